Source: an optimization exercise on an open RTL-to-GDS flow (aim: small area, a short achievable clock period and few clock cycles). Production flows keep margins and buffers that such runs may drop.
RTL that was checked went through simulation tests only; none was proved equivalent to the original.
The runs stand in the order in which they began. Some may have run side by side, so a run need not build on the results above it, and the first need not be the original design.
The series may have gaps, and a smaller design here may also do less where the tests do not look.
Function not checked in runs 2 to 5, 9, 11, 14, 15 and 30 to 32: the RTL went through the layout flow alone.

<file path="design.v">
module demosaic(clk, reset, in_en, data_in, wr_r, addr_r, wdata_r, rdata_r, wr_g, addr_g, wdata_g, rdata_g, wr_b, addr_b, wdata_b, rdata_b, done);
input clk;
input reset;
input in_en;
input [7:0] data_in;
output reg wr_r;
output reg [13:0] addr_r;
output reg [7:0] wdata_r;
input [7:0] rdata_r;
output reg wr_g;
output reg [13:0] addr_g;
output reg [7:0] wdata_g;
input [7:0] rdata_g;
output reg wr_b;
output reg [13:0] addr_b;
output reg [7:0] wdata_b;
input [7:0] rdata_b;
output reg done;
parameter [3:0] GETDATA = 'd0,
                SETTING = 'd1,
                RESET = 'd2,
                GREEN_BLOCK1_GETDATA = 'd3,
                GREEN_BLOCK2_GETDATA = 'd4,
                RED_BLOCK_GETDATA = 'd5,
                BLUE_BLOCK_GETDATA = 'd6,
                WRITE_MEMORY = 'd7,
                RESULT = 'd8;
reg [3:0] state, nextstate;
reg [13:0] center;   
reg [2:0] counter;   
wire [6:0] cx_add1, cx_minus1, cy_add1, cy_minus1;
assign cx_add1 =  center[6:0] + 7'd1;
assign cx_minus1 =  center[6:0] - 7'd1;
assign cy_add1 =  center[13:7] + 7'd1;
assign cy_minus1 =  center[13:7] - 7'd1;
reg [15:0] r_tmp, g_tmp, b_tmp;
always @(*) begin
    case (state)
        GETDATA: nextstate = (center==16383)? SETTING : GETDATA;
        SETTING: nextstate = RESET;
        RESET:begin
            case ({center[7],center[0]})
                'b00: nextstate = GREEN_BLOCK1_GETDATA;
                'b11: nextstate = GREEN_BLOCK2_GETDATA;
                'b01: nextstate = RED_BLOCK_GETDATA;
                'b10: nextstate = BLUE_BLOCK_GETDATA;
                default: nextstate = GREEN_BLOCK1_GETDATA;
            endcase
        end
        GREEN_BLOCK1_GETDATA: nextstate = (counter<='d1)? GREEN_BLOCK1_GETDATA : WRITE_MEMORY;
        GREEN_BLOCK2_GETDATA: nextstate = (counter<='d1)? GREEN_BLOCK2_GETDATA : WRITE_MEMORY;
        RED_BLOCK_GETDATA: nextstate = (counter<='d3)? RED_BLOCK_GETDATA : WRITE_MEMORY;
        BLUE_BLOCK_GETDATA: nextstate = (counter<='d3)? BLUE_BLOCK_GETDATA : WRITE_MEMORY;
        WRITE_MEMORY: nextstate = (center<='d16253)? RESET : RESULT;
        RESULT: nextstate = RESULT;
        default: nextstate = GETDATA;
    endcase
end
always @(posedge clk or posedge reset) begin
    if (reset) begin
        state <= GETDATA;
    end else begin
        state <= nextstate;
    end
end
always @(posedge clk or posedge reset) begin
    if (reset) begin
        wr_r <= 0;
        wr_g <= 0;
        wr_b <= 0;
        addr_r <= 0;
        addr_g <= 0;
        addr_b <= 0;
        wdata_r <= 0;
        wdata_g <= 0;
        wdata_b <= 0;
        center <= 0;
        done <= 0;
    end else begin
        case (state)
            GETDATA: begin
                if (in_en) begin
                    center <= center + 1;
                    case ({center[7],center[0]})
                        'b00, 'b11: begin
                            wr_r <= 0;
                            wr_g <= 1;
                            wr_b <= 0;
                            addr_g <= center;
                            wdata_g <= data_in;
                        end
                        'b01: begin
                            wr_r <= 1;
                            wr_g <= 0;
                            wr_b <= 0;
                            addr_r <= center;
                            wdata_r <= data_in;
                        end
                        'b10: begin
                            wr_r <= 0;
                            wr_g <= 0;
                            wr_b <= 1;
                            addr_b <= center;
                            wdata_b <= data_in;
                        end
                    endcase
                end
            end
            SETTING: center <= 129;
            RESET: begin
                r_tmp <= 0;
                g_tmp <= 0;
                b_tmp <= 0;
                counter <= 0;
                wr_r <= 0;
                wr_g <= 0;
                wr_b <= 0;
            end
            GREEN_BLOCK1_GETDATA: begin
                counter <= counter + 1;
                if (counter<=1) begin
                    case (counter)
                        'd0: begin
                            addr_r <= {center[13:7], cx_minus1};
                            addr_b <= {cy_minus1, center[6:0]};
                        end
                        'd1: begin
                            addr_r <= {center[13:7], cx_add1};
                            addr_b <= {cy_add1, center[6:0]};
                        end
                    endcase
                end
                if (counter>=1) begin
                    r_tmp <= r_tmp + rdata_r;
                    b_tmp <= b_tmp + rdata_b;
                end
            end
            GREEN_BLOCK2_GETDATA: begin
                counter <= counter + 1;
                if (counter<=1) begin
                    case (counter)
                        'd0: begin
                            addr_r <= {cy_minus1, center[6:0]};
                            addr_b <= {center[13:7], cx_minus1};
                        end
                        'd1: begin
                            addr_r <= {cy_add1, center[6:0]};
                            addr_b <= {center[13:7], cx_add1};
                        end
                    endcase
                end
                if (counter>=1) begin
                    r_tmp <= r_tmp + rdata_r;
                    b_tmp <= b_tmp + rdata_b;
                end
            end
            RED_BLOCK_GETDATA: begin
                counter <= counter + 1;
                if (counter<=3) begin
                    case (counter)
                        'd0: begin
                            addr_g <= {cy_minus1, center[6:0]};
                            addr_b <= {cy_minus1, cx_minus1};                        
                        end
                        'd1: begin
                            addr_g <= {center[13:7], cx_minus1};
                            addr_b <= {cy_minus1, cx_add1};
                        end
                        'd2: begin
                            addr_g <= {center[13:7], cx_add1};
                            addr_b <= {cy_add1, cx_minus1};
                        end
                        'd3: begin
                            addr_g <= {cy_add1, center[6:0]};
                            addr_b <= {cy_add1, cx_add1};
                        end
                    endcase
                end
                if(counter>=1) begin
                    g_tmp <= g_tmp + rdata_g;
                    b_tmp <= b_tmp + rdata_b;
                end
            end
            BLUE_BLOCK_GETDATA: begin
                counter <= counter + 1;
                if (counter<=3) begin
                    case (counter)
                        'd0: begin
                            addr_r <= {cy_minus1, cx_minus1};
                            addr_g <= {cy_minus1, center[6:0]};
                        end
                        'd1: begin
                            addr_r <= {cy_minus1, cx_add1};
                            addr_g <= {center[13:7], cx_minus1};
                        end
                        'd2: begin
                            addr_r <= {cy_add1, cx_minus1};
                            addr_g <= {center[13:7], cx_add1};
                        end
                        'd3: begin
                            addr_r <= {cy_add1, cx_add1};
                            addr_g <= {cy_add1, center[6:0]};
                        end
                    endcase
                end
                if (counter>=1) begin
                    r_tmp <= rdata_r + r_tmp;
                    g_tmp <= rdata_g + g_tmp;
                end
            end
            WRITE_MEMORY: begin
                if (center[6:0]!=126) begin
                    center <= center + 1;
                end else begin
                    center <= center + 3;
                end
                addr_r <= center;
                addr_g <= center;
                addr_b <= center;
                case ({center[7], center[0]})
                    'b00, 'b11: begin
                        wr_r <= 1;
                        wr_g <= 0;
                        wr_b <= 1;
                        wdata_r <= r_tmp[8:1];
                        wdata_b <= b_tmp[8:1];
                    end
                    'b01: begin
                        wr_r <= 0;
                        wr_g <= 1;
                        wr_b <= 1;
                        wdata_g <= g_tmp[9:2];
                        wdata_b <= b_tmp[9:2];
                    end
                    'b10: begin
                        wr_r <= 1;
                        wr_g <= 1;
                        wr_b <= 0;
                        wdata_r <= r_tmp[9:2];
                        wdata_g <= g_tmp[9:2];
                    end
                endcase
            end
            RESULT: begin
                done <= 1;
            end
        endcase
    end
end
endmodule
</file>
<file path="constraint.sdc">
create_clock -name core_clock -period 5.0 [get_ports {clk}]
set_input_delay 1.0000 -clock core_clock [delete_from_list [all_inputs] [get_ports {clk}]]
set_output_delay 1.0000 -clock core_clock [all_outputs]
set_load 0.01 [all_outputs]
</file>
<file path="config.mk">
export PLATFORM = sky130hd
export DESIGN_NAME = demosaic
export DESIGN_NICKNAME = demosaic
export VERILOG_FILES = /design/flow/design.v
export SDC_FILE = /design/flow/constraint.sdc
export NUM_CORES = 4
export LEC_CHECK = 0
export CAP_MARGIN = 20
export CORE_MARGIN = 2
export CORE_UTILIZATION = 40
export SLEW_MARGIN = 20
</file>
<file path="run.sh">
#!/bin/bash
# synth_recipe.tcl (not shown) runs the flow's synth.tcl, then flattens the netlist and writes it again
# the make line also repeats each setting of config.mk as NAME=value (left out here)
make -C /OpenROAD-flow-scripts/flow DESIGN_CONFIG=/design/flow/config.mk WORK_HOME=/design/flow/orfs CLKGATE_MAP_FILE= SYNTH_SCRIPT=/design/flow/synth_recipe.tcl finish
</file>
==> run_results.csv, run 1 <==
group,metric,value,unit
cells_and_area,antenna_cells_inserted,0,
yosys,synth_common_cells,"nor2_1, dfrtp_1, nand2_1",
route,vias,8346,
yosys,syn-instance-count,1040,
place,routabilityCongestion,0.962,
clocking,ctsHoldBuffers,0,
yosys,synth_cell_types,88,
place,hpwl,21000,microns
run_status,status,"complete, no violations",
grt,grt_pass1_vias,7741,
critical_path,worstPathMaxFanout,22,
sta,worst_clock_skew,10.1,ps
route,ant_nets,0,
critical_path,critPathRequiredTime,5310,ps
yosys,synth_top_cell_area_share,24.5,%
floorplan,die_h,154,microns
clocking,cts_inserted_buffers,17,
route,drt_iter0_markers,832,
critical_path,startpoint_type,"register",
clocking,path_clk_slew,60,ps
critical_path,worstSetupPathType,"reg2reg",
sta,setup_violations,0,
grt,grt_usage,24.0,%
route,first_pass_iters,8,
yosys,synth_edf_count,33,
flow_run,drv_cap,0,
route,vias_per_cell,5.98,
floorplan,core-area,22000,sq um
yosys,synth_top_family_by_area,"compound AO/OA/AOI/OAI gates",
yosys,yosys.area.top_type,"dfrtp_1",
cells_and_area,nets,1180,
yosys,synthTopCellsByArea,"dfrtp_1, edfxtp_1, ha_1",
clocking,root_buffer,"clkbuf_16",
yosys,async_reset_ff_share,72.7,%
sta,hold_viol_final,0,
clocking,clock_sinks,121,
yosys,ys.flop_type,"dfrtp_1",
sta,fmax,273,MHz
yosys,ys_seq_area_share,35.5,%
grt,gr-total-overflow,0,
clocking,h-tree-depth,4,
grt,antenna_found_initial,1,
sta,finalCritPeriodShare,73.2,%
yosys,synth_compound_area_share,25.4,%
clocking,cts_resized,0,
clocking,clockBufferDepth,2,
floorplan,die_x,154,microns
floorplan,ioPinCount,105,
sta,slew_viol_final,0,
yosys,post-synth-top-count-cell,"nor2_1",
yosys,syn-num-nets,1117,
yosys,ys_ff_latch,121,
cells_and_area,syn2layout_area_growth,18.8,%
yosys,synth_warnings,1,
yosys,synth_fa_ha_area_share,6.10,%
clocking,cts_tree,"yes",
clocking,postCtsSetupRepairBufs,0,
floorplan,rows,54,
critical_path,worst_setup_path_end_kind,"register",
yosys,synth_simple_gate_area_share,18.5,%
route,wl_per_cell,20.4,microns
clocking,insertion_delay,440,ps
hold_path,hold_path_class,"reg2reg",
sta,final.setup.tns,0,ps
route,wirelength,28500,microns
sta,tightest_slew,1010,ps
sta,max_slew_margin,32.6,%
sta,grt_setup_unrepaired,"false",
cells_and_area,drive_gt1_share,8.15,%
critical_path,arrival,3970,ps
yosys,postSynthAreaPerCell,8.64,sq um
yosys,synth_xor_area_share,3.70,%
yosys,synthMuxAreaShare,4.60,%
place,port_buffers,104,
grt,grt_max_degree,52,
floorplan,start_util,40.9,%
route,drc,0,
yosys,synth.cell_area,8980,sq um
floorplan,die_area,23700,sq um
grt,grt_pass1_wl,44200,microns
sta,finalCriticalPeriod,3660,ps
[layer usage]
| metal | part of all wire, % | track usage (%) | wire, microns |
|---|---|---|---|
| met1 | 44 | 32.8 | 12600 |
| met2 | 47 | 38.6 | 13500 |
| met3 | 6.4 | 4.90 | 1820 |
| met4 | 1.8 | 6.94 | 520 |
| met5 | 0.053 | 0 | 15 |
[cell type report]
cell class | count | area [sq um]
Clock inverter | 15 | 143
Sequential cell | 121 | 3190
Clock buffer | 17 | 425
Timing Repair Buffer | 121 | 1170
Multi-Input combinational cell | 803 | 5250
Inverter | 39 | 149
Tap cell | 280 | 350
Fill cell | 2090 | 11300
[stage by stage]
stage / hold slack [ps] / util (%) / std cells / setup WS, ps / area (sq um)
after detailed placement: 465 / 46.0 / 1364 / 1390 / 10100
final: 473 / 48.6 / 1396 / 1340 / 10700
after global placement: 459 / 46.0 / 1364 / 1520 / 10100
after CTS: 478 / 48.6 / 1396 / 1370 / 10700
after floorplan: 512 / - / 1040 / 1720 / 8980
after global routing: 498 / 48.6 / 1396 / 1010 / 10700
[sequential cells by signal (all words and copies together), names as in the netlist, 4 cells and up]
| register | cells |
|---|---|
| addr_b | 14 |
| addr_g | 14 |
| addr_r | 14 |
| center | 14 |
| b_tmp | 10 |
| g_tmp | 10 |
| r_tmp | 10 |
| wdata_b | 8 |
| wdata_g | 8 |
| wdata_r | 8 |
| state | 4 |
[cells by family (layout without fill, tap and decap cells)]
| kind of cell | after synthesis | count (layout) |
|---|---|---|
| AO/OA/AOI/OAI | 344 | 344 |
| XOR/XNOR | 38 | 38 |
| adder cells (fa/ha/maj) | 42 | 42 |
| buffers and inverters | 116 | 192 |
| flip-flops | 121 | 121 |
| multiplexers | 40 | 40 |
| AND/OR/NAND/NOR | 339 | 339 |
[cell usage in the layout, fill, tap and decap left out, drive strengths merged, types with 23 or more instances in the layout]
| cell | instances |
|---|---|
| nor2 | 110 |
| a21o | 26 |
| o21ai | 82 |
| nand3 | 31 |
| a211oi | 23 |
| dfrtp | 88 |
| a21oi | 76 |
| edfxtp | 33 |
| ha | 39 |
| nor3 | 34 |
| a31oi | 28 |
| xnor2 | 26 |
| inv | 44 |
| clkdlybuf4s50 | 104 |
| mux2i | 30 |
| nand2 | 88 |
[path summary, 6_finish.rpt]
kind | slack (ps) | startpoint | endpoint | cells after the start
worst max register to register | 1340 | center[0] | addr_b[6] | 7
min in group asynchronous | 1210 | reset | wdata_b[2] | 2
worst min-delay path | 470 | wdata_r[0] | wdata_r[0] | 1
worst min register to register | 470 | wdata_r[0] | wdata_r[0] | 1
worst max-delay path | 1340 | center[0] | addr_b[6] | 7
max in group asynchronous | 2990 | reset | addr_b[9] | 3
[critical path, stage by stage (launching register included)]
cell     delay, ps
dfrtp_1        660
inv_1          360
ha_1           730
a21oi_1        140
o21ai_0        310
nand3_1        620
inv_1          360
mux2_2         370
Testbench counts, summed over its fixed seeds: cycles 1,339,704.
Power of run 1 is not shown: the default activity estimate is doubtful for this run.
==> run 2: changes to the inputs <==
==> design.v (replaced) <==
module demosaic(clk, reset, in_en, data_in, wr_r, addr_r, wdata_r, rdata_r, wr_g, addr_g, wdata_g, rdata_g, wr_b, addr_b, wdata_b, rdata_b, done);
input clk;
input reset;
input in_en;
input [7:0] data_in;
output reg wr_r;
output reg [13:0] addr_r;
output reg [7:0] wdata_r;
input [7:0] rdata_r;
output reg wr_g;
output reg [13:0] addr_g;
output reg [7:0] wdata_g;
input [7:0] rdata_g;
output reg wr_b;
output reg [13:0] addr_b;
output reg [7:0] wdata_b;
input [7:0] rdata_b;
output reg done;
reg        in_en_q;
reg [7:0]  din_q;
reg [13:0] lcnt;       
reg        ld_done;    
always @(posedge clk) din_q <= data_in;
always @(posedge clk or posedge reset) begin
    if (reset) begin
        in_en_q <= 1'b0;
        lcnt    <= 14'd0;
        ld_done <= 1'b0;
    end else begin
        in_en_q <= in_en;
        if (in_en_q) begin
            lcnt <= lcnt + 14'd1;
            if (&lcnt) ld_done <= 1'b1;
        end
    end
end
wire busy_g = in_en_q & ~(lcnt[7] ^ lcnt[0]);
wire busy_r = in_en_q & ~lcnt[7] &  lcnt[0];
wire busy_b = in_en_q &  lcnt[7] & ~lcnt[0];
reg  [5:0] g_yh;       
reg  [6:0] g_x;        
reg  [6:0] g_xm;       
reg  [6:0] g_s;        
reg        g_wait, g_fin;
reg  [7:0] g_cur0, g_cur1, g_cur2, g_cur3;
reg  [7:0] g_m10, g_m11, g_m12, g_m13;
reg  [7:0] g_m20, g_m21, g_m22, g_m23;
reg  [8:0] g_s1, g_s2;
reg        g_rv;
reg  [1:0] g_ri;
wire g_go = ~g_fin & ~g_wait & ~busy_g;
wire g_rd = |g_s[3:0];
wire g_wv = g_go & ~g_rd & (g_x[6:1] != 6'd0);
wire [1:0] g_roff = {g_s[2] | g_s[3] | (g_s[5] & ~g_x[0]) | g_s[6],
                     g_s[1] | g_s[3] | (g_s[4] & ~g_x[0]) | (g_s[5] & g_x[0]) | (g_s[6] & ~g_x[0])};
wire [5:0] g_rrow = g_yh + {4'd0, g_roff};
wire [13:0] g_addr = {g_rrow, g_x[0], (g_rd ? g_x : g_xm)};
wire [9:0] g_sum = g_s1 + g_s2;
wire ge = ~g_x[0];
wire [7:0] g_c_sel  = ({8{g_s[3] & g_x[0]}} & g_cur0) | ({8{(g_s[3] & ge) | (g_s[4] & g_x[0])}} & g_cur1) |
                      ({8{(g_s[4] & ge) | (g_s[5] & g_x[0])}} & g_cur2) | ({8{g_s[5] & ge}} & g_cur3);
wire [7:0] g_m2_sel = ({8{g_s[3] & g_x[0]}} & g_m20) | ({8{(g_s[3] & ge) | (g_s[4] & g_x[0])}} & g_m21) |
                      ({8{(g_s[4] & ge) | (g_s[5] & g_x[0])}} & g_m22) | ({8{g_s[5] & ge}} & g_m23);
wire [7:0] g_m1a = ({8{g_s[3]}} & g_m10) | ({8{g_s[4]}} & g_m11) | ({8{g_s[5]}} & g_m12);
wire [7:0] g_m1b = ({8{g_s[3]}} & g_m11) | ({8{g_s[4]}} & g_m12) | ({8{g_s[5]}} & g_m13);
always @(posedge clk) begin
    if (g_rv) begin
        case (g_ri)
            2'd0: g_cur0 <= rdata_g;
            2'd1: g_cur1 <= rdata_g;
            2'd2: g_cur2 <= rdata_g;
            default: g_cur3 <= rdata_g;
        endcase
    end
    if (g_go & g_s[6]) begin
        g_m10 <= g_cur0; g_m11 <= g_cur1; g_m12 <= g_cur2; g_m13 <= g_cur3;
        g_m20 <= g_m10;  g_m21 <= g_m11;  g_m22 <= g_m12;  g_m23 <= g_m13;
    end
    if (g_go & (g_s[3] | g_s[4] | g_s[5])) begin
        g_s1 <= g_c_sel + g_m2_sel;
        g_s2 <= g_m1a + g_m1b;
    end
end
always @(posedge clk or posedge reset) begin
    if (reset) begin
        g_yh   <= 6'd0;
        g_x    <= 7'd0;
        g_xm   <= 7'd127;
        g_s    <= 7'd1;
        g_wait <= 1'b1;
        g_fin  <= 1'b0;
        g_rv   <= 1'b0;
        g_ri   <= 2'd0;
    end else begin
        g_rv <= g_go & g_rd;
        g_ri <= {g_s[2] | g_s[3], g_s[1] | g_s[3]};
        if (g_wait & (ld_done | ({1'b0, lcnt[13:8]} >= {1'b0, g_yh} + 7'd4)))
            g_wait <= 1'b0;
        if (g_go) begin
            g_s <= {g_s[5:0], g_s[6]};
            if (g_s[6]) begin
                g_x  <= g_x + 7'd1;
                g_xm <= g_x;
                if (&g_x) begin
                    g_yh   <= g_yh + 6'd3;
                    g_wait <= 1'b1;
                    if (g_yh == 6'd60) g_fin <= 1'b1;
                end
            end
        end
    end
end
wire        r_wv, b_wv, r_fin, b_fin;
wire [13:0] r_addr, b_addr;
wire [7:0]  r_wdata, b_wdata;
demosaic_rb #(.P(1'b1)) u_r (
    .clk(clk), .reset(reset), .busy(busy_r), .ld_done(ld_done), .lrow(lcnt[13:7]),
    .rdata(rdata_r), .wv(r_wv), .addr(r_addr), .wdata(r_wdata), .fin(r_fin));
demosaic_rb #(.P(1'b0)) u_b (
    .clk(clk), .reset(reset), .busy(busy_b), .ld_done(ld_done), .lrow(lcnt[13:7]),
    .rdata(rdata_b), .wv(b_wv), .addr(b_addr), .wdata(b_wdata), .fin(b_fin));
always @(posedge clk) begin
    addr_g  <= busy_g ? lcnt  : g_addr;
    wdata_g <= busy_g ? din_q : g_sum[9:2];
    addr_r  <= busy_r ? lcnt  : r_addr;
    wdata_r <= busy_r ? din_q : r_wdata;
    addr_b  <= busy_b ? lcnt  : b_addr;
    wdata_b <= busy_b ? din_q : b_wdata;
end
always @(posedge clk or posedge reset) begin
    if (reset) begin
        wr_g <= 1'b0;
        wr_r <= 1'b0;
        wr_b <= 1'b0;
        done <= 1'b0;
    end else begin
        wr_g <= busy_g | g_wv;
        wr_r <= busy_r | r_wv;
        wr_b <= busy_b | b_wv;
        done <= ld_done & g_fin & r_fin & b_fin;
    end
end
endmodule
module demosaic_rb #(parameter P = 1'b1) (
    input             clk,
    input             reset,
    input             busy,
    input             ld_done,
    input      [6:0]  lrow,
    input      [7:0]  rdata,
    output            wv,
    output     [13:0] addr,
    output     [7:0]  wdata,
    output reg        fin
);
reg [5:0] ti, ti1;     
reg [5:0] xi, xp;      
reg       x64;         
reg [4:0] s;           
reg       wt;
reg [7:0] a, b, hp;
reg [8:0] vc, vp;
reg       rv, ri;
wire go = ~fin & ~wt & ~busy;
wire [7:0] hs = P ? b : a;
wire [6:0] row_m1 = P ? {ti, 1'b0}  : {ti, 1'b1};
wire [6:0] row_t  = P ? {ti, 1'b1}  : {ti1, 1'b0};
wire [6:0] row_p1 = P ? {ti1, 1'b0} : {ti1, 1'b1};
wire [6:0] row_h  = P ? row_p1 : row_m1;
wire [6:0] col_x  = {xi, P};
wire [6:0] col_x1 = P ? {xi, 1'b0} : {xp, 1'b1};
wire [6:0] col_x2 = P ? {xp, 1'b1} : {xp, 1'b0};
wire xi_lo = (xi == 6'd0) & ~x64;
wire hd_ok = ~xi_lo & ~x64;                                    
wire v_ok  = P ? hd_ok : (x64 | (xi[5:1] != 5'd0));           
reg [6:0] arow, acol;
reg       wok;
reg [7:0] wd;
wire [8:0] hsum = hp + hs;
wire [9:0] dsum = vp + vc;
always @(*) begin
    arow = ({7{s[0]}} & row_m1) | ({7{s[1]}} & row_p1) | ({7{s[2] | s[4]}} & row_t) | ({7{s[3]}} & row_h);
    acol = ({7{s[0] | s[1]}} & col_x) | ({7{s[2]}} & col_x2) | ({7{s[3] | s[4]}} & col_x1);
    wok  = (s[2] & v_ok) | ((s[3] | s[4]) & hd_ok);
    wd   = ({8{s[2]}} & vp[8:1]) | ({8{s[3]}} & hsum[8:1]) | ({8{s[4]}} & dsum[9:2]);
end
assign addr  = {arow, acol};
assign wdata = wd;
assign wv    = go & wok;
always @(posedge clk) begin
    if (rv) begin
        if (ri) b <= rdata;
        else    a <= rdata;
    end
    if (go & s[3]) vc <= a + b;
    if (go & s[4]) begin
        vp <= vc;
        hp <= hs;
    end
end
always @(posedge clk or posedge reset) begin
    if (reset) begin
        ti  <= 6'd0;
        ti1 <= 6'd1;
        xi  <= 6'd0;
        xp  <= 6'd63;
        x64 <= 1'b0;
        s   <= 5'd1;
        wt  <= 1'b1;
        fin <= 1'b0;
        rv  <= 1'b0;
        ri  <= 1'b0;
    end else begin
        rv <= go & (s[0] | s[1]);
        ri <= s[1];
        if (wt & (ld_done | ({1'b0, lrow[6:1]} >= {1'b0, ti} + 7'd2)))
            wt <= 1'b0;
        if (go) begin
            s <= {s[3:0], s[4]};
            if (s[4]) begin
                if (x64) begin
                    xi  <= 6'd0;
                    xp  <= 6'd63;
                    x64 <= 1'b0;
                    ti  <= ti1;
                    ti1 <= ti1 + 6'd1;
                    wt  <= 1'b1;
                    if (ti == 6'd62) fin <= 1'b1;
                end else begin
                    xi  <= xi + 6'd1;
                    xp  <= xi;
                    x64 <= &xi;
                end
            end
        end
    end
end
endmodule
--- a/config.mk
+++ b/config.mk
@@ -10,2 +10,3 @@
 export CORE_UTILIZATION = 40
+export SETUP_SLACK_MARGIN = 2.5
 export SLEW_MARGIN = 20
==> run 2 against run 1 <==
Core utilization increased by 0.21 points; clock skew is 16 ps higher; area after synthesis is 95% higher; via count up 40%; flip-flop and latch count up 271; critical path depth up 4; global-route usage down 6.0 points; setup slack better by 800 ps; final cell count increased by 59%; largest cell class is now sequential cells; die area grew 92%; count of clock-buffer cells in the layout grew 41; still clean on timing, DRC and antenna; synthesized cell count grew 41%; critical path type unchanged.
==> run_results.csv, run 2 <==
group,metric,value,unit
run_status,status,"complete, no violations",
cells_and_area,fillers,3830,
yosys,ys_seq_area_share,59.8,%
route,ant_nets,0,
clocking,clock_sinks,392,
place,hpwl,27800,microns
route,first_pass_iters,7,
sta,finalCriticalPeriod,2860,ps
sta,fmax,349,MHz
grt,grt_max_degree,121,
sta,setup_violations,0,
floorplan,rows,76,
floorplan,die_area,45400,sq um
cells_and_area,final_common_cell,"edfxtp_1",
yosys,synth_common_cells,"edfxtp_1, nand2_1, nor2_1",
route,wl_per_cell,18.2,microns
critical_path,r2r_slack,2140,ps
cells_and_area,final_cells,2215,
critical_path,critPathRequiredTime,5330,ps
grt,grt_usage,18.0,%
clocking,root_buffer,"clkbuf_16",
grt,grt_pass1_wl,63200,microns
yosys,synth_cell_types,77,
place,routabilityCongestion,0.832,
sta,finalCritPeriodShare,57.2,%
yosys,postSynthAreaPerCell,12.0,sq um
sta,worst_clock_skew,25.7,ps
clocking,cts_inserted_buffers,43,
sta,grt_setup_unrepaired,"true",
yosys,ys.flop_type,"edfxtp_1",
sta,tightest_slew,913,ps
clocking,h-tree-depth,2,
yosys,async_reset_ff_share,30.6,%
cells_and_area,nets,1739,
cells_and_area,syn2layout_area_growth,20.3,%
clocking,insertion_delay,580,ps
route,vias,11646,
yosys,synth_warnings,3,
grt,antenna_found_initial,0,
floorplan,die_x,213,microns
route,drc,0,
place,place_inst,2103,
yosys,post-synth-top-count-cell,"edfxtp_1",
sta,final.setup.tns,0,ps
route,wirelength,40200,microns
critical_path,worstSetupPathType,"reg2reg",
cells_and_area,antenna_cells_inserted,0,
grt,gr-total-overflow,0,
yosys,syn-num-nets,1606,
clocking,path_clk_slew,60,ps
place,port_buffers,104,
clocking,cts_tree,"yes",
sta,max_slew_margin,39.0,%
critical_path,worst_setup_path_end_kind,"register",
sta,slew_viol_final,0,
critical_path,worstPathMaxFanout,5,
cells_and_area,final_cell_mix,"edfxtp_1, nand2_1, nor2_1",
yosys,synthTopCellsByArea,"edfxtp_1, dfrtp_1, dfxtp_1",
grt,grt_pass1_vias,11483,
yosys,synth.cell_area,17500,sq um
hold_path,hold_path_class,"reg2reg",
sta,hold_viol_final,0,
cells_and_area,drive_gt1_share,13.1,%
floorplan,ioPinCount,105,
critical_path,startpoint_type,"register",
yosys,synth_edf_count,198,
route,drt_iter0_markers,1044,
flow_run,drv_cap,0,
floorplan,start_util,40.6,%
floorplan,die_h,213,microns
yosys,yosys.area.top_type,"edfxtp_1",
critical_path,arrival,3200,ps
yosys,ys_ff_latch,392,
route,vias_per_cell,5.26,
yosys,synth_top_cell_area_share,34.0,%
floorplan,core-area,43100,sq um
clocking,clockBufferDepth,3,
yosys,syn-instance-count,1462,
run 2: cell types whose count changed after synthesis, moves of 18 or more:
cell,before,now
a221oi_1,7,26
ha_1,39,102
nor2_1,107,137
xor2_1,12,30
mux2i_1,30,11
nand2_1,87,166
buf_2,29,5
xnor2_1,26,59
edfxtp_1,33,198
dfxtp_1,0,74
a222oi_1,3,37
inv_1,37,57
dfstp_2,0,27
run 2: layout make-up:
class                           count  area [sq um]  share of cell area [%]
Clock buffer                       58          1190                    5.67
Clock inverter                     22           285                    1.36
Inverter                           60           236                    1.12
Multi-Input combinational cell    955          6760                    32.1
Sequential cell                   392         10500                    49.8
Tap cell                          585           732                    3.48
Timing Repair Buffer              143          1360                    6.45
run 2: kinds of logic after synthesis:
group | count (synthesis) | share of synthesized area (%)
compound gates | 282 | 11.4
xor+xnor | 90 | 4.55
fa+ha+maj | 109 | 8.10
buf+inv | 115 | 2.53
flops | 392 | 59.8
mux | 32 | 1.98
simple gates | 442 | 11.6
run 2: path summary, 6_finish.rpt:
check / depth (start not counted) / endpoint / from
max in group asynchronous: 3 / g_s[5] / reset
setup reg to reg: 11 / g_s1[6] / g_x[0]
min in group asynchronous: 3 / u_b.ti[0] / reset
hold reg to reg: 0 / g_m10[5] / g_cur0[5]
setup / recovery: 11 / g_s1[6] / g_x[0]
hold / removal: 0 / g_m10[5] / g_cur0[5]
run 2: what timing repair did:
action                                  4_1_cts  5_1_grt
pin swaps                                    20       11
endpoints found under the setup margin       99      105
buffers inserted                             28        4
hold endpoints to repair                      0        0
hold buffers                                  0        0
resized for setup                            45       22
run 2: critical path, stage by stage, from the launching register on:
cell	delay (ps)
dfrtp_2	450
mux2_4	340
buf_6	120
a222oi_1	320
nand2_1	110
ha_2	210
fa_2	360
a21o_1	170
a21oi_2	150
o21bai_1	120
a21oi_2	170
xnor2_1	80
run 2: through the flow:
| step | hold WS (ps) | worst slack (ps) | area (sq um) | utilization (%) |
|---|---|---|---|---|
| 2_1_floorplan | 392 | 2150 | 17600 | - |
| 3_3_place_gp | 429 | 1530 | 19200 | 44.5 |
| 3_5_place_dp | 433 | 1340 | 19200 | 44.5 |
| 4_1_cts | 442 | 2150 | 20900 | 48.6 |
| 5_1_grt | 453 | 2030 | 21000 | 48.8 |
| 6_report | 443 | 2140 | 21000 | 48.8 |
run 2: layer usage:
layer	track usage, %	vias up	part of all wire, %
met5	0	-	0
met2	29.2	284	48
met4	6.63	0	2.8
met3	2.56	59	4.5
met1	24.6	5711	45
li1	-	5592	-
Power of run 2 is not shown: the default activity estimate is doubtful for this run.
==> run 3: changes to the inputs <==
--- a/config.mk
+++ b/config.mk
@@ -7,2 +7,3 @@
 export LEC_CHECK = 0
+export ABC_CLOCK_PERIOD_IN_PS = 2500
 export CAP_MARGIN = 20
==> run 3 against run 2 <==
Still clean; setup slack stayed put; non-clock buffer count stayed put; fmax stayed put; final cell count stayed put; sequential share of layout area stayed put; worst hold slack stayed put; global-route usage stayed put; first-iteration DRC count stayed put; synthesized cell count stayed put; critical path type unchanged; highest routed layer unchanged.
==> run_results.csv, run 3 <==
group,metric,value,unit
route,vias,11646,
grt,grt_busiest_layer,"met2",
grt,gr-total-overflow,0,
grt,grt_usage,18.0,%
yosys,ys_seq_area_share,59.8,%
yosys,syn-instance-count,1462,
critical_path,cp_cell_sequence,"mux2_4, buf_6, a222oi_1, nand2_1, ha_2, fa_2, a21o_1, a21oi_2, o21bai_1, a21oi_2, xnor2_1",
place,pre_cts_ws,1340,ps
critical_path,crit_top_cell,"a21oi_2",
critical_path,startpoint_type,"register",
yosys,synth_warnings,3,
sta,setup_violations,0,
sta,setup_ws,2140,ps
yosys,synth_edf_count,198,
grt,gr-usage-met1,24.6,%
critical_path,arrival,3200,ps
yosys,yosys.area.top_type,"edfxtp_1",
grt,grt_util_met2,29.2,%
yosys,synth_common_cells,"edfxtp_1, nand2_1, nor2_1",
sta,finalCriticalPeriod,2860,ps
route,wl_per_cell,18.2,microns
clocking,clockBufferDepth,3,
grt,use_met3,2.56,%
cells_and_area,nets,1739,
cells_and_area,final_cell_mix,"edfxtp_1, nand2_1, nor2_1",
grt,grt_pass1_vias,11483,
grt,grt_max_degree,121,
critical_path,cp_top_family,"compound AO/OA/AOI/OAI gates",
floorplan,die_x,213,microns
flow_run,drv_cap,0,
clocking,path_clk_slew,60,ps
floorplan,ioPinCount,105,
sta,finalCritPeriodShare,57.2,%
yosys,synthTopCellsByArea,"edfxtp_1, dfrtp_1, dfxtp_1",
yosys,postSynthAreaPerCell,12.0,sq um
route,drt_iter0_markers,1044,
cells_and_area,syn2layout_area_growth,20.3,%
cells_and_area,multi_input_area,6760,sq um
grt,antenna_found_initial,0,
sta,tightest_slew,913,ps
sta,slew_viol_final,0,
yosys,post-synth-top-count-cell,"edfxtp_1",
place,routabilityCongestion,0.832,
route,wirelength,40200,microns
hold_path,hold_path_class,"reg2reg",
run_status,status,"complete, no violations",
sta,grt_setup_unrepaired,"true",
route,ant_nets,0,
critical_path,cp_num_buf_inv,1,
yosys,ys_ff_latch,392,
yosys,ys.flop_type,"edfxtp_1",
sta,final.setup.tns,0,ps
floorplan,die_h,213,microns
critical_path,worst_setup_path_end_kind,"register",
clocking,insertion_delay,580,ps
yosys,syn-num-nets,1606,
clocking,h-tree-depth,2,
place,hpwl,27800,microns
sta,fmax,349,MHz
grt,grt_pass1_wl,63200,microns
yosys,synth_top_cell_area_share,34.0,%
clocking,clock_sinks,392,
cells_and_area,fillers,3830,
sta,hold_viol_final,0,
critical_path,worstSetupPathType,"reg2reg",
clocking,root_buffer,"clkbuf_16",
route,vias_per_cell,5.26,
critical_path,worst_path_largest_cell_delay,450,ps
cells_and_area,final_common_cell,"edfxtp_1",
place,port_buffers,104,
critical_path,crit_path_top_delay_cell,"dfrtp_2",
route,first_pass_iters,7,
sta,worst_clock_skew,25.7,ps
cells_and_area,drive_gt1_share,13.1,%
critical_path,critPathRequiredTime,5330,ps
floorplan,die_area,45400,sq um
critical_path,worstPathMaxFanout,5,
floorplan,start_util,40.6,%
floorplan,core-area,43100,sq um
sta,max_slew_margin,39.0,%
route,drc,0,
yosys,synth.cell_area,17500,sq um
yosys,async_reset_ff_share,30.6,%
yosys,synth_cell_types,77,
cells_and_area,regArea,10500,sq um
clocking,cts_tree,"yes",
clocking,cts_inserted_buffers,43,
floorplan,rows,76,
cells_and_area,antenna_cells_inserted,0,
[run 3: worst paths after layout]
path / from / end / slack, ps / cells after the start
hold reg to reg: g_cur0[5] / g_m10[5] / 440 / 0
max in group asynchronous: reset / g_s[5] / 3490 / 3
setup / recovery: g_x[0] / g_s1[6] / 2140 / 11
hold / removal: g_cur0[5] / g_m10[5] / 440 / 0
min in group asynchronous: reset / u_b.ti[0] / 1000 / 3
setup reg to reg: g_x[0] / g_s1[6] / 2140 / 11
[run 3: logic make-up after synthesis]
logic type	Yosys count	share of synthesized area (%)
AND/OR/NAND/NOR	442	11.6
flip-flops	392	59.8
AO/OA/AOI/OAI	282	11.4
buffers and inverters	115	2.53
adder cells (fa/ha/maj)	109	8.10
XOR/XNOR	90	4.55
multiplexers	32	1.98
[run 3: layout make-up]
cell class              count  share of cell area [%]
repair buffers            143                    6.45
multi-input cells         955                    32.1
clock buffers              58                    5.67
clock inverters            22                    1.36
well taps                 585                    3.48
flip-flops and latches    392                    49.8
inverters                  60                    1.12
[run 3: worst register-to-register path, stage by stage, from the launching register on]
cell and delay (ps):
dfrtp_2 450, mux2_4 340, buf_6 120, a222oi_1 330, nand2_1 110, ha_2 210, fa_2 360, a21o_1 170
a21oi_2 150, o21bai_1 120, a21oi_2 170, xnor2_1 80
[run 3: repair_timing]
item,in CTS,in global routing
resized for setup,45,22
setup buffers,28,4
pin swaps,20,11
hold buffers,0,0
endpoints found under the setup margin,99,105
[run 3: through the flow]
step	area [sq um]	std cells	hold slack, ps	utilization [%]
2_1_floorplan	17600	1462	392	-
3_3_place_gp	19200	2103	429	44.5
3_5_place_dp	19200	2103	433	44.5
4_1_cts	20900	2211	442	48.6
5_1_grt	21000	2215	453	48.8
6_report	21000	2215	443	48.8
[run 3: routing by layer]
metal	vias up	wire, microns
met5	-	0
met4	0	1130
met3	59	1810
met2	284	19100
met1	5711	18100
li1	5592	-
Power of run 3 is not shown: the default activity estimate is doubtful for this run.
==> run 4: changes to the inputs <==
--- a/design.v
+++ b/design.v
@@ -58,9 +58,11 @@
 wire [9:0] g_sum = g_s1 + g_s2;
+reg  [3:0] g_selc;
+reg  [2:0] g_selm;
+wire [7:0] g_c_sel  = ({8{g_selc[0]}} & g_cur0) | ({8{g_selc[1]}} & g_cur1) |
+                      ({8{g_selc[2]}} & g_cur2) | ({8{g_selc[3]}} & g_cur3);
+wire [7:0] g_m2_sel = ({8{g_selc[0]}} & g_m20) | ({8{g_selc[1]}} & g_m21) |
+                      ({8{g_selc[2]}} & g_m22) | ({8{g_selc[3]}} & g_m23);
+wire [7:0] g_m1a = ({8{g_selm[0]}} & g_m10) | ({8{g_selm[1]}} & g_m11) | ({8{g_selm[2]}} & g_m12);
+wire [7:0] g_m1b = ({8{g_selm[0]}} & g_m11) | ({8{g_selm[1]}} & g_m12) | ({8{g_selm[2]}} & g_m13);
 wire ge = ~g_x[0];
-wire [7:0] g_c_sel  = ({8{g_s[3] & g_x[0]}} & g_cur0) | ({8{(g_s[3] & ge) | (g_s[4] & g_x[0])}} & g_cur1) |
-                      ({8{(g_s[4] & ge) | (g_s[5] & g_x[0])}} & g_cur2) | ({8{g_s[5] & ge}} & g_cur3);
-wire [7:0] g_m2_sel = ({8{g_s[3] & g_x[0]}} & g_m20) | ({8{(g_s[3] & ge) | (g_s[4] & g_x[0])}} & g_m21) |
-                      ({8{(g_s[4] & ge) | (g_s[5] & g_x[0])}} & g_m22) | ({8{g_s[5] & ge}} & g_m23);
-wire [7:0] g_m1a = ({8{g_s[3]}} & g_m10) | ({8{g_s[4]}} & g_m11) | ({8{g_s[5]}} & g_m12);
-wire [7:0] g_m1b = ({8{g_s[3]}} & g_m11) | ({8{g_s[4]}} & g_m12) | ({8{g_s[5]}} & g_m13);
 always @(posedge clk) begin
@@ -78,3 +80,3 @@
     end
-    if (g_go & (g_s[3] | g_s[4] | g_s[5])) begin
+    if (g_go & (|g_selm)) begin
         g_s1 <= g_c_sel + g_m2_sel;
@@ -93,2 +95,4 @@
         g_ri   <= 2'd0;
+        g_selc <= 4'd0;
+        g_selm <= 3'd0;
     end else begin
@@ -100,2 +104,5 @@
             g_s <= {g_s[5:0], g_s[6]};
+            g_selc <= {g_s[4] & ge, (g_s[3] & ge) | (g_s[4] & g_x[0]),
+                       (g_s[2] & ge) | (g_s[3] & g_x[0]), g_s[2] & g_x[0]};
+            g_selm <= g_s[4:2];
             if (g_s[6]) begin
--- a/config.mk
+++ b/config.mk
@@ -7,3 +7,2 @@
 export LEC_CHECK = 0
-export ABC_CLOCK_PERIOD_IN_PS = 2500
 export CAP_MARGIN = 20
@@ -11,3 +10,3 @@
 export CORE_UTILIZATION = 40
-export SETUP_SLACK_MARGIN = 2.5
+export SETUP_SLACK_MARGIN = 3.0
 export SLEW_MARGIN = 20
==> run 4 against run 3 <==
Still clean on timing, DRC and antenna; setup slack improved by 330 ps; via count is 3.2% higher; count of clock-buffer cells in the layout grew 9; non-clock buffer count up 44; worst hold slack lost 2.6 ps; critical path depth fell by 2; sequential share of layout area fell by 2.0 points; clock skew down 11 ps; die area rose by 0.51%; wire length is 3.9% higher; critical path type unchanged.
==> run_results.csv, run 4 <==
group,metric,value,unit
run_status,status,"complete, no violations",
cells_and_area,nets,1799,
grt,antenna_found_initial,0,
sta,slew_viol_final,0,
critical_path,cp-startpoint,"g_s[5]",
critical_path,worst_setup_path_end_kind,"register",
sta,grt_setup_unrepaired,"true",
critical_path,worstSetupPathType,"reg2reg",
critical_path,worstPathMaxFanout,4,
floorplan,core-area,43300,sq um
sta,worst_clock_skew,14.3,ps
route,first_pass_iters,5,
clocking,clock_sinks,396,
critical_path,startpoint_type,"register",
grt,grt_max_degree,62,
floorplan,ioPinCount,105,
yosys,ys.flop_type,"edfxtp_1",
yosys,ys_seq_area_share,60.1,%
critical_path,arrival,2830,ps
route,wl_per_cell,18.4,microns
clocking,insertion_delay,560,ps
route,ant_nets,0,
floorplan,rows,76,
hold_path,hold_path_class,"reg2reg",
sta,fmax,395,MHz
floorplan,die_area,45600,sq um
cells_and_area,regArea,10600,sq um
critical_path,critPathRequiredTime,5300,ps
cells_and_area,final_cell_mix,"edfxtp_1, nand2_1, nor2_1",
route,drt_iter0_markers,887,
sta,max_slew_margin,38.9,%
route,drc,0,
yosys,synth_top_cell_area_share,33.8,%
clocking,cts_inserted_buffers,43,
yosys,post-synth-top-count-cell,"edfxtp_1",
place,hpwl,27700,microns
clocking,ctsHoldBuffers,0,
cells_and_area,final_common_cell,"edfxtp_1",
sta,hold_ws,441,ps
grt,gr-total-overflow,0,
place,port_buffers,104,
cells_and_area,antenna_cells_inserted,0,
cells_and_area,fillers,3743,
sta,setup_violations,0,
place,routabilityCongestion,0.835,
yosys,synth.cell_area,17600,sq um
floorplan,die_x,214,microns
sta,finalCritPeriodShare,50.6,%
critical_path,timing.rr.start,"g_s[5]",
clocking,clockBufferDepth,3,
clocking,cts_tree,"yes",
yosys,syn-num-nets,1623,
cells_and_area,syn2layout_area_growth,26.6,%
cells_and_area,multi_input_area,7310,sq um
sta,final.setup.tns,0,ps
floorplan,die_h,214,microns
yosys,synthTopCellsByArea,"edfxtp_1, dfrtp_1, dfxtp_1",
yosys,synth_warnings,3,
clocking,path_clk_slew,60,ps
sta,tightest_slew,913,ps
grt,grt_pass1_wl,65700,microns
flow_run,drv_cap,0,
route,vias,12017,
sta,hold_viol_final,0,
grt,grt_pass1_vias,12073,
grt,grt_usage,18.7,%
yosys,synth_cell_types,70,
yosys,ys_ff_latch,396,
cells_and_area,drive_gt1_share,27.5,%
yosys,async_reset_ff_share,31.3,%
hold_path,min_from,"u_r.s[1]",
floorplan,start_util,40.6,%
route,wirelength,41800,microns
clocking,root_buffer,"clkbuf_16",
yosys,syn-instance-count,1479,
sta,finalCriticalPeriod,2530,ps
clocking,h-tree-depth,2,
yosys,postSynthAreaPerCell,11.9,sq um
yosys,synth_common_cells,"edfxtp_1, nand2_1, nor2_1",
route,vias_per_cell,5.28,
yosys,synth_edf_count,198,
yosys,yosys.area.top_type,"edfxtp_1",
## run 4: changes by cell type after synthesis, sizes merged, moves of 4 or more
cell / previous run / this run
a211oi: 9 / 5
a222oi: 37 / 22
a22oi: 0 / 32
a31oi: 11 / 15
clkbuf: 40 / 45
dfrtp: 93 / 97
mux2: 21 / 17
nand3b: 4 / 8
nand4: 11 / 15
or3: 11 / 5
## run 4: repair_timing
item                                    4_1_cts  5_1_grt
pin swaps                                    33       56
setup buffers                                49       22
gates cloned                                  4        0
endpoints found under the setup margin      331      186
gates resized for setup                     432      116
## run 4: final cells by class
type | count | share of cell area, %
inverters | 58 | 1.10
clock inverters | 12 | 0.748
well taps | 585 | 3.29
repair buffers | 187 | 7.98
flip-flops and latches | 396 | 47.8
clock buffers | 67 | 6.24
multi-input cells | 969 | 32.8
## run 4: path summary, 6_finish.rpt
path,to,slack (ps),depth (start not counted)
max,g_s2[7],2470,9
min,u_r.ri,440,0
max reg2reg,g_s2[7],2470,9
min reg2reg,u_r.ri,440,0
max in group asynchronous,u_r.xp[4],3350,4
min in group asynchronous,g_ri[1],790,2
## run 4: critical path, cell delays in order, from the launching register on
cell and delay (ps):
dfrtp_4 520, a222oi_1 450, inv_1 150, ha_4 260, a21o_1 160, a21oi_2 150
nor2b_1 60, o21a_1 180, o41ai_2 240, xnor2_1 100
## run 4: cells by family after synthesis
| kind of cell | after synthesis | share of synthesized area, % |
|---|---|---|
| AO/OA/AOI/OAI | 301 | 11.6 |
| XOR/XNOR | 91 | 4.53 |
| adder cells (fa/ha/maj) | 109 | 8.06 |
| buffers and inverters | 115 | 2.51 |
| flip-flops | 396 | 60.1 |
| multiplexers | 29 | 1.77 |
| AND/OR/NAND/NOR | 438 | 11.4 |
## run 4: through the flow
| step | util (%) | instance area [sq um] | std cells | setup slack, ps |
|---|---|---|---|---|
| 3_3_place_gp | 44.6 | 19300 | 2119 | 2250 |
| 4_1_cts | 49.9 | 21600 | 2251 | 2540 |
| 5_1_grt | 51.4 | 22300 | 2274 | 2350 |
| 2_1_floorplan | - | 17700 | 1479 | 2500 |
| 6_report | 51.4 | 22300 | 2274 | 2470 |
| 3_5_place_dp | 44.6 | 19300 | 2119 | 2170 |
## run 4: metal layers
metal / wire [microns] / track usage (%) / vias to the layer above
met1: 18000 / 24.6 / 5854
met3: 2220 / 2.78 / 86
met5: 0 / 0 / -
li1: - / - / 5734
met4: 1580 / 7.78 / 0
met2: 20000 / 31.0 / 343
Power of run 4 is not shown: the default activity estimate is doubtful for this run.
==> run 5: changes to the inputs <==
--- a/config.mk
+++ b/config.mk
@@ -9,4 +9,4 @@
 export CORE_MARGIN = 2
-export CORE_UTILIZATION = 40
-export SETUP_SLACK_MARGIN = 3.0
+export CORE_UTILIZATION = 55
+export SETUP_SLACK_MARGIN = 3.3
 export SLEW_MARGIN = 20
==> run 5 against run 4 <==
Final cell count is 2.7% lower; largest cell class unchanged; flip-flop and latch count unchanged; via count is 6.9% higher; worst hold slack better by 3.8 ps; still clean on timing, DRC and antenna; sequential share of layout area shrank 3.2 points.
==> run_results.csv, run 5 <==
group,metric,value,unit
route,ant_nets,0,
sta,final.setup.tns,0,ps
sta,setup_ws,2480,ps
clocking,clockBufferDepth,3,
critical_path,critPathRequiredTime,5290,ps
place,port_buffers,104,
run_status,status,"complete, no violations",
critical_path,worstSetupPathType,"reg2reg",
grt,grt_usage,25.9,%
cells_and_area,fillers,2053,
yosys,synth.cell_area,17600,sq um
cells_and_area,nets,1923,
critical_path,worst_setup_path_end_kind,"register",
sta,hold_viol_final,0,
yosys,ys_ff_latch,396,
floorplan,die_area,33400,sq um
yosys,yosys.area.top_type,"edfxtp_1",
yosys,syn-instance-count,1479,
cells_and_area,syn2layout_area_growth,35.5,%
cells_and_area,final_cell_mix,"edfxtp_1, nand2_1, nor2_1",
yosys,post-synth-top-count-cell,"edfxtp_1",
grt,antenna_found_initial,0,
route,wirelength,45300,microns
grt,gr-total-overflow,0,
grt,grt_pass1_wl,67600,microns
place,hpwl,25900,microns
yosys,synth_warnings,3,
sta,tightest_slew,989,ps
grt,grt_pass1_vias,12399,
sta,max_slew_margin,33.9,%
route,first_pass_iters,5,
floorplan,start_util,55.7,%
clocking,path_clk_slew,60,ps
route,vias_per_cell,5.81,
yosys,synthTopCellsByArea,"edfxtp_1, dfrtp_1, dfxtp_1",
critical_path,startpoint_type,"register",
sta,setup_violations,0,
clocking,clock_sinks,396,
yosys,ys.flop_type,"edfxtp_1",
yosys,ys_seq_area_share,60.1,%
floorplan,die_h,183,microns
critical_path,worstPathMaxFanout,7,
cells_and_area,antenna_cells_inserted,0,
floorplan,rows,65,
route,wl_per_cell,20.5,microns
yosys,postSynthAreaPerCell,11.9,sq um
flow_run,drv_cap,0,
sta,slew_viol_final,0,
grt,grt_max_degree,83,
sta,finalCritPeriodShare,50.5,%
sta,grt_setup_unrepaired,"true",
sta,worst_clock_skew,17.1,ps
floorplan,core-area,31600,sq um
yosys,async_reset_ff_share,31.3,%
yosys,synth_common_cells,"edfxtp_1, nand2_1, nor2_1",
clocking,cts_tree,"yes",
yosys,syn-num-nets,1623,
cells_and_area,drive_gt1_share,36.9,%
place,routabilityCongestion,0.814,
yosys,synth_cell_types,70,
route,drt_iter0_markers,1080,
floorplan,die_x,183,microns
route,vias,12847,
sta,finalCriticalPeriod,2520,ps
yosys,synth_top_cell_area_share,33.8,%
sta,hold_ws,444,ps
floorplan,ioPinCount,105,
critical_path,arrival,2810,ps
cells_and_area,final_common_cell,"edfxtp_1",
sta,fmax,396,MHz
route,drc,0,
yosys,synth_edf_count,198,
hold_path,hold_path_class,"reg2reg",
clocking,h-tree-depth,2,
place,pre_cts_ws,1990,ps
clocking,root_buffer,"clkbuf_16",
clocking,insertion_delay,550,ps
clocking,cts_inserted_buffers,41,
[run 5: cell counts after synthesis]
Identical to the previous run, type by type.
[run 5: worst max-delay path, stage by stage (launching register included)]
cell	delay [ps]
dfrtp_4	530
a222oi_1	410
inv_1	90
ha_1	290
a21o_1	180
a21oi_2	160
nor2b_1	70
o21a_1	190
o41ai_2	250
xnor2_1	100
[run 5: final timing paths]
kind                       slack, ps       from  endpoint  cells past startpoint
setup / recovery                2480     g_s[4]   g_s2[7]                      9
hold / removal                   440  g_cur1[4]  g_m11[4]                      0
setup reg to reg                2480     g_s[4]   g_s2[7]                      9
hold reg to reg                  440  g_cur1[4]  g_m11[4]                      0
max in group asynchronous       3390      reset    g_s[3]                      3
min in group asynchronous       1100      reset  lcnt[13]                      2
[run 5: timing repair]
action / 4_1_cts / 5_1_grt
gates cloned: 12 / 13
resized for setup: 495 / 205
setup buffers: 114 / 63
hold buffers: 0 / 0
pin swaps: 113 / 104
endpoints found under the setup margin: 470 / 307
[run 5: layout make-up]
type / count / area (sq um) / area share, %
Inverter: 58 / 269 / 1.13
Timing Repair Buffer: 302 / 3020 / 12.7
Tap cell: 402 / 503 / 2.11
Multi-Input combinational cell: 973 / 8040 / 33.7
Clock inverter: 14 / 76.3 / 0.320
Clock buffer: 61 / 1240 / 5.21
Sequential cell: 396 / 10600 / 44.6
Timing Repair inverter: 7 / 63.8 / 0.268
[run 5: layer usage]
metal,share of wire [%],vias up,GRT usage (%)
met3,5.1,90,3.34
li1,-,5996,-
met1,41,6328,34.6
met5,0,-,0
met2,50,433,44.6
met4,3.1,0,8.00
[run 5: through the flow]
step	util (%)	instance area, sq um	std cells
after detailed placement	61.0	19300	1936
final	75.5	23800	2213
after floorplan	-	18000	1479
after global routing	75.5	23800	2213
after CTS	70.4	22200	2137
after global placement	61.0	19300	1936
[run 5: logic make-up (layout without fill, tap and decap cells)]
family	after synthesis	after routing	share of synthesized area, %
compound gates	301	301	11.6
fa+ha+maj	109	109	8.06
flops	396	396	60.1
xor+xnor	91	91	4.53
buf+inv	115	442	2.51
simple gates	438	443	11.4
mux	29	29	1.77
Power of run 5 is not shown: the default activity estimate is doubtful for this run.
==> run 6: changes to the inputs <==
--- a/design.v
+++ b/design.v
@@ -52,5 +52,5 @@
 wire g_rd = |g_s[3:0];
+wire g_g6 = g_go & g_s[6];
 wire g_wv = g_go & ~g_rd & (g_x[6:1] != 6'd0);
-wire [1:0] g_roff = {g_s[2] | g_s[3] | (g_s[5] & ~g_x[0]) | g_s[6],
-                     g_s[1] | g_s[3] | (g_s[4] & ~g_x[0]) | (g_s[5] & g_x[0]) | (g_s[6] & ~g_x[0])};
+reg  [1:0] g_roff;     
 wire [5:0] g_rrow = g_yh + {4'd0, g_roff};
@@ -59,3 +59,3 @@
 reg  [3:0] g_selc;
-reg  [2:0] g_selm;
+reg  [2:0] g_selm;     
 wire [7:0] g_c_sel  = ({8{g_selc[0]}} & g_cur0) | ({8{g_selc[1]}} & g_cur1) |
@@ -68,2 +68,9 @@
 always @(posedge clk) begin
+    g_ri <= {g_s[2] | g_s[3], g_s[1] | g_s[3]};
+    if (g_go) begin
+        g_selc <= {g_s[4] & ge, (g_s[3] & ge) | (g_s[4] & g_x[0]),
+                   (g_s[2] & ge) | (g_s[3] & g_x[0]), g_s[2] & g_x[0]};
+        g_selm <= g_s[4:2];
+    end
+    if (g_g6) g_xm <= g_x;
     if (g_rv) begin
@@ -80,3 +87,3 @@
     end
-    if (g_go & (|g_selm)) begin
+    if (g_go & (g_s[3] | g_s[4] | g_s[5])) begin
         g_s1 <= g_c_sel + g_m2_sel;
@@ -89,3 +96,2 @@
         g_x    <= 7'd0;
-        g_xm   <= 7'd127;
         g_s    <= 7'd1;
@@ -94,8 +100,5 @@
         g_rv   <= 1'b0;
-        g_ri   <= 2'd0;
-        g_selc <= 4'd0;
-        g_selm <= 3'd0;
+        g_roff <= 2'd0;
     end else begin
         g_rv <= g_go & g_rd;
-        g_ri <= {g_s[2] | g_s[3], g_s[1] | g_s[3]};
         if (g_wait & (ld_done | ({1'b0, lcnt[13:8]} >= {1'b0, g_yh} + 7'd4)))
@@ -104,8 +107,6 @@
             g_s <= {g_s[5:0], g_s[6]};
-            g_selc <= {g_s[4] & ge, (g_s[3] & ge) | (g_s[4] & g_x[0]),
-                       (g_s[2] & ge) | (g_s[3] & g_x[0]), g_s[2] & g_x[0]};
-            g_selm <= g_s[4:2];
+            g_roff <= {g_s[1] | g_s[2] | (g_s[4] & ge) | g_s[5],
+                       g_s[0] | g_s[2] | (g_s[3] & ge) | (g_s[4] & g_x[0]) | (g_s[5] & ge)};
             if (g_s[6]) begin
                 g_x  <= g_x + 7'd1;
-                g_xm <= g_x;
                 if (&g_x) begin
@@ -197,2 +198,4 @@
 always @(posedge clk) begin
+    ri <= s[1];
+    if (go & s[4] & ~x64) xp <= xi;
     if (rv) begin
@@ -212,3 +215,2 @@
         xi  <= 6'd0;
-        xp  <= 6'd63;
         x64 <= 1'b0;
@@ -218,6 +220,4 @@
         rv  <= 1'b0;
-        ri  <= 1'b0;
     end else begin
         rv <= go & (s[0] | s[1]);
-        ri <= s[1];
         if (wt & (ld_done | ({1'b0, lrow[6:1]} >= {1'b0, ti} + 7'd2)))
@@ -229,3 +229,2 @@
                     xi  <= 6'd0;
-                    xp  <= 6'd63;
                     x64 <= 1'b0;
@@ -237,3 +236,2 @@
                     xi  <= xi + 6'd1;
-                    xp  <= xi;
                     x64 <= &xi;
--- a/config.mk
+++ b/config.mk
@@ -9,3 +9,3 @@
 export CORE_MARGIN = 2
-export CORE_UTILIZATION = 55
+export CORE_UTILIZATION = 40
 export SETUP_SLACK_MARGIN = 3.3
==> run 6 against run 5 <==
Still clean on timing, DRC and antenna; setup slack better by 4.7 ps; final cell count rose by 6.6%; wire length grew 5.2%; count of clock-buffer cells in the layout up 4; non-clock buffer count is 10 higher; clock skew is 7.4 ps higher; first-iteration DRC count fell by 10%; flip-flop and latch count is 5 higher; register-to-register slack is essentially flat; sequential share of layout area decreased by 0.50 points; final area up 3.3%.
==> run_results.csv, run 6 <==
group,metric,value,unit
sta,finalCritPeriodShare,50.4,%
critical_path,worstPathMaxFanout,3,
route,vias,12683,
yosys,synth_cell_types,66,
yosys,synth_edf_count,224,
place,hpwl,29000,microns
floorplan,start_util,40.6,%
yosys,synth_xor_area_share,4.53,%
yosys,async_reset_ff_share,24.7,%
cells_and_area,fillers,3402,
sta,finalCriticalPeriod,2520,ps
yosys,post-synth-top-count-cell,"edfxtp_1",
yosys,synth.cell_area,17600,sq um
cells_and_area,antenna_cells_inserted,0,
clocking,cts_tree,"yes",
grt,grt_pass1_wl,70000,microns
sta,setup_violations,0,
clocking,ctsHoldBuffers,0,
yosys,postSynthAreaPerCell,12.3,sq um
route,vias_per_cell,5.38,
yosys,ys.flop_type,"edfxtp_1",
route,drc,0,
sta,worst_clock_skew,24.5,ps
yosys,synth_fa_ha_area_share,8.06,%
grt,gr-total-overflow,0,
place,port_buffers,104,
cells_and_area,nets,1881,
critical_path,worst_setup_path_end_kind,"register",
yosys,syn-instance-count,1425,
grt,grt_usage,20.1,%
yosys,synth_simple_gate_area_share,10.6,%
clocking,path_clk_slew,60,ps
clocking,root_buffer,"clkbuf_16",
cells_and_area,syn2layout_area_growth,40.1,%
yosys,syn-num-nets,1569,
clocking,cts_inserted_buffers,44,
sta,grt_setup_unrepaired,"true",
yosys,synth_common_cells,"edfxtp_1, nand2_1, ha_1, nor2_1, dfrtp_1",
yosys,ys_seq_area_share,61.3,%
yosys,synth_top_family_by_area,"compound AO/OA/AOI/OAI gates",
clocking,clockBufferDepth,3,
yosys,synth_warnings,3,
floorplan,die_area,45600,sq um
yosys,yosys.area.top_type,"edfxtp_1",
clocking,clock_sinks,401,
sta,final.setup.tns,0,ps
route,first_pass_iters,7,
clocking,h-tree-depth,2,
critical_path,arrival,2850,ps
yosys,ys_ff_latch,401,
run_status,status,"complete, no violations",
critical_path,startpoint_type,"register",
critical_path,worstSetupPathType,"reg2reg",
yosys,synthTopCellsByArea,"edfxtp_1, dfrtp_1, dfxtp_1",
sta,slew_viol_final,0,
grt,antenna_found_initial,0,
floorplan,rows,76,
sta,hold_viol_final,0,
yosys,synth_top_cell_area_share,38.3,%
hold_path,hold_path_class,"reg2reg",
place,routabilityCongestion,0.820,
route,wl_per_cell,20.2,microns
floorplan,ioPinCount,105,
yosys,synth_compound_area_share,11.4,%
floorplan,core-area,43300,sq um
cells_and_area,final_common_cell,"edfxtp_1",
clocking,insertion_delay,580,ps
flow_run,drv_cap,0,
sta,max_slew_margin,35.2,%
cells_and_area,final_cell_mix,"edfxtp_1, buf_6, nand2_1",
critical_path,critPathRequiredTime,5330,ps
route,ant_nets,0,
grt,grt_max_degree,44,
floorplan,die_x,214,microns
cells_and_area,drive_gt1_share,38.4,%
sta,fmax,397,MHz
yosys,synthMuxAreaShare,1.53,%
sta,tightest_slew,968,ps
route,drt_iter0_markers,967,
floorplan,die_h,214,microns
grt,grt_pass1_vias,12465,
route,wirelength,47600,microns
==> run 6: cell count changes after synthesis, sizes merged, moves of 6 or more <==
cell and delta:
edfxtp +26, dfstp -19, o21ai +6, a21oi -13, nand2 -22, nor2 -37, dfrtp -6
==> run 6: critical path: stages, from the launching register on <==
cell and delay [ps]:
edfxtp_1 470, a222oi_1 390, buf_4 200, inv_4 40
ha_4 220, a21o_1 180, a21oi_2 160, nor2b_1 60
o21a_1 190, o41ai_2 250, xnor2_1 100
==> run 6: final timing paths <==
path	slack, ps	depth (start not counted)	startpoint	endpoint
worst max register to register	2480	10	g_selm[0]	g_s2[7]
worst max-delay path	2480	10	g_selm[0]	g_s2[7]
worst min-delay path	440	0	u_b.s[1]	u_b.ri
max in group asynchronous	3390	3	reset	u_r.s[0]
min in group asynchronous	1020	2	reset	g_s[5]
worst min register to register	440	0	u_b.s[1]	u_b.ri
==> run 6: kinds of logic after synthesis <==
family	count (synthesis)
adders and majority gates	109
muxes	25
AOI/OAI and AO/OA	290
and+or+nand+nor	397
xor gates and xnor gates	90
DFF	401
buffers and inverters	113
==> run 6: metrics by stage <==
stage | setup WS (ps) | utilization, % | hold slack, ps | instance area, sq um | instances
final | 2480 | 56.9 | 444 | 24600 | 2358
after global routing | 2370 | 56.9 | 466 | 24600 | 2358
after CTS | 2550 | 53.6 | 449 | 23200 | 2296
after detailed placement | 2220 | 45.3 | 423 | 19600 | 2063
after global placement | 2300 | 45.3 | 415 | 19600 | 2063
after floorplan | 649 | - | 386 | 18100 | 1425
==> run 6: cell type report <==
class                      count  area, sq um  share of cell area [%]
clock buffer                  65         1280                    5.20
sequential                   401        10900                    44.1
tap                          585          732                    2.97
inverter                      57          234                   0.950
clock inverter                17          124                   0.503
timing repair inverter         1         5.00                  0.0203
multi-input combinational    920         8020                    32.6
timing repair buffer         312         3370                    13.7
==> run 6: per-layer routing <==
metal	track usage, %	routed length [microns]
met4	6.68	1240
met1	27.5	20600
met3	3.94	3170
met5	0	0
met2	32.2	22600
==> run 6: timing repair <==
action	in CTS	in global routing
gates cloned	18	9
endpoints found under the setup margin	466	453
resized for setup	571	214
pin swaps	96	110
buffers inserted	133	53
Testbench counts for the RTL of run 6, summed over its fixed seeds: cycles 330,408.
Power of run 6 is not shown: the default activity estimate is doubtful for this run.
==> run 7: changes to the inputs <==
--- a/config.mk
+++ b/config.mk
@@ -10,3 +10,3 @@
 export CORE_UTILIZATION = 40
-export SETUP_SLACK_MARGIN = 3.3
+export SETUP_SLACK_MARGIN = 3.0
 export SLEW_MARGIN = 20
==> run 7 against run 6 <==
Worst hold slack lost 11 ps; flip-flop and latch count is the same; via count shrank 5.7%; highest routed layer unchanged; final cell count shrank 4.7%.
==> run_results.csv, run 7 <==
group,metric,value,unit
route,wl_per_cell,19.2,microns
place,routabilityCongestion,0.818,
sta,worst_clock_skew,9.98,ps
yosys,post-synth-top-count-cell,"edfxtp_1",
floorplan,rows,76,
critical_path,endpoint,"g_s2[7]",
sta,setup_violations,0,
yosys,async_reset_ff_share,24.7,%
critical_path,r2r_slack,2470,ps
run_status,status,"complete, no violations",
route,drc,0,
grt,antenna_found_initial,0,
floorplan,ioPinCount,105,
critical_path,reg2regPathDepth,9,
clocking,path_clk_slew,60,ps
floorplan,core-area,43300,sq um
grt,grt_pass1_wl,66100,microns
sta,slew_viol_final,0,
cells_and_area,final_common_cell,"edfxtp_1",
yosys,synth_warnings,3,
cells_and_area,final_cell_mix,"edfxtp_1, nand2_1, nor2_1",
floorplan,die_x,214,microns
critical_path,startpoint_type,"register",
yosys,syn-instance-count,1425,
yosys,synthTopCellsByArea,"edfxtp_1, dfrtp_1, dfxtp_1",
cells_and_area,nets,1769,
yosys,synth_top_cell_area_share,38.3,%
place,hpwl,28200,microns
critical_path,worstPathMaxFanout,5,
floorplan,start_util,40.6,%
route,drt_iter0_markers,1058,
yosys,synth_edf_count,224,
yosys,yosys.area.top_type,"edfxtp_1",
flow_run,drv_cap,0,
route,vias_per_cell,5.32,
yosys,syn-num-nets,1569,
grt,grt_max_degree,53,
sta,max_slew_margin,38.2,%
yosys,ys_seq_area_share,61.3,%
clocking,insertion_delay,570,ps
route,first_pass_iters,7,
critical_path,critPathRequiredTime,5320,ps
sta,final.setup.tns,0,ps
cells_and_area,syn2layout_area_growth,27.7,%
yosys,synth_cell_types,66,
sta,finalCriticalPeriod,2530,ps
sta,tightest_slew,923,ps
route,wirelength,43100,microns
yosys,synth.cell_area,17600,sq um
sta,fmax,395,MHz
critical_path,cp-startpoint,"g_selm[1]",
cells_and_area,final_core_util,51.9,%
critical_path,timing.rr.start,"g_selm[1]",
clocking,h-tree-depth,2,
place,port_buffers,104,
cells_and_area,drive_gt1_share,27.2,%
sta,finalCritPeriodShare,50.7,%
yosys,ys.flop_type,"edfxtp_1",
floorplan,die_h,214,microns
route,vias,11957,
critical_path,worst_setup_path_end_kind,"register",
critical_path,arrival,2850,ps
hold_path,hold_path_class,"reg2reg",
sta,grt_setup_unrepaired,"true",
route,ant_nets,0,
grt,grt_usage,18.9,%
clocking,clockBufferDepth,3,
cells_and_area,antenna_cells_inserted,0,
yosys,postSynthAreaPerCell,12.3,sq um
floorplan,die_area,45600,sq um
clocking,cts_tree,"yes",
clocking,clock_sinks,401,
critical_path,reg2reg_to,"g_s2[7]",
grt,gr-total-overflow,0,
clocking,cts_inserted_buffers,44,
grt,grt_pass1_vias,11832,
sta,hold_viol_final,0,
critical_path,worstSetupPathType,"reg2reg",
yosys,synth_common_cells,"edfxtp_1, nand2_1, ha_1, nor2_1, dfrtp_1",
clocking,root_buffer,"clkbuf_16",
yosys,ys_ff_latch,401,
==> run 7: worst min-delay path by stage <==
| stage | from | to | depth (start not counted) |
|---|---|---|---|
| after floorplan | u_b.s[1] | u_b.ri | 0 |
| after global placement | u_b.s[1] | u_b.ri | 0 |
| after detailed placement | u_b.s[1] | u_b.ri | 0 |
| after CTS | u_b.s[1] | u_b.ri | 0 |
| after global routing | g_cur2[5] | g_m12[5] | 0 |
| final | u_b.s[1] | u_b.ri | 0 |
==> run 7: cell type report <==
type	instances	area (sq um)
tap	585	732
sequential	401	10800
clock inverter	19	244
clock buffer	63	1280
inverter	57	230
multi-input combinational	914	7150
timing repair buffer	207	1950
fill	3688	20800
==> run 7: kinds of logic after synthesis <==
kind of cell | count (synthesis) | synth area share [%]
AOI/OAI and AO/OA | 290 | 11.4
xor gates and xnor gates | 90 | 4.53
adders and majority gates | 109 | 8.06
buffers and inverters | 113 | 2.53
DFF | 401 | 61.3
muxes | 25 | 1.53
and+or+nand+nor | 397 | 10.6
==> run 7: worst max-delay path, cell delays in order, from the launching register on <==
cell and delay (ps):
edfxtp_1 480, buf_6 180, buf_4 130, a222oi_1 330
inv_1 120, ha_1 350, nor2b_1 150, o21a_1 200
o41ai_2 240, xnor2_1 100
==> run 7: through the flow <==
step	setup slack [ps]	hold slack, ps	instances	area, sq um
after global placement	2110	413	2065	19300
after global routing	2340	461	2246	22400
after CTS	2550	437	2221	21800
final	2470	434	2246	22400
after floorplan	649	386	1425	17800
after detailed placement	1980	420	2065	19300
==> run 7: repair_timing <==
action                     CTS  global route
buffers inserted            69            20
setup endpoints to repair  340           266
gates resized for setup    433            92
cloned                       5             4
pin swaps                   42            51
hold buffers                 0             0
==> run 7: layer usage <==
layer / global-route usage (%) / part of all wire [%] / up-vias
li1: - / - / 5672
met1: 26.2 / 45 / 5904
met4: 6.47 / 2.5 / 0
met3: 3.44 / 5.4 / 67
met2: 30.0 / 47 / 314
met5: 0 / 0 / -
Power of run 7 is not shown: the default activity estimate is doubtful for this run.
==> run 8: changes to the inputs <==
--- a/config.mk
+++ b/config.mk
@@ -10,2 +10,4 @@
 export CORE_UTILIZATION = 40
+export CTS_BUF_LIST = sky130_fd_sc_hd__clkbuf_4 sky130_fd_sc_hd__clkbuf_8
+export CTS_CLUSTER_SIZE = 30
 export SETUP_SLACK_MARGIN = 3.0
==> run 8 against run 7 <==
Sequential share of layout area rose by 0.39 points; clock skew rose by 14 ps; still clean; area after synthesis did not move; highest routed layer unchanged; core utilization fell by 0.42 points; final area fell by 0.81%; non-clock buffer count fell by 7; setup slack got worse by 13 ps.
==> run_results.csv, run 8 <==
group,metric,value,unit
critical_path,startpoint_type,"register",
sta,tightest_slew,939,ps
cells_and_area,final_area,22300,sq um
floorplan,ioPinCount,105,
route,drc,0,
route,vias,12087,
yosys,synth_simple_gate_area_share,10.6,%
critical_path,r2r_slack,2450,ps
hold_path,min_to,"u_b.ri",
floorplan,core-area,43300,sq um
clocking,h-tree-depth,3,
clocking,clockBufferDepth,3,
floorplan,die_h,214,microns
yosys,ys_ff_latch,401,
yosys,synthTopCellsByArea,"edfxtp_1, dfrtp_1, dfxtp_1",
sta,final.setup.tns,0,ps
route,first_pass_iters,7,
critical_path,worstSetupPathType,"reg2reg",
yosys,async_reset_ff_share,24.7,%
place,post_dp_cell_area,19300,sq um
yosys,synth_top_cell_area_share,38.3,%
cells_and_area,final_cell_mix,"edfxtp_1, nand2_1, nor2_1",
clocking,clock_sinks,401,
yosys,post-synth-top-count-cell,"edfxtp_1",
yosys,synth_fa_ha_area_share,8.06,%
yosys,syn-instance-count,1425,
clocking,root_buffer,"clkbuf_8",
place,port_buffers,104,
cells_and_area,nets,1788,
yosys,synth_warnings,3,
floorplan,start_util,40.6,%
grt,antenna_found_initial,0,
cells_and_area,syn2layout_area_growth,26.6,%
clocking,ctsHoldBuffers,0,
critical_path,reg2reg_to,"g_s2[7]",
yosys,synth_compound_area_share,11.4,%
critical_path,timing.rr.start,"g_selm[1]",
critical_path,worst_setup_path_end_kind,"register",
clocking,insertion_delay,630,ps
yosys,ys_seq_area_share,61.3,%
critical_path,critPathRequiredTime,5380,ps
sta,finalCriticalPeriod,2550,ps
grt,gr-total-overflow,0,
yosys,synth_common_cells,"edfxtp_1, nand2_1, ha_1, nor2_1, dfrtp_1",
cells_and_area,fillers,3742,
yosys,postSynthAreaPerCell,12.3,sq um
floorplan,die_area,45600,sq um
sta,finalCritPeriodShare,51.0,%
place,hpwl,28200,microns
critical_path,arrival,2930,ps
sta,slew_viol_final,0,
hold_path,hold_path_class,"reg2reg",
cells_and_area,final_common_cell,"edfxtp_1",
clocking,cts_inserted_buffers,70,
grt,grt_max_degree,53,
yosys,syn-num-nets,1569,
sta,hold_viol_final,0,
route,wirelength,42800,microns
sta,worst_clock_skew,24.0,ps
floorplan,die_x,214,microns
yosys,synth.cell_area,17600,sq um
route,drt_iter0_markers,877,
route,ant_nets,0,
yosys,synth_xor_area_share,4.53,%
yosys,yosys.area.top_type,"edfxtp_1",
route,wl_per_cell,18.7,microns
sta,fmax,392,MHz
route,vias_per_cell,5.29,
yosys,synth_top_family_by_area,"compound AO/OA/AOI/OAI gates",
yosys,synth_cell_types,66,
yosys,synth_edf_count,224,
clocking,cts_tree,"yes",
clocking,path_clk_slew,60,ps
grt,grt_pass1_wl,66300,microns
cells_and_area,antenna_cells_inserted,0,
grt,grt_pass1_vias,11979,
critical_path,reg2regPathDepth,9,
hold_path,holdPathStages,0,
run_status,status,"complete, no violations",
sta,max_slew_margin,37.2,%
grt,grt_usage,19.0,%
place,routabilityCongestion,0.818,
sta,grt_setup_unrepaired,"true",
hold_path,min_from,"u_b.s[1]",
floorplan,rows,76,
sta,setup_violations,0,
flow_run,drv_cap,0,
cells_and_area,final_core_util,51.4,%
yosys,synthMuxAreaShare,1.53,%
yosys,ys.flop_type,"edfxtp_1",
critical_path,worstPathMaxFanout,5,
cells_and_area,drive_gt1_share,28.7,%
[run 8: cell counts after synthesis]
Identical to the previous run, type by type.
[run 8: worst max-delay path: stages, from the launching register on]
cell	delay [ps]
edfxtp_1	480
buf_6	180
buf_4	130
a222oi_1	320
inv_1	120
ha_1	360
nor2b_1	160
o21a_1	200
o41ai_2	240
xnor2_1	100
[run 8: logic make-up after synthesis]
logic type | after synthesis
xor+xnor | 90
simple gates | 397
flops | 401
fa+ha+maj | 109
buf+inv | 113
compound gates | 290
mux | 25
[run 8: layer usage]
| metal | GRT usage, % | up-vias | part of all wire [%] |
|---|---|---|---|
| li1 | - | 5727 | - |
| met1 | 25.9 | 5907 | 45 |
| met2 | 30.3 | 374 | 47 |
| met3 | 3.93 | 79 | 5.8 |
| met4 | 6.44 | 0 | 2.5 |
| met5 | 0 | - | 0 |
[run 8: metrics by stage]
stage          cells  hold WS [ps]  setup slack [ps]
2_1_floorplan   1425           386               649
3_3_place_gp    2065           413              2110
3_5_place_dp    2065           420              1980
4_1_cts         2262           438              2550
5_1_grt         2286           460              2370
6_report        2286           436              2450
[run 8: worst max-delay path by stage]
stage	startpoint	to	slack [ps]	depth (start not counted)
finish	g_selm[1]	g_s2[7]	2450	9
global route	g_selm[0]	g_s2[7]	2370	10
CTS	g_selm[0]	g_s2[7]	2550	10
detailed placement	in_en_q	u_r.ti[2]	1980	7
global placement	in_en_q	u_r.ti[3]	2110	7
floorplan	lcnt[0]	g_yh[5]	650	7
[run 8: cell type report]
| type | count | area, sq um | area share [%] |
|---|---|---|---|
| Multi-Input combinational cell | 914 | 7090 | 31.9 |
| Clock inverter | 22 | 216 | 0.973 |
| Sequential cell | 401 | 10800 | 48.7 |
| Tap cell | 585 | 732 | 3.29 |
| Inverter | 57 | 230 | 1.03 |
| Timing Repair Buffer | 200 | 1830 | 8.21 |
| Clock buffer | 107 | 1320 | 5.91 |
[run 8: what timing repair did]
item / 4_1_cts / 5_1_grt
endpoints found under the setup margin: 342 / 259
pin swaps: 40 / 56
buffers inserted: 64 / 21
cloned: 4 / 2
gates resized for setup: 421 / 87
endpoints found under the hold margin: 0 / 0
Power of run 8 is not shown: the default activity estimate is doubtful for this run.
==> run 9: changes to the inputs <==
--- a/design.v
+++ b/design.v
@@ -39,10 +39,10 @@
 wire busy_b = in_en_q &  lcnt[7] & ~lcnt[0];
-reg  [5:0] g_yh;       
+reg  [5:0] g_yh;
 reg  [6:0] g_x;        
-reg  [6:0] g_xm;       
 reg  [6:0] g_s;        
 reg        g_wait, g_fin;
-reg  [7:0] g_cur0, g_cur1, g_cur2, g_cur3;
-reg  [7:0] g_m10, g_m11, g_m12, g_m13;
-reg  [7:0] g_m20, g_m21, g_m22, g_m23;
+reg  [1:0] g_roff;     
+reg  [7:0] g_c0, g_c1, g_c2, g_c3;        
+reg  [7:0] g_m10, g_m11, g_m12, g_m13;    
+reg  [7:0] g_m20, g_m21, g_m22;           
 reg  [8:0] g_s1, g_s2;
@@ -50,7 +50,9 @@
 reg  [1:0] g_ri;
-wire g_go = ~g_fin & ~g_wait & ~busy_g;
-wire g_rd = |g_s[3:0];
-wire g_g6 = g_go & g_s[6];
-wire g_wv = g_go & ~g_rd & (g_x[6:1] != 6'd0);
-reg  [1:0] g_roff;     
+wire g_go  = ~g_fin & ~g_wait & ~busy_g;
+wire g_rd  = |g_s[3:0];
+wire g_g6  = g_go & g_s[6];
+wire g_rot = g_go & (g_s[3] | g_s[4] | g_s[5]);
+wire g_wv  = g_go & ~g_rd & (g_x[6:1] != 6'd0);
+wire ge    = ~g_x[0];
+wire [6:0] g_xm = g_x - 7'd1;
 wire [5:0] g_rrow = g_yh + {4'd0, g_roff};
@@ -58,34 +60,25 @@
 wire [9:0] g_sum = g_s1 + g_s2;
-reg  [3:0] g_selc;
-reg  [2:0] g_selm;     
-wire [7:0] g_c_sel  = ({8{g_selc[0]}} & g_cur0) | ({8{g_selc[1]}} & g_cur1) |
-                      ({8{g_selc[2]}} & g_cur2) | ({8{g_selc[3]}} & g_cur3);
-wire [7:0] g_m2_sel = ({8{g_selc[0]}} & g_m20) | ({8{g_selc[1]}} & g_m21) |
-                      ({8{g_selc[2]}} & g_m22) | ({8{g_selc[3]}} & g_m23);
-wire [7:0] g_m1a = ({8{g_selm[0]}} & g_m10) | ({8{g_selm[1]}} & g_m11) | ({8{g_selm[2]}} & g_m12);
-wire [7:0] g_m1b = ({8{g_selm[0]}} & g_m11) | ({8{g_selm[1]}} & g_m12) | ({8{g_selm[2]}} & g_m13);
-wire ge = ~g_x[0];
+wire cap0 = g_rv & (g_ri == 2'd0);
+wire cap1 = g_rv & (g_ri == 2'd1);
+wire cap2 = g_rv & (g_ri == 2'd2);
+wire cap3 = g_rv & (g_ri == 2'd3);
 always @(posedge clk) begin
     g_ri <= {g_s[2] | g_s[3], g_s[1] | g_s[3]};
-    if (g_go) begin
-        g_selc <= {g_s[4] & ge, (g_s[3] & ge) | (g_s[4] & g_x[0]),
-                   (g_s[2] & ge) | (g_s[3] & g_x[0]), g_s[2] & g_x[0]};
-        g_selm <= g_s[4:2];
-    end
-    if (g_g6) g_xm <= g_x;
-    if (g_rv) begin
-        case (g_ri)
-            2'd0: g_cur0 <= rdata_g;
-            2'd1: g_cur1 <= rdata_g;
-            2'd2: g_cur2 <= rdata_g;
-            default: g_cur3 <= rdata_g;
-        endcase
-    end
-    if (g_go & g_s[6]) begin
-        g_m10 <= g_cur0; g_m11 <= g_cur1; g_m12 <= g_cur2; g_m13 <= g_cur3;
-        g_m20 <= g_m10;  g_m21 <= g_m11;  g_m22 <= g_m12;  g_m23 <= g_m13;
-    end
-    if (g_go & (g_s[3] | g_s[4] | g_s[5])) begin
-        g_s1 <= g_c_sel + g_m2_sel;
-        g_s2 <= g_m1a + g_m1b;
+    if (g_rot)      g_c0 <= g_c1;
+    else if (cap0)  g_c0 <= rdata_g;
+    if (g_rot)      g_c1 <= cap2 ? rdata_g : g_c2;
+    else if (cap1)  g_c1 <= rdata_g;
+    if (g_rot)      g_c2 <= g_c0;
+    else if (cap2)  g_c2 <= rdata_g;
+    if (cap3)       g_c3 <= rdata_g;
+    if (g_g6) begin
+        g_m10 <= g_c0;  g_m11 <= g_c1;  g_m12 <= g_c2;  g_m13 <= g_c3;
+        g_m20 <= g_m11; g_m21 <= g_m12; g_m22 <= g_m13;
+    end else if (g_rot) begin
+        g_m10 <= g_m11; g_m11 <= g_m12; g_m12 <= g_m13; g_m13 <= g_m10;
+        g_m20 <= g_m21; g_m21 <= g_m22; g_m22 <= g_m20;
+    end
+    if (g_rot) begin
+        g_s1 <= g_c0 + g_m20;
+        g_s2 <= g_m10 + (ge ? g_m11 : g_m13);
     end
@@ -100,3 +93,3 @@
         g_rv   <= 1'b0;
-        g_roff <= 2'd0;
+        g_roff <= 2'd1;          
     end else begin
@@ -107,6 +100,9 @@
             g_s <= {g_s[5:0], g_s[6]};
-            g_roff <= {g_s[1] | g_s[2] | (g_s[4] & ge) | g_s[5],
-                       g_s[0] | g_s[2] | (g_s[3] & ge) | (g_s[4] & g_x[0]) | (g_s[5] & ge)};
+            if (g_s[6])
+                g_roff <= {1'b0, g_x[0]};            
+            else
+                g_roff <= {g_s[1] | g_s[2] | g_s[5], g_s[0] | g_s[2] | g_s[4]}
+                          + {1'b0, ge};
             if (g_s[6]) begin
-                g_x  <= g_x + 7'd1;
+                g_x <= g_x + 7'd1;
                 if (&g_x) begin
--- a/config.mk
+++ b/config.mk
@@ -10,4 +10,2 @@
 export CORE_UTILIZATION = 40
-export CTS_BUF_LIST = sky130_fd_sc_hd__clkbuf_4 sky130_fd_sc_hd__clkbuf_8
-export CTS_CLUSTER_SIZE = 30
 export SETUP_SLACK_MARGIN = 3.0
==> run 9 against run 8 <==
Final cell count up 0.22%; final area down 1.9%; critical endpoint unchanged; core utilization down 0.75 points; count of clock-buffer cells in the layout down 48; wire length up 0.53%; fmax up 10%; via count down 0.64%; highest routed layer unchanged; register-to-register slack better by 230 ps; area after synthesis down 0.54%.
==> run_results.csv, run 9 <==
group,metric,value,unit
run_status,status,"complete, no violations",
critical_path,critPathRequiredTime,5320,ps
route,vias,12010,
critical_path,cp_num_buf_inv,1,
clocking,insertion_delay,570,ps
grt,gr-total-overflow,0,
grt,grt_usage,18.8,%
cells_and_area,drive_gt1_share,27.7,%
route,wl_per_cell,18.8,microns
clocking,h-tree-depth,2,
flow_run,drv_cap,0,
place,post_dp_cell_area,19200,sq um
cells_and_area,final_cell_mix,"edfxtp_1, nand2_1, nor2_1",
yosys,ys_ff_latch,379,
sta,setup_violations,0,
clocking,clock_sinks,379,
yosys,synth_simple_gate_area_share,12.0,%
grt,grt_max_degree,35,
sta,max_slew_margin,40.5,%
clocking,clockBufferDepth,3,
sta,final.setup.tns,0,ps
clocking,path_clk_slew,60,ps
route,drc,0,
grt,grt_pass1_wl,65600,microns
critical_path,cp_top_family,"compound AO/OA/AOI/OAI gates",
clocking,cts_inserted_buffers,43,
cells_and_area,final_area,21800,sq um
grt,grt_pass1_vias,11784,
clocking,cts_tree,"yes",
yosys,postSynthAreaPerCell,11.8,sq um
sta,grt_setup_unrepaired,"true",
cells_and_area,final_common_cell,"edfxtp_1",
sta,fmax,432,MHz
place,port_buffers,104,
cells_and_area,regArea,10100,sq um
yosys,synth_common_cells,"edfxtp_1, nand2_1, nor2_1",
route,wirelength,43000,microns
critical_path,worstSetupPathType,"reg2reg",
yosys,synth_top_family_by_area,"simple AND/OR/NAND/NOR gates",
sta,slew_viol_final,0,
yosys,ys.flop_type,"edfxtp_1",
route,first_pass_iters,6,
critical_path,worst_setup_path_end_kind,"register",
clocking,root_buffer,"clkbuf_16",
yosys,syn-num-nets,1630,
route,ant_nets,0,
floorplan,core-area,43100,sq um
floorplan,start_util,40.6,%
sta,worst_clock_skew,12.6,ps
yosys,async_reset_ff_share,26.1,%
critical_path,crit_path_top_delay_cell,"dfrtp_2",
floorplan,die_area,45400,sq um
yosys,synth_top_cell_area_share,33.3,%
floorplan,die_h,213,microns
place,hpwl,28200,microns
yosys,synth_fa_ha_area_share,8.25,%
clocking,ctsHoldBuffers,0,
floorplan,die_x,213,microns
yosys,synth_cell_types,65,
yosys,yosys.area.top_type,"edfxtp_1",
sta,finalCritPeriodShare,46.3,%
yosys,synthTopCellsByArea,"edfxtp_1, dfrtp_1, dfxtp_1",
grt,antenna_found_initial,0,
place,routabilityCongestion,0.850,
sta,hold_viol_final,0,
cells_and_area,antenna_cells_inserted,0,
yosys,ys_seq_area_share,57.4,%
yosys,post-synth-top-count-cell,"edfxtp_1",
cells_and_area,nets,1817,
yosys,synthMuxAreaShare,5.70,%
critical_path,arrival,2630,ps
yosys,syn-instance-count,1484,
cells_and_area,syn2layout_area_growth,24.9,%
floorplan,rows,76,
critical_path,cp_cell_sequence,"buf_6, mux2_4, ha_4, a21o_1, a21oi_2, nor2b_1, o21a_1, o41ai_2, xnor2_1",
floorplan,ioPinCount,105,
cells_and_area,multi_input_area,7750,sq um
route,vias_per_cell,5.24,
route,drt_iter0_markers,735,
critical_path,startpoint_type,"register",
critical_path,worst_path_largest_cell_delay,460,ps
hold_path,hold_path_class,"reg2reg",
sta,tightest_slew,891,ps
sta,finalCriticalPeriod,2310,ps
cells_and_area,fillers,3763,
yosys,synth_edf_count,194,
yosys,synth_xor_area_share,5.00,%
yosys,synth_compound_area_share,9.25,%
yosys,synth_warnings,3,
critical_path,worstPathMaxFanout,3,
yosys,synth.cell_area,17500,sq um
-- run 9: cell count changes after synthesis, moves of 5 or more --
| cell | delta |
|---|---|
| a221oi_1 | +5 |
| nand2_1 | +25 |
| a22oi_1 | -37 |
| mux2_2 | +62 |
| edfxtp_1 | -30 |
| nor2_1 | +18 |
| a21oi_1 | +7 |
| xnor2_1 | +7 |
| dfxtp_1 | +8 |
| nand3_1 | +6 |
| a222oi_1 | -15 |
| inv_1 | -10 |
-- run 9: path summary, 6_finish.rpt --
check | slack (ps) | to | from | cells past startpoint
setup / recovery | 2690 | g_s2[7] | g_x[0] | 9
hold / removal | 450 | u_b.ri | u_b.s[1] | 0
setup reg to reg | 2690 | g_s2[7] | g_x[0] | 9
hold reg to reg | 450 | u_b.ri | u_b.s[1] | 0
max in group asynchronous | 3260 | u_r.s[3] | reset | 3
min in group asynchronous | 930 | g_yh[1] | reset | 2
-- run 9: cell families after synthesis --
logic type,after synthesis
compound gates,247
xor+xnor,99
fa+ha+maj,111
buf+inv,106
flops,379
mux,90
simple gates,452
-- run 9: layer usage --
layer | vias up | share of wire [%] | GRT usage, %
li1 | 5759 | - | -
met1 | 5874 | 45 | 25.4
met2 | 300 | 47 | 30.0
met3 | 77 | 5.0 | 3.71
met4 | 0 | 3.2 | 7.28
met5 | - | 0 | 0
-- run 9: area by class of cell --
type / instances / share of cell area [%]
Multi-Input combinational cell: 1006 / 35.5
Clock buffer: 59 / 5.39
Sequential cell: 379 / 46.2
Tap cell: 585 / 3.35
Timing Repair Buffer: 190 / 7.75
Timing Repair inverter: 3 / 0.0974
Clock inverter: 21 / 0.745
Inverter: 48 / 0.963
-- run 9: per-stage QoR --
| step | hold slack [ps] | cells | worst slack (ps) | util [%] |
|---|---|---|---|---|
| 2_1_floorplan | 386 | 1484 | 2690 | - |
| 3_3_place_gp | 418 | 2123 | 2160 | 44.6 |
| 3_5_place_dp | 430 | 2123 | 2030 | 44.6 |
| 4_1_cts | 442 | 2258 | 2680 | 49.4 |
| 5_1_grt | 462 | 2291 | 2600 | 50.7 |
| 6_report | 452 | 2291 | 2690 | 50.7 |
-- run 9: timing repair --
| action | 4_1_cts | 5_1_grt |
|---|---|---|
| gates resized for setup | 418 | 81 |
| cloned | 8 | 4 |
| pin swaps | 36 | 56 |
| setup endpoints to repair | 388 | 338 |
| buffers inserted | 47 | 29 |
Power of run 9 is not shown: the default activity estimate is doubtful for this run.
==> run 10: changes to the inputs <==
--- a/design.v
+++ b/design.v
@@ -159,4 +159,6 @@
 );
-reg [5:0] ti, ti1;     
-reg [5:0] xi, xp;      
+reg [5:0] ti;
+reg [5:0] xi;
+wire [5:0] ti1 = ti + 6'd1;
+wire [5:0] xp  = xi - 6'd1;
 reg       x64;         
@@ -195,3 +197,2 @@
     ri <= s[1];
-    if (go & s[4] & ~x64) xp <= xi;
     if (rv) begin
@@ -209,3 +210,2 @@
         ti  <= 6'd0;
-        ti1 <= 6'd1;
         xi  <= 6'd0;
@@ -227,3 +227,2 @@
                     ti  <= ti1;
-                    ti1 <= ti1 + 6'd1;
                     wt  <= 1'b1;
==> run 10 against run 9 <==
First-iteration DRC count is 8.4% lower; flip-flop and latch count is 24 lower; non-clock buffer count is 11 lower; core utilization is 0.57 points lower; via count is 1.4% lower; synthesized cell count is 0.27% higher; die area is 3.3% lower; final cell count is 2.6% lower; critical path depth is 1 higher; critical endpoint is now g_s2[6].
==> run_results.csv, run 10 <==
group,metric,value,unit
run_status,status,"complete, no violations",
yosys,synth_warnings,3,
place,port_buffers,104,
yosys,synth.cell_area,16900,sq um
critical_path,worstPathMaxFanout,5,
flow_run,drv_cap,0,
yosys,postSynthAreaPerCell,11.4,sq um
yosys,synth_cell_types,65,
cells_and_area,fillers,3662,
floorplan,die_h,210,microns
sta,setup_ws,2760,ps
yosys,synth_edf_count,182,
sta,worst_clock_skew,13.1,ps
yosys,async_reset_ff_share,24.5,%
critical_path,r2r_slack,2760,ps
route,vias,11838,
cells_and_area,drive_gt1_share,26.8,%
critical_path,worst_path_largest_cell_delay,530,ps
grt,grt_usage,18.4,%
route,vias_per_cell,5.31,
sta,grt_setup_unrepaired,"true",
sta,setup_violations,0,
place,hpwl,27600,microns
cells_and_area,final_area,21000,sq um
floorplan,die_x,210,microns
place,post_dp_cell_area,18500,sq um
sta,max_slew_margin,36.2,%
cells_and_area,syn2layout_area_growth,24.1,%
sta,finalCriticalPeriod,2240,ps
route,ant_nets,0,
grt,gr-total-overflow,0,
hold_path,hold_path_class,"reg2reg",
sta,finalCritPeriodShare,44.8,%
grt,grt_pass1_vias,11435,
clocking,clockBufferDepth,3,
critical_path,startpoint_type,"register",
clocking,clock_sinks,355,
critical_path,cp_cell_sequence,"mux2_4, ha_4, inv_2, fa_2, nor2b_1, o21ai_1, nand2b_1, a21o_1, a21oi_2, xnor2_1",
sta,tightest_slew,952,ps
route,wl_per_cell,18.6,microns
clocking,h-tree-depth,2,
route,drc,0,
critical_path,crit_path_top_delay_cell,"dfrtp_4",
cells_and_area,antenna_cells_inserted,0,
yosys,synth_common_cells,"edfxtp_1, nand2_1, ha_1",
yosys,synth_top_cell_area_share,32.3,%
clocking,root_buffer,"clkbuf_16",
floorplan,start_util,40.4,%
cells_and_area,final_common_cell,"edfxtp_1",
critical_path,worst_setup_path_end_kind,"register",
yosys,syn-instance-count,1488,
critical_path,critPathRequiredTime,5290,ps
yosys,ys.flop_type,"edfxtp_1",
clocking,insertion_delay,550,ps
sta,fmax,447,MHz
route,drt_iter0_markers,673,
clocking,ctsHoldBuffers,0,
critical_path,worstSetupPathType,"reg2reg",
cells_and_area,nets,1810,
clocking,cts_inserted_buffers,40,
yosys,ys_seq_area_share,55.5,%
floorplan,rows,75,
route,wirelength,41500,microns
sta,final.setup.tns,0,ps
sta,hold_viol_final,0,
floorplan,die_area,43900,sq um
yosys,yosys.area.top_type,"edfxtp_1",
route,first_pass_iters,5,
yosys,syn-num-nets,1638,
critical_path,arrival,2530,ps
floorplan,ioPinCount,105,
grt,grt_max_degree,65,
sta,slew_viol_final,0,
cells_and_area,final_core_util,50.1,%
place,routabilityCongestion,0.884,
clocking,path_clk_slew,60,ps
place,pre_cts_ws,1510,ps
floorplan,core-area,41900,sq um
yosys,synthTopCellsByArea,"edfxtp_1, dfrtp_1, dfxtp_1",
yosys,ys_ff_latch,355,
grt,grt_pass1_wl,63500,microns
clocking,cts_tree,"yes",
yosys,post-synth-top-count-cell,"edfxtp_1",
cells_and_area,final_cell_mix,"edfxtp_1, nand2_1, ha_1",
grt,antenna_found_initial,1,
run 10: cell types whose count changed after synthesis, moves of 12 or more:
cell	change
o21ai_0	+31
nor2_1	-26
a221oi_1	-23
a21oi_1	+18
nor3_1	+17
and3_1	-12
edfxtp_1	-12
run 10: metal layers:
layer / share of wire, % / up-vias / wire length, microns / track usage, %
met5: 0 / - / 0 / 0
met4: 3.0 / 0 / 1250 / 6.38
met3: 4.9 / 74 / 2050 / 3.61
met2: 48 / 277 / 19900 / 30.4
met1: 44 / 5798 / 18300 / 24.4
li1: - / 5689 / - / -
run 10: path summary, 6_finish.rpt:
kind / startpoint / to / depth (start not counted)
worst max-delay path: g_x[0] / g_s2[6] / 10
worst min-delay path: u_b.vc[1] / u_b.vp[1] / 0
worst max register to register: g_x[0] / g_s2[6] / 10
worst min register to register: u_b.vc[1] / u_b.vp[1] / 0
max in group asynchronous: reset / u_b.wt / 3
min in group asynchronous: reset / g_x[0] / 2
run 10: critical path, delay by kind of cell, from the launching register on:
family          cells  cell delay, ps
compound gates      3             470
xor+xnor            1              90
fa+ha+maj           2             370
buf+inv             1              50
flops               1             530
mux                 1             330
simple gates        2             140
run 10: timing repair:
item | 4_1_cts | 5_1_grt
setup buffers | 35 | 33
setup endpoints to repair | 395 | 373
pin swaps | 17 | 51
cloned | 6 | 6
resized for setup | 412 | 107
run 10: kinds of logic after synthesis:
group | Yosys count | synth area share, %
buf+inv | 113 | 2.61
xor+xnor | 104 | 5.44
compound gates | 284 | 10.2
fa+ha+maj | 115 | 8.83
simple gates | 434 | 12.0
flops | 355 | 55.5
mux | 83 | 5.45
run 10: area by class of cell:
cell class / instances / area (sq um) / share of cell area (%)
repair inverters: 6 / 46.3 / 0.221
multi-input cells: 1023 / 7710 / 36.8
flip-flops and latches: 355 / 9440 / 45.0
inverters: 55 / 245 / 1.17
clock inverters: 18 / 123 / 0.585
well taps: 539 / 674 / 3.22
clock buffers: 56 / 1110 / 5.30
repair buffers: 179 / 1620 / 7.74
run 10: metrics by stage:
step                std cells  hold WS, ps
finish                   2231          456
global route             2231          466
CTS                      2192          457
detailed placement       2077          445
global placement         2077          445
floorplan                1488          422
Testbench counts for the RTL of run 10, summed over its fixed seeds: cycles 330,408.
Power of run 10 is not shown: the default activity estimate is doubtful for this run.
==> run 11: changes to the inputs <==
--- a/design.v
+++ b/design.v
@@ -48,2 +48,3 @@
 reg  [8:0] g_s1, g_s2;
+reg        g_ge;       
 reg        g_rv;
@@ -82,3 +83,3 @@
         g_s1 <= g_c0 + g_m20;
-        g_s2 <= g_m10 + (ge ? g_m11 : g_m13);
+        g_s2 <= g_m10 + (g_ge ? g_m11 : g_m13);
     end
@@ -94,5 +95,6 @@
         g_roff <= 2'd1;          
+        g_ge   <= 1'b1;
     end else begin
         g_rv <= g_go & g_rd;
-        if (g_wait & (ld_done | ({1'b0, lcnt[13:8]} >= {1'b0, g_yh} + 7'd4)))
+        if (g_wait & (ld_done | (lcnt[13:7] >= {g_yh, 1'b1} + 7'd6)))    
             g_wait <= 1'b0;
@@ -106,3 +108,4 @@
             if (g_s[6]) begin
-                g_x <= g_x + 7'd1;
+                g_x  <= g_x + 7'd1;
+                g_ge <= g_x[0];
                 if (&g_x) begin
==> run 11 against run 10 <==
Final cell count rose by 4.8%; register-to-register slack got worse by 160 ps; area after synthesis rose by 0.96%; final area rose by 3.3%; wire length rose by 5.5%; setup slack got worse by 160 ps; global-route usage rose by 0.76 points; die area rose by 0.94%; core utilization rose by 1.4 points; flip-flop and latch count rose by 1; fmax fell by 6.6%; worst hold slack improved by 8.2 ps; critical path type unchanged.
==> run_results.csv, run 11 <==
group,metric,value,unit
clocking,clock_sinks,356,
sta,max_slew_margin,33.5,%
cells_and_area,final_common_cell,"nand2_1",
yosys,syn-num-nets,1740,
floorplan,start_util,40.6,%
yosys,syn-instance-count,1590,
route,vias,12400,
flow_run,drv_cap,0,
grt,grt_usage,19.2,%
yosys,synth_common_cells,"nand2_1, edfxtp_1, ha_1",
critical_path,arrival,2700,ps
sta,slew_viol_final,0,
yosys,synth.cell_area,17100,sq um
yosys,post-synth-top-count-cell,"nand2_1",
place,routabilityCongestion,0.875,
yosys,ys_seq_area_share,55.1,%
floorplan,die_area,44300,sq um
sta,grt_setup_unrepaired,"true",
critical_path,critPathRequiredTime,5310,ps
critical_path,startpoint_type,"register",
clocking,path_clk_slew,60,ps
clocking,h-tree-depth,2,
yosys,postSynthAreaPerCell,10.7,sq um
hold_path,holdPathStages,0,
critical_path,worstPathMaxFanout,5,
cells_and_area,final_core_util,51.5,%
sta,tightest_slew,992,ps
route,vias_per_cell,5.30,
sta,worst_clock_skew,31.9,ps
grt,grt_pass1_vias,12006,
route,drt_iter0_markers,924,
sta,setup_violations,0,
cells_and_area,nets,1916,
yosys,async_reset_ff_share,24.7,%
route,wl_per_cell,18.7,microns
floorplan,core-area,42000,sq um
critical_path,reg2regPathDepth,10,
clocking,cts_inserted_buffers,42,
route,ant_nets,0,
yosys,ys.flop_type,"edfxtp_1",
grt,gr-total-overflow,0,
cells_and_area,syn2layout_area_growth,27.0,%
grt,antenna_found_initial,0,
place,port_buffers,104,
clocking,cts_tree,"yes",
critical_path,worst_setup_path_end_kind,"register",
route,first_pass_iters,6,
critical_path,worst_path_largest_cell_delay,670,ps
critical_path,crit_path_top_delay_cell,"dfstp_4",
critical_path,cp_cell_sequence,"mux2_4, ha_4, inv_2, fa_2, inv_2, a21o_1, a21oi_2, o21bai_1, a21oi_2, o21ai_1",
run_status,status,"complete, no violations",
yosys,synthTopCellsByArea,"edfxtp_1, dfrtp_1, dfxtp_1",
cells_and_area,drive_gt1_share,24.6,%
clocking,insertion_delay,570,ps
yosys,yosys.area.top_type,"edfxtp_1",
floorplan,die_h,210,microns
sta,finalCritPeriodShare,47.9,%
cells_and_area,final_cell_mix,"nand2_1, edfxtp_1, nor2_1",
yosys,ys_ff_latch,356,
cells_and_area,antenna_cells_inserted,0,
sta,finalCriticalPeriod,2400,ps
grt,grt_max_degree,62,
yosys,synth_cell_types,72,
hold_path,hold_path_class,"reg2reg",
yosys,synth_top_cell_area_share,32.0,%
route,wirelength,43800,microns
yosys,synth_edf_count,182,
clocking,clockBufferDepth,3,
floorplan,ioPinCount,105,
floorplan,rows,75,
sta,final.setup.tns,0,ps
sta,hold_viol_final,0,
route,drc,0,
grt,grt_pass1_wl,66700,microns
yosys,synth_warnings,3,
place,hpwl,28100,microns
clocking,root_buffer,"clkbuf_16",
critical_path,worstSetupPathType,"reg2reg",
sta,fmax,418,MHz
floorplan,die_x,210,microns
==> run 11: cell count changes after synthesis, moves of 8 or more <==
cell     previous run  this run
o21ai_1             0        10
mux2_2             72        14
mux2_1              0         8
nand3_1            40        25
nand2_1           178       319
buf_2               8        19
a31oi_1             7        15
nor2_1             94       102
o21ai_0            96        69
o21a_1             16         6
and3_1              4        12
==> run 11: cell families (layout without fill, tap and decap cells) <==
family / Yosys count / count (layout) / synth area share (%)
and+or+nand+nor: 570 / 577 / 14.8
DFF: 356 / 356 / 55.1
AOI/OAI and AO/OA: 282 / 282 / 10.5
buffers and inverters: 121 / 324 / 2.96
adders and majority gates: 115 / 115 / 8.74
xor gates and xnor gates: 111 / 111 / 5.74
muxes: 35 / 35 / 2.22
==> run 11: routing by layer <==
| layer | track usage [%] | up-vias | wire length [microns] |
|---|---|---|---|
| met5 | 0 | - | 0 |
| li1 | - | 5954 | - |
| met1 | 25.9 | 6034 | 19400 |
| met2 | 31.4 | 327 | 20800 |
| met4 | 6.56 | 0 | 1360 |
| met3 | 3.26 | 85 | 2300 |
==> run 11: cell type report <==
class,instances,area (sq um)
clock inverters,19,171
multi-input cells,1120,7990
inverters,51,218
flip-flops and latches,356,9460
repair inverters,2,13.8
repair buffers,193,1820
clock buffers,59,1330
fillers,3696,20400
well taps,539,674
==> run 11: per-stage QoR <==
step	instances	hold WS, ps	setup slack (ps)	instance area (sq um)
after detailed placement	2170	445	1960	18600
final	2339	464	2600	21700
after floorplan	1590	345	2710	17100
after global routing	2339	475	2500	21700
after CTS	2292	462	2550	20800
after global placement	2170	443	2000	18600
==> run 11: worst max-delay path: cells and delay by family (launching register included) <==
kind | cells | cell delay [ps]
flip-flops | 1 | 670
multiplexers | 1 | 320
buffers and inverters | 2 | 80
adder cells (fa/ha/maj) | 2 | 370
AO/OA/AOI/OAI | 5 | 700
==> run 11: worst paths after layout <==
| kind | startpoint | end | slack (ps) |
|---|---|---|---|
| setup reg to reg | g_ge | g_s2[8] | 2600 |
| max in group asynchronous | reset | u_b.s[0] | 3210 |
| setup / recovery | g_ge | g_s2[8] | 2600 |
| hold reg to reg | u_b.vc[2] | u_b.vp[2] | 460 |
| hold / removal | u_b.vc[2] | u_b.vp[2] | 460 |
| min in group asynchronous | reset | in_en_q | 990 |
==> run 11: repair_timing <==
| action | in CTS | in global routing |
|---|---|---|
| hold buffers | 0 | 0 |
| cloned | 11 | 5 |
| setup buffers | 33 | 42 |
| gates resized for setup | 418 | 114 |
| pin swaps | 50 | 60 |
| setup endpoints to repair | 376 | 257 |
Power of run 11 is not shown: the default activity estimate is doubtful for this run.
==> run 12: changes to the inputs <==
--- a/design.v
+++ b/design.v
@@ -74,2 +74,3 @@
     if (cap3)       g_c3 <= rdata_g;
+    if (g_g6) g_ge <= g_x[0];
     if (g_g6) begin
@@ -95,3 +96,2 @@
         g_roff <= 2'd1;          
-        g_ge   <= 1'b1;
     end else begin
@@ -109,3 +109,2 @@
                 g_x  <= g_x + 7'd1;
-                g_ge <= g_x[0];
                 if (&g_x) begin
==> run 12 against run 11 <==
Sequential share of layout area decreased by 0.16 points; still clean on timing, DRC and antenna; global-route usage decreased by 0.19 points; via count decreased by 0.33%; final area increased by 0.53%; first-iteration DRC count increased by 0.11%.
==> run_results.csv, run 12 <==
group,metric,value,unit
route,vias_per_cell,5.29,
yosys,synth.cell_area,17000,sq um
yosys,postSynthAreaPerCell,10.8,sq um
critical_path,critPathRequiredTime,5310,ps
sta,setup_violations,0,
cells_and_area,final_cell_mix,"nand2_1, edfxtp_1, nor2_1",
clocking,cts_inserted_buffers,40,
sta,hold_viol_final,0,
floorplan,ioPinCount,105,
clocking,path_clk_slew,60,ps
cells_and_area,nets,1917,
route,ant_nets,0,
route,wirelength,43100,microns
hold_path,hold_path_class,"reg2reg",
yosys,synth_xor_area_share,5.73,%
yosys,ys_seq_area_share,55.4,%
run_status,status,"complete, no violations",
critical_path,startpoint_type,"register",
clocking,h-tree-depth,2,
cells_and_area,syn2layout_area_growth,28.4,%
yosys,synth_fa_ha_area_share,8.80,%
grt,grt_usage,19.0,%
yosys,ys_ff_latch,356,
critical_path,worst_setup_path_end_kind,"register",
yosys,post-synth-top-count-cell,"nand2_1",
yosys,synthTopCellsByArea,"edfxtp_1, dfrtp_1, dfxtp_1",
yosys,synth_common_cells,"nand2_1, edfxtp_1, nor2_1",
place,routabilityCongestion,0.827,
route,drt_iter0_markers,925,
clocking,clock_sinks,356,
yosys,synth_cell_types,65,
cells_and_area,final_common_cell,"nand2_1",
grt,grt_pass1_wl,65500,microns
clocking,cts_tree,"yes",
grt,grt_pass1_vias,11713,
yosys,synth_top_cell_area_share,32.4,%
cells_and_area,antenna_cells_inserted,0,
hold_path,holdPathStages,0,
route,wl_per_cell,18.5,microns
cells_and_area,final_core_util,52.0,%
route,vias,12359,
floorplan,die_area,44100,sq um
sta,final.setup.tns,0,ps
sta,fmax,449,MHz
sta,finalCritPeriodShare,44.5,%
yosys,syn-instance-count,1569,
place,hpwl,27700,microns
yosys,synth_compound_area_share,10.2,%
floorplan,rows,75,
route,drc,0,
sta,slew_viol_final,0,
yosys,synth_edf_count,183,
critical_path,worstSetupPathType,"reg2reg",
critical_path,reg2regPathDepth,11,
sta,finalCriticalPeriod,2220,ps
yosys,synthMuxAreaShare,2.89,%
route,first_pass_iters,5,
floorplan,die_x,210,microns
sta,grt_setup_unrepaired,"true",
floorplan,die_h,210,microns
clocking,insertion_delay,560,ps
critical_path,worstPathMaxFanout,4,
floorplan,start_util,40.5,%
yosys,async_reset_ff_share,24.4,%
place,port_buffers,104,
grt,antenna_found_initial,0,
yosys,ys.flop_type,"edfxtp_1",
yosys,yosys.area.top_type,"edfxtp_1",
sta,max_slew_margin,34.8,%
yosys,synth_warnings,3,
floorplan,core-area,41900,sq um
yosys,syn-num-nets,1719,
clocking,clockBufferDepth,3,
yosys,synth_simple_gate_area_share,14.1,%
clocking,root_buffer,"clkbuf_16",
flow_run,drv_cap,0,
cells_and_area,drive_gt1_share,26.9,%
critical_path,arrival,2540,ps
yosys,synth_top_family_by_area,"simple AND/OR/NAND/NOR gates",
grt,grt_max_degree,51,
grt,gr-total-overflow,0,
sta,worst_clock_skew,19.9,ps
sta,tightest_slew,979,ps
## run 12: path summary, 6_finish.rpt
path | end | start | slack (ps)
setup / recovery | g_s2[6] | g_ge | 2780
hold / removal | u_r.vp[5] | u_r.vc[5] | 460
setup reg to reg | g_s2[6] | g_ge | 2780
hold reg to reg | u_r.vp[5] | u_r.vc[5] | 460
max in group asynchronous | u_r.s[0] | reset | 3230
min in group asynchronous | u_b.s[3] | reset | 890
## run 12: per-layer routing
metal	global-route usage, %	up-vias	share of wire [%]
met2	31.6	294	49
met3	3.25	83	4.6
met4	6.21	0	2.7
li1	-	5944	-
met1	25.3	6038	44
met5	0	-	0
## run 12: worst max-delay path: stages, from the launching register on
cell	delay, ps
edfxtp_1	430
buf_12	170
mux2_4	300
ha_4	160
inv_2	50
fa_2	200
inv_2	40
a21o_1	160
a21oi_2	130
o21bai_1	100
a21oi_2	170
xnor2_1	70
## run 12: area by class of cell
type,instances,area (sq um)
fillers,3628,20100
clock inverters,7,71.3
flip-flops and latches,356,9470
clock buffers,66,1210
inverters,53,231
repair buffers,222,2180
repair inverters,1,7.51
well taps,539,674
multi-input cells,1093,7940
## run 12: kinds of logic (layout without fill, tap and decap cells)
kind of cell	Yosys count	in the layout
AOI/OAI and AO/OA	281	281
xor gates and xnor gates	111	111
adders and majority gates	115	115
buffers and inverters	122	349
DFF	356	356
muxes	45	45
and+or+nand+nor	539	541
## run 12: repair_timing
action | 4_1_cts | 5_1_grt
endpoints found under the setup margin | 361 | 231
hold buffers | 0 | 0
gates cloned | 6 | 4
pin swaps | 45 | 84
gates resized for setup | 432 | 144
buffers inserted | 42 | 61
## run 12: through the flow
stage,hold WS [ps],cells,cell area (sq um),worst slack (ps)
6_report,465,2337,21800,2780
5_1_grt,476,2337,21800,2680
4_1_cts,461,2272,20600,2760
3_5_place_dp,450,2151,18600,2070
3_3_place_gp,446,2151,18600,2170
2_1_floorplan,345,1569,17100,2860
Testbench counts for the RTL of run 12, summed over its fixed seeds: cycles 329,652.
Power of run 12 is not shown: the default activity estimate is doubtful for this run.
==> run 13: changes to the inputs <==
--- a/config.mk
+++ b/config.mk
@@ -10,3 +10,3 @@
 export CORE_UTILIZATION = 40
-export SETUP_SLACK_MARGIN = 3.0
+export SETUP_SLACK_MARGIN = 2.7
 export SLEW_MARGIN = 20
==> run 13 against run 12 <==
Still clean; fmax fell by 3.3%; worst hold slack got worse by 12 ps; area after synthesis did not move; final cell count fell by 3.1%; critical path type unchanged.
==> run_results.csv, run 13 <==
group,metric,value,unit
run_status,status,"complete, no violations",
grt,grt_max_degree,57,
critical_path,crit_path_top_delay_cell,"edfxtp_1",
floorplan,rows,75,
sta,worst_clock_skew,27.7,ps
critical_path,critPathRequiredTime,5310,ps
sta,grt_setup_unrepaired,"true",
sta,hold_viol_final,0,
sta,setup_violations,0,
route,wirelength,40700,microns
yosys,syn-instance-count,1569,
route,first_pass_iters,7,
floorplan,die_x,210,microns
floorplan,start_util,40.5,%
critical_path,reg2reg_to,"g_s2[6]",
clocking,h-tree-depth,2,
yosys,synth_warnings,3,
sta,finalCriticalPeriod,2300,ps
yosys,ys_seq_area_share,55.4,%
critical_path,arrival,2610,ps
sta,slew_viol_final,0,
sta,fmax,435,MHz
critical_path,worstPathMaxFanout,4,
route,drc,0,
critical_path,endpoint,"g_s2[6]",
yosys,ys_ff_latch,356,
place,port_buffers,104,
sta,final.setup.tns,0,ps
flow_run,drv_cap,0,
yosys,synth_common_cells,"nand2_1, edfxtp_1, nor2_1",
clocking,insertion_delay,560,ps
yosys,async_reset_ff_share,24.4,%
hold_path,hold_path_class,"reg2reg",
clocking,root_buffer,"clkbuf_16",
place,hpwl,27200,microns
critical_path,worst_setup_path_end_kind,"register",
sta,tightest_slew,1050,ps
critical_path,startpoint_type,"register",
sta,max_slew_margin,30.0,%
grt,gr-total-overflow,0,
clocking,clock_sinks,356,
route,drt_iter0_markers,916,
clocking,cts_tree,"yes",
yosys,synth.cell_area,17000,sq um
sta,hold_ws,452,ps
critical_path,cp_num_buf_inv,2,
place,routabilityCongestion,0.850,
sta,finalCritPeriodShare,46.0,%
cells_and_area,nets,1842,
critical_path,cp.depth,10,
yosys,yosys.area.top_type,"edfxtp_1",
route,ant_nets,0,
critical_path,worstSetupPathType,"reg2reg",
cells_and_area,drive_gt1_share,11.8,%
grt,grt_pass1_vias,11398,
cells_and_area,syn2layout_area_growth,20.6,%
floorplan,die_h,210,microns
cells_and_area,final_cell_mix,"nand2_1, edfxtp_1, nor2_1",
clocking,ctsHoldBuffers,0,
yosys,synth_cell_types,65,
grt,grt_pass1_wl,63300,microns
route,vias,11874,
grt,antenna_found_initial,0,
yosys,synth_top_cell_area_share,32.4,%
route,vias_per_cell,5.24,
yosys,postSynthAreaPerCell,10.8,sq um
clocking,cts_inserted_buffers,40,
critical_path,reg2regPathDepth,10,
route,wl_per_cell,18.0,microns
critical_path,worst_path_largest_cell_delay,530,ps
critical_path,timing.rr.start,"g_ge",
critical_path,cp_top_family,"compound AO/OA/AOI/OAI gates",
cells_and_area,final_common_cell,"nand2_1",
critical_path,cp_cell_sequence,"mux2_4, ha_4, inv_2, fa_2, inv_2, a21o_1, a21oi_2, o21bai_1, a21oi_2, xnor2_1",
critical_path,cp-startpoint,"g_ge",
floorplan,die_area,44100,sq um
yosys,ys.flop_type,"edfxtp_1",
clocking,clockBufferDepth,3,
yosys,synthTopCellsByArea,"edfxtp_1, dfrtp_1, dfxtp_1",
yosys,synth_edf_count,183,
clocking,path_clk_slew,60,ps
grt,grt_usage,18.4,%
floorplan,ioPinCount,105,
critical_path,r2r_slack,2700,ps
floorplan,core-area,41900,sq um
yosys,post-synth-top-count-cell,"nand2_1",
yosys,syn-num-nets,1719,
[run 13: changes by cell type in the layout (fill, tap and decap cells not counted), moves of 14 or more]
cell           previous run  this run
dlygate4sd2_1             0        70
buf_6                    61         1
buf_4                    88        34
dfxtp_1                  40        86
dfxtp_2                  44         0
buf_2                    23         0
ha_1                     88       105
a21oi_1                  62        78
o21ai_0                  59        75
a21oi_2                  23         8
ha_4                     17         3
[run 13: kinds of logic (layout without fill, tap and decap cells)]
kind of cell             count (synthesis)  after routing  share of synthesized area [%]
AND/OR/NAND/NOR                        539            539                           14.1
flip-flops                             356            356                           55.4
AO/OA/AOI/OAI                          281            282                           10.2
buffers and inverters                  122            276                           2.80
adder cells (fa/ha/maj)                115            115                           8.80
XOR/XNOR                               111            111                           5.73
multiplexers                            45             45                           2.89
other                                    0              1                              0
[run 13: how the worst min path moves through the flow]
stage	cells after the start	from	endpoint
after floorplan	0	u_r.s[1]	u_r.ri
after global placement	0	u_r.vc[4]	u_r.vp[4]
after detailed placement	0	u_b.vc[2]	u_b.vp[2]
after CTS	0	u_b.vc[2]	u_b.vp[2]
after global routing	0	u_b.vc[2]	u_b.vp[2]
final	0	u_b.vc[2]	u_b.vp[2]
[run 13: area by class of cell]
cell class	count	area (sq um)
diodes	1	2.50
multi-input cells	1092	7330
repair inverters	1	7.51
clock buffers	53	1130
well taps	539	674
inverters	53	240
repair buffers	148	1440
fillers	3739	21400
flip-flops and latches	356	9410
clock inverters	21	214
[run 13: what timing repair did]
item | 4_1_cts | 5_1_grt
endpoints found under the hold margin | 0 | 0
buffers inserted | 16 | 14
gates resized for setup | 117 | 32
gates cloned | 4 | 1
endpoints found under the setup margin | 274 | 77
pin swaps | 9 | 14
[run 13: routing by layer]
metal	part of all wire, %	track usage [%]	routed length, microns	vias up
li1	-	-	-	5797
met1	45	25.1	18300	5697
met2	46	29.5	18800	310
met3	5.8	3.22	2350	70
met4	3.2	6.73	1290	0
met5	0	0	0	-
[run 13: through the flow]
| step | std cells | area, sq um | worst slack (ps) | utilization (%) |
|---|---|---|---|---|
| after floorplan | 1569 | 17000 | 2550 | - |
| after global placement | 2153 | 18500 | 1950 | 44.2 |
| after detailed placement | 2153 | 18500 | 1900 | 44.2 |
| after CTS | 2247 | 20100 | 2600 | 48.1 |
| after global routing | 2263 | 20400 | 2600 | 48.9 |
| final | 2264 | 20500 | 2700 | 48.9 |
Power of run 13 is not shown: the default activity estimate is doubtful for this run.
==> run 14: changes to the inputs <==
--- a/design.v
+++ b/design.v
@@ -18,10 +18,6 @@
 output reg done;
-reg        in_en_q;
-reg [7:0]  din_q;
 reg [13:0] lcnt;       
 reg        ld_done;    
-always @(posedge clk) din_q <= data_in;
-always @(posedge clk or posedge reset) begin
-    if (reset) begin
-        in_en_q <= 1'b0;
+always @(posedge clk or posedge reset) begin
+    if (reset) begin
         lcnt    <= 14'd0;
@@ -29,4 +25,3 @@
     end else begin
-        in_en_q <= in_en;
-        if (in_en_q) begin
+        if (in_en) begin
             lcnt <= lcnt + 14'd1;
@@ -36,5 +31,5 @@
 end
-wire busy_g = in_en_q & ~(lcnt[7] ^ lcnt[0]);
-wire busy_r = in_en_q & ~lcnt[7] &  lcnt[0];
-wire busy_b = in_en_q &  lcnt[7] & ~lcnt[0];
+wire busy_g = in_en & ~(lcnt[7] ^ lcnt[0]);
+wire busy_r = in_en & ~lcnt[7] &  lcnt[0];
+wire busy_b = in_en &  lcnt[7] & ~lcnt[0];
 reg  [5:0] g_yh;
@@ -129,7 +124,7 @@
     addr_g  <= busy_g ? lcnt  : g_addr;
-    wdata_g <= busy_g ? din_q : g_sum[9:2];
+    wdata_g <= busy_g ? data_in : g_sum[9:2];
     addr_r  <= busy_r ? lcnt  : r_addr;
-    wdata_r <= busy_r ? din_q : r_wdata;
+    wdata_r <= busy_r ? data_in : r_wdata;
     addr_b  <= busy_b ? lcnt  : b_addr;
-    wdata_b <= busy_b ? din_q : b_wdata;
+    wdata_b <= busy_b ? data_in : b_wdata;
 end
--- a/config.mk
+++ b/config.mk
@@ -10,3 +10,3 @@
 export CORE_UTILIZATION = 40
-export SETUP_SLACK_MARGIN = 2.7
+export SETUP_SLACK_MARGIN = 2.8
 export SLEW_MARGIN = 20
==> run 14 against run 13 <==
Still clean; wire length grew 1.5%; fmax shrank 3.7%; worst hold slack gained 1.6 ps; global-route usage grew 0.62 points; flip-flop and latch count shrank 9; count of clock-buffer cells in the layout grew 5; area after synthesis shrank 0.91%; final cell count grew 1.2%; largest cell class unchanged; highest routed layer unchanged.
==> run_results.csv, run 14 <==
group,metric,value,unit
yosys,synth_warnings,3,
sta,slew_viol_final,0,
critical_path,worstSetupPathType,"reg2reg",
yosys,yosys.area.top_type,"edfxtp_1",
critical_path,cp_cell_sequence,"buf_6, mux2i_4, inv_2, ha_4, a21o_1, a21oi_4, nor2b_1, o21a_1, o41ai_2, xnor2_1",
place,port_buffers,104,
cells_and_area,drive_gt1_share,13.4,%
route,wl_met1,18900,microns
sta,fmax,418,MHz
grt,grt_usage,19.0,%
critical_path,cp_num_buf_inv,2,
route,wirelength,41300,microns
place,routabilityCongestion,0.869,
critical_path,worstPathMaxFanout,4,
run_status,status,"complete, no violations",
cells_and_area,syn2layout_area_growth,21.4,%
critical_path,timing.rr.start,"g_ge",
cells_and_area,fillers,3815,
clocking,clockBufferDepth,3,
sta,grt_setup_unrepaired,"true",
floorplan,die_x,209,microns
route,top_layer,"met4",
sta,finalCritPeriodShare,47.8,%
floorplan,rows,75,
clocking,clock_sinks,347,
yosys,postSynthAreaPerCell,10.5,sq um
route,wl_met3,2330,microns
route,first_pass_iters,6,
clocking,path_clk_slew,60,ps
yosys,syn-instance-count,1600,
route,drc,0,
sta,final.setup.tns,0,ps
critical_path,worst_path_largest_cell_delay,340,ps
yosys,async_reset_ff_share,24.8,%
floorplan,start_util,40.3,%
grt,gr-total-overflow,0,
sta,hold_viol_final,0,
critical_path,reg2regPathDepth,10,
floorplan,ioPinCount,105,
critical_path,worst_setup_path_end_kind,"register",
cells_and_area,final_core_util,49.0,%
clocking,insertion_delay,550,ps
route,route.met2.wl,19200,microns
yosys,ys_seq_area_share,54.9,%
clocking,cts_inserted_buffers,39,
cells_and_area,antenna_cells_inserted,0,
yosys,post-synth-top-count-cell,"nand2_1",
grt,grt_pass1_vias,11881,
grt,grt_max_degree,57,
sta,worst_clock_skew,15.3,ps
route,drt_iter0_markers,884,
cells_and_area,nets,1873,
yosys,synth_cell_types,68,
hold_path,hold_path_class,"reg2reg",
cells_and_area,final_common_cell,"nand2_1",
route,wl_per_cell,18.0,microns
critical_path,cp_top_family,"compound AO/OA/AOI/OAI gates",
floorplan,die_area,43700,sq um
clocking,cts_tree,"yes",
hold_path,holdPathStages,0,
yosys,ys_ff_latch,347,
critical_path,crit_path_top_delay_cell,"edfxtp_1",
yosys,synth_common_cells,"nand2_1, edfxtp_1, ha_1",
clocking,root_buffer,"clkbuf_16",
critical_path,critPathRequiredTime,5280,ps
sta,max_slew_margin,39.5,%
hold_path,min_from,"u_b.vc[1]",
floorplan,die_h,209,microns
yosys,synth.cell_area,16800,sq um
critical_path,arrival,2670,ps
yosys,synth_top_cell_area_share,32.7,%
flow_run,drv_cap,0,
critical_path,startpoint_type,"register",
hold_path,min_to,"u_b.vp[1]",
route,vias,12147,
grt,antenna_found_initial,0,
cells_and_area,final_cell_mix,"nand2_1, edfxtp_1, ha_1",
sta,setup_violations,0,
route,vias_per_cell,5.30,
floorplan,core-area,41700,sq um
clocking,h-tree-depth,2,
yosys,synth_edf_count,183,
sta,tightest_slew,906,ps
sta,finalCriticalPeriod,2390,ps
sta,hold_ws,454,ps
yosys,ys.flop_type,"edfxtp_1",
yosys,syn-num-nets,1750,
critical_path,r2r_slack,2610,ps
critical_path,reg2reg_to,"g_s2[7]",
grt,grt_pass1_wl,65400,microns
yosys,synthTopCellsByArea,"edfxtp_1, dfrtp_1, dfxtp_1",
place,hpwl,28500,microns
route,ant_nets,0,
## run 14: changes by cell type in the layout (fill, tap and decap cells not counted), sizes merged, moves of 8 or more
cell,before,now
dfxtp,86,78
mux2,32,16
clkdlybuf4s15,0,11
dlygate4sd2,70,57
xnor2,73,58
o21ai,80,100
nand2,288,347
nor2,112,91
a21oi,87,72
## run 14: final cells by class
class                           instances  area (sq um)  share of cell area, %
Clock buffer                           58          1220                   6.00
Clock inverter                         13           151                  0.742
Timing Repair Buffer                  141          1250                   6.13
Timing Repair inverter                  3          21.3                  0.104
Sequential cell                       347          9220                   45.2
Tap cell                              539           674                   3.31
Inverter                               54           226                   1.11
Multi-Input combinational cell       1137          7630                   37.4
## run 14: worst max path at each step
| stage | startpoint | end | slack, ps | cells past startpoint |
|---|---|---|---|---|
| 2_1_floorplan | in_en | g_c0[0] | 2440 | 6 |
| 3_3_place_gp | in_en | g_c1[5] | 900 | 7 |
| 3_5_place_dp | in_en | g_c1[3] | 850 | 7 |
| 4_1_cts | g_ge | g_s2[7] | 2660 | 10 |
| 5_1_grt | g_ge | g_s2[7] | 2510 | 10 |
| 6_report | g_ge | g_s2[7] | 2610 | 10 |
## run 14: stage by stage
step	std cells	area [sq um]	setup WS, ps
finish	2292	20400	2610
global route	2292	20400	2510
CTS	2285	20200	2660
floorplan	1600	17000	2440
detailed placement	2181	18400	852
global placement	2181	18400	904
## run 14: logic make-up after synthesis
group / after synthesis / synth area share [%]
buffers and inverters: 121 / 2.81
and+or+nand+nor: 593 / 15.5
muxes: 29 / 1.85
xor gates and xnor gates: 103 / 5.37
adders and majority gates: 115 / 8.88
AOI/OAI and AO/OA: 292 / 10.7
DFF: 347 / 54.9
## run 14: metal layers
layer,track usage (%),vias to the layer above
met5,0,-
met4,4.98,0
met3,3.50,53
met2,30.9,318
met1,26.3,5886
li1,-,5890
## run 14: repair_timing
action                     4_1_cts  5_1_grt
hold buffers                     0        0
resized for setup              143       34
setup endpoints to repair      416       46
buffers inserted                25        7
gates cloned                     8        0
pin swaps                       18       19
hold endpoints to repair         0        0
Power of run 14 is not shown: the default activity estimate is doubtful for this run.
==> run 15: changes to the inputs <==
--- a/config.mk
+++ b/config.mk
@@ -10,3 +10,4 @@
 export CORE_UTILIZATION = 40
-export SETUP_SLACK_MARGIN = 2.8
+export SETUP_SLACK_MARGIN = 3.0
 export SLEW_MARGIN = 20
+export TNS_END_PERCENT = 10
==> run 15 against run 14 <==
Clock skew decreased by 3.0 ps; first-iteration DRC count decreased by 4.0%; critical path depth increased by 1; final cell count increased by 1.4%; final area increased by 1.8%; critical path type unchanged; flip-flop and latch count unchanged; register-to-register slack improved by 140 ps; count of clock-buffer cells in the layout decreased by 1; wire length increased by 0.80%.
==> run_results.csv, run 15 <==
group,metric,value,unit
sta,final.setup.tns,0,ps
route,wl_met1,19300,microns
sta,slew_viol_final,0,
route,wirelength,41700,microns
yosys,synth.cell_area,16800,sq um
cells_and_area,syn2layout_area_growth,23.6,%
route,vias,12328,
run_status,status,"complete, no violations",
clocking,h-tree-depth,2,
cells_and_area,nets,1906,
route,drt_iter0_markers,849,
yosys,syn-instance-count,1600,
yosys,post-synth-top-count-cell,"nand2_1",
cells_and_area,final_common_cell,"nand2_1",
critical_path,reg2regPathDepth,11,
cells_and_area,drive_gt1_share,13.9,%
grt,gr-total-overflow,0,
route,route.met2.wl,19200,microns
route,vias_per_cell,5.30,
place,port_buffers,104,
yosys,synth_warnings,3,
place,hpwl,28000,microns
grt,grt_pass1_vias,11743,
clocking,clockBufferDepth,3,
sta,tightest_slew,970,ps
critical_path,arrival,2520,ps
critical_path,r2r_slack,2750,ps
place,post_dp_cell_area,18300,sq um
critical_path,worst_setup_path_end_kind,"register",
sta,hold_viol_final,0,
floorplan,die_area,43700,sq um
critical_path,reg2reg_to,"g_s2[8]",
yosys,synth_cell_types,68,
clocking,cts_inserted_buffers,38,
place,routabilityCongestion,0.867,
sta,fmax,445,MHz
clocking,root_buffer,"clkbuf_16",
critical_path,worstSetupPathType,"reg2reg",
yosys,ys_ff_latch,347,
hold_path,holdPathStages,0,
sta,finalCriticalPeriod,2250,ps
clocking,path_clk_slew,60,ps
sta,worst_clock_skew,12.3,ps
route,top_layer,"met4",
route,wl_met3,2460,microns
route,ant_nets,0,
floorplan,rows,75,
floorplan,start_util,40.3,%
critical_path,worstPathMaxFanout,4,
sta,finalCritPeriodShare,44.9,%
yosys,synth_top_cell_area_share,32.7,%
yosys,synthTopCellsByArea,"edfxtp_1, dfrtp_1, dfxtp_1",
yosys,yosys.area.top_type,"edfxtp_1",
clocking,cts_tree,"yes",
sta,setup_violations,0,
critical_path,critPathRequiredTime,5270,ps
cells_and_area,final_cell_mix,"nand2_1, edfxtp_1, ha_1",
floorplan,die_x,209,microns
cells_and_area,final_cells,2324,
grt,antenna_found_initial,0,
grt,grt_usage,18.5,%
hold_path,hold_path_class,"reg2reg",
route,first_pass_iters,5,
route,wl_per_cell,17.9,microns
yosys,ys.flop_type,"edfxtp_1",
floorplan,core-area,41700,sq um
grt,grt_pass1_wl,64500,microns
floorplan,ioPinCount,105,
clocking,insertion_delay,530,ps
yosys,async_reset_ff_share,24.8,%
clocking,ctsHoldBuffers,0,
flow_run,drv_cap,0,
yosys,ys_seq_area_share,54.9,%
sta,grt_setup_unrepaired,"true",
critical_path,startpoint_type,"register",
hold_path,min_to,"u_r.vp[2]",
floorplan,die_h,209,microns
yosys,synth_edf_count,183,
clocking,clock_sinks,347,
yosys,syn-num-nets,1750,
cells_and_area,antenna_cells_inserted,0,
sta,max_slew_margin,35.2,%
route,drc,0,
yosys,postSynthAreaPerCell,10.5,sq um
yosys,synth_common_cells,"nand2_1, edfxtp_1, ha_1",
cells_and_area,fillers,3738,
cells_and_area,final_area,20800,sq um
place,place_inst,2184,
critical_path,timing.rr.start,"g_ge",
grt,grt_max_degree,57,
hold_path,min_from,"u_r.vc[2]",
run 15: area by class of cell:
cell class	count	area, sq um	share of cell area [%]
clock buffer	57	1140	5.48
clock inverter	12	143	0.687
inverter	54	238	1.14
multi-input combinational	1134	7560	36.4
sequential	347	9220	44.4
tap	539	674	3.25
timing repair buffer	180	1780	8.59
timing repair inverter	1	8.76	0.0422
run 15: logic make-up (layout without fill, tap and decap cells):
logic type	Yosys count	after routing	synth area share, %
xor+xnor	103	103	5.37
buf+inv	121	304	2.81
simple gates	593	594	15.5
mux	29	29	1.85
compound gates	292	293	10.7
flops	347	347	54.9
fa+ha+maj	115	115	8.88
run 15: worst max-delay path, cell delays in order, from the launching register on:
cell      delay, ps
edfxtp_1        380
buf_6           160
mux2_4          320
ha_4            160
inv_2            60
fa_2            200
inv_1            50
a21o_1          160
a21oi_2         150
o21bai_1        110
a21oi_2         170
o21ai_1          80
run 15: metrics by stage:
step | utilization [%] | setup slack [ps] | hold slack [ps]
global placement | 44.0 | 1060 | 446
finish | 49.8 | 2750 | 465
detailed placement | 44.0 | 1040 | 453
global route | 49.8 | 2650 | 481
CTS | 47.9 | 2750 | 465
floorplan | - | 2210 | 431
run 15: routing by layer:
metal	global-route usage, %	vias up
met5	0	-
met4	4.41	0
met3	3.16	57
met2	29.6	342
met1	26.4	5968
li1	-	5961
run 15: what timing repair did:
action,4_1_cts,5_1_grt
endpoints found under the setup margin,446,383
pin swaps,13,35
gates resized for setup,133,82
setup buffers,17,45
cloned,4,4
run 15: how the worst max path moves through the flow:
stage,from,depth (start not counted),endpoint,slack [ps]
6_report,g_ge,11,g_s2[8],2750
2_1_floorplan,in_en,8,u_r.ti[5],2210
3_3_place_gp,in_en,5,g_c0[5],1060
3_5_place_dp,in_en,5,g_c1[5],1040
5_1_grt,g_ge,11,g_s2[6],2650
4_1_cts,g_ge,8,g_s2[7],2750
Power of run 15 is not shown: the default activity estimate is doubtful for this run.
==> run 16: changes to the inputs <==
--- a/design.v
+++ b/design.v
@@ -18,6 +18,10 @@
 output reg done;
+reg        in_en_q;
+reg [7:0]  din_q;
 reg [13:0] lcnt;       
 reg        ld_done;    
-always @(posedge clk or posedge reset) begin
-    if (reset) begin
+always @(posedge clk) din_q <= data_in;
+always @(posedge clk or posedge reset) begin
+    if (reset) begin
+        in_en_q <= 1'b0;
         lcnt    <= 14'd0;
@@ -25,3 +29,4 @@
     end else begin
-        if (in_en) begin
+        in_en_q <= in_en;
+        if (in_en_q) begin
             lcnt <= lcnt + 14'd1;
@@ -31,5 +36,5 @@
 end
-wire busy_g = in_en & ~(lcnt[7] ^ lcnt[0]);
-wire busy_r = in_en & ~lcnt[7] &  lcnt[0];
-wire busy_b = in_en &  lcnt[7] & ~lcnt[0];
+wire busy_g = in_en_q & ~(lcnt[7] ^ lcnt[0]);
+wire busy_r = in_en_q & ~lcnt[7] &  lcnt[0];
+wire busy_b = in_en_q &  lcnt[7] & ~lcnt[0];
 reg  [5:0] g_yh;
@@ -124,7 +129,7 @@
     addr_g  <= busy_g ? lcnt  : g_addr;
-    wdata_g <= busy_g ? data_in : g_sum[9:2];
+    wdata_g <= busy_g ? din_q : g_sum[9:2];
     addr_r  <= busy_r ? lcnt  : r_addr;
-    wdata_r <= busy_r ? data_in : r_wdata;
+    wdata_r <= busy_r ? din_q : r_wdata;
     addr_b  <= busy_b ? lcnt  : b_addr;
-    wdata_b <= busy_b ? data_in : b_wdata;
+    wdata_b <= busy_b ? din_q : b_wdata;
 end
==> run 16 against run 15 <==
Still clean on timing, DRC and antenna; worst hold slack worse by 3.9 ps; global-route usage decreased by 0.42 points; critical path depth shrank 10; via count decreased by 2.5%; critical path type is now reg2out.
==> run_results.csv, run 16 <==
group,metric,value,unit
yosys,ys.flop_type,"edfxtp_1",
route,wirelength,41000,microns
grt,grt_pass1_vias,11479,
cells_and_area,syn2layout_area_growth,23.2,%
hold_path,min_from,"u_r.vc[2]",
cells_and_area,nets,1865,
critical_path,crit_path_top_delay_cell,"dfxtp_1",
critical_path,reg2regPathDepth,11,
yosys,synth_top_cell_area_share,32.4,%
yosys,postSynthAreaPerCell,10.8,sq um
critical_path,cp_num_buf_inv,1,
critical_path,cp-startpoint,"addr_r[5]",
sta,slew_viol_final,0,
sta,final.setup.tns,0,ps
yosys,syn-instance-count,1569,
clocking,clockBufferDepth,3,
floorplan,die_x,210,microns
yosys,ys_seq_area_share,55.4,%
cells_and_area,final_cell_mix,"nand2_1, edfxtp_1, nor2_1",
yosys,yosys.area.top_type,"edfxtp_1",
critical_path,cp_cell_sequence,"dlygate4sd2_1",
clocking,insertion_delay,560,ps
critical_path,timing.rr.start,"g_ge",
sta,worst_clock_skew,16.9,ps
floorplan,start_util,40.5,%
floorplan,die_h,210,microns
critical_path,arrival,1200,ps
cells_and_area,antenna_cells_inserted,0,
critical_path,worstPathMaxFanout,1,
critical_path,worstSetupPathType,"reg2out",
place,port_buffers,104,
clocking,path_clk_slew,60,ps
route,drt_iter0_markers,907,
critical_path,worst_setup_path_end_kind,"output pin",
sta,finalCritPeriodShare,44.0,%
sta,finalCriticalPeriod,2200,ps
yosys,synthTopCellsByArea,"edfxtp_1, dfrtp_1, dfxtp_1",
route,drc,0,
yosys,post-synth-top-count-cell,"nand2_1",
yosys,ys_ff_latch,356,
route,vias_per_cell,5.26,
place,hpwl,27400,microns
cells_and_area,final_common_cell,"nand2_1",
clocking,cts_tree,"yes",
sta,fmax,455,MHz
yosys,synth.cell_area,17000,sq um
place,routabilityCongestion,0.859,
route,first_pass_iters,8,
critical_path,reg2reg_to,"g_s2[6]",
hold_path,min_to,"u_r.vp[2]",
critical_path,cp_top_family,"flip-flops",
sta,setup_violations,0,
route,vias,12015,
yosys,synth_warnings,3,
yosys,async_reset_ff_share,24.4,%
critical_path,critPathRequiredTime,4000,ps
floorplan,rows,75,
run_status,status,"complete, no violations",
critical_path,r2r_slack,2820,ps
floorplan,die_area,44100,sq um
grt,gr-total-overflow,0,
route,ant_nets,0,
sta,hold_viol_final,0,
hold_path,hold_path_class,"reg2reg",
yosys,synth_cell_types,65,
grt,antenna_found_initial,0,
clocking,clock_sinks,356,
grt,grt_usage,18.1,%
yosys,syn-num-nets,1719,
sta,grt_setup_unrepaired,"true",
clocking,ctsHoldBuffers,0,
route,wl_per_cell,18.0,microns
clocking,cts_inserted_buffers,39,
critical_path,worst_path_largest_cell_delay,360,ps
grt,grt_max_degree,60,
floorplan,core-area,41900,sq um
yosys,synth_common_cells,"nand2_1, edfxtp_1, nor2_1",
clocking,h-tree-depth,2,
critical_path,startpoint_type,"register",
hold_path,holdPathStages,0,
sta,tightest_slew,1000,ps
cells_and_area,drive_gt1_share,16.5,%
floorplan,ioPinCount,105,
sta,max_slew_margin,32.8,%
flow_run,drv_cap,0,
yosys,synth_edf_count,183,
grt,grt_pass1_wl,62900,microns
clocking,root_buffer,"clkbuf_16",
-- run 16: area by class of cell --
cell class	count	area, sq um
fill	3740	21000
sequential	356	9410
multi-input combinational	1092	7700
timing repair buffer	172	1640
clock buffer	57	1090
tap	539	674
inverter	53	223
clock inverter	15	143
timing repair inverter	1	7.51
-- run 16: stage by stage --
| step | setup WS [ps] | utilization (%) | cell area [sq um] | cells | hold slack, ps |
|---|---|---|---|---|---|
| 3_5_place_dp | 1960 | 44.3 | 18500 | 2151 | 445 |
| 5_1_grt | 2720 | 49.9 | 20900 | 2285 | 473 |
| 6_report | 2800 | 49.9 | 20900 | 2285 | 461 |
| 3_3_place_gp | 2090 | 44.3 | 18500 | 2151 | 447 |
| 2_1_floorplan | 2860 | - | 17100 | 1569 | 345 |
| 4_1_cts | 2760 | 47.8 | 20000 | 2240 | 458 |
-- run 16: per-layer routing --
metal | up-vias | part of all wire, % | global-route usage (%)
met5 | - | 0 | 0
met4 | 0 | 3.1 | 6.82
met3 | 61 | 5.1 | 3.13
met2 | 290 | 47 | 29.1
met1 | 5841 | 45 | 24.7
li1 | 5823 | - | -
-- run 16: logic make-up after synthesis --
| logic type | after synthesis | synth area share [%] |
|---|---|---|
| AO/OA/AOI/OAI | 281 | 10.2 |
| XOR/XNOR | 111 | 5.73 |
| adder cells (fa/ha/maj) | 115 | 8.80 |
| buffers and inverters | 122 | 2.80 |
| flip-flops | 356 | 55.4 |
| multiplexers | 45 | 2.89 |
| AND/OR/NAND/NOR | 539 | 14.1 |
-- run 16: worst max-delay path by stage --
stage	to	slack [ps]	cells after the start
floorplan	g_s2[6]	2860	11
global placement	u_b.ti[5]	2090	7
detailed placement	u_b.ti[5]	1960	7
CTS	addr_r[1]	2760	1
global route	u_r.vc[7]	2720	6
finish	addr_r[5]	2800	1
-- run 16: what timing repair did --
| action | 4_1_cts | 5_1_grt |
|---|---|---|
| setup buffers | 15 | 41 |
| resized for setup | 117 | 115 |
| endpoints found under the hold margin | 0 | 0 |
| pin swaps | 8 | 58 |
| endpoints found under the setup margin | 363 | 326 |
| cloned | 2 | 4 |
Testbench counts for the RTL of run 16, summed over its fixed seeds: cycles 329,652.
Power of run 16 is not shown: the default activity estimate is doubtful for this run.
==> run 17: changes to the inputs <==
--- a/config.mk
+++ b/config.mk
@@ -10,2 +10,4 @@
 export CORE_UTILIZATION = 40
+export CTS_BUF_LIST = sky130_fd_sc_hd__clkbuf_8 sky130_fd_sc_hd__clkbuf_16
+export CTS_CLUSTER_SIZE = 20
 export SETUP_SLACK_MARGIN = 3.0
==> run 17 against run 16 <==
Final cell count stayed put; critical path depth stayed put; register-to-register slack hardly changed; critical path type unchanged; global-route usage stayed put; area after synthesis stayed put; flip-flop and latch count stayed put.
==> run_results.csv, run 17 <==
group,metric,value,unit
clocking,ctsHoldBuffers,0,
floorplan,rows,75,
sta,fmax,455,MHz
floorplan,ioPinCount,105,
yosys,synth_common_cells,"nand2_1, edfxtp_1, nor2_1",
place,port_buffers,104,
floorplan,die_area,44100,sq um
cells_and_area,nets,1865,
grt,gr-total-overflow,0,
yosys,syn-instance-count,1569,
critical_path,crit_path_top_delay_cell,"dfxtp_1",
clocking,insertion_delay,560,ps
sta,setup_violations,0,
yosys,synthMuxAreaShare,2.89,%
flow_run,drv_cap,0,
yosys,synth_simple_gate_area_share,14.1,%
grt,gr-usage-met1,24.7,%
sta,grt_setup_unrepaired,"true",
grt,grt_busiest_layer,"met2",
yosys,synth_warnings,3,
route,drt_iter0_markers,914,
clocking,path_clk_slew,60,ps
route,ant_nets,0,
run_status,status,"complete, no violations",
floorplan,die_h,210,microns
yosys,synth_xor_area_share,5.73,%
grt,grt_max_degree,60,
yosys,ys.flop_type,"edfxtp_1",
yosys,synth_cell_types,65,
place,routabilityCongestion,0.859,
yosys,postSynthAreaPerCell,10.8,sq um
yosys,synth_compound_area_share,10.2,%
sta,finalCritPeriodShare,44.0,%
grt,use_met3,3.13,%
route,drc,0,
sta,worst_clock_skew,18.9,ps
route,first_pass_iters,8,
sta,slew_viol_final,0,
yosys,yosys.area.top_type,"edfxtp_1",
cells_and_area,drive_gt1_share,16.5,%
floorplan,die_x,210,microns
sta,tightest_slew,1010,ps
critical_path,cp_cell_sequence,"dlygate4sd2_1",
cells_and_area,antenna_cells_inserted,0,
route,wl_per_cell,17.9,microns
clocking,h-tree-depth,2,
clocking,clock_sinks,356,
yosys,synth_top_family_by_area,"simple AND/OR/NAND/NOR gates",
critical_path,cp_top_family,"flip-flops",
yosys,synth_edf_count,183,
yosys,synth_fa_ha_area_share,8.80,%
cells_and_area,regArea,9410,sq um
yosys,post-synth-top-count-cell,"nand2_1",
grt,grt_pass1_wl,62900,microns
grt,grt_util_met2,29.1,%
sta,final.setup.tns,0,ps
route,wirelength,41000,microns
critical_path,worstSetupPathType,"reg2out",
yosys,syn-num-nets,1719,
clocking,cts_inserted_buffers,39,
floorplan,start_util,40.5,%
yosys,async_reset_ff_share,24.4,%
yosys,ys_ff_latch,356,
critical_path,arrival,1200,ps
cells_and_area,final_cell_mix,"nand2_1, edfxtp_1, nor2_1",
clocking,root_buffer,"clkbuf_16",
critical_path,worst_path_largest_cell_delay,360,ps
critical_path,worstPathMaxFanout,1,
yosys,synthTopCellsByArea,"edfxtp_1, dfrtp_1, dfxtp_1",
sta,max_slew_margin,32.0,%
yosys,ys_seq_area_share,55.4,%
cells_and_area,syn2layout_area_growth,23.2,%
sta,hold_viol_final,0,
clocking,cts_tree,"yes",
critical_path,critPathRequiredTime,4000,ps
critical_path,worst_setup_path_end_kind,"output pin",
grt,grt_pass1_vias,11479,
critical_path,cp_num_buf_inv,1,
sta,finalCriticalPeriod,2200,ps
cells_and_area,final_common_cell,"nand2_1",
yosys,synth.cell_area,17000,sq um
clocking,clockBufferDepth,3,
yosys,synth_top_cell_area_share,32.4,%
grt,grt_usage,18.1,%
critical_path,startpoint_type,"register",
cells_and_area,fillers,3740,
place,hpwl,27400,microns
route,vias_per_cell,5.26,
hold_path,hold_path_class,"reg2reg",
floorplan,core-area,41900,sq um
cells_and_area,multi_input_area,7700,sq um
grt,antenna_found_initial,0,
route,vias,12022,
run 17: cell counts after synthesis:
Identical to the previous run, type by type.
run 17: area by class of cell:
class                   instances  area share (%)
clock buffers                  44            5.00
clock inverters                28           0.916
inverters                      53            1.07
multi-input cells            1092            36.9
flip-flops and latches        356            45.0
well taps                     539            3.23
repair buffers                172            7.84
repair inverters                1          0.0359
run 17: timing repair:
| item | in CTS | in global routing |
|---|---|---|
| resized for setup | 117 | 115 |
| pin swaps | 8 | 58 |
| buffers inserted | 15 | 41 |
| endpoints found under the hold margin | 0 | 0 |
| cloned | 2 | 4 |
| setup endpoints to repair | 364 | 326 |
run 17: worst paths after layout:
path                           start        end  slack [ps]  depth (start not counted)
max                        addr_r[5]  addr_r[5]        2800                          1
min                        u_r.vc[2]  u_r.vp[2]         460                          0
max reg2reg                     g_ge    g_s2[6]        2810                         11
min reg2reg                u_r.vc[2]  u_r.vp[2]         460                          0
max in group asynchronous      reset    lcnt[0]        3510                          3
min in group asynchronous      reset   lcnt[10]         970                          3
run 17: cells by family (layout without fill, tap and decap cells):
kind of cell / Yosys count / in the layout
flops: 356 / 356
simple gates: 539 / 540
compound gates: 281 / 281
xor+xnor: 111 / 111
mux: 45 / 45
fa+ha+maj: 115 / 115
buf+inv: 122 / 298
run 17: layer usage:
metal	up-vias	routed length (microns)	share of wire [%]
met5	-	0	0
met4	0	1260	3.1
met3	61	2100	5.1
met2	290	19300	47
met1	5846	18400	45
li1	5825	-	-
run 17: stage by stage:
stage	util (%)	setup WS [ps]	instances	area (sq um)	hold WS [ps]
after CTS	47.8	2760	2240	20000	458
after detailed placement	44.3	1960	2151	18500	445
after floorplan	-	2860	1569	17100	345
after global placement	44.3	2090	2151	18500	447
final	49.9	2800	2285	20900	461
after global routing	49.9	2720	2285	20900	473
Power of run 17 is not shown: the default activity estimate is doubtful for this run.
==> run 18: changes to the inputs <==
--- a/config.mk
+++ b/config.mk
@@ -7,2 +7,3 @@
 export LEC_CHECK = 0
+export ABC_AREA = 1
 export CAP_MARGIN = 20
@@ -10,4 +11,5 @@
 export CORE_UTILIZATION = 40
-export CTS_BUF_LIST = sky130_fd_sc_hd__clkbuf_8 sky130_fd_sc_hd__clkbuf_16
-export CTS_CLUSTER_SIZE = 20
+export CTS_BUF_LIST = sky130_fd_sc_hd__clkbuf_8
+export CTS_CLUSTER_DIAMETER = 60
+export CTS_CLUSTER_SIZE = 16
 export SETUP_SLACK_MARGIN = 3.0
==> run 18 against run 17 <==
Final cell count up 15%; non-clock buffer count down 15; critical path depth unchanged; wire length up 6.4%; highest routed layer unchanged; via count up 10%.
==> run_results.csv, run 18 <==
group,metric,value,unit
yosys,postSynthAreaPerCell,9.38,sq um
floorplan,start_util,40.5,%
critical_path,startpoint_type,"register",
sta,max_slew_margin,48.8,%
yosys,synth_edf_count,183,
clocking,path_clk_slew,100,ps
floorplan,die_area,45400,sq um
flow_run,drv_cap,0,
route,vias_per_cell,5.03,
grt,gr-total-overflow,0,
yosys,async_reset_ff_share,24.4,%
hold_path,holdPathStages,0,
sta,finalCriticalPeriod,2190,ps
run_status,status,"complete, no violations",
hold_path,min_from,"u_r.vc[6]",
critical_path,cp_num_buf_inv,1,
floorplan,rows,76,
yosys,yosys.area.top_type,"edfxtp_1",
sta,finalCritPeriodShare,43.8,%
yosys,ys.flop_type,"edfxtp_1",
clocking,cts_tree,"yes",
critical_path,cp.depth,1,
route,wirelength,43600,microns
sta,setup_violations,0,
grt,grt_max_degree,65,
clocking,clock_sinks,356,
sta,worst_clock_skew,35.7,ps
critical_path,arrival,1190,ps
place,hpwl,30800,microns
yosys,synth_common_cells,"nand2_1, inv_1, edfxtp_1",
sta,grt_setup_unrepaired,"true",
route,first_pass_iters,5,
route,drc,0,
yosys,syn-num-nets,2015,
floorplan,die_h,213,microns
yosys,ys_seq_area_share,53.7,%
cells_and_area,syn2layout_area_growth,18.1,%
hold_path,min_to,"u_r.vp[6]",
clocking,root_buffer,"clkbuf_8",
critical_path,r2r_slack,2830,ps
sta,slew_viol_final,0,
place,port_buffers,104,
critical_path,reg2reg_to,"g_s2[6]",
critical_path,crit_path_top_delay_cell,"dfxtp_1",
route,vias,13240,
yosys,synth_top_cell_area_share,31.4,%
critical_path,worst_path_largest_cell_delay,340,ps
grt,antenna_found_initial,0,
floorplan,core-area,43200,sq um
sta,tightest_slew,766,ps
critical_path,worst_setup_path_end_kind,"output pin",
sta,hold_viol_final,0,
route,wl_per_cell,16.6,microns
floorplan,die_x,213,microns
yosys,synth_cell_types,49,
route,drt_iter0_markers,876,
critical_path,cp_cell_sequence,"clkdlybuf4s15_2",
hold_path,hold_path_class,"reg2reg",
cells_and_area,nets,2171,
critical_path,critPathRequiredTime,4000,ps
floorplan,ioPinCount,105,
cells_and_area,final_cell_mix,"nand2_1, inv_1, edfxtp_1",
critical_path,timing.rr.start,"g_ge",
cells_and_area,final_common_cell,"nand2_1",
clocking,h-tree-depth,2,
clocking,clockBufferDepth,3,
yosys,synth_warnings,3,
critical_path,worstSetupPathType,"reg2out",
grt,grt_pass1_wl,66200,microns
critical_path,reg2regPathDepth,10,
critical_path,cp_top_family,"flip-flops",
yosys,syn-instance-count,1865,
yosys,synth.cell_area,17500,sq um
yosys,ys_ff_latch,356,
yosys,synthTopCellsByArea,"edfxtp_1, dfrtp_1, dfxtp_1",
sta,fmax,457,MHz
cells_and_area,antenna_cells_inserted,0,
grt,grt_pass1_vias,12415,
cells_and_area,fillers,4085,
place,routabilityCongestion,0.921,
critical_path,worstPathMaxFanout,1,
route,ant_nets,0,
yosys,post-synth-top-count-cell,"nand2_1",
sta,final.setup.tns,0,ps
clocking,cts_inserted_buffers,36,
clocking,insertion_delay,630,ps
cells_and_area,drive_gt1_share,10.8,%
grt,grt_usage,18.8,%
## run 18: layout make-up
class / instances / area [sq um] / area share, %
Clock inverter: 27 / 268 / 1.30
Tap cell: 585 / 732 / 3.54
Inverter: 228 / 890 / 4.30
Timing Repair inverter: 3 / 21.3 / 0.103
Sequential cell: 356 / 9420 / 45.6
Clock buffer: 39 / 537 / 2.60
Multi-Input combinational cell: 1239 / 7280 / 35.3
Timing Repair Buffer: 157 / 1510 / 7.31
## run 18: cells by family (layout without fill, tap and decap cells)
| logic type | count (synthesis) | in the layout | synth area share (%) |
|---|---|---|---|
| DFF | 356 | 356 | 53.7 |
| AOI/OAI and AO/OA | 354 | 354 | 11.1 |
| adders and majority gates | 115 | 115 | 8.52 |
| muxes | 8 | 8 | 0.458 |
| and+or+nand+nor | 687 | 692 | 16.5 |
| buffers and inverters | 275 | 454 | 6.21 |
| xor gates and xnor gates | 70 | 70 | 3.50 |
## run 18: repair_timing
action	4_1_cts	5_1_grt
setup buffers	14	29
hold buffers	0	0
setup endpoints to repair	363	322
gates resized for setup	200	53
gates cloned	5	6
hold endpoints to repair	0	0
pin swaps	4	10
## run 18: how the worst max path moves through the flow
stage               startpoint         to  slack, ps
global placement       lcnt[7]   g_m22[0]       1850
finish               addr_b[8]  addr_b[8]       2810
global route              g_ge    g_s2[6]       2710
floorplan                 g_ge    g_s2[6]       2930
detailed placement     lcnt[7]   g_m22[0]       1700
CTS                       wr_b       wr_b       2770
## run 18: metrics by stage
stage          hold WS (ps)  instances  util [%]  instance area (sq um)  worst slack [ps]
5_1_grt                 474       2634      47.9                  20700              2710
3_5_place_dp            453       2514      44.3                  19100              1700
3_3_place_gp            445       2514      44.3                  19100              1850
2_1_floorplan           389       1865         -                  17500              2930
6_report                467       2634      47.9                  20700              2810
4_1_cts                 467       2599      46.8                  20200              2770
## run 18: layer usage
metal,part of all wire (%),global-route usage [%]
met1,45,25.1
met5,0,0
met2,47,30.2
met3,5.0,3.47
met4,3.2,7.61
Power of run 18 is not shown: the default activity estimate is doubtful for this run.
==> run 19: changes to the inputs <==
==> flow/run.sh (new file) <==
#!/bin/bash
# Standard layout, with the port buffers made of sky130_fd_sc_hd__buf_2 cells
# instead of the delay cells buffer_ports picks by itself.
set -euo pipefail
export BUFFER_PORTS_ARGS="-buffer_cell sky130_fd_sc_hd__buf_2"
bash standard.sh > standard.log 2>&1
==> standard.sh (new file) <==
#!/bin/bash
# synth_recipe.tcl (not shown) runs the flow's synth.tcl, then flattens the netlist and writes it again
# the make line also repeats each setting of config.mk as NAME=value (left out here)
make -C /OpenROAD-flow-scripts/flow DESIGN_CONFIG=/design/flow/config.mk WORK_HOME=/design/flow/orfs CLKGATE_MAP_FILE= SYNTH_SCRIPT=/design/flow/synth_recipe.tcl "${@:-finish}"
--- a/config.mk
+++ b/config.mk
@@ -7,3 +7,2 @@
 export LEC_CHECK = 0
-export ABC_AREA = 1
 export CAP_MARGIN = 20
removed: run.sh
==> run 19 against run 18 <==
Die area is 3.1% lower; first-iteration DRC count is 16% lower; wire length is 4.2% lower; global-route usage is 0.50 points lower; flip-flop and latch count stayed put; setup slack worse by 110 ps; final cell count is 13% lower; count of clock-buffer cells in the layout is 5 lower; fmax is 4.7% lower; non-clock buffer count is 39 higher; register-to-register slack worse by 130 ps; sequential share of layout area is 1.0 points higher; critical endpoint is now g_s2[6].
==> run_results.csv, run 19 <==
group,metric,value,unit
yosys,synth_common_cells,"nand2_1, edfxtp_1, nor2_1",
critical_path,critPathRequiredTime,5400,ps
yosys,synthTopCellsByArea,"edfxtp_1, dfrtp_1, dfxtp_1",
critical_path,r2r_slack,2700,ps
yosys,syn-instance-count,1569,
sta,setup_violations,0,
clocking,clock_sinks,356,
sta,tightest_slew,998,ps
critical_path,worst_setup_path_end_kind,"register",
cells_and_area,drive_gt1_share,22.9,%
sta,final.setup.tns,0,ps
floorplan,core-area,41900,sq um
cells_and_area,final_common_cell,"nand2_1",
cells_and_area,nets,1881,
floorplan,start_util,40.5,%
sta,grt_setup_unrepaired,"true",
yosys,post-synth-top-count-cell,"nand2_1",
clocking,ctsHoldBuffers,0,
floorplan,rows,75,
clocking,root_buffer,"clkbuf_8",
cells_and_area,fillers,3814,
cells_and_area,final_cell_mix,"nand2_1, edfxtp_1, nor2_1",
grt,gr-total-overflow,0,
yosys,ys.flop_type,"edfxtp_1",
grt,grt_max_degree,61,
sta,fmax,435,MHz
floorplan,ioPinCount,105,
critical_path,worstPathMaxFanout,4,
route,drt_iter0_markers,733,
grt,antenna_found_initial,0,
sta,worst_clock_skew,37.3,ps
hold_path,hold_path_class,"in2async",
grt,grt_pass1_wl,64000,microns
route,vias_per_cell,5.23,
grt,grt_pass1_vias,11601,
grt,grt_usage,18.3,%
sta,finalCriticalPeriod,2300,ps
route,ant_nets,0,
clocking,cts_tree,"yes",
yosys,synth_edf_count,183,
place,routabilityCongestion,0.879,
yosys,async_reset_ff_share,24.4,%
clocking,clockBufferDepth,3,
critical_path,worstSetupPathType,"reg2reg",
yosys,synth.cell_area,17000,sq um
route,drc,0,
route,first_pass_iters,5,
yosys,ys_ff_latch,356,
cells_and_area,antenna_cells_inserted,0,
route,vias,11989,
place,port_buffers,104,
place,hpwl,27600,microns
yosys,postSynthAreaPerCell,10.8,sq um
critical_path,arrival,2700,ps
yosys,synth_warnings,3,
floorplan,die_h,210,microns
critical_path,reg2regPathDepth,10,
flow_run,drv_cap,0,
clocking,path_clk_slew,100,ps
yosys,synth_top_cell_area_share,32.4,%
run_status,status,"complete, no violations",
floorplan,die_x,210,microns
sta,max_slew_margin,33.0,%
sta,hold_viol_final,0,
clocking,h-tree-depth,1,
yosys,syn-num-nets,1719,
yosys,yosys.area.top_type,"edfxtp_1",
sta,slew_viol_final,0,
clocking,cts_inserted_buffers,31,
yosys,synth_cell_types,65,
floorplan,die_area,44100,sq um
route,wl_per_cell,18.2,microns
critical_path,startpoint_type,"register",
cells_and_area,syn2layout_area_growth,19.0,%
yosys,ys_seq_area_share,55.4,%
route,wirelength,41800,microns
clocking,insertion_delay,660,ps
sta,finalCritPeriodShare,46.0,%
run 19: cell count changes after synthesis, sizes merged, moves of 19 or more:
| cell | delta |
|---|---|
| inv | -176 |
| nand2 | -140 |
| o21ai | -89 |
| nand3 | -63 |
| xnor2 | +59 |
| clkbuf | +34 |
| a21oi | -32 |
| mux2 | +32 |
| a21o | +21 |
| nor3 | +21 |
| a22oi | -19 |
run 19: per-stage QoR:
step	instance area [sq um]	util, %	worst slack (ps)	hold WS, ps	cells
2_1_floorplan	17100	-	2860	345	1569
6_report	20200	48.2	2700	347	2294
3_3_place_gp	18000	43.0	2080	443	2151
3_5_place_dp	18000	43.0	1990	448	2152
5_1_grt	20200	48.2	2640	346	2294
4_1_cts	19200	46.0	2710	312	2243
run 19: worst paths after layout:
kind | start | endpoint
worst min-delay path | reset | lcnt[5]
min in group core_clock | data_in[7] | din_q[7]
worst max-delay path | g_ge | g_s2[6]
max in group asynchronous | reset | u_b.s[0]
worst min register to register | u_r.vc[8] | u_r.vp[8]
worst max register to register | g_ge | g_s2[6]
run 19: cells by family (layout without fill, tap and decap cells):
group                      Yosys count  in the layout  synth area share [%]
AOI/OAI and AO/OA                  281            281                  10.2
xor gates and xnor gates           111            111                  5.73
adders and majority gates          115            115                  8.80
buffers and inverters              122            307                  2.80
DFF                                356            356                  55.4
muxes                               45             45                  2.89
and+or+nand+nor                    539            540                  14.1
run 19: critical path: stages, from the launching register on:
cell      delay [ps]
edfxtp_1         540
buf_12           190
mux2i_4          170
buf_4            140
fa_2             350
inv_2             60
a21o_1           120
a21oi_2           60
o21bai_1         180
a21oi_2           90
xnor2_1          140
run 19: layout make-up:
| type | count | area, sq um | share of cell area [%] |
|---|---|---|---|
| clock inverters | 23 | 148 | 0.732 |
| flip-flops and latches | 356 | 9410 | 46.6 |
| clock buffers | 34 | 468 | 2.32 |
| repair buffers | 196 | 1500 | 7.45 |
| inverters | 53 | 219 | 1.08 |
| repair inverters | 1 | 7.51 | 0.0372 |
| multi-input cells | 1092 | 7760 | 38.4 |
| well taps | 539 | 674 | 3.34 |
run 19: timing repair:
item | in CTS | in global routing
buffers inserted | 28 | 48
setup endpoints to repair | 363 | 308
pin swaps | 10 | 67
cloned | 6 | 3
gates resized for setup | 53 | 106
run 19: metal layers:
layer	vias up	part of all wire (%)	global-route usage [%]
met5	-	0	0
met4	0	2.7	5.77
met3	59	4.4	2.45
met2	269	47	30.6
met1	5816	45	24.8
li1	5845	-	-
Power of run 19 is not shown: the default activity estimate is doubtful for this run.
==> run 20: changes to the inputs <==
==> run.sh (new file) <==
#!/bin/bash
# synth_recipe.tcl (not shown) runs the flow's synth.tcl, then flattens the netlist and writes it again
# the make line also repeats each setting of config.mk as NAME=value (left out here)
make -C /OpenROAD-flow-scripts/flow DESIGN_CONFIG=/design/flow/config.mk WORK_HOME=/design/flow/orfs CLKGATE_MAP_FILE= SYNTH_SCRIPT=/design/flow/synth_recipe.tcl finish
--- a/config.mk
+++ b/config.mk
@@ -13,3 +13,3 @@
 export CTS_CLUSTER_SIZE = 16
-export SETUP_SLACK_MARGIN = 3.0
+export SETUP_SLACK_MARGIN = 3.15
 export SLEW_MARGIN = 20
removed: flow/run.sh
removed: standard.sh
==> run 20 against run 19 <==
Synthesized cell count unchanged; non-clock buffer count shrank 28; final area about the same; flip-flop and latch count did not move; critical path depth fell by 9; clock skew up 0.68 ps; via count down 0.92%; highest routed layer unchanged.
==> run_results.csv, run 20 <==
group,metric,value,unit
yosys,synth_simple_gate_area_share,14.1,%
sta,max_slew_margin,31.7,%
cells_and_area,final_cell_mix,"nand2_1, edfxtp_1, nor2_1",
place,hpwl,27400,microns
yosys,syn-instance-count,1569,
yosys,ys_seq_area_share,55.4,%
critical_path,worstSetupPathType,"reg2out",
floorplan,ioPinCount,105,
clocking,insertion_delay,660,ps
flow_run,drv_cap,0,
critical_path,critPathRequiredTime,4000,ps
cells_and_area,antenna_cells_inserted,0,
sta,hold_ws,469,ps
cells_and_area,fillers,3850,
clocking,clock_sinks,356,
sta,setup_violations,0,
yosys,synth_fa_ha_area_share,8.80,%
route,vias,11879,
clocking,root_buffer,"clkbuf_8",
route,drt_iter0_markers,849,
sta,finalCriticalPeriod,2230,ps
sta,setup_ws,2770,ps
floorplan,core-area,41900,sq um
route,wirelength,40500,microns
floorplan,rows,75,
yosys,postSynthAreaPerCell,10.8,sq um
sta,slew_viol_final,0,
cells_and_area,final_area,20200,sq um
yosys,ys_ff_latch,356,
grt,grt_max_degree,60,
yosys,synth_common_cells,"nand2_1, edfxtp_1, nor2_1",
place,routabilityCongestion,0.859,
sta,grt_setup_unrepaired,"true",
place,pre_cts_ws,1960,ps
cells_and_area,nets,1852,
cells_and_area,syn2layout_area_growth,18.9,%
sta,fmax,448,MHz
cells_and_area,final_common_cell,"nand2_1",
route,wl_per_cell,17.9,microns
hold_path,hold_path_class,"reg2reg",
clocking,clockBufferDepth,3,
grt,grt_util_met2,29.4,%
floorplan,die_x,210,microns
clocking,h-tree-depth,1,
yosys,synth_edf_count,183,
sta,hold_viol_final,0,
route,first_pass_iters,5,
grt,gr-total-overflow,0,
grt,use_met3,2.33,%
sta,final.setup.tns,0,ps
critical_path,cp_cell_sequence,"buf_2",
yosys,synthTopCellsByArea,"edfxtp_1, dfrtp_1, dfxtp_1",
yosys,post-synth-top-count-cell,"nand2_1",
critical_path,startpoint_type,"register",
yosys,synth_warnings,3,
place,port_buffers,104,
yosys,async_reset_ff_share,24.4,%
yosys,yosys.area.top_type,"edfxtp_1",
grt,grt_pass1_vias,11463,
critical_path,worst_setup_path_end_kind,"output pin",
grt,grt_pass1_wl,62500,microns
sta,finalCritPeriodShare,44.7,%
critical_path,cp_num_buf_inv,1,
yosys,synth_cell_types,65,
yosys,syn-num-nets,1719,
sta,worst_clock_skew,38.0,ps
route,ant_nets,0,
yosys,synth_xor_area_share,5.73,%
place,post_dp_cell_area,18500,sq um
yosys,synth_top_cell_area_share,32.4,%
grt,gr-usage-met1,24.7,%
route,vias_per_cell,5.24,
floorplan,die_h,210,microns
critical_path,worstPathMaxFanout,1,
yosys,synth.cell_area,17000,sq um
grt,antenna_found_initial,0,
critical_path,arrival,1230,ps
sta,tightest_slew,1020,ps
cells_and_area,multi_input_area,7530,sq um
run_status,status,"complete, no violations",
critical_path,cp_top_family,"flip-flops",
clocking,cts_inserted_buffers,30,
yosys,synth_compound_area_share,10.2,%
clocking,path_clk_slew,100,ps
yosys,synthMuxAreaShare,2.89,%
grt,grt_usage,17.8,%
floorplan,die_area,44100,sq um
yosys,synth_top_family_by_area,"simple AND/OR/NAND/NOR gates",
cells_and_area,regArea,9430,sq um
yosys,ys.flop_type,"edfxtp_1",
clocking,cts_tree,"yes",
critical_path,crit_path_top_delay_cell,"dfrtp_1",
cells_and_area,drive_gt1_share,16.6,%
floorplan,start_util,40.5,%
grt,grt_busiest_layer,"met2",
route,drc,0,
critical_path,worst_path_largest_cell_delay,420,ps
run 20: stage by stage:
stage               utilization (%)  std cells
floorplan                         -       1569
global placement               44.3       2151
detailed placement             44.3       2151
CTS                            46.8       2240
global route                   48.2       2265
finish                         48.2       2265
run 20: layout make-up:
| class | instances | area share, % |
|---|---|---|
| timing repair inverter | 2 | 0.0745 |
| inverter | 53 | 1.10 |
| clock inverter | 21 | 0.757 |
| sequential | 356 | 46.8 |
| clock buffer | 35 | 2.39 |
| multi-input combinational | 1091 | 37.3 |
| timing repair buffer | 168 | 8.22 |
| tap | 539 | 3.34 |
run 20: logic make-up (layout without fill, tap and decap cells):
family / after synthesis / in the layout
compound gates: 281 / 281
xor+xnor: 111 / 111
fa+ha+maj: 115 / 115
buf+inv: 122 / 279
flops: 356 / 356
mux: 45 / 45
simple gates: 539 / 539
run 20: worst paths after layout:
path	start	cells past startpoint	endpoint	slack (ps)
min in group asynchronous	reset	3	lcnt[10]	860
worst min register to register	u_r.vc[2]	0	u_r.vp[2]	470
max in group asynchronous	reset	3	lcnt[0]	3610
worst max-delay path	wr_r	1	wr_r	2770
worst max register to register	g_ge	11	g_s2[6]	2790
worst min-delay path	u_r.vc[2]	0	u_r.vp[2]	470
run 20: per-layer routing:
metal | share of wire [%] | up-vias
li1 | - | 5778
met5 | 0 | -
met3 | 4.7 | 66
met2 | 48 | 259
met1 | 45 | 5776
met4 | 2.4 | 0
run 20: repair_timing:
action                     CTS  global route
hold buffers                 0             0
pin swaps                    8            52
setup endpoints to repair  399           373
hold endpoints to repair     0             0
setup buffers               30            23
cloned                       3             2
gates resized for setup    199           114
Power of run 20 is not shown: the default activity estimate is doubtful for this run.
==> run 21: changes to the inputs <==
--- a/config.mk
+++ b/config.mk
@@ -13,3 +13,3 @@
 export CTS_CLUSTER_SIZE = 16
-export SETUP_SLACK_MARGIN = 3.15
+export SETUP_SLACK_MARGIN = 3.0
 export SLEW_MARGIN = 20
==> run 21 against run 20 <==
Still clean on timing, DRC and antenna; final area down 0.45%; worst hold slack about the same; register-to-register slack about the same; critical path depth unchanged; critical path type unchanged; critical endpoint is now addr_r[9].
==> run_results.csv, run 21 <==
group,metric,value,unit
run_status,status,"complete, no violations",
yosys,yosys.area.top_type,"edfxtp_1",
critical_path,reg2regPathDepth,11,
sta,fmax,449,MHz
yosys,syn-num-nets,1719,
floorplan,die_x,210,microns
sta,finalCritPeriodShare,44.5,%
clocking,h-tree-depth,1,
route,drc,0,
route,vias,11858,
critical_path,arrival,1230,ps
cells_and_area,nets,1848,
clocking,cts_inserted_buffers,30,
sta,tightest_slew,1020,ps
yosys,synth_edf_count,183,
place,routabilityCongestion,0.859,
grt,antenna_found_initial,0,
cells_and_area,final_common_cell,"nand2_1",
critical_path,critPathRequiredTime,4000,ps
grt,grt_pass1_wl,61900,microns
critical_path,worstPathMaxFanout,1,
yosys,ys_seq_area_share,55.4,%
floorplan,rows,75,
critical_path,cp_top_family,"flip-flops",
sta,grt_setup_unrepaired,"true",
grt,gr-total-overflow,0,
floorplan,ioPinCount,105,
sta,final.setup.tns,0,ps
yosys,synthTopCellsByArea,"edfxtp_1, dfrtp_1, dfxtp_1",
flow_run,drv_cap,0,
grt,grt_usage,17.7,%
floorplan,die_h,210,microns
sta,worst_clock_skew,40.9,ps
critical_path,timing.rr.start,"g_ge",
critical_path,startpoint_type,"register",
clocking,cts_tree,"yes",
place,place_inst,2151,
grt,grt_max_degree,60,
yosys,synth_top_cell_area_share,32.4,%
place,hpwl,27400,microns
sta,setup_violations,0,
sta,hold_viol_final,0,
place,pre_cts_ws,1960,ps
yosys,ys_ff_latch,356,
cells_and_area,drive_gt1_share,15.8,%
cells_and_area,antenna_cells_inserted,0,
critical_path,cp.depth,1,
route,wl_per_cell,17.8,microns
clocking,root_buffer,"clkbuf_8",
yosys,postSynthAreaPerCell,10.8,sq um
route,wirelength,40300,microns
route,ant_nets,0,
route,first_pass_iters,5,
route,drt_iter0_markers,814,
hold_path,hold_path_class,"reg2reg",
sta,slew_viol_final,0,
sta,setup_ws,2770,ps
grt,grt_pass1_vias,11316,
critical_path,cp_num_buf_inv,1,
sta,finalCriticalPeriod,2230,ps
cells_and_area,final_cell_mix,"nand2_1, edfxtp_1, nor2_1",
sta,max_slew_margin,31.8,%
critical_path,worst_path_largest_cell_delay,310,ps
yosys,synth_common_cells,"nand2_1, edfxtp_1, nor2_1",
floorplan,die_area,44100,sq um
yosys,ys.flop_type,"edfxtp_1",
clocking,clock_sinks,356,
yosys,synth_warnings,3,
hold_path,min_from,"u_r.vc[2]",
yosys,synth_cell_types,65,
place,port_buffers,104,
route,vias_per_cell,5.24,
cells_and_area,final_cells,2261,
cells_and_area,syn2layout_area_growth,18.4,%
critical_path,worst_setup_path_end_kind,"output pin",
yosys,syn-instance-count,1569,
clocking,clockBufferDepth,3,
critical_path,crit_path_top_delay_cell,"dfxtp_1",
critical_path,cp-startpoint,"addr_r[9]",
yosys,post-synth-top-count-cell,"nand2_1",
yosys,async_reset_ff_share,24.4,%
hold_path,holdPathStages,0,
clocking,insertion_delay,660,ps
yosys,synth.cell_area,17000,sq um
floorplan,start_util,40.5,%
clocking,path_clk_slew,100,ps
critical_path,cp_cell_sequence,"dlygate4sd2_1",
critical_path,worstSetupPathType,"reg2out",
floorplan,core-area,41900,sq um
## run 21: cell counts after synthesis
Identical to the previous run, type by type.
## run 21: logic make-up after synthesis
family | count (synthesis) | share of synthesized area (%)
AO/OA/AOI/OAI | 281 | 10.2
AND/OR/NAND/NOR | 539 | 14.1
adder cells (fa/ha/maj) | 115 | 8.80
multiplexers | 45 | 2.89
buffers and inverters | 122 | 2.80
flip-flops | 356 | 55.4
XOR/XNOR | 111 | 5.73
## run 21: routing by layer
| layer | GRT usage, % | part of all wire, % | up-vias |
|---|---|---|---|
| met5 | 0 | 0 | - |
| met3 | 2.24 | 4.8 | 59 |
| met1 | 24.6 | 46 | 5739 |
| li1 | - | - | 5777 |
| met2 | 29.0 | 47 | 283 |
| met4 | 5.31 | 2.5 | 0 |
## run 21: worst register-to-register path, delay by kind of cell, from the launching register on
family	cells	cell delay, ps
AOI/OAI and AO/OA	4	550
DFF	1	390
adders and majority gates	2	380
muxes	1	310
buffers and inverters	3	240
xor gates and xnor gates	1	80
## run 21: cell type report
type                       count  area (sq um)
fill                        3849         21800
tap                          539           674
timing repair inverter         1          7.51
multi-input combinational   1092          7520
inverter                      53           223
clock inverter                21           153
sequential                   356          9430
clock buffer                  35           482
timing repair buffer         164          1590
## run 21: path summary, 6_finish.rpt
| path | endpoint | slack, ps |
|---|---|---|
| setup reg to reg | g_s2[6] | 2790 |
| setup / recovery | addr_r[9] | 2770 |
| hold reg to reg | u_r.vp[2] | 470 |
| min in group asynchronous | lcnt[10] | 860 |
| hold / removal | u_r.vp[2] | 470 |
| max in group asynchronous | lcnt[0] | 3600 |
## run 21: per-stage QoR
stage	hold WS, ps	util, %	instance area [sq um]
3_5_place_dp	445	44.3	18500
3_3_place_gp	447	44.3	18500
4_1_cts	468	46.5	19400
6_report	469	48.0	20100
2_1_floorplan	345	-	17100
5_1_grt	485	48.0	20100
## run 21: timing repair
item,4_1_cts,5_1_grt
pin swaps,7,50
hold buffers,0,0
gates cloned,2,3
hold endpoints to repair,0,0
setup endpoints to repair,365,315
gates resized for setup,187,95
setup buffers,17,32
Power of run 21 is not shown: the default activity estimate is doubtful for this run.
==> run 22: changes to the inputs <==
--- a/config.mk
+++ b/config.mk
@@ -10,5 +10,5 @@
 export CORE_UTILIZATION = 40
-export CTS_BUF_LIST = sky130_fd_sc_hd__clkbuf_8
-export CTS_CLUSTER_DIAMETER = 60
-export CTS_CLUSTER_SIZE = 16
+export CTS_BUF_LIST = sky130_fd_sc_hd__clkbuf_16
+export CTS_CLUSTER_DIAMETER = 100
+export CTS_CLUSTER_SIZE = 32
 export SETUP_SLACK_MARGIN = 3.0
==> run 22 against run 21 <==
Still clean; first-iteration DRC count up 9.3%; critical path depth up 10; register-to-register slack better by 20 ps; setup slack better by 37 ps; non-clock buffer count up 6; die area unchanged; highest routed layer unchanged.
==> run_results.csv, run 22 <==
group,metric,value,unit
run_status,status,"complete, no violations",
route,vias,11706,
critical_path,worstSetupPathType,"reg2reg",
sta,finalCriticalPeriod,2190,ps
place,post_dp_cell_area,18500,sq um
cells_and_area,nets,1838,
yosys,synth_cell_types,65,
critical_path,cp-startpoint,"g_ge",
floorplan,die_h,210,microns
grt,grt_pass1_vias,11103,
grt,grt_max_degree,60,
sta,final.setup.tns,0,ps
cells_and_area,syn2layout_area_growth,18.0,%
yosys,post-synth-top-count-cell,"nand2_1",
sta,finalCritPeriodShare,43.8,%
place,hpwl,27400,microns
yosys,async_reset_ff_share,24.4,%
route,vias_per_cell,5.24,
clocking,h-tree-depth,1,
critical_path,critPathRequiredTime,5290,ps
grt,grt_pass1_wl,61100,microns
clocking,clockBufferDepth,3,
sta,fmax,457,MHz
sta,max_slew_margin,32.8,%
route,wirelength,39700,microns
sta,worst_clock_skew,17.5,ps
yosys,synth_common_cells,"nand2_1, edfxtp_1, nor2_1",
yosys,synth_edf_count,183,
clocking,root_buffer,"clkbuf_16",
critical_path,reg2regPathDepth,11,
floorplan,die_x,210,microns
floorplan,die_area,44100,sq um
sta,slew_viol_final,0,
place,port_buffers,104,
floorplan,core-area,41900,sq um
flow_run,drv_cap,0,
clocking,clock_sinks,356,
cells_and_area,final_area,20000,sq um
yosys,synth_warnings,3,
route,drc,0,
clocking,ctsHoldBuffers,0,
yosys,ys_ff_latch,356,
clocking,cts_inserted_buffers,15,
critical_path,r2r_slack,2810,ps
critical_path,startpoint_type,"register",
floorplan,ioPinCount,105,
grt,grt_usage,17.3,%
floorplan,start_util,40.5,%
grt,gr-total-overflow,0,
critical_path,arrival,2480,ps
yosys,yosys.area.top_type,"edfxtp_1",
sta,tightest_slew,1000,ps
sta,setup_violations,0,
yosys,syn-instance-count,1569,
sta,setup_ws,2810,ps
route,wl_per_cell,17.8,microns
critical_path,timing.rr.start,"g_ge",
clocking,insertion_delay,520,ps
yosys,syn-num-nets,1719,
yosys,synth.cell_area,17000,sq um
grt,antenna_found_initial,0,
clocking,cts_tree,"yes",
yosys,ys.flop_type,"edfxtp_1",
place,pre_cts_ws,1960,ps
critical_path,worstPathMaxFanout,4,
yosys,postSynthAreaPerCell,10.8,sq um
cells_and_area,final_cell_mix,"nand2_1, edfxtp_1, nor2_1",
hold_path,holdPathStages,0,
yosys,ys_seq_area_share,55.4,%
hold_path,min_from,"u_b.vc[8]",
hold_path,min_to,"u_b.vp[8]",
route,drt_iter0_markers,890,
cells_and_area,final_core_util,47.8,%
hold_path,hold_path_class,"reg2reg",
critical_path,worst_setup_path_end_kind,"register",
yosys,synth_top_cell_area_share,32.4,%
clocking,path_clk_slew,120,ps
cells_and_area,drive_gt1_share,14.2,%
floorplan,rows,75,
sta,grt_setup_unrepaired,"true",
cells_and_area,final_common_cell,"nand2_1",
place,routabilityCongestion,0.859,
cells_and_area,antenna_cells_inserted,0,
yosys,synthTopCellsByArea,"edfxtp_1, dfrtp_1, dfxtp_1",
sta,hold_viol_final,0,
route,first_pass_iters,7,
route,ant_nets,0,
critical_path,reg2reg_to,"g_s2[6]",
==> run 22: cell counts after synthesis <==
No cell type changed its count.
==> run 22: cell families after synthesis <==
| kind of cell | count (synthesis) | share of synthesized area (%) |
|---|---|---|
| buf+inv | 122 | 2.80 |
| flops | 356 | 55.4 |
| simple gates | 539 | 14.1 |
| xor+xnor | 111 | 5.73 |
| fa+ha+maj | 115 | 8.80 |
| compound gates | 281 | 10.2 |
| mux | 45 | 2.89 |
==> run 22: worst max-delay path by stage <==
| stage | slack, ps | endpoint |
|---|---|---|
| 2_1_floorplan | 2860 | g_s2[6] |
| 3_3_place_gp | 2090 | u_b.ti[5] |
| 3_5_place_dp | 1960 | u_b.ti[5] |
| 4_1_cts | 2760 | g_s2[6] |
| 5_1_grt | 2720 | g_s2[6] |
| 6_report | 2810 | g_s2[6] |
==> run 22: area by class of cell <==
class / instances / area [sq um]
multi-input cells: 1091 / 7650
well taps: 539 / 674
repair buffers: 170 / 1610
flip-flops and latches: 356 / 9410
repair inverters: 1 / 7.51
inverters: 53 / 225
clock buffers: 15 / 375
clock inverters: 10 / 60.1
fillers: 3837 / 21800
==> run 22: repair_timing <==
action,CTS,global route
gates resized for setup,119,103
buffers inserted,15,39
gates cloned,2,3
pin swaps,8,69
endpoints found under the setup margin,367,334
==> run 22: layer usage <==
metal  share of wire [%]  routed length, microns  GRT usage, %  vias up
met1                  46                   18300          24.7     5654
met3                 4.2                    1690          1.71       45
met2                  47                   18700          28.6      263
li1                    -                       -             -     5744
met4                 2.6                    1040          4.38        0
met5                   0                       0             0        -
==> run 22: critical path: stages (launching register included) <==
cell and delay [ps]:
edfxtp_1 400, buf_6 150, mux2_4 310, ha_4 160
inv_2 60, fa_2 220, inv_2 30, a21o_1 150
a21oi_2 140, o21bai_1 90, a21oi_2 160, xnor2_1 90
==> run 22: stage by stage <==
stage	hold slack, ps	cells
finish	475	2235
global route	482	2235
CTS	471	2193
detailed placement	445	2151
global placement	447	2151
floorplan	345	1569
Power of run 22 is not shown: the default activity estimate is doubtful for this run.
==> run 23: changes to the inputs <==
--- a/config.mk
+++ b/config.mk
@@ -9,6 +9,7 @@
 export CORE_MARGIN = 2
-export CORE_UTILIZATION = 40
-export CTS_BUF_LIST = sky130_fd_sc_hd__clkbuf_16
-export CTS_CLUSTER_DIAMETER = 100
-export CTS_CLUSTER_SIZE = 32
+export CORE_UTILIZATION = 60
+export CTS_BUF_LIST = sky130_fd_sc_hd__clkbuf_8
+export CTS_CLUSTER_DIAMETER = 60
+export CTS_CLUSTER_SIZE = 16
+export PLACE_DENSITY = 0.75
 export SETUP_SLACK_MARGIN = 3.0
==> run 23 against run 22 <==
Worst hold slack got worse by 10 ps; final area shrank 2.1%; global-route usage is 8.1 points higher; highest routed layer unchanged; flip-flop and latch count is the same; critical path depth unchanged; setup slack worse by 110 ps; core utilization grew 23 points; fmax shrank 4.6%; area after synthesis unchanged.
==> run_results.csv, run 23 <==
group,metric,value,unit
run_status,status,"complete, no violations",
critical_path,cp_cell_sequence,"buf_6, mux2_4, ha_4, inv_2, fa_2, inv_2, a21o_1, a21oi_2, o21bai_1, a21oi_2, o21ai_1",
cells_and_area,syn2layout_area_growth,15.6,%
critical_path,cp_num_buf_inv,3,
sta,setup_violations,0,
clocking,insertion_delay,610,ps
cells_and_area,drive_gt1_share,14.2,%
sta,hold_viol_final,0,
sta,grt_setup_unrepaired,"true",
grt,antenna_found_initial,0,
yosys,yosys.area.top_type,"edfxtp_1",
yosys,syn-num-nets,1719,
yosys,synth_warnings,3,
clocking,cts_inserted_buffers,29,
critical_path,cp_top_family,"compound AO/OA/AOI/OAI gates",
critical_path,r2r_slack,2710,ps
floorplan,die_area,29600,sq um
clocking,cts_tree,"yes",
floorplan,die_x,172,microns
route,drc,0,
flow_run,drv_cap,0,
clocking,path_clk_slew,100,ps
place,port_buffers,104,
place,place_inst,1989,
route,drt_iter0_markers,1204,
yosys,synth_edf_count,183,
critical_path,worstSetupPathType,"reg2reg",
hold_path,min_from,"u_b.vc[3]",
floorplan,rows,61,
critical_path,crit_path_top_delay_cell,"edfxtp_1",
route,ant_nets,0,
grt,grt_max_degree,62,
yosys,syn-instance-count,1569,
place,hpwl,25600,microns
yosys,ys.flop_type,"edfxtp_1",
grt,grt_pass1_wl,59100,microns
grt,gr-total-overflow,0,
yosys,post-synth-top-count-cell,"nand2_1",
yosys,ys_ff_latch,356,
sta,max_slew_margin,38.8,%
yosys,synthTopCellsByArea,"edfxtp_1, dfrtp_1, dfxtp_1",
yosys,synth_top_cell_area_share,32.4,%
hold_path,hold_path_class,"reg2reg",
cells_and_area,antenna_cells_inserted,0,
critical_path,critPathRequiredTime,5360,ps
critical_path,reg2regPathDepth,11,
critical_path,cp-startpoint,"g_ge",
sta,fmax,436,MHz
floorplan,start_util,61.0,%
critical_path,worstPathMaxFanout,5,
yosys,ys_seq_area_share,55.4,%
cells_and_area,nets,1829,
critical_path,startpoint_type,"register",
critical_path,timing.rr.start,"g_ge",
yosys,synth_common_cells,"nand2_1, edfxtp_1, nor2_1",
yosys,synth_cell_types,65,
grt,grt_pass1_vias,11408,
floorplan,ioPinCount,105,
route,wl_per_cell,18.3,microns
yosys,async_reset_ff_share,24.4,%
critical_path,arrival,2650,ps
critical_path,worst_setup_path_end_kind,"register",
clocking,h-tree-depth,1,
sta,tightest_slew,911,ps
yosys,synth.cell_area,17000,sq um
critical_path,cp.depth,11,
clocking,root_buffer,"clkbuf_8",
cells_and_area,final_common_cell,"nand2_1",
place,routabilityCongestion,0.911,
sta,worst_clock_skew,26.6,ps
cells_and_area,final_cells,2079,
yosys,postSynthAreaPerCell,10.8,sq um
route,first_pass_iters,6,
grt,grt_usage,25.5,%
route,vias_per_cell,5.78,
cells_and_area,final_cell_mix,"nand2_1, edfxtp_1, nor2_1",
hold_path,holdPathStages,0,
route,vias,12015,
sta,finalCritPeriodShare,45.9,%
critical_path,worst_path_largest_cell_delay,410,ps
floorplan,core-area,27800,sq um
clocking,clock_sinks,356,
sta,slew_viol_final,0,
cells_and_area,final_core_util,70.5,%
floorplan,die_h,172,microns
route,wirelength,38100,microns
sta,finalCriticalPeriod,2290,ps
clocking,clockBufferDepth,3,
sta,final.setup.tns,0,ps
[run 23: cell count changes in the layout (fill, tap and decap cells not counted), sizes merged, moves of 2 or more]
cell,change
clkbuf,+13
inv,+8
clkinv,+4
buf,-15
dlygate4sd2,-8
bufinv,+2
[run 23: routing by layer]
metal	GRT usage (%)	up-vias	part of all wire, %
met4	8.70	0	2.9
li1	-	5740	-
met1	34.7	5770	43
met3	4.21	80	6.7
met2	41.7	425	48
met5	0	-	0
[run 23: through the flow]
step / setup slack [ps] / hold slack (ps) / instance area, sq um
floorplan: 2860 / 345 / 17100
global route: 2640 / 471 / 19600
detailed placement: 1690 / 445 / 18300
finish: 2710 / 465 / 19600
global placement: 1850 / 444 / 18300
CTS: 2690 / 467 / 19100
[run 23: area by class of cell]
type                       instances  area [sq um]
sequential                       356          9420
clock buffer                      29           399
timing repair buffer             144          1290
clock inverter                    24           179
inverter                          53           223
tap                              378           473
fill                            2066          8190
timing repair inverter             2          16.3
multi-input combinational       1093          7590
[run 23: path summary, 6_finish.rpt]
check | endpoint
max | g_s2[8]
min | u_b.vp[3]
max reg2reg | g_s2[8]
min reg2reg | u_b.vp[3]
max in group asynchronous | lcnt[7]
min in group asynchronous | g_yh[0]
[run 23: worst reg2reg max path, stage by stage, from the launching register on]
cell      delay [ps]
edfxtp_1         410
buf_6            160
mux2_4           310
ha_4             160
inv_2             50
fa_2             200
inv_2             30
a21o_1           160
a21oi_2          170
o21bai_1         130
a21oi_2          180
o21ai_1           90
[run 23: kinds of logic (layout without fill, tap and decap cells)]
| kind of cell | Yosys count | after routing | share of synthesized area (%) |
|---|---|---|---|
| buffers and inverters | 122 | 252 | 2.80 |
| adders and majority gates | 115 | 115 | 8.80 |
| and+or+nand+nor | 539 | 540 | 14.1 |
| AOI/OAI and AO/OA | 281 | 282 | 10.2 |
| DFF | 356 | 356 | 55.4 |
| xor gates and xnor gates | 111 | 111 | 5.73 |
| muxes | 45 | 45 | 2.89 |
[run 23: repair_timing]
item / CTS / global route
gates resized for setup: 97 / 136
setup endpoints to repair: 368 / 310
pin swaps: 6 / 65
setup buffers: 17 / 16
gates cloned: 4 / 0
hold buffers: 0 / 0
Power of run 23 is not shown: the default activity estimate is doubtful for this run.
==> run 24: changes to the inputs <==
--- a/config.mk
+++ b/config.mk
@@ -9,3 +9,3 @@
 export CORE_MARGIN = 2
-export CORE_UTILIZATION = 60
+export CORE_UTILIZATION = 40
 export CTS_BUF_LIST = sky130_fd_sc_hd__clkbuf_8
@@ -13,3 +13,4 @@
 export CTS_CLUSTER_SIZE = 16
-export PLACE_DENSITY = 0.75
+export GPL_ROUTABILITY_DRIVEN = 0
+export GPL_TIMING_DRIVEN = 0
 export SETUP_SLACK_MARGIN = 3.0
==> run 24 against run 23 <==
Flip-flop and latch count unchanged; final area up 3.6%; synthesized cell count unchanged; critical path depth unchanged; sequential share of layout area down 1.7 points; highest routed layer unchanged.
==> run_results.csv, run 24 <==
group,metric,value,unit
grt,grt_pass1_wl,65300,microns
yosys,postSynthAreaPerCell,10.8,sq um
sta,setup_violations,0,
yosys,yosys.area.top_type,"edfxtp_1",
place,port_buffers,104,
critical_path,crit_path_top_delay_cell,"edfxtp_1",
clocking,insertion_delay,630,ps
critical_path,r2r_slack,2710,ps
hold_path,holdPathStages,0,
yosys,synth_compound_area_share,10.2,%
floorplan,start_util,40.5,%
yosys,synth_top_cell_area_share,32.4,%
cells_and_area,drive_gt1_share,14.0,%
floorplan,die_h,210,microns
floorplan,die_area,44100,sq um
cells_and_area,final_cell_mix,"nand2_1, edfxtp_1, nor2_1",
yosys,ys_ff_latch,356,
clocking,clock_sinks,356,
clocking,root_buffer,"clkbuf_8",
floorplan,core-area,41900,sq um
hold_path,min_from,"u_r.s[1]",
yosys,synth_fa_ha_area_share,8.80,%
sta,finalCriticalPeriod,2290,ps
grt,grt_util_met2,31.5,%
critical_path,timing.rr.start,"g_ge",
run_status,status,"complete, no violations",
grt,antenna_found_initial,0,
clocking,path_clk_slew,100,ps
yosys,synthTopCellsByArea,"edfxtp_1, dfrtp_1, dfxtp_1",
yosys,synth.cell_area,17000,sq um
clocking,cts_inserted_buffers,34,
yosys,synthMuxAreaShare,2.89,%
yosys,synth_warnings,3,
hold_path,hold_path_class,"reg2reg",
grt,grt_pass1_vias,11680,
yosys,async_reset_ff_share,24.4,%
route,wirelength,42300,microns
sta,slew_viol_final,0,
floorplan,rows,75,
critical_path,worstSetupPathType,"reg2reg",
critical_path,cp_top_family,"compound AO/OA/AOI/OAI gates",
critical_path,startpoint_type,"register",
route,drt_iter0_markers,705,
grt,grt_usage,19.2,%
yosys,synth_xor_area_share,5.73,%
sta,fmax,437,MHz
yosys,post-synth-top-count-cell,"nand2_1",
place,hpwl,30100,microns
yosys,syn-num-nets,1719,
yosys,syn-instance-count,1569,
sta,hold_viol_final,0,
critical_path,cp_cell_sequence,"buf_8, mux2_4, ha_4, inv_2, fa_2, inv_2, a21o_1, a21oi_2, o21bai_1, a21oi_2, o21ai_1",
critical_path,cp_num_buf_inv,3,
clocking,cts_tree,"yes",
hold_path,min_to,"u_r.ri",
critical_path,reg2regPathDepth,11,
cells_and_area,syn2layout_area_growth,19.7,%
route,wl_per_cell,18.3,microns
critical_path,reg2reg_to,"g_s2[8]",
clocking,clockBufferDepth,3,
grt,gr-total-overflow,0,
yosys,synth_cell_types,65,
yosys,synth_edf_count,183,
route,vias_per_cell,5.22,
sta,final.setup.tns,0,ps
cells_and_area,fillers,3834,
route,drc,0,
sta,max_slew_margin,33.1,%
clocking,h-tree-depth,2,
sta,worst_clock_skew,57.6,ps
critical_path,arrival,2650,ps
critical_path,worstPathMaxFanout,4,
yosys,synth_simple_gate_area_share,14.1,%
route,vias,12039,
route,first_pass_iters,5,
cells_and_area,nets,1890,
route,ant_nets,0,
grt,grt_busiest_layer,"met2",
yosys,ys_seq_area_share,55.4,%
floorplan,ioPinCount,105,
yosys,synth_top_family_by_area,"simple AND/OR/NAND/NOR gates",
sta,finalCritPeriodShare,45.8,%
cells_and_area,final_common_cell,"nand2_1",
yosys,synth_common_cells,"nand2_1, edfxtp_1, nor2_1",
sta,tightest_slew,996,ps
critical_path,worst_path_largest_cell_delay,410,ps
critical_path,critPathRequiredTime,5360,ps
grt,gr-usage-met1,25.4,%
floorplan,die_x,210,microns
cells_and_area,antenna_cells_inserted,0,
sta,grt_setup_unrepaired,"true",
grt,grt_max_degree,32,
flow_run,drv_cap,0,
yosys,ys.flop_type,"edfxtp_1",
critical_path,worst_setup_path_end_kind,"register",
grt,use_met3,3.38,%
run 24: cell counts after synthesis:
Identical to the previous run, type by type.
run 24: how the worst max path moves through the flow:
stage,startpoint,to,slack (ps),cells past startpoint
6_report,g_ge,g_s2[8],2710,11
5_1_grt,g_ge,g_s2[6],2640,11
4_1_cts,g_ge,g_s2[8],2620,11
3_5_place_dp,lcnt[0],u_r.x64,2210,8
3_3_place_gp,reset,u_r.rv,1890,2
2_1_floorplan,g_ge,g_s2[6],2860,11
run 24: cell type report:
class	instances	area (sq um)	share of cell area, %
clock buffers	39	537	2.65
multi-input cells	1092	7560	37.3
repair inverters	1	5.00	0.0247
flip-flops and latches	356	9420	46.4
repair buffers	133	1260	6.22
clock inverters	23	224	1.10
well taps	539	674	3.32
plain buffers	69	397	1.95
inverters	53	215	1.06
run 24: cell families after synthesis:
group / after synthesis
flip-flops: 356
adder cells (fa/ha/maj): 115
multiplexers: 45
buffers and inverters: 122
AND/OR/NAND/NOR: 539
AO/OA/AOI/OAI: 281
XOR/XNOR: 111
run 24: through the flow:
| stage | hold WS, ps | util [%] | cells | setup slack (ps) | area [sq um] |
|---|---|---|---|---|---|
| 5_1_grt | 438 | 48.5 | 2305 | 2640 | 20300 |
| 3_5_place_dp | 367 | 45.1 | 2216 | 2210 | 18900 |
| 6_report | 409 | 48.5 | 2305 | 2710 | 20300 |
| 2_1_floorplan | 345 | - | 1569 | 2860 | 17100 |
| 3_3_place_gp | 375 | 44.9 | 2212 | 1890 | 18800 |
| 4_1_cts | 417 | 47.2 | 2287 | 2620 | 19700 |
run 24: timing repair:
action,in CTS,in global routing
hold buffers,0,0
pin swaps,11,40
resized for setup,137,113
cloned,2,0
endpoints found under the setup margin,375,382
endpoints found under the hold margin,0,0
setup buffers,7,18
run 24: per-layer routing:
layer | up-vias | share of wire (%) | wire length, microns
li1 | 5881 | - | -
met1 | 5817 | 44 | 18800
met2 | 275 | 48 | 20100
met3 | 66 | 4.9 | 2080
met4 | 0 | 3.2 | 1360
met5 | - | 0 | 0
Power of run 24 is not shown: the default activity estimate is doubtful for this run.
==> run 25: changes to the inputs <==
--- a/design.v
+++ b/design.v
@@ -18,3 +18,2 @@
 output reg done;
-reg        in_en_q;
 reg [7:0]  din_q;
@@ -22,2 +21,6 @@
 reg        ld_done;    
+reg        busy_g, busy_r, busy_b;    
+wire       in_en_q = busy_g | busy_r | busy_b;
+wire       ln0 = lcnt[0] ^ in_en_q;
+wire       ln7 = lcnt[7] ^ (in_en_q & (&lcnt[6:0]));
 always @(posedge clk) din_q <= data_in;
@@ -25,3 +28,5 @@
     if (reset) begin
-        in_en_q <= 1'b0;
+        busy_g  <= 1'b0;
+        busy_r  <= 1'b0;
+        busy_b  <= 1'b0;
         lcnt    <= 14'd0;
@@ -29,3 +34,5 @@
     end else begin
-        in_en_q <= in_en;
+        busy_g <= in_en & ~(ln7 ^ ln0);
+        busy_r <= in_en & ~ln7 &  ln0;
+        busy_b <= in_en &  ln7 & ~ln0;
         if (in_en_q) begin
@@ -36,5 +43,2 @@
 end
-wire busy_g = in_en_q & ~(lcnt[7] ^ lcnt[0]);
-wire busy_r = in_en_q & ~lcnt[7] &  lcnt[0];
-wire busy_b = in_en_q &  lcnt[7] & ~lcnt[0];
 reg  [5:0] g_yh;
@@ -48,2 +52,3 @@
 reg  [8:0] g_s1, g_s2;
+reg  [7:0] g_m1x;      
 reg        g_ge;       
@@ -75,2 +80,4 @@
     if (g_g6) g_ge <= g_x[0];
+    if (g_g6)        g_m1x <= g_x[0] ? g_c1 : g_c3;     
+    else if (g_rot)  g_m1x <= g_ge ? g_m12 : g_m10;     
     if (g_g6) begin
@@ -84,3 +91,3 @@
         g_s1 <= g_c0 + g_m20;
-        g_s2 <= g_m10 + (g_ge ? g_m11 : g_m13);
+        g_s2 <= g_m10 + g_m1x;
     end
--- a/config.mk
+++ b/config.mk
@@ -13,4 +13,2 @@
 export CTS_CLUSTER_SIZE = 16
-export GPL_ROUTABILITY_DRIVEN = 0
-export GPL_TIMING_DRIVEN = 0
 export SETUP_SLACK_MARGIN = 3.0
==> run 25 against run 24 <==
Final area up 2.1%; setup slack improved by 110 ps; critical endpoint is now wr_r; highest routed layer unchanged; largest cell class unchanged; count of clock-buffer cells in the layout did not move; still clean on timing, DRC and antenna.
==> run_results.csv, run 25 <==
group,metric,value,unit
floorplan,core-area,43900,sq um
grt,gr-usage-met1,22.9,%
critical_path,worstPathMaxFanout,1,
floorplan,rows,77,
sta,tightest_slew,833,ps
route,ant_nets,0,
critical_path,worstSetupPathType,"reg2out",
sta,worst_clock_skew,42.9,ps
floorplan,die_area,45900,sq um
hold_path,hold_path_class,"reg2reg",
grt,grt_max_degree,65,
place,routabilityCongestion,0.859,
yosys,synth_warnings,3,
floorplan,die_x,214,microns
critical_path,arrival,1170,ps
clocking,root_buffer,"clkbuf_8",
yosys,postSynthAreaPerCell,10.8,sq um
critical_path,worst_path_largest_cell_delay,430,ps
yosys,syn-instance-count,1642,
clocking,cts_inserted_buffers,36,
yosys,synth.cell_area,17700,sq um
grt,grt_usage,17.4,%
cells_and_area,nets,1920,
grt,gr-total-overflow,0,
critical_path,reg2reg_to,"wdata_r[7]",
sta,max_slew_margin,44.4,%
yosys,post-synth-top-count-cell,"nand2_1",
route,wl_per_cell,17.2,microns
yosys,ys_seq_area_share,54.8,%
floorplan,ioPinCount,105,
yosys,synthTopCellsByArea,"edfxtp_1, dfrtp_1, dfxtp_1",
critical_path,startpoint_type,"register",
place,post_dp_cell_area,19300,sq um
sta,slew_viol_final,0,
yosys,syn-num-nets,1792,
cells_and_area,final_cell_mix,"nand2_1, edfxtp_1, o21ai_0",
yosys,async_reset_ff_share,24.3,%
sta,hold_viol_final,0,
run_status,status,"complete, no violations",
critical_path,cp_num_buf_inv,1,
grt,grt_pass1_vias,11900,
critical_path,worst_setup_path_end_kind,"output pin",
place,port_buffers,104,
cells_and_area,final_common_cell,"nand2_1",
clocking,clock_sinks,366,
grt,antenna_found_initial,0,
clocking,ctsHoldBuffers,0,
yosys,ys.flop_type,"edfxtp_1",
floorplan,die_h,214,microns
critical_path,r2r_slack,2920,ps
clocking,path_clk_slew,90,ps
grt,use_met3,3.19,%
sta,grt_setup_unrepaired,"true",
critical_path,crit_path_top_delay_cell,"dfrtp_1",
route,drt_iter0_markers,744,
flow_run,drv_cap,0,
cells_and_area,syn2layout_area_growth,17.0,%
critical_path,timing.rr.start,"u_r.vc[2]",
critical_path,cp_cell_sequence,"buf_6",
hold_path,min_to,"u_b.vp[1]",
grt,grt_util_met2,29.3,%
cells_and_area,final_area,20700,sq um
clocking,h-tree-depth,2,
sta,finalCriticalPeriod,2170,ps
grt,grt_pass1_wl,64300,microns
route,first_pass_iters,5,
place,hpwl,27700,microns
yosys,yosys.area.top_type,"edfxtp_1",
critical_path,reg2regPathDepth,7,
clocking,cts_tree,"yes",
cells_and_area,antenna_cells_inserted,0,
route,wirelength,41000,microns
grt,grt_busiest_layer,"met2",
sta,final.setup.tns,0,ps
yosys,ys_ff_latch,366,
critical_path,cp_top_family,"flip-flops",
sta,setup_violations,0,
sta,finalCritPeriodShare,43.5,%
yosys,synth_edf_count,191,
sta,fmax,460,MHz
route,vias,12291,
clocking,clockBufferDepth,3,
route,drc,0,
yosys,synth_common_cells,"nand2_1, edfxtp_1, o21ai_0",
cells_and_area,final_core_util,47.1,%
route,vias_per_cell,5.14,
yosys,synth_top_cell_area_share,32.4,%
cells_and_area,drive_gt1_share,16.8,%
yosys,synth_cell_types,75,
hold_path,min_from,"u_b.vc[1]",
hold_path,holdPathStages,0,
clocking,insertion_delay,620,ps
floorplan,start_util,40.3,%
critical_path,critPathRequiredTime,4000,ps
run 25: cell count changes after synthesis, sizes merged, moves of 9 or more:
cell    change
nand2b     +20
mux2i      +13
a31oi      -12
a21o       -10
and2       +10
a211oi      +9
nor2b      +16
xnor2      -10
nor2       -51
nand2      +58
a21oi      -10
o21ai      +34
run 25: timing repair:
item	CTS	global route
endpoints found under the setup margin	336	226
resized for setup	133	196
cloned	5	2
pin swaps	3	45
buffers inserted	11	27
endpoints found under the hold margin	0	0
run 25: cell families (layout without fill, tap and decap cells):
| logic type | Yosys count | in the layout | synth area share [%] |
|---|---|---|---|
| mux | 51 | 51 | 3.06 |
| fa+ha+maj | 115 | 115 | 8.43 |
| xor+xnor | 101 | 101 | 5.04 |
| simple gates | 582 | 584 | 15.2 |
| compound gates | 304 | 304 | 10.7 |
| flops | 366 | 366 | 54.8 |
| buf+inv | 123 | 276 | 2.72 |
run 25: per-layer routing:
metal  wire length (microns)  vias up  part of all wire [%]
met5                       0        -                     0
met4                     884        0                   2.2
met3                    1770       58                   4.3
met2                   19800      228                    48
met1                   18600     5954                    45
li1                        -     6051                     -
run 25: worst max-delay path by stage:
stage | startpoint | to | depth (start not counted) | slack [ps]
2_1_floorplan | reset | busy_b | 1 | 2970
3_3_place_gp | busy_g | g_c1[6] | 6 | 1760
3_5_place_dp | busy_g | g_c1[6] | 6 | 1650
4_1_cts | addr_b[0] | addr_b[0] | 1 | 2750
5_1_grt | wr_r | wr_r | 1 | 2770
6_report | wr_r | wr_r | 1 | 2830
run 25: per-stage QoR:
step / hold slack [ps] / std cells / setup slack [ps]
after floorplan: 428 / 1642 / 2970
after detailed placement: 443 / 2279 / 1650
final: 466 / 2389 / 2830
after global routing: 479 / 2389 / 2770
after global placement: 435 / 2279 / 1760
after CTS: 460 / 2360 / 2750
run 25: cell type report:
| type | instances | area, sq um |
|---|---|---|
| Clock buffer | 39 | 537 |
| Sequential cell | 366 | 9710 |
| Fill cell | 4130 | 23200 |
| Timing Repair inverter | 4 | 32.5 |
| Multi-Input combinational cell | 1155 | 7930 |
| Inverter | 57 | 262 |
| Clock inverter | 26 | 259 |
| Timing Repair Buffer | 150 | 1230 |
| Tap cell | 592 | 741 |
Testbench counts for the RTL of run 25, summed over its fixed seeds: cycles 329,652.
Power of run 25 is not shown: the default activity estimate is doubtful for this run.
==> run 26: changes to the inputs <==
==> flow/run.sh (new file) <==
#!/bin/bash
# Standard layout, with the port buffers made of sky130_fd_sc_hd__buf_2 cells
# instead of the delay cells buffer_ports picks by itself.
set -euo pipefail
export BUFFER_PORTS_ARGS="-buffer_cell sky130_fd_sc_hd__buf_2"
bash standard.sh > standard.log 2>&1
==> standard.sh (new file) <==
#!/bin/bash
# synth_recipe.tcl (not shown) runs the flow's synth.tcl, then flattens the netlist and writes it again
# the make line also repeats each setting of config.mk as NAME=value (left out here)
make -C /OpenROAD-flow-scripts/flow DESIGN_CONFIG=/design/flow/config.mk WORK_HOME=/design/flow/orfs CLKGATE_MAP_FILE= SYNTH_SCRIPT=/design/flow/synth_recipe.tcl "${@:-finish}"
removed: run.sh
==> run 26 against run 25 <==
Count of clock-buffer cells in the layout did not move; critical path type unchanged; highest routed layer unchanged; sequential share of layout area rose by 0.62 points; global-route usage fell by 0.34 points; area after synthesis did not move.
==> run_results.csv, run 26 <==
group,metric,value,unit
run_status,status,"complete, no violations",
sta,finalCritPeriodShare,42.8,%
grt,grt_usage,17.0,%
clocking,clockBufferDepth,3,
yosys,syn-num-nets,1792,
clocking,clock_sinks,366,
yosys,postSynthAreaPerCell,10.8,sq um
floorplan,ioPinCount,105,
yosys,synth_cell_types,75,
critical_path,worst_setup_path_end_kind,"output pin",
yosys,ys.flop_type,"edfxtp_1",
critical_path,startpoint_type,"register",
sta,finalCriticalPeriod,2140,ps
cells_and_area,syn2layout_area_growth,15.4,%
yosys,synth_edf_count,191,
route,wl_per_cell,17.0,microns
route,wirelength,40600,microns
yosys,yosys.area.top_type,"edfxtp_1",
route,ant_nets,0,
critical_path,worst_path_largest_cell_delay,420,ps
clocking,h-tree-depth,2,
sta,hold_viol_final,0,
yosys,post-synth-top-count-cell,"nand2_1",
place,port_buffers,104,
critical_path,cp_num_buf_inv,1,
yosys,synth.cell_area,17700,sq um
grt,grt_pass1_wl,63100,microns
grt,antenna_found_initial,0,
clocking,path_clk_slew,110,ps
place,routabilityCongestion,0.850,
sta,max_slew_margin,43.1,%
yosys,ys_seq_area_share,54.8,%
place,hpwl,27500,microns
sta,setup_violations,0,
sta,hold_ws,459,ps
cells_and_area,antenna_cells_inserted,0,
critical_path,critPathRequiredTime,4000,ps
yosys,syn-instance-count,1642,
yosys,async_reset_ff_share,24.3,%
sta,tightest_slew,852,ps
cells_and_area,final_cell_mix,"nand2_1, edfxtp_1, o21ai_0",
cells_and_area,final_area,20400,sq um
sta,grt_setup_unrepaired,"true",
clocking,root_buffer,"clkbuf_8",
sta,worst_clock_skew,29.7,ps
route,first_pass_iters,6,
floorplan,start_util,40.3,%
clocking,cts_tree,"yes",
cells_and_area,nets,1921,
critical_path,crit_path_top_delay_cell,"dfrtp_1",
clocking,cts_inserted_buffers,34,
flow_run,drv_cap,0,
floorplan,die_x,214,microns
yosys,ys_ff_latch,366,
route,drc,0,
floorplan,die_area,45900,sq um
sta,final.setup.tns,0,ps
critical_path,r2r_slack,2890,ps
grt,gr-total-overflow,0,
sta,fmax,468,MHz
place,post_dp_cell_area,18800,sq um
critical_path,worstSetupPathType,"reg2out",
route,drt_iter0_markers,862,
floorplan,rows,77,
clocking,ctsHoldBuffers,0,
floorplan,core-area,43900,sq um
yosys,synth_common_cells,"nand2_1, edfxtp_1, o21ai_0",
grt,grt_max_degree,65,
floorplan,die_h,214,microns
grt,grt_pass1_vias,11637,
critical_path,arrival,1140,ps
critical_path,worstPathMaxFanout,1,
cells_and_area,drive_gt1_share,19.2,%
critical_path,cp_cell_sequence,"buf_6",
sta,slew_viol_final,0,
yosys,synth_warnings,3,
hold_path,hold_path_class,"in2async",
yosys,synthTopCellsByArea,"edfxtp_1, dfrtp_1, dfxtp_1",
yosys,synth_top_cell_area_share,32.4,%
route,vias,12345,
cells_and_area,final_common_cell,"nand2_1",
clocking,insertion_delay,610,ps
critical_path,cp_top_family,"flip-flops",
route,vias_per_cell,5.17,
run 26: changes by cell type in the layout (fill, tap and decap cells not counted), sizes merged, moves of 3 or more:
cell / previous run / this run
clkdlybuf4s50: 34 / 0
clkdlybuf4s15: 19 / 0
clkinv: 12 / 9
buf: 58 / 153
clkinvlp: 5 / 2
clkbuf: 78 / 42
run 26: worst paths after layout:
path                            from   endpoint  cells after the start
max reg2reg                 u_r.b[1]  u_r.vc[7]                      6
max in group asynchronous      reset      g_fin                      3
max                             wr_r       wr_r                      1
min                            reset  u_b.ti[3]                      2
min in group core_clock    u_r.vc[8]  u_r.vp[8]                      0
min reg2reg                u_r.vc[8]  u_r.vp[8]                      0
run 26: cell type report:
class,instances,area (sq um)
fill,4114,23500
sequential,366,9700
multi-input combinational,1154,7920
timing repair buffer,157,1070
tap,592,741
clock buffer,39,537
inverter,57,241
clock inverter,22,196
timing repair inverter,1,8.76
run 26: timing repair:
action,in CTS,in global routing
cloned,2,4
setup buffers,7,34
setup endpoints to repair,318,174
pin swaps,7,54
gates resized for setup,30,86
run 26: stage by stage:
stage          setup slack, ps  util [%]  cells
2_1_floorplan             2970         -   1642
3_3_place_gp              2050      42.7   2280
3_5_place_dp              2000      42.7   2280
4_1_cts                   2810      44.9   2350
5_1_grt                   2800      46.5   2388
6_report                  2860      46.5   2388
run 26: kinds of logic after synthesis:
kind of cell	after synthesis	synth area share [%]
AO/OA/AOI/OAI	304	10.7
adder cells (fa/ha/maj)	115	8.43
flip-flops	366	54.8
AND/OR/NAND/NOR	582	15.2
XOR/XNOR	101	5.04
multiplexers	51	3.06
buffers and inverters	123	2.72
run 26: metal layers:
| metal | part of all wire [%] | track usage, % |
|---|---|---|
| met2 | 47 | 27.4 |
| met3 | 4.2 | 3.09 |
| met5 | 0 | 0 |
| met4 | 1.9 | 4.19 |
| met1 | 47 | 23.8 |
Power of run 26 is not shown: the default activity estimate is doubtful for this run.
==> run 27: changes to the inputs <==
--- a/config.mk
+++ b/config.mk
@@ -13,3 +13,3 @@
 export CTS_CLUSTER_SIZE = 16
-export SETUP_SLACK_MARGIN = 3.0
+export SETUP_SLACK_MARGIN = 3.2
 export SLEW_MARGIN = 20
==> run 27 against run 26 <==
Register-to-register slack improved by 20 ps; sequential share of layout area decreased by 0.81 points; area after synthesis unchanged; final cell count increased by 0.96%; highest routed layer unchanged; global-route usage increased by 0.27 points; critical path depth unchanged; still clean on timing, DRC and antenna; first-iteration DRC count increased by 5.6%; worst hold slack got worse by 3.9 ps; largest cell class unchanged; synthesized cell count unchanged.
==> run_results.csv, run 27 <==
group,metric,value,unit
sta,hold_viol_final,0,
yosys,synth_warnings,3,
route,vias,12434,
sta,setup_violations,0,
place,pre_cts_ws,2000,ps
yosys,synth_cell_types,75,
critical_path,cp_top_family,"flip-flops",
grt,grt_util_met2,27.9,%
cells_and_area,nets,1944,
route,ant_nets,0,
grt,antenna_found_initial,0,
grt,grt_max_degree,65,
yosys,synth_top_family_by_area,"simple AND/OR/NAND/NOR gates",
clocking,path_clk_slew,110,ps
route,vias_per_cell,5.16,
yosys,synth_compound_area_share,10.7,%
cells_and_area,final_cells,2411,
clocking,cts_inserted_buffers,34,
route,first_pass_iters,7,
cells_and_area,syn2layout_area_growth,17.5,%
cells_and_area,drive_gt1_share,21.4,%
yosys,postSynthAreaPerCell,10.8,sq um
clocking,insertion_delay,620,ps
place,port_buffers,104,
route,wl_per_cell,17.2,microns
grt,grt_usage,17.3,%
yosys,post-synth-top-count-cell,"nand2_1",
run_status,status,"complete, no violations",
cells_and_area,final_common_cell,"nand2_1",
yosys,synth_fa_ha_area_share,8.43,%
yosys,yosys.area.top_type,"edfxtp_1",
grt,gr-usage-met1,24.1,%
clocking,root_buffer,"clkbuf_8",
floorplan,core-area,43900,sq um
route,wirelength,41500,microns
floorplan,die_h,214,microns
critical_path,worst_setup_path_end_kind,"output pin",
grt,use_met3,3.11,%
sta,hold_ws,455,ps
critical_path,worstPathMaxFanout,1,
yosys,synth.cell_area,17700,sq um
critical_path,arrival,1140,ps
clocking,cts_tree,"yes",
sta,tightest_slew,844,ps
yosys,syn-num-nets,1792,
clocking,clock_sinks,366,
yosys,synth_top_cell_area_share,32.4,%
critical_path,cp_num_buf_inv,1,
sta,max_slew_margin,43.6,%
clocking,clockBufferDepth,3,
critical_path,crit_path_top_delay_cell,"dfrtp_1",
flow_run,drv_cap,0,
critical_path,critPathRequiredTime,4000,ps
floorplan,die_area,45900,sq um
place,hpwl,27500,microns
yosys,async_reset_ff_share,24.3,%
sta,setup_ws,2860,ps
hold_path,hold_path_class,"in2async",
place,routabilityCongestion,0.850,
critical_path,cp_cell_sequence,"buf_6",
clocking,h-tree-depth,2,
floorplan,die_x,214,microns
sta,worst_clock_skew,31.2,ps
sta,finalCriticalPeriod,2140,ps
floorplan,ioPinCount,105,
critical_path,r2r_slack,2910,ps
grt,grt_pass1_wl,63900,microns
floorplan,rows,77,
grt,gr-total-overflow,0,
yosys,syn-instance-count,1642,
sta,final.setup.tns,0,ps
yosys,synthMuxAreaShare,3.06,%
sta,fmax,467,MHz
yosys,synthTopCellsByArea,"edfxtp_1, dfrtp_1, dfxtp_1",
cells_and_area,final_cell_mix,"nand2_1, edfxtp_1, o21ai_0",
critical_path,worst_path_largest_cell_delay,420,ps
yosys,synth_edf_count,191,
place,place_inst,2280,
critical_path,startpoint_type,"register",
sta,finalCritPeriodShare,42.8,%
cells_and_area,antenna_cells_inserted,0,
sta,grt_setup_unrepaired,"true",
sta,slew_viol_final,0,
grt,grt_busiest_layer,"met2",
yosys,ys_ff_latch,366,
route,drt_iter0_markers,910,
yosys,ys_seq_area_share,54.8,%
floorplan,start_util,40.3,%
grt,grt_pass1_vias,11724,
yosys,synth_xor_area_share,5.04,%
critical_path,worstSetupPathType,"reg2out",
yosys,synth_common_cells,"nand2_1, edfxtp_1, o21ai_0",
route,drc,0,
yosys,ys.flop_type,"edfxtp_1",
yosys,synth_simple_gate_area_share,15.2,%
[run 27: cell counts after synthesis]
Identical to the previous run, type by type.
[run 27: worst paths after layout]
kind / start / end / cells past startpoint
max: wr_r / wr_r / 1
min: reset / u_b.ti[3] / 2
max reg2reg: u_r.b[1] / wdata_r[7] / 8
min reg2reg: u_r.vc[8] / u_r.vp[8] / 0
max in group asynchronous: reset / g_fin / 3
min in group core_clock: u_r.vc[8] / u_r.vp[8] / 0
[run 27: timing repair]
action / in CTS / in global routing
hold buffers: 0 / 0
cloned: 4 / 4
resized for setup: 33 / 126
buffers inserted: 15 / 47
pin swaps: 7 / 74
setup endpoints to repair: 383 / 373
[run 27: stage by stage]
stage / utilization, % / instance area, sq um
finish: 47.3 / 20800
floorplan: - / 17700
detailed placement: 42.7 / 18800
global placement: 42.7 / 18800
global route: 47.3 / 20800
CTS: 45.2 / 19800
[run 27: cells by family (layout without fill, tap and decap cells)]
logic type                 count (synthesis)  after routing
muxes                                     51             51
and+or+nand+nor                          582            584
buffers and inverters                    123            298
adders and majority gates                115            115
AOI/OAI and AO/OA                        304            304
xor gates and xnor gates                 101            101
DFF                                      366            366
[run 27: cell type report]
class                           instances  area [sq um]
Multi-Input combinational cell       1155          8050
Fill cell                            4086         23100
Timing Repair inverter                  1          8.76
Clock inverter                         22           196
Tap cell                              592           741
Sequential cell                       366          9710
Timing Repair Buffer                  179          1300
Inverter                               57           253
Clock buffer                           39           537
[run 27: layer usage]
metal  share of wire [%]  vias to the layer above
li1                    -                     6091
met1                  46                     6029
met2                  47                      260
met3                 4.5                       54
met4                 1.9                        0
met5                   0                        -
Power of run 27 is not shown: the default activity estimate is doubtful for this run.
==> run 28: changes to the inputs <==
--- a/config.mk
+++ b/config.mk
@@ -13,4 +13,4 @@
 export CTS_CLUSTER_SIZE = 16
-export SETUP_SLACK_MARGIN = 3.2
+export SETUP_SLACK_MARGIN = 2.9
 export SLEW_MARGIN = 20
-export TNS_END_PERCENT = 10
+export TNS_END_PERCENT = 5
==> run 28 against run 27 <==
Still clean; core utilization down 2.2 points; global-route usage down 0.33 points; die area unchanged; flip-flop and latch count unchanged; count of clock-buffer cells in the layout down 2; sequential share of layout area up 2.2 points; worst hold slack better by 9.4 ps; highest routed layer unchanged.
==> run_results.csv, run 28 <==
group,metric,value,unit
yosys,synth_common_cells,"nand2_1, edfxtp_1, o21ai_0",
cells_and_area,final_cells,2366,
yosys,postSynthAreaPerCell,10.8,sq um
grt,grt_pass1_vias,11780,
yosys,syn-num-nets,1792,
clocking,ctsHoldBuffers,0,
grt,gr-total-overflow,0,
route,wirelength,39100,microns
clocking,clock_sinks,366,
floorplan,ioPinCount,105,
critical_path,reg2reg_to,"g_s2[8]",
clocking,root_buffer,"clkbuf_8",
route,vias_per_cell,5.14,
yosys,synth.cell_area,17700,sq um
clocking,insertion_delay,610,ps
sta,worst_clock_skew,43.3,ps
yosys,synth_cell_types,75,
critical_path,cp.depth,9,
place,port_buffers,104,
critical_path,cp_num_buf_inv,1,
yosys,post-synth-top-count-cell,"nand2_1",
cells_and_area,final_area,19800,sq um
run_status,status,"complete, no violations",
grt,antenna_found_initial,0,
grt,grt_max_degree,63,
grt,grt_pass1_wl,63100,microns
critical_path,worst_setup_path_end_kind,"register",
critical_path,endpoint,"g_s2[8]",
sta,fmax,445,MHz
cells_and_area,final_core_util,45.1,%
critical_path,worst_path_largest_cell_delay,460,ps
critical_path,cp_top_family,"compound AO/OA/AOI/OAI gates",
yosys,synth_warnings,3,
clocking,h-tree-depth,2,
cells_and_area,final_common_cell,"nand2_1",
critical_path,worstSetupPathType,"reg2reg",
critical_path,crit_path_top_delay_cell,"edfxtp_1",
critical_path,reg2regPathDepth,9,
clocking,path_clk_slew,100,ps
hold_path,hold_path_class,"reg2reg",
sta,finalCritPeriodShare,44.9,%
yosys,ys_ff_latch,366,
clocking,cts_tree,"yes",
floorplan,die_x,214,microns
critical_path,cp-startpoint,"g_m10[0]",
cells_and_area,antenna_cells_inserted,0,
route,drc,0,
floorplan,start_util,40.3,%
cells_and_area,drive_gt1_share,15.3,%
sta,hold_viol_final,0,
place,hpwl,27500,microns
floorplan,die_area,45900,sq um
route,wl_per_cell,16.5,microns
route,vias,12160,
sta,tightest_slew,853,ps
yosys,async_reset_ff_share,24.3,%
critical_path,critPathRequiredTime,5350,ps
route,ant_nets,0,
cells_and_area,regArea,9700,sq um
yosys,ys.flop_type,"edfxtp_1",
cells_and_area,fillers,4218,
place,place_inst,2281,
critical_path,timing.rr.start,"g_m10[0]",
clocking,clockBufferDepth,3,
route,drt_iter0_markers,860,
floorplan,rows,77,
sta,final.setup.tns,0,ps
yosys,synth_edf_count,191,
yosys,syn-instance-count,1642,
route,first_pass_iters,6,
grt,grt_usage,17.0,%
hold_path,holdPathStages,0,
yosys,synth_top_cell_area_share,32.4,%
yosys,yosys.area.top_type,"edfxtp_1",
yosys,synthTopCellsByArea,"edfxtp_1, dfrtp_1, dfxtp_1",
sta,slew_viol_final,0,
place,routabilityCongestion,0.824,
cells_and_area,syn2layout_area_growth,12.1,%
cells_and_area,nets,1897,
critical_path,worstPathMaxFanout,3,
cells_and_area,final_cell_mix,"nand2_1, edfxtp_1, o21ai_0",
cells_and_area,multi_input_area,7650,sq um
clocking,cts_inserted_buffers,35,
yosys,ys_seq_area_share,54.8,%
sta,grt_setup_unrepaired,"true",
sta,setup_violations,0,
place,post_dp_cell_area,18800,sq um
sta,finalCriticalPeriod,2250,ps
critical_path,startpoint_type,"register",
flow_run,drv_cap,0,
critical_path,arrival,2600,ps
floorplan,die_h,214,microns
sta,max_slew_margin,43.0,%
critical_path,cp_cell_sequence,"ha_1, inv_1, fa_1, nor2b_1, o21ai_1, nand2b_1, a21o_1, a21oi_1, o21ai_0",
critical_path,r2r_slack,2750,ps
floorplan,core-area,43900,sq um
## run 28: how the worst min path moves through the flow
stage                          start    endpoint
after floorplan             din_q[0]  wdata_g[0]
after global placement     u_b.vc[6]   u_b.vp[6]
after detailed placement   u_b.vc[4]   u_b.vp[4]
after CTS                 data_in[1]    din_q[1]
after global routing      data_in[6]    din_q[6]
final                      u_r.vc[8]   u_r.vp[8]
## run 28: routing by layer
layer | GRT usage [%] | part of all wire (%) | vias to the layer above
met5 | 0 | 0 | -
met1 | 23.6 | 47 | 5854
li1 | - | - | 6007
met2 | 27.3 | 46 | 249
met4 | 4.47 | 2.1 | 0
met3 | 3.06 | 4.3 | 50
## run 28: stage by stage
stage | hold WS, ps | setup slack [ps]
detailed placement | 441 | 1880
global placement | 438 | 1970
global route | 435 | 2710
finish | 464 | 2750
CTS | 426 | 2780
floorplan | 428 | 1890
## run 28: repair_timing
item / CTS / global route
pin swaps: 6 / 7
gates resized for setup: 23 / 15
cloned: 4 / 0
endpoints found under the setup margin: 241 / 162
setup buffers: 4 / 13
## run 28: cell families (layout without fill, tap and decap cells)
logic type / Yosys count / count (layout) / share of synthesized area [%]
XOR/XNOR: 101 / 101 / 5.04
adder cells (fa/ha/maj): 115 / 115 / 8.43
AO/OA/AOI/OAI: 304 / 304 / 10.7
AND/OR/NAND/NOR: 582 / 585 / 15.2
multiplexers: 51 / 51 / 3.06
buffers and inverters: 123 / 252 / 2.72
flip-flops: 366 / 366 / 54.8
## run 28: layout make-up
cell class / instances / area share, %
Clock buffer: 37 / 2.57
Clock inverter: 27 / 1.33
Inverter: 57 / 1.23
Multi-Input combinational cell: 1156 / 38.6
Sequential cell: 366 / 48.9
Tap cell: 592 / 3.73
Timing Repair Buffer: 130 / 3.65
Timing Repair inverter: 1 / 0.0315
Power of run 28 is not shown: the default activity estimate is doubtful for this run.
==> run 29: changes to the inputs <==
--- a/config.mk
+++ b/config.mk
@@ -10,7 +10,4 @@
 export CORE_UTILIZATION = 40
-export CTS_BUF_LIST = sky130_fd_sc_hd__clkbuf_8
-export CTS_CLUSTER_DIAMETER = 60
-export CTS_CLUSTER_SIZE = 16
-export SETUP_SLACK_MARGIN = 2.9
+export SETUP_SLACK_MARGIN = 3.0
 export SLEW_MARGIN = 20
-export TNS_END_PERCENT = 5
+export TNS_END_PERCENT = 10
==> run 29 against run 28 <==
Worst hold slack got worse by 4.5 ps; final cell count increased by 1.1%; fmax is 6.1% higher; clock skew fell by 24 ps; via count rose by 1.6%; flip-flop and latch count unchanged; first-iteration DRC count rose by 2.1%; count of clock-buffer cells in the layout is 25 higher; setup slack improved by 130 ps; final area increased by 5.3%; synthesized cell count unchanged; largest cell class unchanged; die area stayed put; highest routed layer unchanged.
==> run_results.csv, run 29 <==
group,metric,value,unit
floorplan,rows,77,
cells_and_area,final_core_util,47.6,%
grt,use_met3,3.09,%
route,drt_iter0_markers,878,
grt,gr-usage-met1,24.0,%
floorplan,core-area,43900,sq um
critical_path,cp-startpoint,"wr_r",
critical_path,worstSetupPathType,"reg2out",
yosys,post-synth-top-count-cell,"nand2_1",
sta,fmax,472,MHz
critical_path,cp_num_buf_inv,1,
grt,grt_max_degree,65,
route,vias_per_cell,5.16,
route,drc,0,
yosys,synthTopCellsByArea,"edfxtp_1, dfrtp_1, dfxtp_1",
grt,antenna_found_initial,0,
yosys,syn-num-nets,1792,
critical_path,worst_path_largest_cell_delay,410,ps
cells_and_area,syn2layout_area_growth,18.1,%
cells_and_area,final_cell_mix,"nand2_1, edfxtp_1, o21ai_0",
cells_and_area,final_common_cell,"nand2_1",
clocking,ctsHoldBuffers,0,
critical_path,reg2reg_to,"wdata_b[5]",
yosys,async_reset_ff_share,24.3,%
yosys,synth_edf_count,191,
sta,tightest_slew,844,ps
sta,hold_ws,460,ps
sta,final.setup.tns,0,ps
sta,setup_violations,0,
grt,grt_busiest_layer,"met2",
route,ant_nets,0,
critical_path,r2r_slack,2910,ps
yosys,synth_top_family_by_area,"simple AND/OR/NAND/NOR gates",
critical_path,crit_path_top_delay_cell,"dfrtp_1",
critical_path,reg2regPathDepth,7,
critical_path,arrival,1120,ps
floorplan,ioPinCount,105,
yosys,synth_compound_area_share,10.7,%
yosys,ys_seq_area_share,54.8,%
critical_path,endpoint,"wr_r",
yosys,synth_cell_types,75,
floorplan,die_area,45900,sq um
floorplan,die_x,214,microns
clocking,path_clk_slew,60,ps
clocking,h-tree-depth,2,
cells_and_area,antenna_cells_inserted,0,
cells_and_area,drive_gt1_share,19.0,%
critical_path,critPathRequiredTime,4000,ps
place,place_inst,2280,
yosys,yosys.area.top_type,"edfxtp_1",
sta,worst_clock_skew,18.8,ps
grt,grt_util_met2,27.8,%
grt,grt_pass1_vias,11775,
grt,grt_pass1_wl,63900,microns
critical_path,timing.rr.start,"u_b.vc[2]",
place,port_buffers,104,
place,hpwl,27500,microns
route,wirelength,40300,microns
yosys,synth_warnings,3,
clocking,cts_inserted_buffers,41,
flow_run,drv_cap,0,
place,routabilityCongestion,0.850,
clocking,insertion_delay,570,ps
yosys,synth_fa_ha_area_share,8.43,%
sta,max_slew_margin,43.7,%
yosys,ys_ff_latch,366,
sta,grt_setup_unrepaired,"true",
clocking,cts_tree,"yes",
yosys,synthMuxAreaShare,3.06,%
route,first_pass_iters,5,
floorplan,start_util,40.3,%
yosys,synth_xor_area_share,5.04,%
yosys,syn-instance-count,1642,
critical_path,cp_top_family,"flip-flops",
sta,finalCriticalPeriod,2120,ps
sta,finalCritPeriodShare,42.4,%
hold_path,hold_path_class,"reg2reg",
yosys,postSynthAreaPerCell,10.8,sq um
yosys,synth_top_cell_area_share,32.4,%
route,wl_per_cell,16.8,microns
critical_path,worst_setup_path_end_kind,"output pin",
critical_path,worstPathMaxFanout,1,
sta,hold_viol_final,0,
critical_path,cp_cell_sequence,"buf_6",
route,vias,12353,
grt,gr-total-overflow,0,
sta,slew_viol_final,0,
critical_path,startpoint_type,"register",
clocking,clockBufferDepth,3,
yosys,ys.flop_type,"edfxtp_1",
cells_and_area,nets,1918,
clocking,root_buffer,"clkbuf_16",
critical_path,cp.depth,1,
yosys,synth_common_cells,"nand2_1, edfxtp_1, o21ai_0",
yosys,synth.cell_area,17700,sq um
clocking,clock_sinks,366,
yosys,synth_simple_gate_area_share,15.2,%
grt,grt_usage,17.2,%
floorplan,die_h,214,microns
cells_and_area,final_cells,2393,
run_status,status,"complete, no violations",
-- run 29: cell counts after synthesis --
No cell type changed its count.
-- run 29: repair_timing --
item | in CTS | in global routing
gates resized for setup | 34 | 76
setup buffers | 8 | 26
pin swaps | 8 | 42
gates cloned | 2 | 1
endpoints found under the setup margin | 316 | 224
endpoints found under the hold margin | 0 | 0
-- run 29: area by class of cell --
cell class / count / area, sq um
clock buffer: 62 / 1210
clock inverter: 14 / 119
fill: 4063 / 23000
inverter: 57 / 248
multi-input combinational: 1155 / 7990
sequential: 366 / 9700
tap: 592 / 741
timing repair buffer: 146 / 875
timing repair inverter: 1 / 8.76
-- run 29: metal layers --
metal,up-vias,wire length [microns]
met5,-,0
met4,0,875
met3,66,1880
met2,261,18900
met1,5968,18700
li1,6058,-
-- run 29: per-stage QoR --
| step | setup WS (ps) | cell area (sq um) |
|---|---|---|
| global placement | 2050 | 18800 |
| CTS | 2840 | 20300 |
| detailed placement | 2000 | 18800 |
| global route | 2840 | 20900 |
| finish | 2880 | 20900 |
| floorplan | 2970 | 17700 |
-- run 29: worst min path at each step --
stage / startpoint / to / depth (start not counted)
floorplan: din_q[0] / wdata_g[0] / 2
global placement: u_b.vc[4] / u_b.vp[4] / 0
detailed placement: u_r.vc[8] / u_r.vp[8] / 0
CTS: u_b.vc[5] / u_b.vp[5] / 0
global route: u_b.vc[5] / u_b.vp[5] / 0
finish: u_r.vc[8] / u_r.vp[8] / 0
-- run 29: kinds of logic after synthesis --
| group | Yosys count |
|---|---|
| flip-flops | 366 |
| AO/OA/AOI/OAI | 304 |
| XOR/XNOR | 101 |
| multiplexers | 51 |
| adder cells (fa/ha/maj) | 115 |
| AND/OR/NAND/NOR | 582 |
| buffers and inverters | 123 |
Power of run 29 is not shown: the default activity estimate is doubtful for this run.
==> run 30: changes to the inputs <==
--- a/design.v
+++ b/design.v
@@ -18,27 +18,19 @@
 output reg done;
-reg [7:0]  din_q;
 reg [13:0] lcnt;       
 reg        ld_done;    
-reg        busy_g, busy_r, busy_b;    
-wire       in_en_q = busy_g | busy_r | busy_b;
-wire       ln0 = lcnt[0] ^ in_en_q;
-wire       ln7 = lcnt[7] ^ (in_en_q & (&lcnt[6:0]));
-always @(posedge clk) din_q <= data_in;
-always @(posedge clk or posedge reset) begin
-    if (reset) begin
-        busy_g  <= 1'b0;
-        busy_r  <= 1'b0;
-        busy_b  <= 1'b0;
+wire       col_g = ~(lcnt[7] ^ lcnt[0]);
+wire       col_r = ~lcnt[7] &  lcnt[0];
+wire       col_b =  lcnt[7] & ~lcnt[0];
+always @(posedge clk or posedge reset) begin
+    if (reset) begin
         lcnt    <= 14'd0;
         ld_done <= 1'b0;
-    end else begin
-        busy_g <= in_en & ~(ln7 ^ ln0);
-        busy_r <= in_en & ~ln7 &  ln0;
-        busy_b <= in_en &  ln7 & ~ln0;
-        if (in_en_q) begin
-            lcnt <= lcnt + 14'd1;
-            if (&lcnt) ld_done <= 1'b1;
-        end
-    end
-end
+    end else if (in_en) begin
+        lcnt <= lcnt + 14'd1;
+        if (&lcnt) ld_done <= 1'b1;
+    end
+end
+wire busy_g = ~ld_done & col_g;
+wire busy_r = ~ld_done & col_r;
+wire busy_b = ~ld_done & col_b;
 reg  [5:0] g_yh;
@@ -135,8 +127,8 @@
 always @(posedge clk) begin
-    addr_g  <= busy_g ? lcnt  : g_addr;
-    wdata_g <= busy_g ? din_q : g_sum[9:2];
-    addr_r  <= busy_r ? lcnt  : r_addr;
-    wdata_r <= busy_r ? din_q : r_wdata;
-    addr_b  <= busy_b ? lcnt  : b_addr;
-    wdata_b <= busy_b ? din_q : b_wdata;
+    addr_g  <= busy_g ? lcnt    : g_addr;
+    wdata_g <= busy_g ? data_in : g_sum[9:2];
+    addr_r  <= busy_r ? lcnt    : r_addr;
+    wdata_r <= busy_r ? data_in : r_wdata;
+    addr_b  <= busy_b ? lcnt    : b_addr;
+    wdata_b <= busy_b ? data_in : b_wdata;
 end
@@ -149,5 +141,5 @@
     end else begin
-        wr_g <= busy_g | g_wv;
-        wr_r <= busy_r | r_wv;
-        wr_b <= busy_b | b_wv;
+        wr_g <= (in_en & col_g) | g_wv;
+        wr_r <= (in_en & col_r) | r_wv;
+        wr_b <= (in_en & col_b) | b_wv;
         done <= ld_done & g_fin & r_fin & b_fin;
--- a/config.mk
+++ b/config.mk
@@ -10,2 +10,5 @@
 export CORE_UTILIZATION = 40
+export CTS_BUF_LIST = sky130_fd_sc_hd__clkbuf_8
+export CTS_CLUSTER_DIAMETER = 60
+export CTS_CLUSTER_SIZE = 16
 export SETUP_SLACK_MARGIN = 3.0
==> run 30 against run 29 <==
Sequential share of layout area increased by 0.21 points; setup slack lost 130 ps; clock skew increased by 32 ps; largest cell class unchanged; highest routed layer unchanged.
==> run_results.csv, run 30 <==
group,metric,value,unit
run_status,status,"complete, no violations",
yosys,postSynthAreaPerCell,10.6,sq um
sta,finalCritPeriodShare,44.9,%
cells_and_area,syn2layout_area_growth,17.7,%
yosys,synth.cell_area,17200,sq um
yosys,syn-instance-count,1626,
yosys,ys_seq_area_share,54.8,%
floorplan,die_h,212,microns
clocking,path_clk_slew,100,ps
sta,setup_violations,0,
cells_and_area,final_cells,2349,
yosys,async_reset_ff_share,24.2,%
yosys,yosys.area.top_type,"edfxtp_1",
sta,finalCriticalPeriod,2240,ps
grt,antenna_found_initial,0,
grt,grt_pass1_vias,11838,
critical_path,worstSetupPathType,"reg2reg",
route,first_pass_iters,5,
sta,tightest_slew,905,ps
yosys,post-synth-top-count-cell,"nand2_1",
sta,grt_setup_unrepaired,"true",
sta,slew_viol_final,0,
critical_path,worstPathMaxFanout,4,
clocking,clockBufferDepth,3,
grt,grt_pass1_wl,64800,microns
cells_and_area,final_area,20300,sq um
route,vias_per_cell,5.32,
clocking,cts_tree,"yes",
grt,gr-total-overflow,0,
grt,gr-usage-met1,25.6,%
grt,grt_busiest_layer,"met2",
place,place_inst,2213,
sta,hold_viol_final,0,
cells_and_area,nets,1929,
cells_and_area,drive_gt1_share,18.8,%
yosys,synth_cell_types,67,
grt,grt_max_degree,60,
place,hpwl,28300,microns
flow_run,drv_cap,0,
yosys,synth_top_cell_area_share,33.3,%
yosys,ys_ff_latch,355,
critical_path,startpoint_type,"register",
grt,grt_util_met2,29.1,%
yosys,syn-num-nets,1778,
hold_path,holdPathStages,0,
floorplan,rows,76,
yosys,synth_common_cells,"nand2_1, edfxtp_1, ha_1",
hold_path,hold_path_class,"reg2reg",
clocking,cts_inserted_buffers,34,
route,drt_iter0_markers,841,
route,wirelength,42300,microns
route,ant_nets,0,
route,vias,12507,
sta,fmax,446,MHz
yosys,ys.flop_type,"edfxtp_1",
clocking,root_buffer,"clkbuf_8",
place,routabilityCongestion,0.922,
floorplan,die_area,44800,sq um
floorplan,die_x,212,microns
route,drc,0,
grt,use_met3,3.55,%
critical_path,worst_setup_path_end_kind,"register",
place,post_dp_cell_area,18300,sq um
grt,grt_usage,18.5,%
cells_and_area,final_cell_mix,"nand2_1, edfxtp_1, buf_2",
clocking,insertion_delay,620,ps
floorplan,start_util,40.3,%
yosys,synthTopCellsByArea,"edfxtp_1, dfrtp_1, dfxtp_1",
sta,worst_clock_skew,50.6,ps
route,wl_per_cell,18.0,microns
floorplan,ioPinCount,105,
place,port_buffers,104,
clocking,h-tree-depth,2,
critical_path,arrival,2720,ps
clocking,clock_sinks,355,
clocking,ctsHoldBuffers,0,
floorplan,core-area,42800,sq um
yosys,synth_warnings,3,
sta,final.setup.tns,0,ps
sta,max_slew_margin,39.2,%
critical_path,critPathRequiredTime,5480,ps
yosys,synth_edf_count,191,
cells_and_area,final_common_cell,"nand2_1",
critical_path,reg2regPathDepth,8,
-- run 30: cell types whose count changed after synthesis, moves of 8 or more --
cell	before	now
a21o_1	15	26
and2_1	17	9
clkbuf_1	51	62
dfxtp_1	86	78
mux2_2	22	13
nand2_1	342	332
nand2b_1	26	17
nand3_1	15	32
nor2_1	61	80
or3_1	3	12
-- run 30: what timing repair did --
item,4_1_cts,5_1_grt
gates resized for setup,48,75
cloned,12,7
pin swaps,7,32
buffers inserted,16,39
setup endpoints to repair,406,372
-- run 30: per-layer routing --
metal | wire length (microns) | part of all wire (%) | vias up
li1 | - | - | 6081
met1 | 19300 | 46 | 6030
met2 | 19200 | 46 | 326
met3 | 2380 | 5.6 | 70
met4 | 1390 | 3.3 | 0
met5 | 0 | 0 | -
-- run 30: kinds of logic after synthesis --
family / after synthesis / share of synthesized area (%)
xor gates and xnor gates: 100 / 5.08
DFF: 355 / 54.8
buffers and inverters: 120 / 2.66
muxes: 36 / 2.18
adders and majority gates: 117 / 8.79
AOI/OAI and AO/OA: 303 / 10.8
and+or+nand+nor: 595 / 15.7
-- run 30: worst max-delay path, stage by stage, from the launching register on --
cell,delay (ps)
edfxtp_1,460
and2_4,200
fa_2,370
a211oi_2,210
nor2_2,70
o21a_1,180
or3_1,310
a32oi_1,190
a31oi_1,120
-- run 30: final timing paths --
path | from | endpoint | slack, ps
min in group asynchronous | reset | g_x[1] | 470
max in group asynchronous | reset | lcnt[7] | 3270
hold reg to reg | u_r.vc[6] | u_r.vp[6] | 460
setup reg to reg | u_r.b[0] | wdata_r[5] | 2760
hold / removal | u_r.vc[6] | u_r.vp[6] | 460
setup / recovery | u_r.b[0] | wdata_r[5] | 2760
-- run 30: final cells by class --
class	count	area (sq um)
clock inverters	24	265
repair inverters	4	32.5
flip-flops and latches	355	9460
well taps	546	683
clock buffers	37	509
inverters	48	216
multi-input cells	1159	7830
fillers	3908	22500
diodes	1	2.50
repair buffers	175	1290
-- run 30: per-stage QoR --
stage | worst slack [ps] | hold slack [ps] | utilization, %
floorplan | 2400 | 345 | -
detailed placement | 1350 | 444 | 42.7
CTS | 2710 | 438 | 45.6
finish | 2760 | 464 | 47.4
global route | 2570 | 478 | 47.4
global placement | 1440 | 441 | 42.7
Power of run 30 is not shown: the default activity estimate is doubtful for this run.
==> run 31: changes to the inputs <==
--- a/design.v
+++ b/design.v
@@ -48,2 +48,3 @@
 reg  [1:0] g_ri;
+wire [5:0] g_yh3 = g_yh + 6'd3;
 wire g_go  = ~g_fin & ~g_wait & ~busy_g;
@@ -97,3 +98,3 @@
         g_rv <= g_go & g_rd;
-        if (g_wait & (ld_done | (lcnt[13:7] >= {g_yh, 1'b1} + 7'd6)))    
+        if (g_wait & (ld_done | (lcnt[13:7] > {g_yh3, 1'b0})))    
             g_wait <= 1'b0;
@@ -109,3 +110,3 @@
                 if (&g_x) begin
-                    g_yh   <= g_yh + 6'd3;
+                    g_yh   <= g_yh3;
                     g_wait <= 1'b1;
@@ -219,3 +220,3 @@
         rv <= go & (s[0] | s[1]);
-        if (wt & (ld_done | ({1'b0, lrow[6:1]} >= {1'b0, ti} + 7'd2)))
+        if (wt & (ld_done | (lrow[6:1] > ti1)))        
             wt <= 1'b0;
==> run 31 against run 30 <==
Still clean on timing, DRC and antenna; flip-flop and latch count is the same; final cell count grew 2.2%; final area increased by 0.57%; first-iteration DRC count up 24%; count of clock-buffer cells in the layout is 2 higher; worst hold slack gained 9.5 ps; synthesized cell count is 0.37% higher; non-clock buffer count rose by 5; critical endpoint is now g_c1[6]; highest routed layer unchanged.
==> run_results.csv, run 31 <==
group,metric,value,unit
grt,grt_pass1_vias,11827,
critical_path,worstPathMaxFanout,8,
cells_and_area,drive_gt1_share,19.7,%
flow_run,drv_cap,0,
hold_path,hold_path_class,"reg2reg",
floorplan,die_h,212,microns
yosys,synthTopCellsByArea,"edfxtp_1, dfrtp_1, dfxtp_1",
route,vias,12457,
yosys,ys_ff_latch,355,
route,wirelength,42500,microns
sta,max_slew_margin,40.2,%
cells_and_area,final_cell_mix,"nand2_1, edfxtp_1, buf_2",
sta,setup_violations,0,
route,vias_per_cell,5.19,
critical_path,worst_path_largest_cell_delay,460,ps
yosys,synth_top_cell_area_share,33.2,%
cells_and_area,syn2layout_area_growth,18.2,%
clocking,ctsHoldBuffers,0,
route,drc,0,
floorplan,core-area,42900,sq um
sta,final.setup.tns,0,ps
yosys,synth.cell_area,17300,sq um
place,routabilityCongestion,0.887,
yosys,synth_top_family_by_area,"simple AND/OR/NAND/NOR gates",
floorplan,ioPinCount,105,
sta,slew_viol_final,0,
yosys,ys.flop_type,"edfxtp_1",
yosys,synth_common_cells,"nand2_1, edfxtp_1, ha_1",
critical_path,arrival,2590,ps
yosys,yosys.area.top_type,"edfxtp_1",
clocking,h-tree-depth,2,
clocking,clockBufferDepth,3,
cells_and_area,fillers,3942,
clocking,path_clk_slew,100,ps
yosys,synth_fa_ha_area_share,8.57,%
floorplan,start_util,40.3,%
cells_and_area,final_common_cell,"nand2_1",
run_status,status,"complete, no violations",
clocking,insertion_delay,610,ps
cells_and_area,nets,1939,
yosys,synth_xor_area_share,5.28,%
sta,finalCritPeriodShare,44.8,%
yosys,synthMuxAreaShare,2.16,%
critical_path,worstSetupPathType,"reg2reg",
critical_path,worst_setup_path_end_kind,"register",
critical_path,crit_path_top_delay_cell,"dfrtp_2",
grt,grt_usage,18.7,%
grt,antenna_found_initial,1,
grt,grt_pass1_wl,64900,microns
place,port_buffers,104,
yosys,syn-num-nets,1781,
place,hpwl,28900,microns
route,drt_iter0_markers,1040,
critical_path,cp_cell_sequence,"ha_4, nor2b_4, buf_12, or3_4, buf_12, clkinv_16, nand2_8, mux2_4",
clocking,clock_sinks,355,
clocking,cts_inserted_buffers,34,
route,wl_per_cell,17.7,microns
clocking,root_buffer,"clkbuf_8",
critical_path,startpoint_type,"register",
sta,finalCriticalPeriod,2240,ps
route,ant_nets,0,
yosys,ys_seq_area_share,54.8,%
floorplan,rows,76,
sta,grt_setup_unrepaired,"true",
yosys,syn-instance-count,1632,
route,first_pass_iters,5,
yosys,async_reset_ff_share,24.2,%
floorplan,die_x,212,microns
cells_and_area,regArea,9470,sq um
grt,grt_max_degree,61,
cells_and_area,multi_input_area,7850,sq um
critical_path,critPathRequiredTime,5350,ps
sta,tightest_slew,896,ps
floorplan,die_area,44800,sq um
sta,worst_clock_skew,34.9,ps
yosys,synth_compound_area_share,10.7,%
critical_path,crit_top_cell,"buf_12",
yosys,postSynthAreaPerCell,10.6,sq um
yosys,synth_simple_gate_area_share,15.7,%
yosys,synth_edf_count,191,
yosys,synth_cell_types,73,
grt,gr-total-overflow,0,
yosys,synth_warnings,3,
sta,hold_viol_final,0,
yosys,post-synth-top-count-cell,"nand2_1",
sta,fmax,446,MHz
clocking,cts_tree,"yes",
-- run 31: cell types whose count changed after synthesis, moves of 5 or more --
cell and delta:
a21oi_1 +5, a31oi_1 +5, buf_1 -5, buf_2 +8, clkbuf_1 -8, mux2_2 -11, mux2_4 +8, nand2_1 +9
nor2_1 +21, o21ai_0 -15, xnor2_1 +6
-- run 31: critical path: cells and delay by family (launching register included) --
family                   cells  cell delay, ps
AND/OR/NAND/NOR              3             550
multiplexers                 1             330
buffers and inverters        3             350
adder cells (fa/ha/maj)      1             270
flip-flops                   1             460
-- run 31: layer usage --
layer,share of wire [%],track usage [%]
met2,46,29.5
met3,6.4,3.49
met4,2.5,6.48
met5,0,0
met1,45,25.9
-- run 31: what timing repair did --
action	in CTS	in global routing
cloned	10	3
setup endpoints to repair	412	379
pin swaps	6	31
gates resized for setup	52	85
buffers inserted	32	32
-- run 31: cell type report --
class                           instances  share of cell area [%]
Multi-Input combinational cell       1162                    38.5
Clock inverter                         22                    1.11
Inverter                               52                    1.23
Timing Repair inverter                  5                   0.239
Clock buffer                           39                    2.63
Tap cell                              585                    3.59
Antenna cell                            1                  0.0123
Sequential cell                       355                    46.4
Timing Repair Buffer                  180                    6.34
-- run 31: final timing paths --
| kind | startpoint | endpoint | slack [ps] | cells past startpoint |
|---|---|---|---|---|
| worst max-delay path | lcnt[7] | g_c1[6] | 2760 | 8 |
| worst min-delay path | u_b.vc[8] | u_b.vp[8] | 470 | 0 |
| worst max register to register | lcnt[7] | g_c1[6] | 2760 | 8 |
| worst min register to register | u_b.vc[8] | u_b.vp[8] | 470 | 0 |
| max in group asynchronous | reset | g_yh[4] | 3260 | 3 |
| min in group asynchronous | reset | done | 530 | 2 |
-- run 31: metrics by stage --
stage / worst slack, ps / instances / hold slack [ps] / instance area [sq um] / utilization [%]
finish: 2760 / 2401 / 474 / 20400 / 47.6
global route: 2670 / 2401 / 490 / 20400 / 47.6
CTS: 2710 / 2365 / 478 / 19800 / 46.1
floorplan: 2650 / 1632 / 422 / 17300 / -
detailed placement: 1830 / 2262 / 458 / 18300 / 42.7
global placement: 1950 / 2262 / 460 / 18300 / 42.7
-- run 31: cell families (layout without fill, tap and decap cells) --
group,count (synthesis),after routing
AO/OA/AOI/OAI,299,299
XOR/XNOR,104,104
adder cells (fa/ha/maj),114,114
buffers and inverters,119,298
flip-flops,355,355
multiplexers,33,33
other,0,1
AND/OR/NAND/NOR,608,612
Power of run 31 is not shown: the default activity estimate is doubtful for this run.
==> run 32: changes to the inputs <==
--- a/design.v
+++ b/design.v
@@ -23,2 +23,6 @@
 wire       col_b =  lcnt[7] & ~lcnt[0];
+reg        busy_g, busy_r, busy_b;
+wire       ln0 = lcnt[0] ^ in_en;                     
+wire       ln7 = lcnt[7] ^ (in_en & (&lcnt[6:0]));
+wire       ldn = ld_done | (in_en & (&lcnt));         
 always @(posedge clk or posedge reset) begin
@@ -27,10 +31,13 @@
         ld_done <= 1'b0;
-    end else if (in_en) begin
-        lcnt <= lcnt + 14'd1;
-        if (&lcnt) ld_done <= 1'b1;
-    end
-end
-wire busy_g = ~ld_done & col_g;
-wire busy_r = ~ld_done & col_r;
-wire busy_b = ~ld_done & col_b;
+        busy_g  <= 1'b1;
+        busy_r  <= 1'b0;
+        busy_b  <= 1'b0;
+    end else begin
+        if (in_en) lcnt <= lcnt + 14'd1;
+        ld_done <= ldn;
+        busy_g  <= ~ldn & ~(ln7 ^ ln0);
+        busy_r  <= ~ldn & ~ln7 &  ln0;
+        busy_b  <= ~ldn &  ln7 & ~ln0;
+    end
+end
 reg  [5:0] g_yh;
==> run 32 against run 31 <==
Synthesized cell count fell by 7.0%; final area rose by 0.37%; non-clock buffer count fell by 4; critical path depth fell by 1; register-to-register slack improved by 20 ps; die area rose by 0.89%; clock skew rose by 14 ps.
==> run_results.csv, run 32 <==
group,metric,value,unit
place,routabilityCongestion,0.800,
grt,grt_usage,17.8,%
yosys,postSynthAreaPerCell,11.5,sq um
sta,grt_setup_unrepaired,"true",
yosys,post-synth-top-count-cell,"edfxtp_1",
clocking,cts_inserted_buffers,35,
route,wl_per_cell,18.3,microns
route,ant_nets,0,
route,vias_per_cell,5.25,
grt,grt_pass1_vias,11215,
floorplan,die_area,45200,sq um
cells_and_area,final_core_util,47.6,%
yosys,synth.cell_area,17400,sq um
yosys,synth_warnings,3,
cells_and_area,drive_gt1_share,26.0,%
yosys,yosys.area.top_type,"edfxtp_1",
cells_and_area,fillers,3863,
critical_path,worstSetupPathType,"reg2reg",
yosys,ys.flop_type,"edfxtp_1",
critical_path,critPathRequiredTime,5490,ps
floorplan,rows,76,
hold_path,hold_path_class,"in2async",
floorplan,die_x,213,microns
sta,final.setup.tns,0,ps
grt,gr-total-overflow,0,
yosys,ys_ff_latch,358,
flow_run,drv_cap,0,
cells_and_area,final_area,20500,sq um
grt,grt_pass1_wl,62100,microns
critical_path,worstPathMaxFanout,5,
clocking,cts_tree,"yes",
cells_and_area,syn2layout_area_growth,17.6,%
route,wirelength,41700,microns
floorplan,core-area,43100,sq um
floorplan,ioPinCount,105,
critical_path,cp-startpoint,"u_b.vp[4]",
yosys,synth_cell_types,67,
sta,fmax,449,MHz
route,drt_iter0_markers,845,
yosys,synth_top_cell_area_share,32.9,%
cells_and_area,final_common_cell,"edfxtp_1",
cells_and_area,final_cell_mix,"edfxtp_1, nand2_1, buf_2",
sta,max_slew_margin,42.3,%
yosys,syn-num-nets,1667,
place,post_dp_cell_area,18400,sq um
clocking,path_clk_slew,100,ps
route,first_pass_iters,6,
floorplan,start_util,40.4,%
yosys,synthTopCellsByArea,"edfxtp_1, dfrtp_1, dfxtp_1",
sta,tightest_slew,865,ps
clocking,root_buffer,"clkbuf_8",
grt,grt_max_degree,64,
critical_path,arrival,2720,ps
critical_path,worst_setup_path_end_kind,"register",
yosys,ys_seq_area_share,54.7,%
route,vias,11990,
clocking,insertion_delay,630,ps
yosys,syn-instance-count,1518,
place,port_buffers,104,
run_status,status,"complete, no violations",
cells_and_area,nets,1821,
yosys,async_reset_ff_share,24.9,%
clocking,h-tree-depth,2,
critical_path,timing.rr.start,"u_b.vp[4]",
sta,worst_clock_skew,48.7,ps
sta,finalCritPeriodShare,44.5,%
sta,finalCriticalPeriod,2230,ps
place,hpwl,27700,microns
grt,antenna_found_initial,1,
clocking,clock_sinks,358,
route,drc,0,
critical_path,startpoint_type,"register",
yosys,synth_edf_count,191,
clocking,clockBufferDepth,3,
sta,setup_violations,0,
floorplan,die_h,213,microns
sta,hold_viol_final,0,
yosys,synth_common_cells,"edfxtp_1, nand2_1, o21ai_0",
clocking,ctsHoldBuffers,0,
sta,slew_viol_final,0,
==> run 32: logic make-up (layout without fill, tap and decap cells) <==
family | Yosys count | in the layout | synth area share (%)
mux | 102 | 102 | 6.42
simple gates | 414 | 422 | 11.5
compound gates | 303 | 303 | 10.9
xor+xnor | 106 | 106 | 5.33
flops | 358 | 358 | 54.7
buf+inv | 121 | 294 | 2.68
fa+ha+maj | 114 | 114 | 8.49
other cells | 0 | 1 | 0
==> run 32: final cells by class <==
class	instances	area (sq um)	share of cell area [%]
multi-input cells	1047	8090	39.5
diodes	1	2.50	0.0122
repair inverters	2	16.3	0.0794
clock buffers	38	523	2.55
well taps	585	732	3.57
flip-flops and latches	358	9550	46.6
clock inverters	26	246	1.20
inverters	52	215	1.05
repair buffers	176	1110	5.41
==> run 32: metal layers <==
layer | GRT usage [%] | wire (microns)
met5 | 0 | 0
met4 | 5.09 | 949
met3 | 4.31 | 2440
met2 | 28.5 | 19700
met1 | 24.0 | 18600
==> run 32: metrics by stage <==
step / hold WS, ps / instances / worst slack (ps)
CTS: 453 / 2221 / 2750
global placement: 449 / 2142 / 1890
detailed placement: 442 / 2142 / 1820
global route: 467 / 2285 / 2650
finish: 458 / 2285 / 2770
floorplan: 345 / 1518 / 2870
==> run 32: what timing repair did <==
action	CTS	global route
endpoints found under the setup margin	348	351
setup buffers	8	60
pin swaps	7	55
resized for setup	25	135
cloned	7	3
==> run 32: path summary, 6_finish.rpt <==
path | endpoint | slack [ps] | depth (start not counted)
worst max-delay path | wdata_b[4] | 2770 | 7
max in group asynchronous | u_r.ti[4] | 3200 | 3
worst min-delay path | g_s[6] | 460 | 2
worst max register to register | wdata_b[4] | 2770 | 7
worst min register to register | u_r.vp[6] | 460 | 0
min in group core_clock | u_r.vp[6] | 460 | 0
==> run 32: worst max-delay path, cell delays in order (launching register included) <==
cell	delay [ps]
edfxtp_1	410
ha_2	340
a21oi_2	180
nor2b_1	60
a311o_1	400
xor2_1	190
a2111oi_2	440
a21oi_1	80
Power of run 32 is not shown: the default activity estimate is doubtful for this run.

-- port drivers added, routing unchanged --
How much do the figures lean on ideal ports? The routed layouts below were timed once more, with nothing changed but the port constraints.
Step 1 (the two cells are an assumption about what drives the block):
set clk [get_ports {clk}]
set_driving_cell -lib_cell sky130_fd_sc_hd__clkbuf_16 $clk
set_driving_cell -lib_cell sky130_fd_sc_hd__buf_2 [delete_from_list [all_inputs] $clk]
Step 2, shift: input delay + t, output delay - t, t = (earliest + latest rising clock arrival at the registers) / 2. This alone moves slack from input paths to output paths.
Slacks: ideal / step 1 / step 2; pairs: ideal / step 1.
run | t, ns | setup WS [ns] | slew at the worst register clock pin (ns) | worst data-port slew with drivers (ns)
run 1 | 0.478 | 1.340 / 1.340 / 1.340 | 0.07 / 0.07 | 0.04
run 2 | 0.615 | 2.138 / 2.138 / 2.138 | 0.07 / 0.07 | 0.05
run 3 | 0.615 | 2.138 / 2.138 / 2.138 | 0.07 / 0.07 | 0.05
run 4 | 0.610 | 2.470 / 2.470 / 2.470 | 0.06 / 0.06 | 0.07
run 5 | 0.593 | 2.476 / 2.476 / 2.476 | 0.06 / 0.06 | 0.04
run 6 | 0.625 | 2.481 / 2.481 / 2.481 | 0.06 / 0.06 | 0.05
run 7 | 0.623 | 2.465 / 2.465 / 2.465 | 0.06 / 0.06 | 0.07
run 8 | 0.669 | 2.452 / 2.452 / 2.452 | 0.07 / 0.07 | 0.07
run 9 | 0.623 | 2.686 / 2.686 / 2.663 | 0.06 / 0.06 | 0.05
run 10 | 0.599 | 2.762 / 2.762 / 2.611 | 0.06 / 0.06 | 0.06
run 11 | 0.611 | 2.605 / 2.605 / 2.605 | 0.06 / 0.06 | 0.05
run 12 | 0.605 | 2.775 / 2.775 / 2.649 | 0.06 / 0.06 | 0.05
run 13 | 0.605 | 2.699 / 2.699 / 2.699 | 0.06 / 0.06 | 0.05
run 14 | 0.596 | 2.609 / 2.609 / 2.261 | 0.06 / 0.06 | 0.05
run 15 | 0.576 | 2.753 / 2.753 / 2.262 | 0.07 / 0.07 | 0.16
run 16 | 0.603 | 2.801 / 2.747 / 2.816 | 0.06 / 0.06 | 0.05
run 17 | 0.605 | 2.802 / 2.748 / 2.813 | 0.06 / 0.06 | 0.05
run 18 | 0.665 | 2.810 / 2.756 / 2.620 | 0.11 / 0.11 | 0.06
run 19 | 0.690 | 2.702 / 2.702 / 2.702 | 0.10 / 0.10 | 0.04
run 20 | 0.691 | 2.766 / 2.714 / 2.792 | 0.11 / 0.11 | 0.05
run 21 | 0.690 | 2.774 / 2.721 / 2.792 | 0.11 / 0.11 | 0.05
run 22 | 0.567 | 2.811 / 2.763 / 2.811 | 0.12 / 0.12 | 0.05
run 23 | 0.639 | 2.706 / 2.706 / 2.630 | 0.10 / 0.10 | 0.05
run 24 | 0.647 | 2.712 / 2.688 / 2.712 | 0.11 / 0.11 | 0.05
run 25 | 0.647 | 2.826 / 2.777 / 2.711 | 0.10 / 0.10 | 0.05
run 26 | 0.651 | 2.862 / 2.811 / 2.656 | 0.11 / 0.11 | 0.05
run 27 | 0.653 | 2.859 / 2.808 / 2.646 | 0.11 / 0.11 | 0.05
run 28 | 0.643 | 2.753 / 2.753 / 2.640 | 0.11 / 0.11 | 0.08
run 29 | 0.614 | 2.882 / 2.829 / 2.639 | 0.06 / 0.06 | 0.05
run 30 | 0.640 | 2.756 / 2.756 / 2.567 | 0.10 / 0.10 | 0.06
run 31 | 0.642 | 2.759 / 2.759 / 2.651 | 0.11 / 0.11 | 0.06
run 32 | 0.654 | 2.775 / 2.775 / 2.568 | 0.10 / 0.10 | 0.06
After both steps setup and hold are still met in every run listed. The setup slack of run 15, which loses most, moves by 0.000 ns with the drivers and by -0.491 ns with both steps. Setup slack includes reset recovery checks.
